This is an optimization exercise on Yosys and OpenROAD, whose aim is small area and a short achievable clock period, not a production implementation.
RTL that was checked went through simulation tests only; none was proved equivalent to the original.
The runs stand in the order in which they began. Some may have run side by side, so a run need not build on the results above it, and the first need not be the original design.
Some runs may be left out. An edit can pass the tests and still lose a function that they never use.
For runs 2 to 7, 10 to 12 and 15 to 17, only the layout was checked, not whether the RTL still works.

File: flow/run.sh
#!/bin/bash
# synth_recipe.tcl (not shown) runs the flow's synth.tcl, then flattens the netlist and writes it again
# the make line also repeats each setting of config.mk as NAME=value (left out here)
make -C /OpenROAD-flow-scripts/flow DESIGN_CONFIG=/design/flow/config.mk WORK_HOME=/design/flow/orfs CLKGATE_MAP_FILE= SYNTH_SCRIPT=/design/flow/synth_recipe.tcl finish
File: flow/config.mk
export PLATFORM = sky130hd
export DESIGN_NAME = router
export DESIGN_NICKNAME = router
export VERILOG_FILES = /design/flow/design.v
export SDC_FILE = /design/flow/constraint.sdc
export NUM_CORES = 4
export LEC_CHECK = 0
export CAP_MARGIN = 20
export CORE_MARGIN = 2
export CORE_UTILIZATION = 45
export PLACE_DENSITY = 0.6
export SLEW_MARGIN = 20
File: flow/constraint.sdc
create_clock -name core_clock -period 7.5 [get_ports {clk_i}]
set_input_delay 1.5000 -clock core_clock [delete_from_list [all_inputs] [get_ports {clk_i}]]
set_output_delay 1.5000 -clock core_clock [all_outputs]
set_load 0.01 [all_outputs]
File: flow/design.v
module stream_fifo #(
    parameter DATA_WIDTH = 32,
    parameter FIFO_LEN = 16
) (
    input logic ACLK,
    input logic ARESETn,
    input logic [DATA_WIDTH-1:0] data_i,
    input logic valid_i,
    output logic ready_o,
    output logic [DATA_WIDTH-1:0]  data_o,
    output logic valid_o,
    input logic ready_i
);
    localparam ADDR_WIDTH = $clog2(FIFO_LEN);
    logic [DATA_WIDTH-1:0] fifo_mem [FIFO_LEN];
    logic [ADDR_WIDTH-1:0] read_ptr, read_ptr_reg;
    logic [ADDR_WIDTH-1:0] write_ptr;
    logic [ADDR_WIDTH:0] count;
    assign data_o = fifo_mem[read_ptr];
    assign valid_o = (count > 0);
    assign ready_o = !(count == FIFO_LEN);
    always_ff @(posedge ACLK or negedge ARESETn) begin
        if (!ARESETn) begin
            read_ptr <= 0;
            write_ptr <= 0;
            count <= 0;
        end
        else begin
            if (valid_i && ready_o) begin
                write_ptr <= (write_ptr == (FIFO_LEN - 1)) ? 0 : write_ptr + 1;
            end
            if (valid_o && ready_i) begin
                read_ptr <= (read_ptr == (FIFO_LEN - 1)) ? 0 : read_ptr + 1;
            end
            if (valid_i && ready_o && !(valid_o && ready_i)) begin
                count <= count + 1;
            end
            else if (!(valid_i && ready_o) && (valid_o && ready_i)) begin
                count <= count - 1;
            end
        end
    end
    always @(posedge ACLK) begin
        if (valid_i && ready_o) begin
            fifo_mem[write_ptr] <= data_i;
        end
    end
endmodule
module algorithm_selector_XY #(
    parameter MAX_ROUTERS_X = 4,
    parameter MAX_ROUTERS_X_WIDTH
    = $clog2(MAX_ROUTERS_X),
    parameter MAX_ROUTERS_Y = 4,
    parameter MAX_ROUTERS_Y_WIDTH
    = $clog2(MAX_ROUTERS_Y),
    parameter ROUTER_X = 0,
    parameter ROUTER_Y = 0,
    parameter CHANNEL_NUMBER = 5
) (
    input  logic [MAX_ROUTERS_X_WIDTH-1:0] target_x_i,
    input  logic [MAX_ROUTERS_Y_WIDTH-1:0] target_y_i,
    output logic [CHANNEL_NUMBER-1:0]      selector_o
);
    assign selector_o[0] = ((target_x_i == ROUTER_X) && (target_y_i == ROUTER_Y));
    assign selector_o[1] = (target_y_i < ROUTER_Y);
    assign selector_o[2] = (target_x_i > ROUTER_X);
    assign selector_o[3] = (target_y_i > ROUTER_Y);
    assign selector_o[4] = (target_x_i < ROUTER_X);
endmodule
module arbiter #(
    parameter AXIS_DATA_WIDTH = 40,
    parameter ID_WIDTH = 4,
    parameter CHANNEL_NUMBER = 5,
    parameter CHANNEL_NUMBER_WIDTH
    = $clog2(CHANNEL_NUMBER),
    parameter MAX_ROUTERS_X = 4,
    parameter MAX_ROUTERS_X_WIDTH
    = $clog2(MAX_ROUTERS_X),
    parameter MAX_ROUTERS_Y = 4,
    parameter MAX_ROUTERS_Y_WIDTH
    = $clog2(MAX_ROUTERS_Y),
    parameter FLIT_WIDTH = AXIS_DATA_WIDTH + 2*(AXIS_DATA_WIDTH/8) + 1 + ID_WIDTH
) (
    input clk_i, rst_n_i,
    input  logic [CHANNEL_NUMBER*FLIT_WIDTH-1:0] in_data_i,
    input  logic [CHANNEL_NUMBER-1:0]            in_valid_i,
    output logic [CHANNEL_NUMBER-1:0]            in_ready_o,
    output logic [FLIT_WIDTH-1:0]                out_data_o,
    output logic                                 out_valid_o,
    input  logic                                 out_ready_i,
    output logic [CHANNEL_NUMBER_WIDTH-1:0] current_grant_o,
    output logic [MAX_ROUTERS_X_WIDTH-1:0] target_x_o,
    output logic [MAX_ROUTERS_Y_WIDTH-1:0] target_y_o
);
    localparam [ID_WIDTH-1:0] ROUTING_HEADER = '0;
    logic [MAX_ROUTERS_X_WIDTH-1:0] target_x_reg [CHANNEL_NUMBER];
    logic [MAX_ROUTERS_Y_WIDTH-1:0] target_y_reg [CHANNEL_NUMBER];
    logic [CHANNEL_NUMBER_WIDTH-1:0] next_grant;
    logic [CHANNEL_NUMBER_WIDTH-1:0] increment;
    logic [CHANNEL_NUMBER-1:0] valid_i;
    logic [CHANNEL_NUMBER*2 - 1:0] shifted_valid_i;
    logic [7:0] packages_left [CHANNEL_NUMBER];
    logic [ID_WIDTH-1:0] out_tid;
    logic [AXIS_DATA_WIDTH-1:0] out_tdata;
    logic out_is_header;
    assign out_tid   = out_data_o[ID_WIDTH-1:0];
    assign out_tdata = out_data_o[FLIT_WIDTH-1 -: AXIS_DATA_WIDTH];
    assign out_is_header = out_valid_o && (out_tid == ROUTING_HEADER);
    assign target_x_o = out_is_header ?
                        out_tdata[
                            MAX_ROUTERS_X_WIDTH+MAX_ROUTERS_Y_WIDTH-1:
                            MAX_ROUTERS_X_WIDTH
                        ] : target_x_reg[current_grant_o];
    assign target_y_o = out_is_header ?
                        out_tdata[
                            MAX_ROUTERS_X_WIDTH-1:0
                        ] : target_y_reg[current_grant_o];
    assign valid_i = in_valid_i;
    assign shifted_valid_i = {valid_i, valid_i} >> current_grant_o;
    always_ff @(posedge clk_i or negedge rst_n_i) begin
        if (!rst_n_i) begin
            current_grant_o <= '0;
            for (int i = 0; i < CHANNEL_NUMBER; i++) begin
                packages_left[i] <= '0;
                target_x_reg[i]  <= '0;
                target_y_reg[i]  <= '0;
            end
        end
        else begin
            if (out_is_header) begin
                packages_left[current_grant_o] <= out_tdata[
                    (MAX_ROUTERS_X_WIDTH+MAX_ROUTERS_Y_WIDTH) * 2
                    +8-1:
                    (MAX_ROUTERS_X_WIDTH+MAX_ROUTERS_Y_WIDTH) * 2
                ];
                target_y_reg[current_grant_o] <= out_tdata[
                    MAX_ROUTERS_X_WIDTH-1:0
                ];
                target_x_reg[current_grant_o] <= out_tdata[
                    MAX_ROUTERS_X_WIDTH+MAX_ROUTERS_Y_WIDTH-1:
                    MAX_ROUTERS_X_WIDTH
                ];
            end
            else begin
                packages_left[current_grant_o] <= packages_left[current_grant_o] - {7'd0, (in_ready_o[current_grant_o] & out_valid_o)};
            end
            if (!in_ready_o[current_grant_o] || !out_valid_o || (packages_left[current_grant_o] == 1 && out_valid_o && in_ready_o[current_grant_o])) begin
                current_grant_o <= next_grant;
            end
        end
    end
    always_comb begin
        next_grant = current_grant_o;
        increment = 0;
        for (int i = CHANNEL_NUMBER-1; i > 0; i--) begin
            if (shifted_valid_i[i]) begin
                increment = i;
            end
        end
        next_grant = ({29'd0, next_grant} + {29'd0, increment}) >= CHANNEL_NUMBER ?
        (next_grant + increment - CHANNEL_NUMBER):
        (next_grant + increment);
    end
    always_comb begin
        in_ready_o = '0;
        out_data_o  = in_data_i[current_grant_o*FLIT_WIDTH +: FLIT_WIDTH];
        out_valid_o = in_valid_i[current_grant_o];
        in_ready_o[current_grant_o] = out_ready_i;
    end
endmodule
module algorithm #(
    parameter AXIS_DATA_WIDTH = 40,
    parameter ID_WIDTH = 4,
    parameter CHANNEL_NUMBER = 5,
    parameter CHANNEL_NUMBER_WIDTH
    = $clog2(CHANNEL_NUMBER),
    parameter MAX_ROUTERS_X = 4,
    parameter MAX_ROUTERS_X_WIDTH
    = $clog2(MAX_ROUTERS_X),
    parameter MAX_ROUTERS_Y = 4,
    parameter MAX_ROUTERS_Y_WIDTH
    = $clog2(MAX_ROUTERS_Y),
    parameter ROUTER_X = 0,
    parameter ROUTER_Y = 0,
    parameter FLIT_WIDTH = AXIS_DATA_WIDTH + 2*(AXIS_DATA_WIDTH/8) + 1 + ID_WIDTH
) (
    input clk_i, rst_n_i,
    input  logic [FLIT_WIDTH-1:0]                in_data_i,
    input  logic                                 in_valid_i,
    output logic                                 in_ready_o,
    output logic [CHANNEL_NUMBER*FLIT_WIDTH-1:0] out_data_o,
    output logic [CHANNEL_NUMBER-1:0]            out_valid_o,
    input  logic [CHANNEL_NUMBER-1:0]            out_ready_i,
    input logic [MAX_ROUTERS_X_WIDTH-1:0] target_x_i,
    input logic [MAX_ROUTERS_Y_WIDTH-1:0] target_y_i
);
    localparam [ID_WIDTH-1:0] ROUTING_HEADER = '0;
    logic [CHANNEL_NUMBER_WIDTH-1:0] ctrl;
    logic [CHANNEL_NUMBER-1:0] selector;
    logic [CHANNEL_NUMBER-1:0] busy;
    logic [CHANNEL_NUMBER-1:0] busy_next;
    logic in_is_header;
    logic in_tlast;
    logic pass;
    assign in_is_header = (in_data_i[ID_WIDTH-1:0] == ROUTING_HEADER);
    assign in_tlast     = in_data_i[ID_WIDTH];
    algorithm_selector_XY #(
       .MAX_ROUTERS_X(MAX_ROUTERS_X),
       .MAX_ROUTERS_Y(MAX_ROUTERS_Y),
       .ROUTER_X(ROUTER_X),
       .ROUTER_Y(ROUTER_Y),
       .CHANNEL_NUMBER(CHANNEL_NUMBER)
    ) algorithm_selector (
        .target_x_i(target_x_i),
        .target_y_i(target_y_i),
        .selector_o(selector)
    );
    always_comb begin
        ctrl = '0;
        for (int i = 0; i < CHANNEL_NUMBER; i++) begin
            if(selector[CHANNEL_NUMBER - 1 - i]) begin
                ctrl = CHANNEL_NUMBER - 1 - i;
            end
        end
    end
    assign pass = !in_is_header || !busy[ctrl];
    always_comb begin
        out_data_o  = '0;
        out_valid_o = '0;
        in_ready_o  = pass ? out_ready_i[ctrl] : 1'b0;
        out_data_o[ctrl*FLIT_WIDTH +: FLIT_WIDTH] = pass ? in_data_i : '0;
        out_valid_o[ctrl] = pass ? in_valid_i : 1'b0;
    end
    always_ff @(posedge clk_i or negedge rst_n_i) begin
        if(!rst_n_i) begin
            busy <= '0;
        end else begin
            busy <= busy_next;
        end
    end
    always_comb begin
        busy_next = busy;
        if (in_valid_i && in_is_header) begin
            busy_next[ctrl] = out_ready_i[ctrl] ? 1'b1 : busy[ctrl];
        end
        else if (in_valid_i) begin
            if (in_tlast && out_ready_i[ctrl]) begin
                busy_next[ctrl] = 1'b0;
            end
        end
    end
endmodule
module router #(
    parameter AXIS_DATA_WIDTH = 40,
    parameter ID_WIDTH = 4,
    parameter CHANNEL_NUMBER = 5,
    parameter BUFFER_LENGTH = 8,
    parameter MAX_ROUTERS_X = 4,
    parameter MAX_ROUTERS_X_WIDTH
    = $clog2(MAX_ROUTERS_X),
    parameter MAX_ROUTERS_Y = 4,
    parameter MAX_ROUTERS_Y_WIDTH
    = $clog2(MAX_ROUTERS_Y),
    parameter ROUTER_X = 1,
    parameter ROUTER_Y = 2,
    parameter STRB_WIDTH = AXIS_DATA_WIDTH/8
)(
    input  clk_i, rst_n_i,
    input  logic [CHANNEL_NUMBER*AXIS_DATA_WIDTH-1:0] in_tdata_i,
    input  logic [CHANNEL_NUMBER*STRB_WIDTH-1:0]      in_tstrb_i,
    input  logic [CHANNEL_NUMBER*STRB_WIDTH-1:0]      in_tkeep_i,
    input  logic [CHANNEL_NUMBER-1:0]                 in_tlast_i,
    input  logic [CHANNEL_NUMBER*ID_WIDTH-1:0]        in_tid_i,
    input  logic [CHANNEL_NUMBER-1:0]                 in_tvalid_i,
    output logic [CHANNEL_NUMBER-1:0]                 in_tready_o,
    output logic [CHANNEL_NUMBER*AXIS_DATA_WIDTH-1:0] out_tdata_o,
    output logic [CHANNEL_NUMBER*STRB_WIDTH-1:0]      out_tstrb_o,
    output logic [CHANNEL_NUMBER*STRB_WIDTH-1:0]      out_tkeep_o,
    output logic [CHANNEL_NUMBER-1:0]                 out_tlast_o,
    output logic [CHANNEL_NUMBER*ID_WIDTH-1:0]        out_tid_o,
    output logic [CHANNEL_NUMBER-1:0]                 out_tvalid_o,
    input  logic [CHANNEL_NUMBER-1:0]                 out_tready_i
);
    localparam FLIT_WIDTH = AXIS_DATA_WIDTH + 2*STRB_WIDTH + 1 + ID_WIDTH;
    logic [CHANNEL_NUMBER*FLIT_WIDTH-1:0] in_flit;
    logic [CHANNEL_NUMBER*FLIT_WIDTH-1:0] queue_o_data;
    logic [CHANNEL_NUMBER-1:0]            queue_o_valid;
    logic [CHANNEL_NUMBER-1:0]            queue_o_ready;
    logic [FLIT_WIDTH-1:0] arbiter_o_data;
    logic                  arbiter_o_valid;
    logic                  arbiter_o_ready;
    logic [CHANNEL_NUMBER*FLIT_WIDTH-1:0] out_flit;
    logic [MAX_ROUTERS_X_WIDTH-1:0] target_x;
    logic [MAX_ROUTERS_Y_WIDTH-1:0] target_y;
    generate
        genvar i;
        for (i = 0; i < CHANNEL_NUMBER; i++) begin : gen_fifos
            assign in_flit[i*FLIT_WIDTH +: FLIT_WIDTH] = {
                in_tdata_i[i*AXIS_DATA_WIDTH +: AXIS_DATA_WIDTH],
                in_tstrb_i[i*STRB_WIDTH +: STRB_WIDTH],
                in_tkeep_i[i*STRB_WIDTH +: STRB_WIDTH],
                in_tlast_i[i],
                in_tid_i[i*ID_WIDTH +: ID_WIDTH]
            };
            assign {
                out_tdata_o[i*AXIS_DATA_WIDTH +: AXIS_DATA_WIDTH],
                out_tstrb_o[i*STRB_WIDTH +: STRB_WIDTH],
                out_tkeep_o[i*STRB_WIDTH +: STRB_WIDTH],
                out_tlast_o[i],
                out_tid_o[i*ID_WIDTH +: ID_WIDTH]
            } = out_flit[i*FLIT_WIDTH +: FLIT_WIDTH];
            stream_fifo #(
                .DATA_WIDTH(FLIT_WIDTH),
                .FIFO_LEN(BUFFER_LENGTH)
            ) q (
                .ACLK(clk_i),
                .ARESETn(rst_n_i),
                .data_i(in_flit[i*FLIT_WIDTH +: FLIT_WIDTH]),
                .valid_i(in_tvalid_i[i]),
                .ready_o(in_tready_o[i]),
                .data_o(queue_o_data[i*FLIT_WIDTH +: FLIT_WIDTH]),
                .valid_o(queue_o_valid[i]),
                .ready_i(queue_o_ready[i])
            );
        end
    endgenerate
    arbiter #(
        .AXIS_DATA_WIDTH(AXIS_DATA_WIDTH),
        .ID_WIDTH(ID_WIDTH),
        .CHANNEL_NUMBER(CHANNEL_NUMBER),
        .MAX_ROUTERS_X(MAX_ROUTERS_X),
        .MAX_ROUTERS_Y(MAX_ROUTERS_Y)
    ) arb (
        .clk_i(clk_i), .rst_n_i(rst_n_i),
        .in_data_i(queue_o_data),
        .in_valid_i(queue_o_valid),
        .in_ready_o(queue_o_ready),
        .out_data_o(arbiter_o_data),
        .out_valid_o(arbiter_o_valid),
        .out_ready_i(arbiter_o_ready),
        .current_grant_o(),
        .target_x_o(target_x),
        .target_y_o(target_y)
    );
    algorithm #(
        .AXIS_DATA_WIDTH(AXIS_DATA_WIDTH),
        .ID_WIDTH(ID_WIDTH),
        .CHANNEL_NUMBER(CHANNEL_NUMBER),
        .MAX_ROUTERS_X(MAX_ROUTERS_X),
        .MAX_ROUTERS_Y(MAX_ROUTERS_Y),
        .ROUTER_X(ROUTER_X),
        .ROUTER_Y(ROUTER_Y)
    ) alg (
        .clk_i(clk_i), .rst_n_i(rst_n_i),
        .in_data_i(arbiter_o_data),
        .in_valid_i(arbiter_o_valid),
        .in_ready_o(arbiter_o_ready),
        .out_data_o(out_flit),
        .out_valid_o(out_tvalid_o),
        .out_ready_i(out_tready_i),
        .target_x_i(target_x),
        .target_y_i(target_y)
    );
endmodule
==> out/metrics.cfg, run 1 <==
[timing]
tightest_slew_ns = 1.11
skew_ns = 0.0803
rsz0062_at_grt = yes
fin_crit_ns = 7.43
drv_slew = 0
holdWs_ns = 0.479
fmax_mhz = 135
finalSetupViolations = 0
setup_ws_ns = 0.0714
fin_crit_sh = 0.990
hold_viol = 0
setup_tns_ns = 0
slew_headroom = 0.258

[clocking]
clk_latency_ns = 0.90
cts_buffer_depth = 3
htree_levels = 4
numCtsBuffers = 230
cts_hold_buf = 0
clk_pin_slew_worst_paths_ns = 0.06
root_buffer = clkbuf_16
cts.sinks = 2318
tritoncts = built

[layout]
largest_reg_flops = 2200
final_common_cell = edfxtp_1
fin_nets = 5685
fill_cells = 16000
stdcell_area_sq_um = 111000
layout-drive-gt1-share = 0.231
reg.largest.list = gen_fifos.q.fifo_mem (2200), arb.packages_left (40), gen_fifos.q.count (20)
final_cell_mix = edfxtp_1, clkdlybuf4s50_1, mux4_2
top_register = gen_fifos.q.fifo_mem
syn2layout_area_growth_pct = 19.6

[min_path]
hp-start = gen_fifos[1].q.count[3]
hold_path_end = gen_fifos[1].q.count[3]
worstHoldPathType = register to register
holdPathStages = 1

[floorplan]
die_h_um = 457
num_rows = 166
core_sq_um = 204000
initial_utilization = 0.453
io_pins = 572
die_area_sq_um = 209000
die_x_um = 457

[worst_setup_path]
start_kind = register
reg2regPathDepth = 23
r2r-start = gen_fifos[0].q.read_ptr[0]
crit_required_ns = 6.00
cp-end-kind = output pin
crit_fanout = 57
worstReg2RegEnd = gen_fifos[1].q.count[3]
critPathTopFamily = buffers and inverters
cp_cell_sequence = buf_2 -> buf_4 -> mux4_2 -> o22ai_1 -> a311oi_2 -> a31o_2 -> inv_1 -> buf_4 -> nor2_1 -> mux2i_2 -> ha_1 -> mux2_4 -> or3_2 -> buf_8 -> nor2_4 -> clkdlybuf4s50_1
path_buf_inv = 6
cpMaxStageDelayCell = clkdlybuf4s50_1
worstPathArrival_ns = 5.93
slowest_delay_ns = 0.58
crit_cells = 16
rrSetupSlack_ns = 1.48
path_class = register to output pin
cp_common_cell = buf_4

[placed_design]
pre_cts_ws_ns = 0.0983
place_area_sq_um = 102000
port_buffers = 571
gp_congestion = 0.877
hpwl_um = 160000

[yosys]
synth_ff_type = edfxtp_1
syn_inst = 4581
syn-num-nets = 4925
yosysUniqueCellTypes = 77
synth_top_cells_by_area = edfxtp_1, mux4_2, mux2i_1
synth-edff-count = 2200
yosysSeqAreaShare = 0.746
yosys_warnings = 6
synth_top_area_cell = edfxtp_1
synth_top_area_share = 0.714
ys_seq_elements = 2318
synthArstFlopShare = 0.0509
synth_area_per_cell_sq_um = 20.2
syn_area_sq_um = 92500

[route]
drtAntennaViolNets = 0
wirelength_um = 252000
drt_iter0_markers = 4570
vias = 47500
drc = 0
wire_per_inst_um = 30.6
dr.pass1.iters = 6
drt-vias-per-instance = 5.77

[global_route]
grt_pass1_vias = 46700
grt_pass1_wl_um = 353000
grt_max_degree = 97
grt_usage = 0.239
overflow = 0
antenna_found_initial = 88

[outcome]
status = finished clean

[run]
maxCapViolCount = 0

timing repair:
action                                 CTS  global route
gates cloned                             4             0
setup buffers                           24            21
pin swaps                                5             4
gates resized for setup                 42            26
endpoints found under the hold margin    0             0
setup endpoints to repair              280           255
worst max path at each step:
stage	from	end	slack, ns
2_1_floorplan	in_tvalid_i[4]	gen_fifos[4].q.fifo_mem[0][0]	0.02
3_3_place_gp	gen_fifos[4].q.read_ptr[1]	out_tdata_o[98]	0.17
3_5_place_dp	gen_fifos[4].q.read_ptr[1]	out_tdata_o[98]	0.1
4_1_cts	gen_fifos[0].q.read_ptr[0]	out_tdata_o[98]	0.005
5_1_grt	gen_fifos[4].q.read_ptr[1]	out_tdata_o[98]	-0.05
6_report	gen_fifos[0].q.read_ptr[0]	out_tdata_o[98]	0.07
worst register-to-register path, stage by stage (launching register included):
cell and delay, ns:
dfrtp_4 0.49, buf_2 0.22, buf_4 0.20, buf_16 0.29, mux4_2 0.57, mux2_2 0.32, nand3_1 0.11, o2111ai_1 0.29
nor4_2 0.27, mux2i_2 0.22, o21a_2 0.34, o21ai_4 0.10, buf_12 0.16, buf_12 0.19, nor4b_4 0.68, inv_1 0.11
ha_1 0.26, inv_1 0.12, ha_1 0.24, a21o_1 0.17, a21oi_1 0.18, xnor2_1 0.14, nor2_1 0.07, xor2_1 0.14
stage by stage:
step            util  cells
3_3_place_gp   0.500   7748
3_5_place_dp   0.500   7748
5_1_grt        0.541   8238
2_1_floorplan      -   4581
6_report       0.541   8246
4_1_cts        0.540   8207
layer usage:
| layer | up-vias | wire length (um) | GRT usage |
|---|---|---|---|
| met4 | 48 | 8900 | 0.0785 |
| met2 | 1739 | 128000 | 0.405 |
| met3 | 451 | 17300 | 0.0506 |
| met5 | - | 290 | 0 |
| met1 | 25000 | 98000 | 0.307 |
| li1 | 20300 | - | - |
logic make-up (layout without fill, tap and decap cells):
| logic type | Yosys count | in the layout | share of synthesized area |
|---|---|---|---|
| multiplexers | 925 | 925 | 0.177 |
| AND/OR/NAND/NOR | 690 | 692 | 0.0339 |
| XOR/XNOR | 29 | 29 | 0.00275 |
| adder cells (fa/ha/maj) | 57 | 57 | 0.00820 |
| flip-flops | 2318 | 2318 | 0.746 |
| AO/OA/AOI/OAI | 273 | 274 | 0.0189 |
| other | 0 | 18 | 0 |
| buffers and inverters | 289 | 1245 | 0.0130 |
Yosys cell counts (8+ instances only):
master and n:
buf_1 69, a22oi_1 23, dfrtp_1 118, edfxtp_1 2200
nor2b_1 22, nor3_1 36, xor2_1 10, mux2i_1 311
nor4_1 15, buf_4 8, nand3_1 20, o22ai_1 62
and3_1 11, a211oi_1 11, a31oi_1 9, a21o_1 11
a21oi_1 57, clkbuf_1 134, inv_1 38, xnor2_1 19
nand2_1 162, mux2_2 48, buf_2 30, nor2_1 345
nor2_4 9, ha_1 51, o21ai_0 54, mux4_2 563
nand2b_1 23
final cells by class:
class                      count  area [sq um]  area share
timing repair buffer         773          7530      0.0681
clock buffer                 272          5930      0.0536
inverter                      41           154     0.00139
tap                         2688          3360      0.0304
clock inverter               159          1700      0.0153
antenna                       18          45.0    0.000407
multi-input combinational   1977         22800       0.206
sequential                  2318         69100       0.624
Power of run 1 is not shown: the default activity estimate is doubtful for this run.
==> run 2, diff against run 1 <==
==> flow/design.v (replaced) <==
module stream_fifo #(
    parameter DATA_WIDTH = 55,
    parameter FIFO_LEN = 8
) (
    input  logic                  ACLK,
    input  logic                  ARESETn,
    input  logic [DATA_WIDTH-1:0] data_i,
    input  logic                  valid_i,
    output logic                  ready_o,
    output logic [DATA_WIDTH-1:0] data_o,
    output logic                  valid_o,
    input  logic                  ready_i
);
    localparam MEM_LEN = FIFO_LEN - 1;
    localparam CW = $clog2(FIFO_LEN + 1);
    logic [DATA_WIDTH-1:0] head;
    logic [DATA_WIDTH-1:0] mem [MEM_LEN];
    logic [MEM_LEN-1:0]    rptr, wptr;
    logic [CW-1:0]         count;
    logic                  head_valid, not_full;
    logic push, pop, c1, ld_in, ld_mem, wr_mem;
    logic [DATA_WIDTH-1:0] mem_rd;
    assign data_o  = head;
    assign valid_o = head_valid;
    assign ready_o = not_full;
    assign push   = valid_i & not_full;
    assign pop    = ready_i & head_valid;
    assign c1     = (count == 1);
    assign ld_in  = push & (!head_valid | (pop & c1));
    assign ld_mem = pop & !c1;
    assign wr_mem = push & head_valid & !(pop & c1);
    always_comb begin
        mem_rd = '0;
        for (int k = 0; k < MEM_LEN; k++)
            mem_rd = mem_rd | ({DATA_WIDTH{rptr[k]}} & mem[k]);
    end
    always_ff @(posedge ACLK) begin
        if (ld_in)
            head <= data_i;
        else if (ld_mem)
            head <= mem_rd;
    end
    always_ff @(posedge ACLK) begin
        for (int k = 0; k < MEM_LEN; k++)
            if (wr_mem && wptr[k])
                mem[k] <= data_i;
    end
    always_ff @(posedge ACLK or negedge ARESETn) begin
        if (!ARESETn) begin
            rptr       <= 1;
            wptr       <= 1;
            count      <= '0;
            head_valid <= 1'b0;
            not_full   <= 1'b1;
        end else begin
            if (ld_mem)
                rptr <= {rptr[MEM_LEN-2:0], rptr[MEM_LEN-1]};
            if (wr_mem)
                wptr <= {wptr[MEM_LEN-2:0], wptr[MEM_LEN-1]};
            if (push && !pop) begin
                count      <= count + 1'b1;
                head_valid <= 1'b1;
                not_full   <= (count != FIFO_LEN - 1);
            end else if (pop && !push) begin
                count      <= count - 1'b1;
                head_valid <= !c1;
                not_full   <= 1'b1;
            end
        end
    end
endmodule
module algorithm_selector_XY #(
    parameter MAX_ROUTERS_X = 4,
    parameter MAX_ROUTERS_X_WIDTH
    = $clog2(MAX_ROUTERS_X),
    parameter MAX_ROUTERS_Y = 4,
    parameter MAX_ROUTERS_Y_WIDTH
    = $clog2(MAX_ROUTERS_Y),
    parameter ROUTER_X = 0,
    parameter ROUTER_Y = 0,
    parameter CHANNEL_NUMBER = 5
) (
    input  logic [MAX_ROUTERS_X_WIDTH-1:0] target_x_i,
    input  logic [MAX_ROUTERS_Y_WIDTH-1:0] target_y_i,
    output logic [CHANNEL_NUMBER-1:0]      selector_o
);
    logic [CHANNEL_NUMBER-1:0] cand;
    assign cand[0] = ((target_x_i == ROUTER_X) && (target_y_i == ROUTER_Y));
    assign cand[1] = (target_y_i < ROUTER_Y);
    assign cand[2] = (target_x_i > ROUTER_X);
    assign cand[3] = (target_y_i > ROUTER_Y);
    assign cand[4] = (target_x_i < ROUTER_X);
    always_comb begin
        selector_o = '0;
        for (int i = CHANNEL_NUMBER - 1; i >= 0; i--)
            if (cand[i])
                selector_o = CHANNEL_NUMBER'(1) << i;
    end
endmodule
module arbiter #(
    parameter CHANNEL_NUMBER = 5,
    parameter [CHANNEL_NUMBER-1:0] RESET_PORT = 5'b00010
) (
    input  logic clk_i, rst_n_i,
    input  logic [CHANNEL_NUMBER-1:0]   valid_i,      
    input  logic [CHANNEL_NUMBER-1:0]   header_i,     
    input  logic [CHANNEL_NUMBER*8-1:0] count_i,      
    input  logic [CHANNEL_NUMBER*CHANNEL_NUMBER-1:0] port_i,  
    input  logic                        take_i,
    output logic [CHANNEL_NUMBER-1:0]   grant_o,      
    output logic                        valid_o,
    output logic                        header_o,
    output logic [CHANNEL_NUMBER-1:0]   ctrl_o
);
    localparam CN = CHANNEL_NUMBER;
    logic [7:0]    left [CN];
    logic [CN-1:0] stored [CN];
    logic [CN-1:0] next_grant;
    logic          last_one, move;
    always_comb begin
        valid_o  = |(grant_o & valid_i);
        header_o = |(grant_o & header_i);
        ctrl_o   = '0;
        last_one = 1'b0;
        for (int c = 0; c < CN; c++) begin
            if (grant_o[c]) begin
                ctrl_o   = ctrl_o | (header_i[c] ? port_i[c*CN +: CN] : stored[c]);
                last_one = last_one | (left[c] == 8'd1);
            end
        end
    end
    always_comb begin
        next_grant = '0;
        for (int g = 0; g < CN; g++) begin
            logic [CN-1:0] pick;
            pick = CN'(1) << g;
            for (int i = CN - 1; i > 0; i--)
                if (valid_i[(g + i) % CN])
                    pick = CN'(1) << ((g + i) % CN);
            if (grant_o[g])
                next_grant = next_grant | pick;
        end
    end
    assign move = !take_i | last_one;
    always_ff @(posedge clk_i or negedge rst_n_i) begin
        if (!rst_n_i) begin
            grant_o <= 1;
            for (int c = 0; c < CN; c++) begin
                left[c]   <= '0;
                stored[c] <= RESET_PORT;
            end
        end else begin
            for (int c = 0; c < CN; c++) begin
                if (grant_o[c]) begin
                    if (valid_o && header_o) begin
                        left[c]   <= count_i[c*8 +: 8];
                        stored[c] <= port_i[c*CN +: CN];
                    end else if (take_i) begin
                        left[c]   <= left[c] - 8'd1;
                    end
                end
            end
            if (move)
                grant_o <= next_grant;
        end
    end
endmodule
module algorithm #(
    parameter CHANNEL_NUMBER = 5
) (
    input  logic clk_i, rst_n_i,
    input  logic                      valid_i,    
    input  logic                      header_i,   
    input  logic                      tlast_i,    
    input  logic [CHANNEL_NUMBER-1:0] ctrl_i,     
    output logic                      take_o,     
    output logic [CHANNEL_NUMBER-1:0] out_valid_o,
    input  logic [CHANNEL_NUMBER-1:0] out_ready_i
);
    logic [CHANNEL_NUMBER-1:0] busy;
    logic blocked;
    assign blocked     = header_i & |(ctrl_i & busy);
    assign out_valid_o = (valid_i & !blocked) ? ctrl_i : '0;
    assign take_o      = |(out_valid_o & out_ready_i);
    always_ff @(posedge clk_i or negedge rst_n_i) begin
        if (!rst_n_i) begin
            busy <= '0;
        end else begin
            for (int o = 0; o < CHANNEL_NUMBER; o++)
                if (valid_i && ctrl_i[o] && out_ready_i[o])
                    busy[o] <= header_i | (busy[o] & !tlast_i);
        end
    end
endmodule
module router #(
    parameter AXIS_DATA_WIDTH = 40,
    parameter ID_WIDTH = 4,
    parameter CHANNEL_NUMBER = 5,
    parameter BUFFER_LENGTH = 8,
    parameter MAX_ROUTERS_X = 4,
    parameter MAX_ROUTERS_X_WIDTH
    = $clog2(MAX_ROUTERS_X),
    parameter MAX_ROUTERS_Y = 4,
    parameter MAX_ROUTERS_Y_WIDTH
    = $clog2(MAX_ROUTERS_Y),
    parameter ROUTER_X = 1,
    parameter ROUTER_Y = 2,
    parameter STRB_WIDTH = AXIS_DATA_WIDTH/8
)(
    input  clk_i, rst_n_i,
    input  logic [CHANNEL_NUMBER*AXIS_DATA_WIDTH-1:0] in_tdata_i,
    input  logic [CHANNEL_NUMBER*STRB_WIDTH-1:0]      in_tstrb_i,
    input  logic [CHANNEL_NUMBER*STRB_WIDTH-1:0]      in_tkeep_i,
    input  logic [CHANNEL_NUMBER-1:0]                 in_tlast_i,
    input  logic [CHANNEL_NUMBER*ID_WIDTH-1:0]        in_tid_i,
    input  logic [CHANNEL_NUMBER-1:0]                 in_tvalid_i,
    output logic [CHANNEL_NUMBER-1:0]                 in_tready_o,
    output logic [CHANNEL_NUMBER*AXIS_DATA_WIDTH-1:0] out_tdata_o,
    output logic [CHANNEL_NUMBER*STRB_WIDTH-1:0]      out_tstrb_o,
    output logic [CHANNEL_NUMBER*STRB_WIDTH-1:0]      out_tkeep_o,
    output logic [CHANNEL_NUMBER-1:0]                 out_tlast_o,
    output logic [CHANNEL_NUMBER*ID_WIDTH-1:0]        out_tid_o,
    output logic [CHANNEL_NUMBER-1:0]                 out_tvalid_o,
    input  logic [CHANNEL_NUMBER-1:0]                 out_tready_i
);
    localparam CN = CHANNEL_NUMBER;
    localparam FLIT_WIDTH = AXIS_DATA_WIDTH + 2*STRB_WIDTH + 1 + ID_WIDTH;
    localparam DATA_LSB = FLIT_WIDTH - AXIS_DATA_WIDTH;
    localparam XYW = MAX_ROUTERS_X_WIDTH + MAX_ROUTERS_Y_WIDTH;
    function automatic [CN-1:0] port_of_origin();
        port_of_origin = '0;
        for (int i = CN - 1; i >= 0; i--) begin
            if ((i == 0 && ROUTER_X == 0 && ROUTER_Y == 0) ||
                (i == 1 && 0 < ROUTER_Y) || (i == 2 && 0 > ROUTER_X) ||
                (i == 3 && 0 > ROUTER_Y) || (i == 4 && 0 < ROUTER_X))
                port_of_origin = CN'(1) << i;
        end
    endfunction
    logic [FLIT_WIDTH-1:0] head [CN];
    logic [CN-1:0]         head_valid;
    logic [CN-1:0]         head_header;
    logic [CN*8-1:0]       head_count;
    logic [CN*CN-1:0]      head_port;
    logic [CN-1:0]         pop;
    logic [CN-1:0]         grant;
    logic                  g_valid, g_header, take;
    logic [CN-1:0]         g_ctrl;
    logic [FLIT_WIDTH-1:0] g_flit;
    generate
        genvar i;
        for (i = 0; i < CN; i++) begin : gen_in
            logic [FLIT_WIDTH-1:0] flit;
            assign flit = {
                in_tdata_i[i*AXIS_DATA_WIDTH +: AXIS_DATA_WIDTH],
                in_tstrb_i[i*STRB_WIDTH +: STRB_WIDTH],
                in_tkeep_i[i*STRB_WIDTH +: STRB_WIDTH],
                in_tlast_i[i],
                in_tid_i[i*ID_WIDTH +: ID_WIDTH]
            };
            stream_fifo #(
                .DATA_WIDTH(FLIT_WIDTH),
                .FIFO_LEN(BUFFER_LENGTH)
            ) q (
                .ACLK(clk_i),
                .ARESETn(rst_n_i),
                .data_i(flit),
                .valid_i(in_tvalid_i[i]),
                .ready_o(in_tready_o[i]),
                .data_o(head[i]),
                .valid_o(head_valid[i]),
                .ready_i(pop[i])
            );
            assign pop[i]         = take & grant[i];
            assign head_header[i] = (head[i][ID_WIDTH-1:0] == '0);
            assign head_count[i*8 +: 8] = head[i][DATA_LSB + 2*XYW +: 8];
            algorithm_selector_XY #(
               .MAX_ROUTERS_X(MAX_ROUTERS_X),
               .MAX_ROUTERS_Y(MAX_ROUTERS_Y),
               .ROUTER_X(ROUTER_X),
               .ROUTER_Y(ROUTER_Y),
               .CHANNEL_NUMBER(CN)
            ) sel (
                .target_x_i(head[i][DATA_LSB + MAX_ROUTERS_Y_WIDTH +: MAX_ROUTERS_X_WIDTH]),
                .target_y_i(head[i][DATA_LSB +: MAX_ROUTERS_Y_WIDTH]),
                .selector_o(head_port[i*CN +: CN])
            );
            assign {
                out_tdata_o[i*AXIS_DATA_WIDTH +: AXIS_DATA_WIDTH],
                out_tstrb_o[i*STRB_WIDTH +: STRB_WIDTH],
                out_tkeep_o[i*STRB_WIDTH +: STRB_WIDTH],
                out_tlast_o[i],
                out_tid_o[i*ID_WIDTH +: ID_WIDTH]
            } = g_flit;
        end
    endgenerate
    always_comb begin
        g_flit = '0;
        for (int c = 0; c < CN; c++)
            g_flit = g_flit | ({FLIT_WIDTH{grant[c]}} & head[c]);
    end
    arbiter #(
        .CHANNEL_NUMBER(CN),
        .RESET_PORT(port_of_origin())
    ) arb (
        .clk_i(clk_i), .rst_n_i(rst_n_i),
        .valid_i(head_valid),
        .header_i(head_header),
        .count_i(head_count),
        .port_i(head_port),
        .take_i(take),
        .grant_o(grant),
        .valid_o(g_valid),
        .header_o(g_header),
        .ctrl_o(g_ctrl)
    );
    algorithm #(
        .CHANNEL_NUMBER(CN)
    ) alg (
        .clk_i(clk_i), .rst_n_i(rst_n_i),
        .valid_i(g_valid),
        .header_i(g_header),
        .tlast_i(g_flit[ID_WIDTH]),
        .ctrl_i(g_ctrl),
        .take_o(take),
        .out_valid_o(out_tvalid_o),
        .out_ready_i(out_tready_i)
    );
endmodule
==> run 2 against run 1 <==
  * Synthesized area is 0.70% lower
  * Critical path type unchanged
  * Maximum frequency is 12% higher
  * Global-route usage grew 0.45 points
  * Highest routed layer unchanged
  * Register-to-register slack improved by 0.17 ns
  * Non-clock buffer count is 86 lower
  * Clock skew decreased by 0.028 ns
  * Worst hold slack improved by 0.0067 ns
  * First-iteration DRC count rose by 59%
==> out/metrics.cfg, run 2 <==
[yosys]
syn_area_sq_um = 91800  ; -0.70%
synth_top_cells_by_area = edfxtp_1, a22oi_1, dfrtp_1
ys_seq_elements = 2375  ; +2.5%
yosys_warnings = 9  ; +3
syn_inst = 5164  ; +13%
synth_area_per_cell_sq_um = 17.8  ; -12%
yosysUniqueCellTypes = 71  ; -7.8%
synthArstFlopShare = 0.0737  ; +0.0228
synth_ff_type = edfxtp_1
yosysSeqAreaShare = 0.767  ; +0.0210
synth-edff-count = 2200  ; unchanged
syn-num-nets = 5481  ; +11%
synthTopCellsByCount = edfxtp_1, a22oi_1, a222oi_1, nand3_1, clkbuf_1
synth_top_area_cell = edfxtp_1
yosysMostFrequentCell = edfxtp_1
synth_top_area_share = 0.719  ; +0.00500

[layout]
top_register = gen_in.q.mem
reg.largest.list = gen_in.q.mem (1925), gen_in.q.head (275), arb.left (40)
largest_reg_flops = 1925  ; -13%
final_common_cell = edfxtp_1
layout-drive-gt1-share = 0.166  ; -0.0648
fill_cells = 16000  ; +0.40%
syn2layout_area_growth_pct = 16.0
fin_nets = 5855  ; +3.0%
stdcell_area_sq_um = 106000  ; -3.7%
final_cell_mix = edfxtp_1, a22oi_1, clkdlybuf4s50_1
final_cells = 8411  ; +2.0%

[worst_setup_path]
worstReg2RegEnd = gen_in[3].q.mem[0][39]
rrSetupSlack_ns = 1.65  ; +0.17 ns
cp-end-kind = output pin
worstPathArrival_ns = 5.11  ; -0.82 ns
reg2regPathDepth = 10  ; -57%
start_kind = register
crit_required_ns = 6.00  ; about the same
path_class = register to output pin
crit_fanout = 6  ; -89%
r2r-start = gen_in[2].q.head[3]

[min_path]
hp-start = arb.stored[2][1]
worstHoldPathType = register to register
hold_path_end = arb.stored[2][1]
holdPathStages = 2  ; +1

[route]
drtAntennaViolNets = 0  ; unchanged
drt_iter0_markers = 7286  ; +59%
drc = 0  ; unchanged
drt-vias-per-instance = 6.09  ; +5.6%
wirelength_um = 259000  ; +2.8%
dr.pass1.iters = 9  ; +3
wire_per_inst_um = 30.8  ; +0.80%
vias = 51200  ; +7.7%

[global_route]
grt_usage = 0.243  ; +0.00450
antenna_found_initial = 22  ; -75%
grt_pass1_wl_um = 368000  ; +4.3%
overflow = 0  ; unchanged
grt_max_degree = 69  ; -29%
grt_pass1_vias = 50000  ; +7.1%

[timing]
fmax_mhz = 151  ; +12%
setup_tns_ns = 0  ; unchanged
hold_viol = 0  ; unchanged
slew_headroom = 0.152  ; -0.106
tightest_slew_ns = 1.27  ; +0.159 ns
fin_crit_sh = 0.881  ; -0.110
drv_slew = 0  ; unchanged
finalSetupViolations = 0  ; unchanged
skew_ns = 0.0525  ; -0.0278 ns
rsz0062_at_grt = no
fin_crit_ns = 6.61  ; -0.823 ns

[run]
maxCapViolCount = 0  ; unchanged

[placed_design]
hpwl_um = 165000  ; +3.0%
gp_congestion = 0.916  ; +4.5%
placedCellCount = 7973  ; +2.9%
port_buffers = 571  ; unchanged
place_area_sq_um = 99000  ; -3.1%

[clocking]
cts_setup_buffers = 0  ; -100%
htree_levels = 4  ; unchanged
clk_latency_ns = 0.87  ; -0.03 ns
root_buffer = clkbuf_16
clk_pin_slew_worst_paths_ns = 0.06  ; about the same
tritoncts = built
cts_buffer_depth = 3  ; unchanged
numCtsBuffers = 229  ; -0.43%
cts.sinks = 2375  ; +2.5%
cts_hold_buf = 0  ; unchanged
postCtsResizedCells = 0  ; -100%

[floorplan]
die_area_sq_um = 208000  ; -0.69%
die_x_um = 456  ; -0.35%
die_h_um = 456  ; -0.35%
initial_utilization = 0.453  ; +0.000959
core_sq_um = 203000  ; -0.91%
io_pins = 572  ; unchanged
num_rows = 165  ; -0.60%

[outcome]
status = finished clean

-- run 2: changes by cell type after synthesis, moves of 36 or more --
cell,previous run,this run
a222oi_1,7,330
a22oi_1,23,612
buf_4,8,231
clkbuf_1,134,234
dfrtp_1,118,154
mux2_2,48,180
mux2_4,0,195
mux2i_1,311,20
mux4_2,563,0
nand3_1,20,307
nor2_1,345,38
o22ai_1,62,9
-- run 2: worst max-delay path, cell delays in order, from the launching register on --
cell and delay (ns):
edfxtp_1 0.43, nor4_4 0.58, mux2_2 0.39, a221oi_1 0.50, nand2_1 0.14, a222oi_1 0.55
a21o_1 0.24, nand2_1 0.11, a21oi_1 0.62, clkdlybuf4s50_1 0.67
-- run 2: metrics by stage --
stage	setup WS, ns	util	hold slack, ns
finish	0.894	0.526	0.485
global route	0.826	0.526	0.507
CTS	0.983	0.526	0.484
detailed placement	1.51	0.489	0.467
global placement	1.41	0.489	0.458
floorplan	2.62	-	0.442
-- run 2: logic make-up after synthesis --
logic type | synth area share
compound gates | 0.0983
mux | 0.0561
simple gates | 0.0370
xor+xnor | 0.00191
fa+ha+maj | 0.00409
buf+inv | 0.0353
flops | 0.767
-- run 2: worst max-delay path by stage --
stage | slack [ns] | end | from | cells after the start
after detailed placement | 1.51 | gen_in[4].q.mem[6][35] | out_tready_i[2] | 9
after global placement | 1.41 | gen_in[4].q.mem[6][42] | out_tready_i[2] | 9
final | 0.89 | out_tvalid_o[4] | gen_in[4].q.head[1] | 9
after CTS | 0.98 | out_tvalid_o[4] | gen_in[4].q.head[1] | 9
after floorplan | 2.62 | gen_in[4].q.mem[0][0] | gen_in[3].q.head[1] | 12
after global routing | 0.83 | out_tvalid_o[0] | gen_in[4].q.head[1] | 9
-- run 2: cell type report --
cell class | count | area, sq um | share of cell area
inverter | 47 | 176 | 0.00166
clock inverter | 136 | 1360 | 0.0127
tap | 2672 | 3340 | 0.0314
multi-input combinational | 2198 | 18200 | 0.171
clock buffer | 291 | 6080 | 0.0571
sequential | 2375 | 70500 | 0.662
antenna | 5 | 12.5 | 0.000117
timing repair buffer | 687 | 6780 | 0.0636
-- run 2: metal layers --
layer / vias up / part of all wire / track usage
met5: - / 0.00059 / 0
met1: 26500 / 0.39 / 0.323
met3: 386 / 0.076 / 0.0457
met4: 24 / 0.039 / 0.0913
li1: 22000 / - / -
met2: 2334 / 0.49 / 0.398
Power of run 2 is not shown: the default activity estimate is doubtful for this run.
==> run 3, diff against run 2 <==
--- a/flow/design.v
+++ b/flow/design.v
@@ -7,9 +7,14 @@
     input  logic [DATA_WIDTH-1:0] data_i,
     input  logic                  valid_i,
     output logic                  ready_o,
-    output logic [DATA_WIDTH-1:0] data_o,
-    output logic                  valid_o,
-    input  logic                  ready_i
+    output logic [DATA_WIDTH-1:0] data_o,        
+    output logic                  valid_o,       
+    input  logic                  ready_i,       
+    output logic [DATA_WIDTH-1:0] mem_head_o,    
+    output logic                  load_in_o,     
+    output logic                  load_mem_o,    
+    output logic [DATA_WIDTH-1:0] data_next_o,   
+    output logic                  valid_next_o   
 );
     localparam MEM_LEN = FIFO_LEN - 1;
     localparam CW = $clog2(FIFO_LEN + 1);
@@ -24,7 +29,7 @@
     assign valid_o = head_valid;
     assign ready_o = not_full;
     assign push   = valid_i & not_full;
-    assign pop    = ready_i & head_valid;
+    assign pop    = ready_i;
     assign c1     = (count == 1);
     assign ld_in  = push & (!head_valid | (pop & c1));
     assign ld_mem = pop & !c1;
@@ -34,11 +39,13 @@
         for (int k = 0; k < MEM_LEN; k++)
             mem_rd = mem_rd | ({DATA_WIDTH{rptr[k]}} & mem[k]);
     end
+    assign mem_head_o   = mem_rd;
+    assign load_in_o    = ld_in;
+    assign load_mem_o   = ld_mem;
+    assign data_next_o  = ld_in ? data_i : (ld_mem ? mem_rd : head);
+    assign valid_next_o = push | (head_valid & !(pop & c1));
     always_ff @(posedge ACLK) begin
-        if (ld_in)
-            head <= data_i;
-        else if (ld_mem)
-            head <= mem_rd;
+        head <= data_next_o;
     end
     always_ff @(posedge ACLK) begin
         for (int k = 0; k < MEM_LEN; k++)
@@ -57,14 +64,13 @@
                 rptr <= {rptr[MEM_LEN-2:0], rptr[MEM_LEN-1]};
             if (wr_mem)
                 wptr <= {wptr[MEM_LEN-2:0], wptr[MEM_LEN-1]};
+            head_valid <= valid_next_o;
             if (push && !pop) begin
-                count      <= count + 1'b1;
-                head_valid <= 1'b1;
-                not_full   <= (count != FIFO_LEN - 1);
+                count    <= count + 1'b1;
+                not_full <= (count != FIFO_LEN - 1);
             end else if (pop && !push) begin
-                count      <= count - 1'b1;
-                head_valid <= !c1;
-                not_full   <= 1'b1;
+                count    <= count - 1'b1;
+                not_full <= 1'b1;
             end
         end
     end
@@ -102,35 +108,37 @@
     parameter [CHANNEL_NUMBER-1:0] RESET_PORT = 5'b00010
 ) (
     input  logic clk_i, rst_n_i,
-    input  logic [CHANNEL_NUMBER-1:0]   valid_i,      
-    input  logic [CHANNEL_NUMBER-1:0]   header_i,     
-    input  logic [CHANNEL_NUMBER*8-1:0] count_i,      
-    input  logic [CHANNEL_NUMBER*CHANNEL_NUMBER-1:0] port_i,  
+    input  logic [CHANNEL_NUMBER-1:0]   valid_i,         
+    input  logic [CHANNEL_NUMBER-1:0]   valid_next_i,    
+    input  logic [CHANNEL_NUMBER-1:0]   header_next_i,   
+    input  logic [CHANNEL_NUMBER*CHANNEL_NUMBER-1:0] port_next_i,  
+    input  logic [7:0]                  count_i,         
     input  logic                        take_i,
-    output logic [CHANNEL_NUMBER-1:0]   grant_o,      
-    output logic                        valid_o,
+    output logic [CHANNEL_NUMBER-1:0]   grant_o,         
+    output logic [CHANNEL_NUMBER-1:0]   grant_next_o,
+    output logic                        valid_o,         
     output logic                        header_o,
-    output logic [CHANNEL_NUMBER-1:0]   ctrl_o
+    output logic [CHANNEL_NUMBER-1:0]   ctrl_o,
+    output logic                        valid_next_o,    
+    output logic                        header_next_o,
+    output logic [CHANNEL_NUMBER-1:0]   ctrl_next_o
 );
     localparam CN = CHANNEL_NUMBER;
     logic [7:0]    left [CN];
     logic [CN-1:0] stored [CN];
-    logic [CN-1:0] next_grant;
+    logic [CN-1:0] stored_next [CN];
+    logic [CN-1:0] header;              
+    logic [CN-1:0] port [CN];           
+    logic [CN-1:0] rr_grant;
     logic          last_one, move;
     always_comb begin
-        valid_o  = |(grant_o & valid_i);
-        header_o = |(grant_o & header_i);
-        ctrl_o   = '0;
         last_one = 1'b0;
-        for (int c = 0; c < CN; c++) begin
-            if (grant_o[c]) begin
-                ctrl_o   = ctrl_o | (header_i[c] ? port_i[c*CN +: CN] : stored[c]);
+        for (int c = 0; c < CN; c++)
+            if (grant_o[c])
                 last_one = last_one | (left[c] == 8'd1);
-            end
-        end
     end
     always_comb begin
-        next_grant = '0;
+        rr_grant = '0;
         for (int g = 0; g < CN; g++) begin
             logic [CN-1:0] pick;
             pick = CN'(1) << g;
@@ -138,30 +146,55 @@
                 if (valid_i[(g + i) % CN])
                     pick = CN'(1) << ((g + i) % CN);
             if (grant_o[g])
-                next_grant = next_grant | pick;
+                rr_grant = rr_grant | pick;
+        end
+    end
+    assign move         = !take_i | last_one;
+    assign grant_next_o = move ? rr_grant : grant_o;
+    always_comb begin
+        valid_next_o  = 1'b0;
+        header_next_o = 1'b0;
+        ctrl_next_o   = '0;
+        for (int c = 0; c < CN; c++) begin
+            stored_next[c] = (grant_o[c] && valid_o && header_o) ? port[c] : stored[c];
+            if (grant_next_o[c]) begin
+                valid_next_o  = valid_next_o  | valid_next_i[c];
+                header_next_o = header_next_o | header_next_i[c];
+                ctrl_next_o   = ctrl_next_o   |
+                                (header_next_i[c] ? port_next_i[c*CN +: CN] : stored_next[c]);
+            end
         end
     end
-    assign move = !take_i | last_one;
     always_ff @(posedge clk_i or negedge rst_n_i) begin
         if (!rst_n_i) begin
-            grant_o <= 1;
+            grant_o  <= 1;
+            valid_o  <= 1'b0;
+            header_o <= 1'b0;
+            ctrl_o   <= '0;
             for (int c = 0; c < CN; c++) begin
                 left[c]   <= '0;
                 stored[c] <= RESET_PORT;
             end
         end else begin
+            grant_o  <= grant_next_o;
+            valid_o  <= valid_next_o;
+            header_o <= header_next_o;
+            ctrl_o   <= ctrl_next_o;
             for (int c = 0; c < CN; c++) begin
+                stored[c] <= stored_next[c];
                 if (grant_o[c]) begin
-                    if (valid_o && header_o) begin
-                        left[c]   <= count_i[c*8 +: 8];
-                        stored[c] <= port_i[c*CN +: CN];
-                    end else if (take_i) begin
-                        left[c]   <= left[c] - 8'd1;
-                    end
+                    if (valid_o && header_o)
+                        left[c] <= count_i;
+                    else if (take_i)
+                        left[c] <= left[c] - 8'd1;
                 end
             end
-            if (move)
-                grant_o <= next_grant;
+        end
+    end
+    always_ff @(posedge clk_i) begin
+        for (int c = 0; c < CN; c++) begin
+            header[c] <= header_next_i[c];
+            port[c]   <= port_next_i[c*CN +: CN];
         end
     end
 endmodule
@@ -169,26 +202,32 @@
     parameter CHANNEL_NUMBER = 5
 ) (
     input  logic clk_i, rst_n_i,
-    input  logic                      valid_i,    
+    input  logic                      valid_i,
     input  logic                      header_i,   
-    input  logic                      tlast_i,    
+    input  logic                      tlast_i,
     input  logic [CHANNEL_NUMBER-1:0] ctrl_i,     
+    input  logic                      valid_next_i,
+    input  logic                      header_next_i,
+    input  logic [CHANNEL_NUMBER-1:0] ctrl_next_i,
     output logic                      take_o,     
     output logic [CHANNEL_NUMBER-1:0] out_valid_o,
     input  logic [CHANNEL_NUMBER-1:0] out_ready_i
 );
-    logic [CHANNEL_NUMBER-1:0] busy;
-    logic blocked;
-    assign blocked     = header_i & |(ctrl_i & busy);
-    assign out_valid_o = (valid_i & !blocked) ? ctrl_i : '0;
-    assign take_o      = |(out_valid_o & out_ready_i);
+    logic [CHANNEL_NUMBER-1:0] busy, busy_next;
+    assign take_o = |(out_valid_o & out_ready_i);
+    always_comb begin
+        for (int o = 0; o < CHANNEL_NUMBER; o++)
+            busy_next[o] = (valid_i && ctrl_i[o] && out_ready_i[o]) ?
+                           (header_i | (busy[o] & !tlast_i)) : busy[o];
+    end
     always_ff @(posedge clk_i or negedge rst_n_i) begin
         if (!rst_n_i) begin
-            busy <= '0;
+            busy        <= '0;
+            out_valid_o <= '0;
         end else begin
-            for (int o = 0; o < CHANNEL_NUMBER; o++)
-                if (valid_i && ctrl_i[o] && out_ready_i[o])
-                    busy[o] <= header_i | (busy[o] & !tlast_i);
+            busy        <= busy_next;
+            out_valid_o <= (valid_next_i && !(header_next_i && |(ctrl_next_i & busy_next))) ?
+                           ctrl_next_i : '0;
         end
     end
 endmodule
@@ -236,20 +275,25 @@
                 port_of_origin = CN'(1) << i;
         end
     endfunction
-    logic [FLIT_WIDTH-1:0] head [CN];
-    logic [CN-1:0]         head_valid;
-    logic [CN-1:0]         head_header;
-    logic [CN*8-1:0]       head_count;
-    logic [CN*CN-1:0]      head_port;
+    logic [FLIT_WIDTH-1:0] head_next [CN];
+    logic [FLIT_WIDTH-1:0] mem_head [CN];
+    logic [CN-1:0]         head_valid, head_valid_next;
+    logic [CN-1:0]         load_in, load_mem;
+    logic [CN-1:0]         header_next;
+    logic [CN*CN-1:0]      port_next;
     logic [CN-1:0]         pop;
-    logic [CN-1:0]         grant;
+    logic [CN-1:0]         grant, grant_next;
     logic                  g_valid, g_header, take;
     logic [CN-1:0]         g_ctrl;
-    logic [FLIT_WIDTH-1:0] g_flit;
+    logic                  g_valid_next, g_header_next;
+    logic [CN-1:0]         g_ctrl_next;
+    logic [FLIT_WIDTH-1:0] g_flit, g_flit_next;
     generate
         genvar i;
         for (i = 0; i < CN; i++) begin : gen_in
             logic [FLIT_WIDTH-1:0] flit;
+            logic [CN-1:0]         port_in, port_mem, port_head;
+            logic                  header_head;
             assign flit = {
                 in_tdata_i[i*AXIS_DATA_WIDTH +: AXIS_DATA_WIDTH],
                 in_tstrb_i[i*STRB_WIDTH +: STRB_WIDTH],
@@ -266,24 +310,40 @@
                 .data_i(flit),
                 .valid_i(in_tvalid_i[i]),
                 .ready_o(in_tready_o[i]),
-                .data_o(head[i]),
+                .data_o(),
                 .valid_o(head_valid[i]),
-                .ready_i(pop[i])
+                .ready_i(pop[i]),
+                .mem_head_o(mem_head[i]),
+                .load_in_o(load_in[i]),
+                .load_mem_o(load_mem[i]),
+                .data_next_o(head_next[i]),
+                .valid_next_o(head_valid_next[i])
             );
-            assign pop[i]         = take & grant[i];
-            assign head_header[i] = (head[i][ID_WIDTH-1:0] == '0);
-            assign head_count[i*8 +: 8] = head[i][DATA_LSB + 2*XYW +: 8];
+            assign pop[i] = take & grant[i];
             algorithm_selector_XY #(
-               .MAX_ROUTERS_X(MAX_ROUTERS_X),
-               .MAX_ROUTERS_Y(MAX_ROUTERS_Y),
-               .ROUTER_X(ROUTER_X),
-               .ROUTER_Y(ROUTER_Y),
-               .CHANNEL_NUMBER(CN)
-            ) sel (
-                .target_x_i(head[i][DATA_LSB + MAX_ROUTERS_Y_WIDTH +: MAX_ROUTERS_X_WIDTH]),
-                .target_y_i(head[i][DATA_LSB +: MAX_ROUTERS_Y_WIDTH]),
-                .selector_o(head_port[i*CN +: CN])
+               .MAX_ROUTERS_X(MAX_ROUTERS_X), .MAX_ROUTERS_Y(MAX_ROUTERS_Y),
+               .ROUTER_X(ROUTER_X), .ROUTER_Y(ROUTER_Y), .CHANNEL_NUMBER(CN)
+            ) sel_in (
+                .target_x_i(flit[DATA_LSB + MAX_ROUTERS_Y_WIDTH +: MAX_ROUTERS_X_WIDTH]),
+                .target_y_i(flit[DATA_LSB +: MAX_ROUTERS_Y_WIDTH]),
+                .selector_o(port_in)
             );
+            algorithm_selector_XY #(
+               .MAX_ROUTERS_X(MAX_ROUTERS_X), .MAX_ROUTERS_Y(MAX_ROUTERS_Y),
+               .ROUTER_X(ROUTER_X), .ROUTER_Y(ROUTER_Y), .CHANNEL_NUMBER(CN)
+            ) sel_mem (
+                .target_x_i(mem_head[i][DATA_LSB + MAX_ROUTERS_Y_WIDTH +: MAX_ROUTERS_X_WIDTH]),
+                .target_y_i(mem_head[i][DATA_LSB +: MAX_ROUTERS_Y_WIDTH]),
+                .selector_o(port_mem)
+            );
+            always_ff @(posedge clk_i) begin
+                header_head <= header_next[i];
+                port_head   <= port_next[i*CN +: CN];
+            end
+            assign header_next[i] = load_in[i]  ? (flit[ID_WIDTH-1:0] == '0) :
+                                    load_mem[i] ? (mem_head[i][ID_WIDTH-1:0] == '0) : header_head;
+            assign port_next[i*CN +: CN] = load_in[i]  ? port_in :
+                                           load_mem[i] ? port_mem : port_head;
             assign {
                 out_tdata_o[i*AXIS_DATA_WIDTH +: AXIS_DATA_WIDTH],
                 out_tstrb_o[i*STRB_WIDTH +: STRB_WIDTH],
@@ -294,9 +354,12 @@
         end
     endgenerate
     always_comb begin
-        g_flit = '0;
+        g_flit_next = '0;
         for (int c = 0; c < CN; c++)
-            g_flit = g_flit | ({FLIT_WIDTH{grant[c]}} & head[c]);
+            g_flit_next = g_flit_next | ({FLIT_WIDTH{grant_next[c]}} & head_next[c]);
+    end
+    always_ff @(posedge clk_i) begin
+        g_flit <= g_flit_next;
     end
     arbiter #(
         .CHANNEL_NUMBER(CN),
@@ -304,14 +367,19 @@
     ) arb (
         .clk_i(clk_i), .rst_n_i(rst_n_i),
         .valid_i(head_valid),
-        .header_i(head_header),
-        .count_i(head_count),
-        .port_i(head_port),
+        .valid_next_i(head_valid_next),
+        .header_next_i(header_next),
+        .port_next_i(port_next),
+        .count_i(g_flit[DATA_LSB + 2*XYW +: 8]),
         .take_i(take),
         .grant_o(grant),
+        .grant_next_o(grant_next),
         .valid_o(g_valid),
         .header_o(g_header),
-        .ctrl_o(g_ctrl)
+        .ctrl_o(g_ctrl),
+        .valid_next_o(g_valid_next),
+        .header_next_o(g_header_next),
+        .ctrl_next_o(g_ctrl_next)
     );
     algorithm #(
         .CHANNEL_NUMBER(CN)
@@ -321,6 +389,9 @@
         .header_i(g_header),
         .tlast_i(g_flit[ID_WIDTH]),
         .ctrl_i(g_ctrl),
+        .valid_next_i(g_valid_next),
+        .header_next_i(g_header_next),
+        .ctrl_next_i(g_ctrl_next),
         .take_o(take),
         .out_valid_o(out_tvalid_o),
         .out_ready_i(out_tready_i)
==> run 3 against run 2 <==
  * Core utilization rose by 0.084 points
  * First-iteration DRC count rose by 7.9%
  * Routed wire length rose by 10%
  * Synthesized area rose by 1.3%
  * Cell area rose by 1.4%
  * Final cell count rose by 12%
  * Clock skew fell by 0.0072 ns
  * Still clean
  * Synthesized cell count rose by 19%
  * Register-to-register slack improved by 0.92 ns
  * Clock-buffer cell count rose by 66
==> out/metrics.cfg, run 3 <==
[yosys]
synth_top_cells_by_area = edfxtp_1, dfxtp_1, dfrtp_1
synth-edff-count = 1925  ; -13%
yosys.area_share.simple = 0.0394  ; +0.00246
syn-num-nets = 6486  ; +18%
syn_inst = 6169  ; +19%
synth_top_area_share = 0.622  ; -0.0977
synthArstFlopShare = 0.0756  ; +0.00196
synth_top_family_by_area = compound AO/OA/AOI/OAI gates
yosysSeqAreaShare = 0.750  ; -0.0175
synth_ff_type = edfxtp_1
synth_compound_area_frac = 0.154  ; +0.0555
synth_top_area_cell = edfxtp_1
synth_mux_area_frac = 0.0119  ; -0.0443
yosysUniqueCellTypes = 88  ; +24%
ys_seq_elements = 2472  ; +4.1%
synthTopCellsByCount = edfxtp_1, a21oi_1, nand2_1, dfxtp_1, clkbuf_1
yosys_warnings = 12  ; +3
synth_area_per_cell_sq_um = 15.1  ; -15%
yosysMostFrequentCell = edfxtp_1
syn_area_sq_um = 93000  ; +1.3%
synthAdderAreaFrac = 0.00404  ; -0.0000505
synth_xor_area_frac = 0.00188  ; -0.0000236

[worst_setup_path]
crit_required_ns = 8.08  ; +2.08 ns
cp_common_cell = buf_4
path_class = input pin to register
cp-end-kind = register
critPathTopFamily = simple AND/OR/NAND/NOR gates
slowest_delay_ns = 1.02  ; +0.35 ns
path_buf_inv = 3  ; +2
start_kind = input pin
cpMaxStageDelayCell = and2_2
crit_fanout = 34  ; +28
rrSetupSlack_ns = 2.57  ; +0.92 ns
worstPathArrival_ns = 5.97  ; +0.86 ns
cp_cell_sequence = clkdlybuf4s50_1 -> a222oi_1 -> buf_4 -> and2_1 -> o21ai_0 -> nor2_1 -> and2_2 -> buf_4

[timing]
finalSetupViolations = 0  ; unchanged
fin_crit_ns = 5.38  ; -1.22 ns
drv_slew = 0  ; unchanged
tightest_slew_ns = 1.30  ; +0.0261 ns
holdWs_ns = 0.481  ; -0.00420 ns
slew_headroom = 0.125  ; -0.0266
skew_ns = 0.0453  ; -0.00724 ns
fin_crit_sh = 0.718  ; -0.163
fmax_mhz = 186  ; +23%
hold_viol = 0  ; unchanged
rsz0062_at_grt = no
setup_tns_ns = 0  ; unchanged

[layout]
final_cells = 9383  ; +12%
layout-drive-gt1-share = 0.0983  ; -0.0677
largest_reg_flops = 1925  ; unchanged
stdcell_area_sq_um = 108000  ; +1.4%
syn2layout_area_growth_pct = 16.1
fill_cells = 16800  ; +4.7%
reg.largest.list = gen_in.q.mem (1925), gen_in.q.head (275), g_flit (55)
top_register = gen_in.q.mem
final_common_cell = edfxtp_1
fin_nets = 6774  ; +16%
final_cell_mix = edfxtp_1, a21oi_1, clkdlybuf4s50_1

[floorplan]
die_x_um = 459  ; +0.62%
initial_utilization = 0.454  ; about the same
core_sq_um = 205000  ; +1.2%
die_area_sq_um = 210000  ; +1.2%
io_pins = 572  ; unchanged
die_h_um = 459  ; +0.62%
num_rows = 166  ; +0.61%

[clocking]
htree_levels = 4  ; unchanged
clk_latency_ns = 0.90  ; +0.03 ns
root_buffer = clkbuf_16
tritoncts = built
cts_hold_buf = 0  ; unchanged
clk_pin_slew_worst_paths_ns = 0.07  ; about the same
cts.sinks = 2472  ; +4.1%
cts_buffer_depth = 3  ; unchanged
numCtsBuffers = 237  ; +3.5%
cts_setup_buffers = 0  ; unchanged
postCtsResizedCells = 0  ; unchanged

[route]
dr.pass1.iters = 9  ; unchanged
wire_per_inst_um = 30.5  ; -1.1%
drc = 0  ; unchanged
wirelength_um = 286000  ; +10%
drtAntennaViolNets = 0  ; unchanged
drt-vias-per-instance = 6.16  ; +1.1%
vias = 57800  ; +13%
drt_iter0_markers = 7862  ; +7.9%

[min_path]
worstHoldPathType = register to register

[global_route]
overflow = 0  ; unchanged
grt_pass1_vias = 54600  ; +9.0%
grt_usage = 0.265  ; +0.0221
grt_pass1_wl_um = 405000  ; +9.9%
antenna_found_initial = 57  ; +160%
grt_max_degree = 101  ; +46%

[outcome]
status = finished clean

[placed_design]
place_area_sq_um = 100000  ; +1.1%
gp_congestion = 0.923  ; +0.79%
hpwl_um = 181000  ; +10%
port_buffers = 571  ; unchanged
placedCellCount = 8906  ; +12%

[run]
maxCapViolCount = 0  ; unchanged

[run 3: cell count changes after synthesis, moves of 115 or more]
cell and change:
a21oi_1 +556, dfxtp_1 +360, mux2_2 -115, nand2_1 +288
a22o_1 +288, edfxtp_1 -275, o21ai_0 +288, nand3_1 -261
a221oi_1 +283, mux2_4 -195, a22oi_1 -514
[run 3: worst min-delay path, cell delays in order (launching register included)]
cell and delay (ns):
dfrtp_1 0.32, nand2_1 0.06, nand2_1 0.06
[run 3: worst paths after layout]
kind                               startpoint                      to  cells past startpoint
hold reg to reg                   alg.busy[4]             alg.busy[4]                      2
hold / removal                    alg.busy[4]             alg.busy[4]                      2
min in group asynchronous             rst_n_i     gen_in[1].q.wptr[2]                      1
setup / recovery              out_tready_i[0]  gen_in[4].q.mem[5][21]                      8
setup reg to reg           alg.out_valid_o[0]  gen_in[4].q.mem[5][21]                      7
max in group asynchronous             rst_n_i     gen_in[0].q.rptr[6]                      2
[run 3: cell type report]
| type | instances | area (sq um) | area share |
|---|---|---|---|
| Sequential cell | 2472 | 69800 | 0.647 |
| Multi-Input combinational cell | 2967 | 19800 | 0.183 |
| Clock buffer | 357 | 6840 | 0.0633 |
| Timing Repair Buffer | 680 | 6790 | 0.0629 |
| Tap cell | 2688 | 3360 | 0.0311 |
| Clock inverter | 98 | 947 | 0.00877 |
| Inverter | 99 | 372 | 0.00344 |
| Antenna cell | 22 | 55.1 | 0.000510 |
[run 3: routing by layer]
metal	vias up	track usage	wire [um]
met4	52	0.105	12200
met1	29600	0.351	112000
met2	2647	0.422	134000
met3	520	0.0643	27000
li1	25000	-	-
met5	-	0	326
[run 3: through the flow]
step / utilization / setup WS, ns
4_1_cts: 0.526 / 2.13
3_3_place_gp: 0.488 / 1.17
2_1_floorplan: - / 2.62
3_5_place_dp: 0.488 / 1.20
5_1_grt: 0.526 / 1.96
6_report: 0.527 / 2.12
[run 3: cell families (layout without fill, tap and decap cells)]
| family | count (synthesis) | count (layout) |
|---|---|---|
| and+or+nand+nor | 805 | 805 |
| other | 0 | 22 |
| AOI/OAI and AO/OA | 2010 | 2010 |
| muxes | 102 | 102 |
| DFF | 2472 | 2472 |
| buffers and inverters | 730 | 1234 |
| xor gates and xnor gates | 20 | 20 |
| adders and majority gates | 30 | 30 |
Power of run 3 is not shown: the default activity estimate is doubtful for this run.
==> run 4, diff against run 3 <==
--- a/flow/config.mk
+++ b/flow/config.mk
@@ -5,8 +5,10 @@
 export SDC_FILE = /design/flow/constraint.sdc
 export NUM_CORES = 4
 export LEC_CHECK = 0
+export ABC_CLOCK_PERIOD_IN_PS = 3000
 export CAP_MARGIN = 20
 export CORE_MARGIN = 2
 export CORE_UTILIZATION = 45
 export PLACE_DENSITY = 0.6
+export SETUP_SLACK_MARGIN = 4.5
 export SLEW_MARGIN = 20
==> run 4 against run 3 <==
  * Critical path type unchanged
  * Cell area grew 15%
  * Global-route usage grew 5.6 points
  * Register-to-register slack improved by 1.2 ns
  * Still clean
  * Flip-flop and latch count unchanged
==> out/metrics.cfg, run 4 <==
[timing]
drv_slew = 0  ; unchanged
tightest_slew_ns = 1.07  ; -0.231 ns
finalSetupViolations = 0  ; unchanged
slew_headroom = 0.288  ; +0.163
skew_ns = 0.0754  ; +0.0301 ns
hold_viol = 0  ; unchanged
setup_ws_ns = 3.76  ; +1.64 ns
rsz0062_at_grt = yes
fin_crit_sh = 0.499  ; -0.219
fin_crit_ns = 3.74  ; -1.64 ns
setup_tns_ns = 0  ; unchanged
fmax_mhz = 267  ; +44%

[clocking]
clk_latency_ns = 0.95  ; +0.05 ns
numCtsBuffers = 275  ; +16%
htree_levels = 5  ; +1
root_buffer = clkbuf_16
cts_buffer_depth = 4  ; +1
cts.sinks = 2472  ; unchanged
cts_hold_buf = 0  ; unchanged
clk_pin_slew_worst_paths_ns = 0.06  ; about the same
tritoncts = built

[route]
wire_per_inst_um = 35.5  ; +16%
dr.pass1.iters = 10  ; +1
drc = 0  ; unchanged
vias = 67700  ; +17%
drt_iter0_markers = 10800  ; +38%
drtAntennaViolNets = 0  ; unchanged
wirelength_um = 366000  ; +28%
drt-vias-per-instance = 6.56  ; +6.5%

[yosys]
ys_seq_elements = 2472  ; unchanged
syn_inst = 6169  ; unchanged
synth_top_cells_by_area = edfxtp_1, dfxtp_1, dfrtp_1
synth-edff-count = 1925  ; unchanged
synth_top_area_share = 0.622  ; unchanged
yosysUniqueCellTypes = 88  ; unchanged
syn-num-nets = 6486  ; unchanged
yosys_warnings = 12  ; unchanged
synth_ff_type = edfxtp_1
synthTopCellsByCount = edfxtp_1, a21oi_1, nand2_1, dfxtp_1, clkbuf_1
yosysSeqAreaShare = 0.750  ; unchanged
synth_area_per_cell_sq_um = 15.1  ; unchanged
synthArstFlopShare = 0.0756  ; unchanged
syn_area_sq_um = 93000  ; unchanged
synth_top_area_cell = edfxtp_1
yosysMostFrequentCell = edfxtp_1

[layout]
fin_nets = 7726  ; +14%
largest_reg_flops = 1925  ; unchanged
final_cell_mix = edfxtp_1, buf_6, a21oi_1
layout-drive-gt1-share = 0.308  ; +0.209
top_register = gen_in.q.mem
syn2layout_area_growth_pct = 33.9
reg.largest.list = gen_in.q.mem (1925), gen_in.q.head (275), g_flit (55)
final_core_util = 0.607  ; +0.0808
final_common_cell = edfxtp_1

[floorplan]
die_h_um = 459  ; unchanged
die_area_sq_um = 210000  ; unchanged
initial_utilization = 0.454  ; unchanged
io_pins = 572  ; unchanged
core_sq_um = 205000  ; unchanged
die_x_um = 459  ; unchanged
num_rows = 166  ; unchanged

[worst_setup_path]
worstPathArrival_ns = 4.58  ; -1.39 ns
start_kind = input pin
worstReg2RegEnd = alg.out_valid_o[3]
crit_end = alg.out_valid_o[3]
r2r-start = alg.out_valid_o[3]
cp-end-kind = register
path_class = input pin to register
reg2regPathDepth = 14  ; +7
crit_required_ns = 8.34  ; +0.26 ns
cp-startpoint = out_tready_i[0]
crit_fanout = 18  ; -47%
rrSetupSlack_ns = 3.81  ; +1.24 ns

[global_route]
antenna_found_initial = 68  ; +19%
grt_max_degree = 68  ; -33%
grt_pass1_vias = 60600  ; +11%
overflow = 0  ; unchanged
grt_usage = 0.322  ; +0.0564
grt_pass1_wl_um = 479000  ; +18%

[placed_design]
pre_cts_ws_ns = 1.55  ; +0.344 ns
hpwl_um = 181000  ; -0.41%
gp_congestion = 0.908  ; -1.7%
port_buffers = 571  ; unchanged

[outcome]
status = finished clean

[min_path]
worstHoldPathType = register to register

[run]
maxCapViolCount = 0  ; unchanged

run 4: worst min path at each step:
stage	from	to	cells past startpoint
floorplan	alg.busy[2]	alg.busy[2]	2
detailed placement	arb.stored[1][4]	arb.stored[1][4]	2
finish	arb.stored[1][0]	arb.stored[1][0]	1
global route	arb.stored[2][3]	arb.stored[2][3]	1
global placement	arb.stored[0][4]	arb.stored[0][4]	2
CTS	alg.busy[2]	alg.busy[2]	2
run 4: critical path, cell delays in order:
cell and delay (ns):
buf_12 0.12, a222oi_1 0.34, buf_4 0.21, buf_6 0.12, buf_12 0.15, a211oi_2 0.10
buf_4 0.26, and4b_1 0.23, a211oi_1 0.22, a21oi_1 0.08, mux2i_1 0.27, o22a_1 0.24
a32oi_1 0.14, a2111o_1 0.41, o21ai_1 0.19
run 4: layer usage:
| metal | vias to the layer above | share of wire | GRT usage |
|---|---|---|---|
| met1 | 34100 | 0.35 | 0.417 |
| met5 | - | 0.0011 | 0 |
| met2 | 5206 | 0.44 | 0.485 |
| met3 | 1144 | 0.13 | 0.0875 |
| li1 | 27200 | - | - |
| met4 | 64 | 0.075 | 0.191 |
run 4: layout make-up:
type | count | area (sq um)
timing repair buffer | 1429 | 17700
tap | 2688 | 3360
sequential | 2472 | 70000
timing repair inverter | 1 | 11.3
clock buffer | 385 | 7730
antenna | 25 | 62.6
inverter | 99 | 414
clock inverter | 92 | 917
multi-input combinational | 3131 | 24300
fill | 14800 | 80500
run 4: what timing repair did:
| action | 4_1_cts | 5_1_grt |
|---|---|---|
| cloned | 165 | 59 |
| setup endpoints to repair | 2679 | 2407 |
| resized for setup | 2377 | 571 |
| pin swaps | 131 | 115 |
| buffers inserted | 469 | 244 |
run 4: cell families after synthesis:
kind of cell,after synthesis,share of synthesized area
AO/OA/AOI/OAI,2010,0.154
XOR/XNOR,20,0.00188
adder cells (fa/ha/maj),30,0.00404
buffers and inverters,730,0.0392
flip-flops,2472,0.750
multiplexers,102,0.0119
AND/OR/NAND/NOR,805,0.0394
run 4: stage by stage:
step                instances  cell area (sq um)  hold slack (ns)
finish                  10300             125000            0.497
global route            10300             125000            0.507
CTS                      9994             119000            0.492
detailed placement       8883             100000            0.472
global placement         8881             100000            0.464
floorplan                6169              94100            0.432
Power of run 4 is not shown: the default activity estimate is doubtful for this run.
==> run 5, diff against run 4 <==
--- a/flow/design.v
+++ b/flow/design.v
@@ -14,7 +14,9 @@
     output logic                  load_in_o,     
     output logic                  load_mem_o,    
     output logic [DATA_WIDTH-1:0] data_next_o,   
-    output logic                  valid_next_o   
+    output logic                  valid_next_o,  
+    output logic                  push_o,        
+    output logic                  single_o       
 );
     localparam MEM_LEN = FIFO_LEN - 1;
     localparam CW = $clog2(FIFO_LEN + 1);
@@ -44,12 +46,14 @@
     assign load_mem_o   = ld_mem;
     assign data_next_o  = ld_in ? data_i : (ld_mem ? mem_rd : head);
     assign valid_next_o = push | (head_valid & !(pop & c1));
+    assign push_o       = push;
+    assign single_o     = c1;
     always_ff @(posedge ACLK) begin
         head <= data_next_o;
     end
     always_ff @(posedge ACLK) begin
         for (int k = 0; k < MEM_LEN; k++)
-            if (wr_mem && wptr[k])
+            if (push && wptr[k])
                 mem[k] <= data_i;
     end
     always_ff @(posedge ACLK or negedge ARESETn) begin
@@ -109,9 +113,14 @@
 ) (
     input  logic clk_i, rst_n_i,
     input  logic [CHANNEL_NUMBER-1:0]   valid_i,         
-    input  logic [CHANNEL_NUMBER-1:0]   valid_next_i,    
-    input  logic [CHANNEL_NUMBER-1:0]   header_next_i,   
-    input  logic [CHANNEL_NUMBER*CHANNEL_NUMBER-1:0] port_next_i,  
+    input  logic [CHANNEL_NUMBER-1:0]   single_i,        
+    input  logic [CHANNEL_NUMBER-1:0]   push_i,          
+    input  logic [CHANNEL_NUMBER-1:0]   header_i,
+    input  logic [CHANNEL_NUMBER*CHANNEL_NUMBER-1:0] port_i,
+    input  logic [CHANNEL_NUMBER-1:0]   header_in_i,
+    input  logic [CHANNEL_NUMBER*CHANNEL_NUMBER-1:0] port_in_i,
+    input  logic [CHANNEL_NUMBER-1:0]   header_mem_i,
+    input  logic [CHANNEL_NUMBER*CHANNEL_NUMBER-1:0] port_mem_i,
     input  logic [7:0]                  count_i,         
     input  logic                        take_i,
     output logic [CHANNEL_NUMBER-1:0]   grant_o,         
@@ -126,16 +135,38 @@
     localparam CN = CHANNEL_NUMBER;
     logic [7:0]    left [CN];
     logic [CN-1:0] stored [CN];
-    logic [CN-1:0] stored_next [CN];
-    logic [CN-1:0] header;              
-    logic [CN-1:0] port [CN];           
     logic [CN-1:0] rr_grant;
-    logic          last_one, move;
+    logic          last_one, other, to_other, stay_pop;
+    logic          g_valid, g_single, g_push, g_hdr, g_hdr_in, g_hdr_mem;
+    logic [CN-1:0] g_port, g_port_in, g_port_mem, g_stored;
+    logic          n_hdr;
+    logic [CN-1:0] n_port, n_stored;
     always_comb begin
-        last_one = 1'b0;
-        for (int c = 0; c < CN; c++)
-            if (grant_o[c])
-                last_one = last_one | (left[c] == 8'd1);
+        last_one  = 1'b0;
+        g_valid   = 1'b0; g_single  = 1'b0; g_push    = 1'b0;
+        g_hdr     = 1'b0; g_hdr_in  = 1'b0; g_hdr_mem = 1'b0;
+        g_port    = '0;   g_port_in = '0;   g_port_mem = '0; g_stored = '0;
+        n_hdr     = 1'b0; n_port    = '0;   n_stored  = '0;
+        for (int c = 0; c < CN; c++) begin
+            if (grant_o[c]) begin
+                last_one   = last_one | (left[c] == 8'd1);
+                g_valid    = g_valid    | valid_i[c];
+                g_single   = g_single   | single_i[c];
+                g_push     = g_push     | push_i[c];
+                g_hdr      = g_hdr      | header_i[c];
+                g_hdr_in   = g_hdr_in   | header_in_i[c];
+                g_hdr_mem  = g_hdr_mem  | header_mem_i[c];
+                g_port     = g_port     | port_i[c*CN +: CN];
+                g_port_in  = g_port_in  | port_in_i[c*CN +: CN];
+                g_port_mem = g_port_mem | port_mem_i[c*CN +: CN];
+                g_stored   = g_stored   | stored[c];
+            end
+            if (rr_grant[c]) begin
+                n_hdr    = n_hdr    | header_i[c];
+                n_port   = n_port   | port_i[c*CN +: CN];
+                n_stored = n_stored | stored[c];
+            end
+        end
     end
     always_comb begin
         rr_grant = '0;
@@ -149,20 +180,47 @@
                 rr_grant = rr_grant | pick;
         end
     end
-    assign move         = !take_i | last_one;
-    assign grant_next_o = move ? rr_grant : grant_o;
+    assign other        = |(valid_i & ~grant_o);
+    assign to_other     = other & (!take_i | last_one);
+    assign stay_pop     = take_i & !to_other;
+    assign grant_next_o = to_other ? rr_grant : grant_o;
+    logic [CN-1:0] g_stored_next;
+    assign g_stored_next = (valid_o && header_o) ? g_port : g_stored;
+    logic          p_valid, p_hdr;       
+    logic [CN-1:0] p_port;
+    logic          s_valid, s_hdr;       
+    logic [CN-1:0] s_port;
     always_comb begin
-        valid_next_o  = 1'b0;
-        header_next_o = 1'b0;
-        ctrl_next_o   = '0;
-        for (int c = 0; c < CN; c++) begin
-            stored_next[c] = (grant_o[c] && valid_o && header_o) ? port[c] : stored[c];
-            if (grant_next_o[c]) begin
-                valid_next_o  = valid_next_o  | valid_next_i[c];
-                header_next_o = header_next_o | header_next_i[c];
-                ctrl_next_o   = ctrl_next_o   |
-                                (header_next_i[c] ? port_next_i[c*CN +: CN] : stored_next[c]);
-            end
+        if (g_single) begin
+            p_valid = g_push;
+            p_hdr   = g_hdr_in;
+            p_port  = g_hdr_in ? g_port_in : g_stored_next;
+        end else begin
+            p_valid = 1'b1;
+            p_hdr   = g_hdr_mem;
+            p_port  = g_hdr_mem ? g_port_mem : g_stored_next;
+        end
+        if (g_valid) begin
+            s_valid = 1'b1;
+            s_hdr   = g_hdr;
+            s_port  = g_hdr ? g_port : g_stored_next;
+        end else begin
+            s_valid = g_push;
+            s_hdr   = g_hdr_in;
+            s_port  = g_hdr_in ? g_port_in : g_stored_next;
+        end
+        if (to_other) begin
+            valid_next_o  = 1'b1;
+            header_next_o = n_hdr;
+            ctrl_next_o   = n_hdr ? n_port : n_stored;
+        end else if (take_i) begin
+            valid_next_o  = p_valid;
+            header_next_o = p_hdr;
+            ctrl_next_o   = p_port;
+        end else begin
+            valid_next_o  = s_valid;
+            header_next_o = s_hdr;
+            ctrl_next_o   = s_port;
         end
     end
     always_ff @(posedge clk_i or negedge rst_n_i) begin
@@ -181,8 +239,8 @@
             header_o <= header_next_o;
             ctrl_o   <= ctrl_next_o;
             for (int c = 0; c < CN; c++) begin
-                stored[c] <= stored_next[c];
                 if (grant_o[c]) begin
+                    stored[c] <= g_stored_next;
                     if (valid_o && header_o)
                         left[c] <= count_i;
                     else if (take_i)
@@ -191,12 +249,6 @@
             end
         end
     end
-    always_ff @(posedge clk_i) begin
-        for (int c = 0; c < CN; c++) begin
-            header[c] <= header_next_i[c];
-            port[c]   <= port_next_i[c*CN +: CN];
-        end
-    end
 endmodule
 module algorithm #(
     parameter CHANNEL_NUMBER = 5
@@ -277,10 +329,11 @@
     endfunction
     logic [FLIT_WIDTH-1:0] head_next [CN];
     logic [FLIT_WIDTH-1:0] mem_head [CN];
-    logic [CN-1:0]         head_valid, head_valid_next;
+    logic [CN-1:0]         head_valid;
     logic [CN-1:0]         load_in, load_mem;
-    logic [CN-1:0]         header_next;
-    logic [CN*CN-1:0]      port_next;
+    logic [CN-1:0]         push, single;
+    logic [CN-1:0]         header_next, header_head, header_in, header_mem;
+    logic [CN*CN-1:0]      port_next, port_head, port_in, port_mem;
     logic [CN-1:0]         pop;
     logic [CN-1:0]         grant, grant_next;
     logic                  g_valid, g_header, take;
@@ -292,8 +345,6 @@
         genvar i;
         for (i = 0; i < CN; i++) begin : gen_in
             logic [FLIT_WIDTH-1:0] flit;
-            logic [CN-1:0]         port_in, port_mem, port_head;
-            logic                  header_head;
             assign flit = {
                 in_tdata_i[i*AXIS_DATA_WIDTH +: AXIS_DATA_WIDTH],
                 in_tstrb_i[i*STRB_WIDTH +: STRB_WIDTH],
@@ -317,7 +368,9 @@
                 .load_in_o(load_in[i]),
                 .load_mem_o(load_mem[i]),
                 .data_next_o(head_next[i]),
-                .valid_next_o(head_valid_next[i])
+                .valid_next_o(),
+                .push_o(push[i]),
+                .single_o(single[i])
             );
             assign pop[i] = take & grant[i];
             algorithm_selector_XY #(
@@ -326,7 +379,7 @@
             ) sel_in (
                 .target_x_i(flit[DATA_LSB + MAX_ROUTERS_Y_WIDTH +: MAX_ROUTERS_X_WIDTH]),
                 .target_y_i(flit[DATA_LSB +: MAX_ROUTERS_Y_WIDTH]),
-                .selector_o(port_in)
+                .selector_o(port_in[i*CN +: CN])
             );
             algorithm_selector_XY #(
                .MAX_ROUTERS_X(MAX_ROUTERS_X), .MAX_ROUTERS_Y(MAX_ROUTERS_Y),
@@ -334,16 +387,19 @@
             ) sel_mem (
                 .target_x_i(mem_head[i][DATA_LSB + MAX_ROUTERS_Y_WIDTH +: MAX_ROUTERS_X_WIDTH]),
                 .target_y_i(mem_head[i][DATA_LSB +: MAX_ROUTERS_Y_WIDTH]),
-                .selector_o(port_mem)
+                .selector_o(port_mem[i*CN +: CN])
             );
             always_ff @(posedge clk_i) begin
-                header_head <= header_next[i];
-                port_head   <= port_next[i*CN +: CN];
+                header_head[i]           <= header_next[i];
+                port_head[i*CN +: CN]    <= port_next[i*CN +: CN];
             end
-            assign header_next[i] = load_in[i]  ? (flit[ID_WIDTH-1:0] == '0) :
-                                    load_mem[i] ? (mem_head[i][ID_WIDTH-1:0] == '0) : header_head;
-            assign port_next[i*CN +: CN] = load_in[i]  ? port_in :
-                                           load_mem[i] ? port_mem : port_head;
+            assign header_in[i]  = (flit[ID_WIDTH-1:0] == '0);
+            assign header_mem[i] = (mem_head[i][ID_WIDTH-1:0] == '0);
+            assign header_next[i] = load_in[i]  ? header_in[i] :
+                                    load_mem[i] ? header_mem[i] : header_head[i];
+            assign port_next[i*CN +: CN] = load_in[i]  ? port_in[i*CN +: CN] :
+                                           load_mem[i] ? port_mem[i*CN +: CN] :
+                                                         port_head[i*CN +: CN];
             assign {
                 out_tdata_o[i*AXIS_DATA_WIDTH +: AXIS_DATA_WIDTH],
                 out_tstrb_o[i*STRB_WIDTH +: STRB_WIDTH],
@@ -367,9 +423,14 @@
     ) arb (
         .clk_i(clk_i), .rst_n_i(rst_n_i),
         .valid_i(head_valid),
-        .valid_next_i(head_valid_next),
-        .header_next_i(header_next),
-        .port_next_i(port_next),
+        .single_i(single),
+        .push_i(push),
+        .header_i(header_head),
+        .port_i(port_head),
+        .header_in_i(header_in),
+        .port_in_i(port_in),
+        .header_mem_i(header_mem),
+        .port_mem_i(port_mem),
         .count_i(g_flit[DATA_LSB + 2*XYW +: 8]),
         .take_i(take),
         .grant_o(grant),
==> run 5 against run 4 <==
  * Highest routed layer unchanged
  * Final cell count shrank 2.8%
  * Critical endpoint unchanged
  * Via count shrank 3.7%
  * Critical path type is now register to register
  * Sequential share of layout area grew 3.3 points
  * Still clean on timing, DRC and antenna
==> out/metrics.cfg, run 5 <==
[yosys]
synth_top_area_cell = edfxtp_1
synth_top_area_share = 0.627  ; +0.00574
syn_area_sq_um = 93600  ; +0.63%
synth-edff-count = 1955  ; +1.6%
syn_inst = 6228  ; +0.96%
syn-num-nets = 6545  ; +0.91%
synth_area_per_cell_sq_um = 15.0  ; -0.32%
synth_ff_type = edfxtp_1
ys_seq_elements = 2472  ; unchanged
yosysMostFrequentCell = edfxtp_1
yosys_warnings = 10  ; -2
yosysUniqueCellTypes = 80  ; -9.1%
yosysSeqAreaShare = 0.748  ; -0.00148
synth_top_cells_by_area = edfxtp_1, dfxtp_1, a22oi_1
synthArstFlopShare = 0.0756  ; unchanged
synthTopCellsByCount = edfxtp_1, a22oi_1, o21ai_0, nand2_1, dfxtp_1

[timing]
fin_crit_sh = 0.474  ; -0.0251
slew_headroom = 0.257  ; -0.0318
rsz0062_at_grt = yes
hold_viol = 0  ; unchanged
skew_ns = 0.0656  ; -0.00979 ns
drv_slew = 0  ; unchanged
fin_crit_ns = 3.55  ; -0.188 ns
fmax_mhz = 281  ; +5.3%
setup_ws_ns = 3.95  ; +0.188 ns
setup_tns_ns = 0  ; unchanged
tightest_slew_ns = 1.12  ; +0.0477 ns
finalSetupViolations = 0  ; unchanged

[route]
dr.pass1.iters = 10  ; unchanged
wire_per_inst_um = 34.7  ; -2.1%
vias = 65200  ; -3.7%
drt-vias-per-instance = 6.50  ; -0.96%
drc = 0  ; unchanged
drtAntennaViolNets = 0  ; unchanged
drt_iter0_markers = 10600  ; -2.0%
wirelength_um = 348000  ; -4.8%

[floorplan]
io_pins = 572  ; unchanged
die_area_sq_um = 212000  ; +0.62%
num_rows = 167  ; +0.60%
die_h_um = 460  ; +0.31%
initial_utilization = 0.452  ; -0.00125
die_x_um = 460  ; +0.31%
core_sq_um = 207000  ; +0.91%

[clocking]
numCtsBuffers = 240  ; -13%
tritoncts = built
htree_levels = 4  ; -1
cts.sinks = 2472  ; unchanged
root_buffer = clkbuf_16
clk_pin_slew_worst_paths_ns = 0.06  ; about the same
clk_latency_ns = 0.91  ; -0.04 ns
cts_buffer_depth = 3  ; -1

[placed_design]
pre_cts_ws_ns = 2.02  ; +0.474 ns
port_buffers = 571  ; unchanged
hpwl_um = 199000  ; +9.9%
gp_congestion = 0.938  ; +3.3%

[global_route]
antenna_found_initial = 99  ; +46%
grt_pass1_wl_um = 473000  ; -1.2%
grt_max_degree = 141  ; +110%
grt_usage = 0.316  ; -0.00544
grt_pass1_vias = 60000  ; -1.0%
overflow = 0  ; unchanged

[layout]
final_core_util = 0.571  ; -0.0362
fin_nets = 7375  ; -4.5%
layout-drive-gt1-share = 0.277  ; -0.0306
final_common_cell = edfxtp_1
largest_reg_flops = 1925  ; unchanged
syn2layout_area_growth_pct = 26.3
regArea_sq_um = 70400  ; +0.43%
final_cell_mix = edfxtp_1, a22oi_1, nand2_1
top_register = gen_in.q.mem
multi_input_area_sq_um = 22800  ; -6.3%
fill_cells = 15900  ; +7.2%
reg.largest.list = gen_in.q.mem (1925), gen_in.q.head (275), g_flit (55)

[worst_setup_path]
crit_fanout = 43  ; +25
path_buf_inv = 2  ; -3
critPathTopFamily = compound AO/OA/AOI/OAI gates
cp_common_cell = buf_4
slowest_delay_ns = 0.65  ; +0.24 ns
crit_required_ns = 8.24  ; -0.10 ns
worstPathArrival_ns = 4.29  ; -0.29 ns
cp-end-kind = register
cp_cell_sequence = buf_4 -> a222oi_1 -> and3_1 -> nor4_2 -> a32oi_1 -> o211ai_1 -> o21ai_1 -> a32oi_2 -> a221oi_2 -> buf_4 -> a31oi_4 -> nor2b_1
path_class = register to register
cpMaxStageDelayCell = buf_4
start_kind = register

[min_path]
worstHoldPathType = register to register

[outcome]
status = finished clean

[run]
maxCapViolCount = 0  ; unchanged

## run 5: worst paths after layout
path	slack, ns	end	start	cells after the start
min reg2reg	0.50	arb.stored[1][1]	arb.stored[1][1]	2
min	0.50	arb.stored[1][1]	arb.stored[1][1]	2
min in group asynchronous	0.58	gen_in[0].q.wptr[4]	rst_n_i	1
max in group asynchronous	5.57	gen_in[2].q.rptr[5]	rst_n_i	2
max	3.95	alg.out_valid_o[3]	gen_in[4].q.rptr[6]	12
max reg2reg	3.95	alg.out_valid_o[3]	gen_in[4].q.rptr[6]	12
## run 5: through the flow
| stage | std cells | instance area [sq um] | hold slack (ns) |
|---|---|---|---|
| finish | 10000 | 118000 | 0.497 |
| global placement | 9012 | 101000 | 0.485 |
| floorplan | 6228 | 94000 | 0.434 |
| detailed placement | 9014 | 101000 | 0.483 |
| global route | 9999 | 118000 | 0.525 |
| CTS | 9869 | 115000 | 0.505 |
## run 5: timing repair
action / 4_1_cts / 5_1_grt
gates resized for setup: 2212 / 510
hold buffers: 0 / 0
cloned: 52 / 10
setup buffers: 342 / 102
endpoints found under the setup margin: 1045 / 384
pin swaps: 137 / 118
## run 5: cell type report
| cell class | count | share of cell area |
|---|---|---|
| multi-input combinational | 3099 | 0.193 |
| clock buffer | 322 | 0.0568 |
| timing repair buffer | 1199 | 0.112 |
| antenna | 55 | 0.00116 |
| inverter | 46 | 0.00159 |
| sequential | 2472 | 0.595 |
| clock inverter | 139 | 0.0119 |
| tap | 2704 | 0.0286 |
## run 5: kinds of logic (layout without fill, tap and decap cells)
group	Yosys count	count (layout)	share of synthesized area
fa+ha+maj	30	30	0.00401
compound gates	1744	1750	0.132
flops	2472	2472	0.748
other cells	0	55	0
buf+inv	686	1706	0.0380
mux	135	135	0.0158
xor+xnor	20	20	0.00187
simple gates	1141	1164	0.0606
## run 5: tightest hold or removal path, delay by kind of cell (launching register included)
kind	cells	cell delay (ns)
buffers and inverters	1	0.06
AO/OA/AOI/OAI	1	0.07
flip-flops	1	0.37
## run 5: per-layer routing
| metal | part of all wire | track usage | vias to the layer above | routed length (um) |
|---|---|---|---|---|
| met5 | 0.0013 | 0 | - | 440 |
| met4 | 0.050 | 0.141 | 70 | 17400 |
| met3 | 0.13 | 0.0843 | 668 | 46500 |
| met2 | 0.45 | 0.469 | 4510 | 155000 |
| met1 | 0.37 | 0.437 | 33300 | 129000 |
| li1 | - | - | 26600 | - |
Power of run 5 is not shown: the default activity estimate is doubtful for this run.
==> run 6, diff against run 5 <==
--- a/flow/design.v
+++ b/flow/design.v
@@ -1,6 +1,7 @@
 module stream_fifo #(
     parameter DATA_WIDTH = 55,
-    parameter FIFO_LEN = 8
+    parameter FIFO_LEN = 8,
+    parameter [DATA_WIDTH-1:0] KEY_MASK = '0
 ) (
     input  logic                  ACLK,
     input  logic                  ARESETn,
@@ -11,6 +12,7 @@
     output logic                  valid_o,       
     input  logic                  ready_i,       
     output logic [DATA_WIDTH-1:0] mem_head_o,    
+    output logic [DATA_WIDTH-1:0] mem_key_o,     
     output logic                  load_in_o,     
     output logic                  load_mem_o,    
     output logic [DATA_WIDTH-1:0] data_next_o,   
@@ -26,7 +28,8 @@
     logic [CW-1:0]         count;
     logic                  head_valid, not_full;
     logic push, pop, c1, ld_in, ld_mem, wr_mem;
-    logic [DATA_WIDTH-1:0] mem_rd;
+    logic [DATA_WIDTH-1:0] mem_rd, mem_rd2, mem_key;
+    logic [MEM_LEN-1:0]    rptr_inc;
     assign data_o  = head;
     assign valid_o = head_valid;
     assign ready_o = not_full;
@@ -41,7 +44,20 @@
         for (int k = 0; k < MEM_LEN; k++)
             mem_rd = mem_rd | ({DATA_WIDTH{rptr[k]}} & mem[k]);
     end
+    assign rptr_inc = {rptr[MEM_LEN-2:0], rptr[MEM_LEN-1]};
+    always_comb begin
+        mem_rd2 = '0;
+        for (int k = 0; k < MEM_LEN; k++)
+            mem_rd2 = mem_rd2 | ({DATA_WIDTH{rptr_inc[k]}} & mem[k] & KEY_MASK);
+    end
+    always_ff @(posedge ACLK) begin
+        if (push && (ld_mem ? |(wptr & rptr_inc) : |(wptr & rptr)))
+            mem_key <= data_i & KEY_MASK;
+        else if (ld_mem)
+            mem_key <= mem_rd2;
+    end
     assign mem_head_o   = mem_rd;
+    assign mem_key_o    = mem_key;
     assign load_in_o    = ld_in;
     assign load_mem_o   = ld_mem;
     assign data_next_o  = ld_in ? data_i : (ld_mem ? mem_rd : head);
@@ -65,7 +81,7 @@
             not_full   <= 1'b1;
         end else begin
             if (ld_mem)
-                rptr <= {rptr[MEM_LEN-2:0], rptr[MEM_LEN-1]};
+                rptr <= rptr_inc;
             if (wr_mem)
                 wptr <= {wptr[MEM_LEN-2:0], wptr[MEM_LEN-1]};
             head_valid <= valid_next_o;
@@ -318,6 +334,8 @@
     localparam FLIT_WIDTH = AXIS_DATA_WIDTH + 2*STRB_WIDTH + 1 + ID_WIDTH;
     localparam DATA_LSB = FLIT_WIDTH - AXIS_DATA_WIDTH;
     localparam XYW = MAX_ROUTERS_X_WIDTH + MAX_ROUTERS_Y_WIDTH;
+    localparam [FLIT_WIDTH-1:0] KEY_MASK =
+        {{(FLIT_WIDTH-DATA_LSB-XYW){1'b0}}, {XYW{1'b1}}, {(DATA_LSB-ID_WIDTH){1'b0}}, {ID_WIDTH{1'b1}}};
     function automatic [CN-1:0] port_of_origin();
         port_of_origin = '0;
         for (int i = CN - 1; i >= 0; i--) begin
@@ -329,6 +347,7 @@
     endfunction
     logic [FLIT_WIDTH-1:0] head_next [CN];
     logic [FLIT_WIDTH-1:0] mem_head [CN];
+    logic [FLIT_WIDTH-1:0] mem_key [CN];
     logic [CN-1:0]         head_valid;
     logic [CN-1:0]         load_in, load_mem;
     logic [CN-1:0]         push, single;
@@ -354,7 +373,8 @@
             };
             stream_fifo #(
                 .DATA_WIDTH(FLIT_WIDTH),
-                .FIFO_LEN(BUFFER_LENGTH)
+                .FIFO_LEN(BUFFER_LENGTH),
+                .KEY_MASK(KEY_MASK)
             ) q (
                 .ACLK(clk_i),
                 .ARESETn(rst_n_i),
@@ -365,6 +385,7 @@
                 .valid_o(head_valid[i]),
                 .ready_i(pop[i]),
                 .mem_head_o(mem_head[i]),
+                .mem_key_o(mem_key[i]),
                 .load_in_o(load_in[i]),
                 .load_mem_o(load_mem[i]),
                 .data_next_o(head_next[i]),
@@ -385,8 +406,8 @@
                .MAX_ROUTERS_X(MAX_ROUTERS_X), .MAX_ROUTERS_Y(MAX_ROUTERS_Y),
                .ROUTER_X(ROUTER_X), .ROUTER_Y(ROUTER_Y), .CHANNEL_NUMBER(CN)
             ) sel_mem (
-                .target_x_i(mem_head[i][DATA_LSB + MAX_ROUTERS_Y_WIDTH +: MAX_ROUTERS_X_WIDTH]),
-                .target_y_i(mem_head[i][DATA_LSB +: MAX_ROUTERS_Y_WIDTH]),
+                .target_x_i(mem_key[i][DATA_LSB + MAX_ROUTERS_Y_WIDTH +: MAX_ROUTERS_X_WIDTH]),
+                .target_y_i(mem_key[i][DATA_LSB +: MAX_ROUTERS_Y_WIDTH]),
                 .selector_o(port_mem[i*CN +: CN])
             );
             always_ff @(posedge clk_i) begin
@@ -394,7 +415,7 @@
                 port_head[i*CN +: CN]    <= port_next[i*CN +: CN];
             end
             assign header_in[i]  = (flit[ID_WIDTH-1:0] == '0);
-            assign header_mem[i] = (mem_head[i][ID_WIDTH-1:0] == '0);
+            assign header_mem[i] = (mem_key[i][ID_WIDTH-1:0] == '0);
             assign header_next[i] = load_in[i]  ? header_in[i] :
                                     load_mem[i] ? header_mem[i] : header_head[i];
             assign port_next[i*CN +: CN] = load_in[i]  ? port_in[i*CN +: CN] :
==> flow/flow/run.sh (new file) <==
#!/bin/bash
# The standard layout, with plain buffers (rather than the delay cells
# buffer_ports picks by itself) as the port buffers.
set -uo pipefail
export BUFFER_PORTS_ARGS="-buffer_cell sky130_fd_sc_hd__buf_2"
bash standard.sh > standard.log 2>&1
==> flow/standard.sh (new file) <==
#!/bin/bash
# synth_recipe.tcl (not shown) runs the flow's synth.tcl, then flattens the netlist and writes it again
# the make line also repeats each setting of config.mk as NAME=value (left out here)
make -C /OpenROAD-flow-scripts/flow DESIGN_CONFIG=/design/flow/config.mk WORK_HOME=/design/flow/orfs CLKGATE_MAP_FILE= SYNTH_SCRIPT=/design/flow/synth_recipe.tcl "${@:-finish}"
--- a/flow/config.mk
+++ b/flow/config.mk
@@ -10,5 +10,5 @@
 export CORE_MARGIN = 2
 export CORE_UTILIZATION = 45
 export PLACE_DENSITY = 0.6
-export SETUP_SLACK_MARGIN = 4.5
+export SETUP_SLACK_MARGIN = 4.3
 export SLEW_MARGIN = 20
removed: flow/run.sh
==> run 6 against run 5 <==
  * Die area rose by 3.4%
  * Clock skew rose by 0.029 ns
  * Via count rose by 1.2%
  * Routed wire length fell by 4.1%
  * Critical path type is now input pin to register
  * Non-clock buffer count fell by 233
  * Core utilization fell by 3.2 points
  * Synthesized area rose by 3.4%
  * Flip-flop and latch count rose by 40
  * Sequential share of layout area rose by 2.2 points
==> out/metrics.cfg, run 6 <==
[outcome]
status = finished clean

[placed_design]
gp_congestion = 0.970  ; +3.4%
port_buffers = 571  ; unchanged
hpwl_um = 201000  ; +1.0%

[timing]
skew_ns = 0.0949  ; +0.0293 ns
hold_viol = 0  ; unchanged
tightest_slew_ns = 1.08  ; -0.0357 ns
setup_tns_ns = 0  ; unchanged
rsz0062_at_grt = yes
slew_headroom = 0.280  ; +0.0238
fin_crit_ns = 3.47  ; -0.0786 ns
holdWs_ns = 0.501  ; +0.00389 ns
finalSetupViolations = 0  ; unchanged
fmax_mhz = 288  ; +2.3%
fin_crit_sh = 0.463  ; -0.0105
drv_slew = 0  ; unchanged

[yosys]
syn_area_sq_um = 96800  ; +3.4%
yosysUniqueCellTypes = 81  ; +1.3%
synth-edff-count = 1995  ; +2.0%
synth_ff_type = edfxtp_1
syn-num-nets = 6841  ; +4.5%
yosysSeqAreaShare = 0.736  ; -0.0122
synth_top_area_share = 0.619  ; -0.00823
synthArstFlopShare = 0.0744  ; -0.00120
synth_top_cells_by_area = edfxtp_1, dfxtp_1, a22oi_1
synth_area_per_cell_sq_um = 14.8  ; -1.3%
yosysMostFrequentCell = edfxtp_1
synthTopCellsByCount = edfxtp_1, a22oi_1, nand2_1, clkbuf_1, a222oi_1
ys_seq_elements = 2512  ; +1.6%
syn_inst = 6524  ; +4.8%
yosys_warnings = 11  ; +1
synth_top_area_cell = edfxtp_1

[floorplan]
core_sq_um = 214000  ; +3.5%
io_pins = 572  ; unchanged
die_h_um = 468  ; +1.7%
die_area_sq_um = 219000  ; +3.4%
num_rows = 170  ; +1.8%
initial_utilization = 0.452  ; -0.000619
die_x_um = 468  ; +1.7%

[worst_setup_path]
crit_required_ns = 8.25  ; about the same
worstPathArrival_ns = 4.22  ; -0.07 ns
cp-end-kind = register
r2r-start = arb.grant_o[3]
cp-startpoint = out_tready_i[0]
cpMaxStageDelayCell = a22oi_2
rrSetupSlack_ns = 4.13  ; +0.18 ns
worstReg2RegEnd = g_flit[20]
crit_fanout = 23  ; -47%
path_class = input pin to register
cp_common_cell = buf_4
cp_cell_sequence = buf_6 -> a222oi_1 -> nand2_2 -> buf_12 -> buf_4 -> buf_4 -> nand3_4 -> buf_8 -> a31oi_1 -> a21oi_1 -> o21ai_1 -> a22oi_2 -> o211ai_1
start_kind = input pin
reg2regPathDepth = 12  ; unchanged
crit_end = g_flit[49]
slowest_delay_ns = 0.46  ; -0.19 ns

[route]
wire_per_inst_um = 32.7  ; -5.7%
vias = 66000  ; +1.2%
wirelength_um = 334000  ; -4.1%
dr.pass1.iters = 10  ; unchanged
drtAntennaViolNets = 0  ; unchanged
drc = 0  ; unchanged
drt_iter0_markers = 10200  ; -3.7%
drt-vias-per-instance = 6.46  ; -0.52%

[clocking]
clk_pin_slew_worst_paths_ns = 0.06  ; about the same
cts_buffer_depth = 4  ; +1
root_buffer = clkbuf_16
numCtsBuffers = 278  ; +16%
cts.sinks = 2512  ; +1.6%
clk_latency_ns = 0.94  ; +0.03 ns
htree_levels = 5  ; +1
tritoncts = built

[global_route]
top_usage_layer = met2
grt_max_degree = 92  ; -35%
grt_use_met3 = 0.0762  ; -0.00812
grt_usage = 0.293  ; -0.0230
grt_pass1_vias = 60500  ; +0.80%
gr-usage-met2 = 0.427  ; -0.0418
overflow = 0  ; unchanged
antenna_found_initial = 127  ; +28%
grtUsageMet1 = 0.407  ; -0.0302
grt_pass1_wl_um = 461000  ; -2.5%

[layout]
fin_nets = 7430  ; +0.75%
top_register = gen_in.q.mem
final_common_cell = edfxtp_1
final_cell_mix = edfxtp_1, a22oi_1, buf_2
largest_reg_flops = 1925  ; unchanged
syn2layout_area_growth_pct = 19.4
layout-drive-gt1-share = 0.273  ; -0.00440
reg.largest.list = gen_in.q.mem (1925), gen_in.q.head (275), g_flit (55)

[min_path]
worstHoldPathType = register to register
holdPathStages = 2  ; unchanged

[run]
maxCapViolCount = 0  ; unchanged

[run 6: worst min-delay path by stage]
stage,slack (ns),to,startpoint
after CTS,0.50,alg.busy[2],alg.busy[2]
after floorplan,0.43,alg.busy[0],alg.busy[0]
after global routing,0.53,gen_in[1].q.count[3],gen_in[1].q.count[3]
after global placement,0.47,alg.busy[2],alg.busy[2]
final,0.50,alg.busy[2],alg.busy[2]
after detailed placement,0.49,alg.busy[2],alg.busy[2]
[run 6: cell type report]
| class | count | area (sq um) |
|---|---|---|
| flip-flops and latches | 2512 | 71400 |
| clock buffers | 408 | 7950 |
| diodes | 54 | 135 |
| clock inverters | 80 | 714 |
| inverters | 112 | 463 |
| multi-input cells | 3240 | 24100 |
| fillers | 17200 | 98700 |
| repair inverters | 3 | 17.5 |
| repair buffers | 966 | 7200 |
| well taps | 2838 | 3550 |
[run 6: through the flow]
step	util	setup slack, ns	instances	cell area [sq um]
after global placement	0.474	1.74	9417	101000
after floorplan	-	4.06	6524	97300
after detailed placement	0.474	1.97	9428	102000
after CTS	0.527	4.03	10000	113000
after global routing	0.539	4.00	10200	115000
final	0.539	4.03	10200	116000
[run 6: kinds of logic after synthesis]
group / synth area share
adder cells (fa/ha/maj): 0.00388
AO/OA/AOI/OAI: 0.164
multiplexers: 0.0147
flip-flops: 0.736
XOR/XNOR: 0.00181
AND/OR/NAND/NOR: 0.0397
buffers and inverters: 0.0401
[run 6: repair_timing]
item / in CTS / in global routing
gates cloned: 29 / 10
hold buffers: 0 / 0
pin swaps: 44 / 115
buffers inserted: 90 / 114
resized for setup: 429 / 317
endpoints found under the setup margin: 549 / 138
[run 6: critical path, delay by kind of cell]
kind | cells | cell delay, ns
compound gates | 6 | 1.42
buf+inv | 5 | 0.89
simple gates | 2 | 0.38
[run 6: metal layers]
metal | up-vias | routed length [um]
met4 | 80 | 19300
li1 | 27600 | -
met5 | - | 510
met3 | 757 | 39300
met1 | 33600 | 128000
met2 | 4057 | 147000
Power of run 6 is not shown: the default activity estimate is doubtful for this run.
==> run 7, diff against run 6 <==
--- a/flow/config.mk
+++ b/flow/config.mk
@@ -10,5 +10,5 @@
 export CORE_MARGIN = 2
 export CORE_UTILIZATION = 45
 export PLACE_DENSITY = 0.6
-export SETUP_SLACK_MARGIN = 4.3
+export SETUP_SLACK_MARGIN = 4.0
 export SLEW_MARGIN = 20
==> run 7 against run 6 <==
  * Clock skew decreased by 0.024 ns
  * Cell area decreased by 2.9%
  * Register-to-register slack got worse by 0.22 ns
  * Setup slack got worse by 0.20 ns
  * Synthesized cell count unchanged
  * Clock-buffer cell count decreased by 10
  * Routed wire length increased by 2.3%
  * Global-route usage increased by 0.68 points
  * Sequential share of layout area increased by 1.8 points
  * Worst hold slack got worse by 0.0070 ns
  * Final cell count decreased by 1.6%
==> out/metrics.cfg, run 7 <==
[worst_setup_path]
cp-end-kind = register
path_class = input pin to register
crit_required_ns = 8.28  ; +0.03 ns
slowest_delay_ns = 0.72  ; +0.26 ns
worstPathArrival_ns = 4.45  ; +0.23 ns
cp_common_cell = buf_4
cp_cell_sequence = buf_4 -> a222oi_1 -> nand2_1 -> buf_12 -> buf_4 -> nand2_4 -> o21ai_4 -> and2_4 -> buf_4 -> o21ai_1 -> a22oi_2 -> o211ai_1
cpMaxStageDelayCell = a22oi_2
crit_fanout = 13  ; -43%
start_kind = input pin

[yosys]
yosysMostFrequentCell = edfxtp_1
synth_ff_type = edfxtp_1
synth_area_per_cell_sq_um = 14.8  ; unchanged
ys_seq_elements = 2512  ; unchanged
synth_compound_area_frac = 0.164  ; unchanged
synth_top_area_share = 0.619  ; unchanged
synth_xor_area_frac = 0.00181  ; unchanged
synthAdderAreaFrac = 0.00388  ; unchanged
yosysUniqueCellTypes = 81  ; unchanged
yosysSeqAreaShare = 0.736  ; unchanged
yosys_warnings = 11  ; unchanged
synthArstFlopShare = 0.0744  ; unchanged
syn-num-nets = 6841  ; unchanged
synth-edff-count = 1995  ; unchanged
synth_top_family_by_area = compound AO/OA/AOI/OAI gates
synth_top_cells_by_area = edfxtp_1, dfxtp_1, a22oi_1
synth_top_area_cell = edfxtp_1
synthTopCellsByCount = edfxtp_1, a22oi_1, nand2_1, clkbuf_1, a222oi_1
yosys.area_share.simple = 0.0397  ; unchanged
syn_area_sq_um = 96800  ; unchanged
synth_mux_area_frac = 0.0147  ; unchanged
syn_inst = 6524  ; unchanged

[route]
drt_iter0_markers = 10100  ; -1.2%
drt-vias-per-instance = 6.50  ; +0.57%
dr.pass1.iters = 10  ; unchanged
drtAntennaViolNets = 0  ; unchanged
wire_per_inst_um = 34.0  ; +4.0%
vias = 65300  ; -1.0%
wirelength_um = 342000  ; +2.3%
drc = 0  ; unchanged

[global_route]
grt_max_degree = 96  ; +4.3%
grt_usage = 0.300  ; +0.00683
grt_pass1_vias = 60600  ; +0.16%
antenna_found_initial = 110  ; -13%
overflow = 0  ; unchanged
grt_pass1_wl_um = 468000  ; +1.4%

[run]
maxCapViolCount = 0  ; unchanged

[layout]
final_core_util = 0.524  ; -0.0156
fill_cells = 17500  ; +1.8%
final_cell_mix = edfxtp_1, a22oi_1, buf_2
largest_reg_flops = 1925  ; unchanged
final_cells = 10100  ; -1.6%
layout-drive-gt1-share = 0.222  ; -0.0504
multi_input_area_sq_um = 22700  ; -6.2%
final_common_cell = edfxtp_1
top_register = gen_in.q.mem
syn2layout_area_growth_pct = 15.9
fin_nets = 7299  ; -1.8%
reg.largest.list = gen_in.q.mem (1925), gen_in.q.head (275), g_flit (55)
regArea_sq_um = 71300  ; -0.12%

[floorplan]
io_pins = 572  ; unchanged
die_area_sq_um = 219000  ; unchanged
num_rows = 170  ; unchanged
core_sq_um = 214000  ; unchanged
die_x_um = 468  ; unchanged
die_h_um = 468  ; unchanged
initial_utilization = 0.452  ; unchanged

[placed_design]
port_buffers = 571  ; unchanged
placedCellCount = 9438  ; +0.11%
gp_congestion = 0.981  ; +1.1%
hpwl_um = 211000  ; +5.2%

[clocking]
root_buffer = clkbuf_16
cts_buffer_depth = 4  ; unchanged
tritoncts = built
clk_latency_ns = 0.95  ; about the same
numCtsBuffers = 279  ; +0.36%
cts.sinks = 2512  ; unchanged
htree_levels = 5  ; unchanged
clk_pin_slew_worst_paths_ns = 0.06  ; about the same

[timing]
slew_headroom = 0.188  ; -0.0921
fmax_mhz = 272  ; -5.4%
finalSetupViolations = 0  ; unchanged
drv_slew = 0  ; unchanged
skew_ns = 0.0714  ; -0.0235 ns
rsz0062_at_grt = yes
hold_viol = 0  ; unchanged
setup_tns_ns = 0  ; unchanged
fin_crit_ns = 3.67  ; +0.197 ns
fin_crit_sh = 0.490  ; +0.0263
holdWs_ns = 0.494  ; -0.00696 ns
tightest_slew_ns = 1.22  ; +0.138 ns

[outcome]
status = finished clean

[min_path]
worstHoldPathType = register to register

-- run 7: changes by cell type in the layout (fill, tap and decap cells not counted), sizes merged --
cell      change
and2          +2
buf         -130
bufbuf        -2
bufinv        +5
clkbuf       -10
clkinv        -2
clkinvlp      +4
diode        -26
nand3         -2
nor2          +1
-- run 7: worst max-delay path: cells and delay by family --
family	cells	cell delay [ns]
AND/OR/NAND/NOR	3	0.56
buffers and inverters	4	0.76
AO/OA/AOI/OAI	5	1.57
-- run 7: final timing paths --
kind | depth (start not counted) | from | slack [ns] | endpoint
min reg2reg | 2 | alg.busy[0] | 0.49 | alg.busy[0]
max | 12 | out_tready_i[0] | 3.83 | g_flit[33]
max reg2reg | 10 | arb.grant_o[2] | 3.91 | g_flit[26]
min | 2 | alg.busy[0] | 0.49 | alg.busy[0]
max in group asynchronous | 2 | rst_n_i | 5.60 | gen_in[1].q.rptr[5]
min in group asynchronous | 1 | rst_n_i | 0.69 | gen_in[3].q.wptr[4]
-- run 7: stage by stage --
stage	area, sq um	worst slack (ns)
finish	112000	3.83
global route	112000	3.88
CTS	111000	3.85
detailed placement	101000	1.86
global placement	101000	1.70
floorplan	96800	3.98
-- run 7: area by class of cell --
class                      instances  area share
clock buffer                     398      0.0708
multi-input combinational       3241       0.202
timing repair buffer             834      0.0479
clock inverter                    88     0.00731
antenna                           28    0.000625
tap                             2838      0.0317
timing repair inverter             2    0.000156
sequential                      2512       0.635
inverter                         112     0.00438
-- run 7: repair_timing --
item                       CTS  global route
hold buffers                 0             0
setup endpoints to repair  285            82
gates cloned                17            14
buffers inserted            29            41
resized for setup          134           127
pin swaps                   20            36
-- run 7: logic make-up after synthesis --
family | after synthesis
DFF | 2512
AOI/OAI and AO/OA | 2193
and+or+nand+nor | 849
buffers and inverters | 792
muxes | 128
adders and majority gates | 30
xor gates and xnor gates | 20
-- run 7: layer usage --
layer | GRT usage | wire, um | vias to the layer above | share of wire
met5 | 0 | 471 | - | 0.0014
met4 | 0.161 | 20600 | 72 | 0.060
met3 | 0.0745 | 38400 | 759 | 0.11
met2 | 0.461 | 156000 | 4167 | 0.46
met1 | 0.393 | 126000 | 33100 | 0.37
li1 | - | - | 27200 | -
Power of run 7 is not shown: the default activity estimate is doubtful for this run.
==> run 8, diff against run 7 <==
--- a/flow/design.v
+++ b/flow/design.v
@@ -11,10 +11,7 @@
     output logic [DATA_WIDTH-1:0] data_o,        
     output logic                  valid_o,       
     input  logic                  ready_i,       
-    output logic [DATA_WIDTH-1:0] mem_head_o,    
     output logic [DATA_WIDTH-1:0] mem_key_o,     
-    output logic                  load_in_o,     
-    output logic                  load_mem_o,    
     output logic [DATA_WIDTH-1:0] data_next_o,   
     output logic                  valid_next_o,  
     output logic                  push_o,        
@@ -27,7 +24,7 @@
     logic [MEM_LEN-1:0]    rptr, wptr;
     logic [CW-1:0]         count;
     logic                  head_valid, not_full;
-    logic push, pop, c1, ld_in, ld_mem, wr_mem;
+    logic push, pop, c1, ld_mem, wr_mem;
     logic [DATA_WIDTH-1:0] mem_rd, mem_rd2, mem_key;
     logic [MEM_LEN-1:0]    rptr_inc;
     assign data_o  = head;
@@ -36,7 +33,6 @@
     assign push   = valid_i & not_full;
     assign pop    = ready_i;
     assign c1     = (count == 1);
-    assign ld_in  = push & (!head_valid | (pop & c1));
     assign ld_mem = pop & !c1;
     assign wr_mem = push & head_valid & !(pop & c1);
     always_comb begin
@@ -56,11 +52,8 @@
         else if (ld_mem)
             mem_key <= mem_rd2;
     end
-    assign mem_head_o   = mem_rd;
     assign mem_key_o    = mem_key;
-    assign load_in_o    = ld_in;
-    assign load_mem_o   = ld_mem;
-    assign data_next_o  = ld_in ? data_i : (ld_mem ? mem_rd : head);
+    assign data_next_o  = pop ? (c1 ? data_i : mem_rd) : (head_valid ? head : data_i);
     assign valid_next_o = push | (head_valid & !(pop & c1));
     assign push_o       = push;
     assign single_o     = c1;
@@ -346,10 +339,8 @@
         end
     endfunction
     logic [FLIT_WIDTH-1:0] head_next [CN];
-    logic [FLIT_WIDTH-1:0] mem_head [CN];
     logic [FLIT_WIDTH-1:0] mem_key [CN];
     logic [CN-1:0]         head_valid;
-    logic [CN-1:0]         load_in, load_mem;
     logic [CN-1:0]         push, single;
     logic [CN-1:0]         header_next, header_head, header_in, header_mem;
     logic [CN*CN-1:0]      port_next, port_head, port_in, port_mem;
@@ -384,10 +375,7 @@
                 .data_o(),
                 .valid_o(head_valid[i]),
                 .ready_i(pop[i]),
-                .mem_head_o(mem_head[i]),
                 .mem_key_o(mem_key[i]),
-                .load_in_o(load_in[i]),
-                .load_mem_o(load_mem[i]),
                 .data_next_o(head_next[i]),
                 .valid_next_o(),
                 .push_o(push[i]),
@@ -416,11 +404,11 @@
             end
             assign header_in[i]  = (flit[ID_WIDTH-1:0] == '0);
             assign header_mem[i] = (mem_key[i][ID_WIDTH-1:0] == '0);
-            assign header_next[i] = load_in[i]  ? header_in[i] :
-                                    load_mem[i] ? header_mem[i] : header_head[i];
-            assign port_next[i*CN +: CN] = load_in[i]  ? port_in[i*CN +: CN] :
-                                           load_mem[i] ? port_mem[i*CN +: CN] :
-                                                         port_head[i*CN +: CN];
+            assign header_next[i] = pop[i] ? (single[i] ? header_in[i] : header_mem[i]) :
+                                    (head_valid[i] ? header_head[i] : header_in[i]);
+            assign port_next[i*CN +: CN] =
+                pop[i] ? (single[i] ? port_in[i*CN +: CN] : port_mem[i*CN +: CN]) :
+                         (head_valid[i] ? port_head[i*CN +: CN] : port_in[i*CN +: CN]);
             assign {
                 out_tdata_o[i*AXIS_DATA_WIDTH +: AXIS_DATA_WIDTH],
                 out_tstrb_o[i*STRB_WIDTH +: STRB_WIDTH],
--- a/flow/config.mk
+++ b/flow/config.mk
@@ -8,7 +8,7 @@
 export ABC_CLOCK_PERIOD_IN_PS = 3000
 export CAP_MARGIN = 20
 export CORE_MARGIN = 2
-export CORE_UTILIZATION = 45
-export PLACE_DENSITY = 0.6
-export SETUP_SLACK_MARGIN = 4.0
+export CORE_UTILIZATION = 60
+export PLACE_DENSITY = 0.7
+export SETUP_SLACK_MARGIN = 4.3
 export SLEW_MARGIN = 20
==> run 8 against run 7 <==
  * Via count shrank 2.9%
  * Routed wire length shrank 9.8%
  * Still clean
  * Cell area shrank 2.6%
  * Critical endpoint is now g_flit[42]
  * Flip-flop and latch count is the same
  * Synthesized cell count shrank 8.0%
  * Sequential share of layout area grew 1.7 points
  * Maximum frequency grew 12%
  * Clock skew shrank 0.020 ns
  * Largest cell class unchanged
  * First-iteration DRC count grew 11%
  * Highest routed layer unchanged
==> out/metrics.cfg, run 8 <==
[route]
drc = 0  ; unchanged
wirelength_um = 308000  ; -9.8%
vias = 63500  ; -2.9%
drt-vias-per-instance = 7.29  ; +12%
dr.pass1.iters = 10  ; unchanged
drtAntennaViolNets = 0  ; unchanged
drt_iter0_markers = 11200  ; +11%
wire_per_inst_um = 35.4  ; +4.2%

[worst_setup_path]
start_kind = input pin
critPathTopFamily = compound AO/OA/AOI/OAI gates
r2r-start = arb.grant_o[2]
cp_cell_sequence = buf_4 -> a22oi_2 -> nand4_1 -> buf_6 -> buf_12 -> nand3_4 -> nor2b_4 -> buf_4 -> a221o_1 -> a22oi_1 -> nand3_1
worstPathArrival_ns = 4.08  ; -0.37 ns
cp-end-kind = register
slowest_delay_ns = 0.60  ; -0.12 ns
path_buf_inv = 4  ; unchanged
cpMaxStageDelayCell = a221o_1
crit_required_ns = 8.30  ; +0.02 ns
cp-startpoint = out_tready_i[3]
crit_fanout = 30  ; +17
path_class = input pin to register
cp_common_cell = buf_4

[placed_design]
hpwl_um = 181000  ; -14%
gp_congestion = 0.957  ; -2.4%
port_buffers = 571  ; unchanged

[outcome]
status = finished clean

[layout]
fill_cells = 10400  ; -41%
syn2layout_area_growth_pct = 14.2
largest_reg_flops = 1925  ; unchanged
top_register = gen_in.q.mem
regArea_sq_um = 71300  ; about the same
multi_input_area_sq_um = 22000  ; -2.8%
reg.largest.list = gen_in.q.mem (1925), gen_in.q.head (275), g_flit (55)
final_common_cell = edfxtp_1
final_cell_mix = edfxtp_1, a22oi_1, buf_2
layout-drive-gt1-share = 0.239  ; +0.0169
fin_nets = 6695  ; -8.3%

[clocking]
numCtsBuffers = 233  ; -16%
htree_levels = 4  ; -1
cts.sinks = 2512  ; unchanged
clk_latency_ns = 0.88  ; -0.07 ns
clk_pin_slew_worst_paths_ns = 0.06  ; about the same
cts_buffer_depth = 3  ; -1
tritoncts = built
root_buffer = clkbuf_16

[yosys]
ys_seq_elements = 2512  ; unchanged
syn_area_sq_um = 95700  ; -1.1%
yosysMostFrequentCell = edfxtp_1
synth-edff-count = 1995  ; unchanged
syn_inst = 6005  ; -8.0%
synth_xor_area_frac = 0.00183  ; +0.0000204
synth_ff_type = edfxtp_1
yosysSeqAreaShare = 0.744  ; +0.00829
yosysUniqueCellTypes = 81  ; unchanged
syn-num-nets = 6322  ; -7.6%
synthArstFlopShare = 0.0744  ; unchanged
synth_mux_area_frac = 0.0153  ; +0.000623
synth_compound_area_frac = 0.162  ; -0.00160
synth_top_area_cell = edfxtp_1
yosys_warnings = 10  ; -1
yosys.area_share.simple = 0.0349  ; -0.00478
synth_top_cells_by_area = edfxtp_1, dfxtp_1, a22oi_1
synth_top_family_by_area = compound AO/OA/AOI/OAI gates
synth_top_area_share = 0.626  ; +0.00697
synth_area_per_cell_sq_um = 15.9  ; +7.4%
synthAdderAreaFrac = 0.00392  ; +0.0000437
synthTopCellsByCount = edfxtp_1, a22oi_1, a222oi_1, clkbuf_1, dfxtp_1

[timing]
slew_headroom = 0.252  ; +0.0637
tightest_slew_ns = 1.12  ; -0.0956 ns
skew_ns = 0.0509  ; -0.0204 ns
fmax_mhz = 305  ; +12%
fin_crit_sh = 0.437  ; -0.0521
hold_viol = 0  ; unchanged
drv_slew = 0  ; unchanged
fin_crit_ns = 3.28  ; -0.390 ns
setup_tns_ns = 0  ; unchanged
finalSetupViolations = 0  ; unchanged
rsz0062_at_grt = yes

[floorplan]
die_x_um = 403  ; -14%
die_area_sq_um = 163000  ; -26%
io_pins = 572  ; unchanged
die_h_um = 403  ; -14%
initial_utilization = 0.604  ; +0.152
core_sq_um = 158000  ; -26%
num_rows = 146  ; -14%

[global_route]
overflow = 0  ; unchanged
antenna_found_initial = 90  ; -18%
grt_usage = 0.368  ; +0.0684
grt_max_degree = 76  ; -21%
grt_pass1_wl_um = 432000  ; -7.7%
grt_pass1_vias = 59000  ; -2.6%

[run]
maxCapViolCount = 0  ; unchanged

[min_path]
worstHoldPathType = register to register
hp-start = gen_in[3].q.head[12]

## run 8: cells by family (layout without fill, tap and decap cells)
| kind of cell | Yosys count | in the layout |
|---|---|---|
| flip-flops | 2512 | 2512 |
| AO/OA/AOI/OAI | 1934 | 1935 |
| buffers and inverters | 702 | 1278 |
| AND/OR/NAND/NOR | 675 | 684 |
| multiplexers | 132 | 132 |
| adder cells (fa/ha/maj) | 30 | 30 |
| XOR/XNOR | 20 | 20 |
| other | 0 | 43 |
## run 8: per-stage QoR
step | instances | setup WS, ns | utilization | hold WS (ns) | cell area (sq um)
after CTS | 8627 | 4.21 | 0.685 | 0.490 | 108000
final | 8706 | 4.22 | 0.690 | 0.490 | 109000
after detailed placement | 8107 | 1.56 | 0.625 | 0.470 | 99000
after floorplan | 6005 | 4.20 | - | 0.434 | 96000
after global routing | 8681 | 4.26 | 0.690 | 0.497 | 109000
after global placement | 8105 | 1.38 | 0.625 | 0.470 | 99000
## run 8: layer usage
metal | global-route usage | share of wire | vias up | routed length (um)
met5 | 0 | 0.0013 | - | 400
met4 | 0.206 | 0.065 | 68 | 20000
met3 | 0.0922 | 0.13 | 847 | 40800
met2 | 0.547 | 0.45 | 4931 | 138000
met1 | 0.502 | 0.35 | 31800 | 109000
li1 | - | - | 25800 | -
## run 8: path summary, 6_finish.rpt
check | slack [ns] | endpoint | cells past startpoint
min in group asynchronous | 0.59 | gen_in[3].q.wptr[6] | 1
max in group asynchronous | 5.43 | arb.grant_o[1] | 2
hold / removal | 0.49 | gen_in[3].q.head[12] | 1
setup reg to reg | 4.28 | g_flit[53] | 12
hold reg to reg | 0.49 | gen_in[3].q.head[12] | 1
setup / recovery | 4.22 | g_flit[42] | 11
## run 8: cell type report
type	instances	area share
Multi-Input combinational cell	2801	0.201
Clock inverter	96	0.00839
Sequential cell	2512	0.652
Clock buffer	352	0.0630
Timing Repair Buffer	782	0.0483
Antenna cell	43	0.000985
Inverter	48	0.00167
Tap cell	2072	0.0237
## run 8: worst reg2reg max path, stage by stage, from the launching register on
cell and delay [ns]:
dfrtp_2 0.42, buf_12 0.18, nand2_1 0.12, nor4_2 0.05
or4_4 0.52, o31ai_4 0.24, buf_6 0.15, buf_12 0.15
a21oi_4 0.08, buf_12 0.16, buf_16 0.19, a22oi_2 0.63
nand3_1 0.16
## run 8: repair_timing
| item | in CTS | in global routing |
|---|---|---|
| setup endpoints to repair | 618 | 74 |
| hold buffers | 0 | 0 |
| gates cloned | 20 | 9 |
| pin swaps | 32 | 40 |
| gates resized for setup | 202 | 74 |
| setup buffers | 52 | 27 |
Power of run 8 is not shown: the default activity estimate is doubtful for this run.
==> run 9, diff against run 8 <==
--- a/flow/config.mk
+++ b/flow/config.mk
@@ -9,6 +9,8 @@
 export CAP_MARGIN = 20
 export CORE_MARGIN = 2
 export CORE_UTILIZATION = 60
+export CTS_CLUSTER_DIAMETER = 50
+export CTS_CLUSTER_SIZE = 20
 export PLACE_DENSITY = 0.7
 export SETUP_SLACK_MARGIN = 4.3
 export SLEW_MARGIN = 20
==> run 9 against run 8 <==
  * Via count decreased by 1.0%
  * Critical path depth is the same
  * Critical endpoint is now g_flit[20]
  * Setup slack got worse by 0.026 ns
==> out/metrics.cfg, run 9 <==
[clocking]
cts_buffer_depth = 3  ; unchanged
numCtsBuffers = 181  ; -22%
cts.sinks = 2512  ; unchanged
htree_levels = 4  ; unchanged
clk_pin_slew_worst_paths_ns = 0.08  ; +0.02 ns
tritoncts = built
clk_latency_ns = 0.87  ; about the same
root_buffer = clkbuf_16
cts_hold_buf = 0  ; unchanged

[worst_setup_path]
cp-end-kind = register
r2r-start = arb.grant_o[0]
start_kind = register
rrSetupSlack_ns = 4.19  ; -0.09 ns
path_class = register to register
worstReg2RegEnd = g_flit[20]
crit_required_ns = 8.20  ; -0.10 ns
worstPathArrival_ns = 4.01  ; -0.07 ns
reg2regPathDepth = 11  ; -1
crit_fanout = 56  ; +87%

[timing]
hold_viol = 0  ; unchanged
slew_headroom = 0.247  ; -0.00490
rsz0062_at_grt = yes
tightest_slew_ns = 1.13  ; +0.00735 ns
fin_crit_ns = 3.31  ; +0.0260 ns
fmax_mhz = 302  ; -0.79%
fin_crit_sh = 0.441  ; +0.00346
skew_ns = 0.0508  ; -0.000128 ns
finalSetupViolations = 0  ; unchanged
setup_tns_ns = 0  ; unchanged
drv_slew = 0  ; unchanged

[layout]
syn2layout_area_growth_pct = 12.6
top_register = gen_in.q.mem
fin_nets = 6647  ; -0.72%
layout-drive-gt1-share = 0.233  ; -0.00622
final_cell_mix = edfxtp_1, a22oi_1, buf_2
final_common_cell = edfxtp_1
reg.largest.list = gen_in.q.mem (1925), gen_in.q.head (275), g_flit (55)
fill_cells = 10600  ; +2.0%
largest_reg_flops = 1925  ; unchanged

[yosys]
yosysUniqueCellTypes = 81  ; unchanged
synth_area_per_cell_sq_um = 15.9  ; unchanged
syn_inst = 6005  ; unchanged
synthArstFlopShare = 0.0744  ; unchanged
synth-edff-count = 1995  ; unchanged
synthTopCellsByCount = edfxtp_1, a22oi_1, a222oi_1, clkbuf_1, dfxtp_1
yosys_warnings = 10  ; unchanged
synth_top_cells_by_area = edfxtp_1, dfxtp_1, a22oi_1
synth_top_area_share = 0.626  ; unchanged
yosysMostFrequentCell = edfxtp_1
syn_area_sq_um = 95700  ; unchanged
synth_ff_type = edfxtp_1
ys_seq_elements = 2512  ; unchanged
syn-num-nets = 6322  ; unchanged
yosysSeqAreaShare = 0.744  ; unchanged
synth_top_area_cell = edfxtp_1

[min_path]
holdPathStages = 1  ; unchanged
worstHoldPathType = register to register
hold_path_end = gen_in[4].q.count[3]
hp-start = gen_in[4].q.count[3]

[global_route]
antenna_found_initial = 93  ; +3.3%
overflow = 0  ; unchanged
grt_usage = 0.368  ; -0.000868
grt_pass1_wl_um = 430000  ; -0.43%
grt_max_degree = 76  ; unchanged
grt_pass1_vias = 58500  ; -0.76%

[floorplan]
die_x_um = 403  ; unchanged
die_h_um = 403  ; unchanged
initial_utilization = 0.604  ; unchanged
num_rows = 146  ; unchanged
die_area_sq_um = 163000  ; unchanged
core_sq_um = 158000  ; unchanged
io_pins = 572  ; unchanged

[placed_design]
hpwl_um = 181000  ; unchanged
gp_congestion = 0.957  ; unchanged
port_buffers = 571  ; unchanged

[route]
drc = 0  ; unchanged
wirelength_um = 307000  ; -0.47%
dr.pass1.iters = 13  ; +3
wire_per_inst_um = 35.7  ; +0.82%
drtAntennaViolNets = 0  ; unchanged
vias = 62800  ; -1.0%
drt_iter0_markers = 11300  ; +1.2%
drt-vias-per-instance = 7.31  ; +0.23%

[run]
maxCapViolCount = 0  ; unchanged

[outcome]
status = finished clean

## run 9: cells by family (layout without fill, tap and decap cells)
kind of cell    after synthesis  in the layout  share of synthesized area
compound gates             1934           1935                      0.162
simple gates                675            684                     0.0349
flops                      2512           2512                      0.744
fa+ha+maj                    30             30                    0.00392
buf+inv                     702           1175                     0.0375
other cells                   0             35                          0
xor+xnor                     20             20                    0.00183
mux                         132            132                     0.0153
## run 9: final cells by class
cell class              count  area [sq um]  area share
inverters                  48           186     0.00173
clock inverters           112          1230      0.0115
flip-flops and latches   2512         71300       0.662
well taps                2072          2590      0.0241
multi-input cells        2801         22000       0.204
repair buffers            786          5380      0.0500
clock buffers             229          4890      0.0454
diodes                     35          87.6    0.000813
## run 9: critical path, stage by stage (launching register included)
cell and delay, ns:
dfstp_2 0.43, buf_12 0.18, nand3b_1 0.11, nor3_2 0.05, or4_4 0.54, o31ai_4 0.24, buf_12 0.17, buf_6 0.18
o21ai_4 0.08, buf_8 0.24, a22oi_2 0.66, nand3_1 0.14
## run 9: worst max path at each step
stage	cells past startpoint	slack [ns]	from	endpoint
floorplan	9	4.20	out_tready_i[0]	g_flit[47]
global placement	11	1.38	out_tready_i[0]	g_flit[4]
detailed placement	11	1.56	out_tready_i[0]	g_flit[34]
CTS	13	4.20	arb.left[2][0]	g_flit[4]
global route	13	4.26	arb.grant_o[3]	alg.out_valid_o[0]
finish	11	4.19	arb.grant_o[0]	g_flit[20]
## run 9: stage by stage
| stage | utilization | std cells | instance area (sq um) | setup WS (ns) | hold WS (ns) |
|---|---|---|---|---|---|
| after floorplan | - | 6005 | 96000 | 4.20 | 0.434 |
| after global placement | 0.625 | 8105 | 99000 | 1.38 | 0.470 |
| after detailed placement | 0.625 | 8107 | 99000 | 1.56 | 0.470 |
| after CTS | 0.675 | 8529 | 107000 | 4.20 | 0.492 |
| after global routing | 0.680 | 8584 | 108000 | 4.26 | 0.499 |
| final | 0.680 | 8595 | 108000 | 4.19 | 0.493 |
## run 9: what timing repair did
action                     CTS  global route
pin swaps                   26            41
gates cloned                20             9
buffers inserted            61            21
setup endpoints to repair  612            80
resized for setup          199            77
## run 9: per-layer routing
| metal | global-route usage | part of all wire |
|---|---|---|
| met3 | 0.101 | 0.13 |
| met1 | 0.499 | 0.35 |
| met5 | 0 | 0.0015 |
| met2 | 0.543 | 0.45 |
| met4 | 0.204 | 0.061 |
Power of run 9 is not shown: the default activity estimate is doubtful for this run.
==> run 10, diff against run 9 <==
--- a/flow/design.v
+++ b/flow/design.v
@@ -1,7 +1,6 @@
 module stream_fifo #(
     parameter DATA_WIDTH = 55,
-    parameter FIFO_LEN = 8,
-    parameter [DATA_WIDTH-1:0] KEY_MASK = '0
+    parameter FIFO_LEN = 8
 ) (
     input  logic                  ACLK,
     input  logic                  ARESETn,
@@ -11,7 +10,7 @@
     output logic [DATA_WIDTH-1:0] data_o,        
     output logic                  valid_o,       
     input  logic                  ready_i,       
-    output logic [DATA_WIDTH-1:0] mem_key_o,     
+    output logic [DATA_WIDTH-1:0] mem_head_o,    
     output logic [DATA_WIDTH-1:0] data_next_o,   
     output logic                  valid_next_o,  
     output logic                  push_o,        
@@ -25,8 +24,7 @@
     logic [CW-1:0]         count;
     logic                  head_valid, not_full;
     logic push, pop, c1, ld_mem, wr_mem;
-    logic [DATA_WIDTH-1:0] mem_rd, mem_rd2, mem_key;
-    logic [MEM_LEN-1:0]    rptr_inc;
+    logic [DATA_WIDTH-1:0] mem_rd;
     assign data_o  = head;
     assign valid_o = head_valid;
     assign ready_o = not_full;
@@ -40,19 +38,7 @@
         for (int k = 0; k < MEM_LEN; k++)
             mem_rd = mem_rd | ({DATA_WIDTH{rptr[k]}} & mem[k]);
     end
-    assign rptr_inc = {rptr[MEM_LEN-2:0], rptr[MEM_LEN-1]};
-    always_comb begin
-        mem_rd2 = '0;
-        for (int k = 0; k < MEM_LEN; k++)
-            mem_rd2 = mem_rd2 | ({DATA_WIDTH{rptr_inc[k]}} & mem[k] & KEY_MASK);
-    end
-    always_ff @(posedge ACLK) begin
-        if (push && (ld_mem ? |(wptr & rptr_inc) : |(wptr & rptr)))
-            mem_key <= data_i & KEY_MASK;
-        else if (ld_mem)
-            mem_key <= mem_rd2;
-    end
-    assign mem_key_o    = mem_key;
+    assign mem_head_o   = mem_rd;
     assign data_next_o  = pop ? (c1 ? data_i : mem_rd) : (head_valid ? head : data_i);
     assign valid_next_o = push | (head_valid & !(pop & c1));
     assign push_o       = push;
@@ -74,7 +60,7 @@
             not_full   <= 1'b1;
         end else begin
             if (ld_mem)
-                rptr <= rptr_inc;
+                rptr <= {rptr[MEM_LEN-2:0], rptr[MEM_LEN-1]};
             if (wr_mem)
                 wptr <= {wptr[MEM_LEN-2:0], wptr[MEM_LEN-1]};
             head_valid <= valid_next_o;
@@ -327,8 +313,6 @@
     localparam FLIT_WIDTH = AXIS_DATA_WIDTH + 2*STRB_WIDTH + 1 + ID_WIDTH;
     localparam DATA_LSB = FLIT_WIDTH - AXIS_DATA_WIDTH;
     localparam XYW = MAX_ROUTERS_X_WIDTH + MAX_ROUTERS_Y_WIDTH;
-    localparam [FLIT_WIDTH-1:0] KEY_MASK =
-        {{(FLIT_WIDTH-DATA_LSB-XYW){1'b0}}, {XYW{1'b1}}, {(DATA_LSB-ID_WIDTH){1'b0}}, {ID_WIDTH{1'b1}}};
     function automatic [CN-1:0] port_of_origin();
         port_of_origin = '0;
         for (int i = CN - 1; i >= 0; i--) begin
@@ -339,7 +323,7 @@
         end
     endfunction
     logic [FLIT_WIDTH-1:0] head_next [CN];
-    logic [FLIT_WIDTH-1:0] mem_key [CN];
+    logic [FLIT_WIDTH-1:0] mem_head [CN];
     logic [CN-1:0]         head_valid;
     logic [CN-1:0]         push, single;
     logic [CN-1:0]         header_next, header_head, header_in, header_mem;
@@ -364,8 +348,7 @@
             };
             stream_fifo #(
                 .DATA_WIDTH(FLIT_WIDTH),
-                .FIFO_LEN(BUFFER_LENGTH),
-                .KEY_MASK(KEY_MASK)
+                .FIFO_LEN(BUFFER_LENGTH)
             ) q (
                 .ACLK(clk_i),
                 .ARESETn(rst_n_i),
@@ -375,7 +358,7 @@
                 .data_o(),
                 .valid_o(head_valid[i]),
                 .ready_i(pop[i]),
-                .mem_key_o(mem_key[i]),
+                .mem_head_o(mem_head[i]),
                 .data_next_o(head_next[i]),
                 .valid_next_o(),
                 .push_o(push[i]),
@@ -394,8 +377,8 @@
                .MAX_ROUTERS_X(MAX_ROUTERS_X), .MAX_ROUTERS_Y(MAX_ROUTERS_Y),
                .ROUTER_X(ROUTER_X), .ROUTER_Y(ROUTER_Y), .CHANNEL_NUMBER(CN)
             ) sel_mem (
-                .target_x_i(mem_key[i][DATA_LSB + MAX_ROUTERS_Y_WIDTH +: MAX_ROUTERS_X_WIDTH]),
-                .target_y_i(mem_key[i][DATA_LSB +: MAX_ROUTERS_Y_WIDTH]),
+                .target_x_i(mem_head[i][DATA_LSB + MAX_ROUTERS_Y_WIDTH +: MAX_ROUTERS_X_WIDTH]),
+                .target_y_i(mem_head[i][DATA_LSB +: MAX_ROUTERS_Y_WIDTH]),
                 .selector_o(port_mem[i*CN +: CN])
             );
             always_ff @(posedge clk_i) begin
@@ -403,7 +386,7 @@
                 port_head[i*CN +: CN]    <= port_next[i*CN +: CN];
             end
             assign header_in[i]  = (flit[ID_WIDTH-1:0] == '0);
-            assign header_mem[i] = (mem_key[i][ID_WIDTH-1:0] == '0);
+            assign header_mem[i] = (mem_head[i][ID_WIDTH-1:0] == '0);
             assign header_next[i] = pop[i] ? (single[i] ? header_in[i] : header_mem[i]) :
                                     (head_valid[i] ? header_head[i] : header_in[i]);
             assign port_next[i*CN +: CN] =
--- a/flow/config.mk
+++ b/flow/config.mk
@@ -9,8 +9,9 @@
 export CAP_MARGIN = 20
 export CORE_MARGIN = 2
 export CORE_UTILIZATION = 60
-export CTS_CLUSTER_DIAMETER = 50
-export CTS_CLUSTER_SIZE = 20
+export CTS_BUF_LIST = sky130_fd_sc_hd__clkbuf_8 sky130_fd_sc_hd__clkbuf_16
+export CTS_CLUSTER_DIAMETER = 70
+export CTS_CLUSTER_SIZE = 25
 export PLACE_DENSITY = 0.7
 export SETUP_SLACK_MARGIN = 4.3
 export SLEW_MARGIN = 20
==> run 10 against run 9 <==
  * Still clean
  * Sequential share of layout area increased by 1.4 points
  * Die area is 3.3% lower
  * Routed wire length fell by 0.65%
  * Largest cell class unchanged
  * Highest routed layer unchanged
==> out/metrics.cfg, run 10 <==
[placed_design]
port_buffers = 571  ; unchanged
hpwl_um = 177000  ; -2.2%
gp_congestion = 0.930  ; -2.9%
placedCellCount = 7824  ; -3.5%

[global_route]
grt_max_degree = 97  ; +28%
overflow = 0  ; unchanged
grt_pass1_wl_um = 418000  ; -2.9%
antenna_found_initial = 93  ; unchanged
grt_pass1_vias = 55200  ; -5.6%
gr-usage-met2 = 0.533  ; -0.00903
grt_usage = 0.372  ; +0.00461
top_usage_layer = met2
grt_use_met3 = 0.107  ; +0.00658
grtUsageMet1 = 0.533  ; +0.0339

[timing]
drv_slew = 0  ; unchanged
fin_crit_sh = 0.463  ; +0.0219
finalSetupViolations = 0  ; unchanged
fin_crit_ns = 3.47  ; +0.165 ns
rsz0062_at_grt = yes
hold_viol = 0  ; unchanged
skew_ns = 0.0493  ; -0.00155 ns
setup_tns_ns = 0  ; unchanged
tightest_slew_ns = 1.10  ; -0.0319 ns
slew_headroom = 0.268  ; +0.0212
fmax_mhz = 288  ; -4.7%
holdWs_ns = 0.490  ; -0.00354 ns

[layout]
final_cell_mix = edfxtp_1, buf_2, a22oi_1
top_register = gen_in.q.mem
layout-drive-gt1-share = 0.231  ; -0.00162
final_cells = 8299  ; -3.4%
syn2layout_area_growth_pct = 12.2
reg.largest.list = gen_in.q.mem (1925), gen_in.q.head (275), g_flit (55)
final_core_util = 0.676  ; -0.00431
largest_reg_flops = 1925  ; unchanged
fin_nets = 6420  ; -3.4%
final_common_cell = edfxtp_1

[worst_setup_path]
worstPathArrival_ns = 4.15  ; +0.14 ns
cp-end-kind = register
crit_fanout = 8  ; -86%
crit_required_ns = 8.18  ; -0.02 ns
path_class = register to register
start_kind = register

[clocking]
numCtsBuffers = 134  ; -26%
root_buffer = clkbuf_16
tritoncts = built
htree_levels = 4  ; unchanged
clk_latency_ns = 0.83  ; -0.04 ns
cts_buffer_depth = 3  ; unchanged
cts_hold_buf = 0  ; unchanged
clk_pin_slew_worst_paths_ns = 0.09  ; about the same
cts.sinks = 2472  ; -1.6%

[yosys]
synth_ff_type = edfxtp_1
synth_top_cells_by_area = edfxtp_1, dfxtp_1, a22oi_1
yosys_warnings = 10  ; unchanged
yosysSeqAreaShare = 0.757  ; +0.0123
synth_top_area_share = 0.634  ; +0.00827
ys_seq_elements = 2472  ; -1.6%
synthTopCellsByCount = edfxtp_1, a22oi_1, dfxtp_1, a222oi_1, clkbuf_1
syn_area_sq_um = 92500  ; -3.3%
yosysUniqueCellTypes = 90  ; +11%
syn-num-nets = 6036  ; -4.5%
synth_area_per_cell_sq_um = 16.2  ; +1.6%
synth_top_area_cell = edfxtp_1
syn_inst = 5719  ; -4.8%
yosysMostFrequentCell = edfxtp_1
synth-edff-count = 1955  ; -2.0%
synthArstFlopShare = 0.0756  ; +0.00120

[floorplan]
die_h_um = 397  ; -1.6%
io_pins = 572  ; unchanged
die_area_sq_um = 157000  ; -3.3%
initial_utilization = 0.602  ; -0.00199
num_rows = 144  ; -1.4%
die_x_um = 397  ; -1.6%
core_sq_um = 154000  ; -3.0%

[route]
vias = 60900  ; -3.1%
wirelength_um = 305000  ; -0.65%
dr.pass1.iters = 8  ; -5
drc = 0  ; unchanged
drt-vias-per-instance = 7.34  ; +0.41%
drtAntennaViolNets = 0  ; unchanged
wire_per_inst_um = 36.8  ; +2.9%
drt_iter0_markers = 11300  ; +0.13%

[outcome]
status = finished clean

[run]
maxCapViolCount = 0  ; unchanged

[min_path]
worstHoldPathType = register to register

## run 10: changes by cell type in the layout (fill, tap and decap cells not counted), moves of 29 or more
cell	before	now
a21oi_1	43	98
a221oi_1	5	52
a222oi_1	350	299
a22o_1	10	50
a22oi_1	720	522
a31oi_1	299	201
buf_4	145	181
clkbuf_1	37	0
clkbuf_16	196	156
edfxtp_1	1995	1955
inv_1	46	86
mux2_2	114	81
nand3_1	130	93
nor2_1	77	106
## run 10: layout make-up
cell class / instances / area (sq um)
Timing Repair Buffer: 855 / 6140
Multi-Input combinational cell: 2595 / 20300
Inverter: 45 / 188
Sequential cell: 2472 / 70200
Fill cell: 10200 / 49800
Clock inverter: 94 / 768
Tap cell: 2044 / 2560
Antenna cell: 46 / 115
Clock buffer: 148 / 3660
## run 10: layer usage
layer  share of wire  vias up  wire length [um]
li1                -    24300                 -
met1            0.36    30700            110000
met2            0.43     5144            132000
met3            0.15      751             46700
met4           0.051       62             15600
met5          0.0013        -               390
## run 10: kinds of logic (layout without fill, tap and decap cells)
| logic type | after synthesis | after routing | synth area share |
|---|---|---|---|
| DFF | 2472 | 2472 | 0.757 |
| AOI/OAI and AO/OA | 1723 | 1724 | 0.150 |
| and+or+nand+nor | 708 | 722 | 0.0381 |
| buffers and inverters | 668 | 1142 | 0.0373 |
| muxes | 98 | 99 | 0.0118 |
| adders and majority gates | 30 | 30 | 0.00406 |
| xor gates and xnor gates | 20 | 20 | 0.00189 |
| other | 0 | 46 | 0 |
## run 10: through the flow
step / setup WS (ns) / cell area [sq um]
floorplan: 4.07 / 92800
global placement: 2.21 / 95800
detailed placement: 2.14 / 95800
CTS: 4.22 / 102000
global route: 4.01 / 104000
finish: 4.03 / 104000
## run 10: repair_timing
action / CTS / global route
setup endpoints to repair: 359 / 62
pin swaps: 46 / 63
resized for setup: 218 / 117
buffers inserted: 87 / 67
gates cloned: 16 / 17
## run 10: final timing paths
check,startpoint,to,slack (ns),depth (start not counted)
max in group asynchronous,rst_n_i,gen_in[1].q.rptr[5],5.36,2
min in group asynchronous,rst_n_i,alg.busy[2],0.76,1
min reg2reg,alg.busy[2],alg.busy[2],0.49,2
min,alg.busy[2],alg.busy[2],0.49,2
max,gen_in[3].q.rptr[2],alg.out_valid_o[0],4.03,12
max reg2reg,gen_in[3].q.rptr[2],alg.out_valid_o[0],4.03,12
## run 10: worst max-delay path, cell delays in order, from the launching register on
cell and delay [ns]:
dfrtp_4 0.53, a222oi_1 0.51, nand3_2 0.20, nor4_4 0.31, buf_6 0.18, a222oi_1 0.10
buf_4 0.19, and2_4 0.20, a311o_1 0.33, a32oi_2 0.32, a32oi_2 0.13, a21oi_4 0.26
nor3b_2 0.07
Power of run 10 is not shown: the default activity estimate is doubtful for this run.
==> run 11, diff against run 10 <==
--- a/flow/design.v
+++ b/flow/design.v
@@ -1,6 +1,7 @@
 module stream_fifo #(
     parameter DATA_WIDTH = 55,
-    parameter FIFO_LEN = 8
+    parameter FIFO_LEN = 8,
+    parameter [DATA_WIDTH-1:0] KEY_MASK = '0
 ) (
     input  logic                  ACLK,
     input  logic                  ARESETn,
@@ -10,7 +11,7 @@
     output logic [DATA_WIDTH-1:0] data_o,        
     output logic                  valid_o,       
     input  logic                  ready_i,       
-    output logic [DATA_WIDTH-1:0] mem_head_o,    
+    output logic [DATA_WIDTH-1:0] mem_key_o,     
     output logic [DATA_WIDTH-1:0] data_next_o,   
     output logic                  valid_next_o,  
     output logic                  push_o,        
@@ -22,13 +23,16 @@
     logic [DATA_WIDTH-1:0] mem [MEM_LEN];
     logic [MEM_LEN-1:0]    rptr, wptr;
     logic [CW-1:0]         count;
-    logic                  head_valid, not_full;
+    logic                  head_valid, full_q;
     logic push, pop, c1, ld_mem, wr_mem;
-    logic [DATA_WIDTH-1:0] mem_rd;
+    logic [DATA_WIDTH-1:0] mem_rd, mem_rd2, mem_key;
+    logic [MEM_LEN-1:0]    rptr_inc;
+    logic [MEM_LEN-1:0]    rptr_q;       
+    assign rptr = rptr_q ^ MEM_LEN'(1);
     assign data_o  = head;
     assign valid_o = head_valid;
-    assign ready_o = not_full;
-    assign push   = valid_i & not_full;
+    assign ready_o = !full_q;
+    assign push   = valid_i & (count != FIFO_LEN);
     assign pop    = ready_i;
     assign c1     = (count == 1);
     assign ld_mem = pop & !c1;
@@ -38,7 +42,19 @@
         for (int k = 0; k < MEM_LEN; k++)
             mem_rd = mem_rd | ({DATA_WIDTH{rptr[k]}} & mem[k]);
     end
-    assign mem_head_o   = mem_rd;
+    assign rptr_inc = {rptr[MEM_LEN-2:0], rptr[MEM_LEN-1]};
+    always_comb begin
+        mem_rd2 = '0;
+        for (int k = 0; k < MEM_LEN; k++)
+            mem_rd2 = mem_rd2 | ({DATA_WIDTH{rptr_inc[k]}} & mem[k] & KEY_MASK);
+    end
+    always_ff @(posedge ACLK) begin
+        if (push && (ld_mem ? |(wptr & rptr_inc) : |(wptr & rptr)))
+            mem_key <= data_i & KEY_MASK;
+        else if (ld_mem)
+            mem_key <= mem_rd2;
+    end
+    assign mem_key_o    = mem_key;
     assign data_next_o  = pop ? (c1 ? data_i : mem_rd) : (head_valid ? head : data_i);
     assign valid_next_o = push | (head_valid & !(pop & c1));
     assign push_o       = push;
@@ -53,23 +69,23 @@
     end
     always_ff @(posedge ACLK or negedge ARESETn) begin
         if (!ARESETn) begin
-            rptr       <= 1;
+            rptr_q     <= '0;
             wptr       <= 1;
             count      <= '0;
             head_valid <= 1'b0;
-            not_full   <= 1'b1;
+            full_q     <= 1'b0;
         end else begin
             if (ld_mem)
-                rptr <= {rptr[MEM_LEN-2:0], rptr[MEM_LEN-1]};
+                rptr_q <= rptr_inc ^ MEM_LEN'(1);
             if (wr_mem)
                 wptr <= {wptr[MEM_LEN-2:0], wptr[MEM_LEN-1]};
             head_valid <= valid_next_o;
             if (push && !pop) begin
                 count    <= count + 1'b1;
-                not_full <= (count != FIFO_LEN - 1);
+                full_q   <= (count == FIFO_LEN - 1);
             end else if (pop && !push) begin
                 count    <= count - 1'b1;
-                not_full <= 1'b1;
+                full_q   <= 1'b0;
             end
         end
     end
@@ -179,6 +195,8 @@
     assign to_other     = other & (!take_i | last_one);
     assign stay_pop     = take_i & !to_other;
     assign grant_next_o = to_other ? rr_grant : grant_o;
+    logic [CN-1:0] grant_q;
+    assign grant_o = grant_q ^ CN'(1);
     logic [CN-1:0] g_stored_next;
     assign g_stored_next = (valid_o && header_o) ? g_port : g_stored;
     logic          p_valid, p_hdr;       
@@ -220,7 +238,7 @@
     end
     always_ff @(posedge clk_i or negedge rst_n_i) begin
         if (!rst_n_i) begin
-            grant_o  <= 1;
+            grant_q  <= '0;
             valid_o  <= 1'b0;
             header_o <= 1'b0;
             ctrl_o   <= '0;
@@ -229,7 +247,7 @@
                 stored[c] <= RESET_PORT;
             end
         end else begin
-            grant_o  <= grant_next_o;
+            grant_q  <= grant_next_o ^ CN'(1);
             valid_o  <= valid_next_o;
             header_o <= header_next_o;
             ctrl_o   <= ctrl_next_o;
@@ -313,6 +331,8 @@
     localparam FLIT_WIDTH = AXIS_DATA_WIDTH + 2*STRB_WIDTH + 1 + ID_WIDTH;
     localparam DATA_LSB = FLIT_WIDTH - AXIS_DATA_WIDTH;
     localparam XYW = MAX_ROUTERS_X_WIDTH + MAX_ROUTERS_Y_WIDTH;
+    localparam [FLIT_WIDTH-1:0] KEY_MASK =
+        {{(FLIT_WIDTH-DATA_LSB-XYW){1'b0}}, {XYW{1'b1}}, {(DATA_LSB-ID_WIDTH){1'b0}}, {ID_WIDTH{1'b1}}};
     function automatic [CN-1:0] port_of_origin();
         port_of_origin = '0;
         for (int i = CN - 1; i >= 0; i--) begin
@@ -323,7 +343,7 @@
         end
     endfunction
     logic [FLIT_WIDTH-1:0] head_next [CN];
-    logic [FLIT_WIDTH-1:0] mem_head [CN];
+    logic [FLIT_WIDTH-1:0] mem_key [CN];
     logic [CN-1:0]         head_valid;
     logic [CN-1:0]         push, single;
     logic [CN-1:0]         header_next, header_head, header_in, header_mem;
@@ -348,7 +368,8 @@
             };
             stream_fifo #(
                 .DATA_WIDTH(FLIT_WIDTH),
-                .FIFO_LEN(BUFFER_LENGTH)
+                .FIFO_LEN(BUFFER_LENGTH),
+                .KEY_MASK(KEY_MASK)
             ) q (
                 .ACLK(clk_i),
                 .ARESETn(rst_n_i),
@@ -358,7 +379,7 @@
                 .data_o(),
                 .valid_o(head_valid[i]),
                 .ready_i(pop[i]),
-                .mem_head_o(mem_head[i]),
+                .mem_key_o(mem_key[i]),
                 .data_next_o(head_next[i]),
                 .valid_next_o(),
                 .push_o(push[i]),
@@ -377,8 +398,8 @@
                .MAX_ROUTERS_X(MAX_ROUTERS_X), .MAX_ROUTERS_Y(MAX_ROUTERS_Y),
                .ROUTER_X(ROUTER_X), .ROUTER_Y(ROUTER_Y), .CHANNEL_NUMBER(CN)
             ) sel_mem (
-                .target_x_i(mem_head[i][DATA_LSB + MAX_ROUTERS_Y_WIDTH +: MAX_ROUTERS_X_WIDTH]),
-                .target_y_i(mem_head[i][DATA_LSB +: MAX_ROUTERS_Y_WIDTH]),
+                .target_x_i(mem_key[i][DATA_LSB + MAX_ROUTERS_Y_WIDTH +: MAX_ROUTERS_X_WIDTH]),
+                .target_y_i(mem_key[i][DATA_LSB +: MAX_ROUTERS_Y_WIDTH]),
                 .selector_o(port_mem[i*CN +: CN])
             );
             always_ff @(posedge clk_i) begin
@@ -386,7 +407,7 @@
                 port_head[i*CN +: CN]    <= port_next[i*CN +: CN];
             end
             assign header_in[i]  = (flit[ID_WIDTH-1:0] == '0);
-            assign header_mem[i] = (mem_head[i][ID_WIDTH-1:0] == '0);
+            assign header_mem[i] = (mem_key[i][ID_WIDTH-1:0] == '0);
             assign header_next[i] = pop[i] ? (single[i] ? header_in[i] : header_mem[i]) :
                                     (head_valid[i] ? header_head[i] : header_in[i]);
             assign port_next[i*CN +: CN] =
==> run 11 against run 10 <==
  * Non-clock buffer count decreased by 37
  * Synthesized cell count increased by 5.5%
  * Sequential share of layout area decreased by 1.1 points
  * First-iteration DRC count increased by 6.0%
  * Global-route usage increased by 0.44 points
  * Cell area increased by 3.4%
  * Highest routed layer unchanged
==> out/metrics.cfg, run 11 <==
[outcome]
status = finished clean

[yosys]
syn_area_sq_um = 95900  ; +3.6%
synthArstFlopShare = 0.0744  ; -0.00120
synth_top_area_share = 0.625  ; -0.00972
yosysSeqAreaShare = 0.742  ; -0.0142
synth_top_area_cell = edfxtp_1
yosysMostFrequentCell = edfxtp_1
yosysUniqueCellTypes = 81  ; -10%
syn_inst = 6036  ; +5.5%
ys_seq_elements = 2512  ; +1.6%
yosys_warnings = 10  ; unchanged
syn-num-nets = 6353  ; +5.3%
synth_ff_type = edfxtp_1
synth_area_per_cell_sq_um = 15.9  ; -1.8%
synth-edff-count = 1995  ; +2.0%
synthTopCellsByCount = edfxtp_1, a22oi_1, clkbuf_1, a222oi_1, dfxtp_1
synth_top_cells_by_area = edfxtp_1, dfxtp_1, dfrtp_1

[route]
wire_per_inst_um = 37.0  ; +0.75%
drt-vias-per-instance = 7.42  ; +1.1%
drtAntennaViolNets = 0  ; unchanged
drt_iter0_markers = 12000  ; +6.0%
wirelength_um = 318000  ; +4.1%
drc = 0  ; unchanged
vias = 63600  ; +4.5%
dr.pass1.iters = 10  ; +2

[global_route]
grt_pass1_wl_um = 438000  ; +4.9%
grtUsageMet1 = 0.513  ; -0.0198
grt_pass1_vias = 57800  ; +4.6%
grt_use_met3 = 0.118  ; +0.0105
overflow = 0  ; unchanged
top_usage_layer = met2
grt_usage = 0.377  ; +0.00438
antenna_found_initial = 87  ; -6.5%
grt_max_degree = 86  ; -11%
gr-usage-met2 = 0.541  ; +0.00759

[run]
maxCapViolCount = 0  ; unchanged

[worst_setup_path]
crit_fanout = 8  ; unchanged
slowest_delay_ns = 0.51  ; -0.02 ns
cp_cell_sequence = buf_6 -> a222oi_1 -> buf_4 -> and3_4 -> nor2_4 -> clkinv_4 -> o21ai_4 -> buf_12 -> buf_6 -> a221o_1 -> a22oi_2 -> nand3_1
cp-end-kind = register
r2r-start = arb.grant_q[4]
critPathTopFamily = compound AO/OA/AOI/OAI gates
path_class = input pin to register
cpMaxStageDelayCell = a22oi_2
worstPathArrival_ns = 4.06  ; -0.09 ns
cp_common_cell = buf_6
path_buf_inv = 5  ; +3
rrSetupSlack_ns = 4.19  ; +0.16 ns
start_kind = input pin
cp-startpoint = out_tready_i[0]
crit_required_ns = 8.16  ; -0.02 ns

[timing]
skew_ns = 0.0421  ; -0.00716 ns
drv_slew = 0  ; unchanged
slew_headroom = 0.280  ; +0.0112
fmax_mhz = 294  ; +2.1%
rsz0062_at_grt = yes
fin_crit_sh = 0.453  ; -0.00964
fin_crit_ns = 3.40  ; -0.0723 ns
hold_viol = 0  ; unchanged
tightest_slew_ns = 1.08  ; -0.0168 ns
setup_tns_ns = 0  ; unchanged
finalSetupViolations = 0  ; unchanged

[clocking]
cts.sinks = 2512  ; +1.6%
tritoncts = built
root_buffer = clkbuf_16
cts_hold_buf = 0  ; unchanged
cts_buffer_depth = 3  ; unchanged
clk_latency_ns = 0.81  ; -0.02 ns
htree_levels = 4  ; unchanged
clk_pin_slew_worst_paths_ns = 0.10  ; about the same
numCtsBuffers = 132  ; -1.5%

[floorplan]
die_area_sq_um = 163000  ; +3.6%
num_rows = 146  ; +1.4%
io_pins = 572  ; unchanged
die_h_um = 404  ; +1.8%
initial_utilization = 0.605  ; +0.00270
die_x_um = 404  ; +1.8%
core_sq_um = 159000  ; +3.2%

[layout]
fill_cells = 10600  ; +4.0%
fin_nets = 6669  ; +3.9%
syn2layout_area_growth_pct = 11.9
final_common_cell = edfxtp_1
reg.largest.list = gen_in.q.mem (1925), gen_in.q.head (275), g_flit (55)
layout-drive-gt1-share = 0.237  ; +0.00564
largest_reg_flops = 1925  ; unchanged
top_register = gen_in.q.mem
final_cell_mix = edfxtp_1, buf_2, a22oi_1

[placed_design]
hpwl_um = 196000  ; +11%
gp_congestion = 0.941  ; +1.3%
port_buffers = 571  ; unchanged

[min_path]
worstHoldPathType = register to register
hp-start = gen_in[0].q.full_q

[run 11: changes by cell type in the layout (fill, tap and decap cells not counted), moves of 33 or more]
cell      change
a22oi_1      -51
a31oi_1      -46
a221o_1      -33
a221oi_1     +61
a21oi_1      +54
nand3_1      +34
a22o_1       +70
edfxtp_1     +40
a222oi_1     +48
a221o_2      +42
[run 11: metal layers]
metal	up-vias	share of wire
met4	42	0.066
met5	-	0.0026
met3	811	0.15
li1	25600	-
met2	5315	0.43
met1	31800	0.35
[run 11: cell type report]
class,instances,area (sq um),area share
sequential,2512,71300,0.664
multi-input combinational,2824,23000,0.214
timing repair buffer,818,5810,0.0541
clock buffer,143,3520,0.0328
tap,2072,2590,0.0241
clock inverter,93,729,0.00680
inverter,64,256,0.00239
antenna,52,130,0.00121
[run 11: worst paths after layout]
| kind | to | cells past startpoint |
|---|---|---|
| setup reg to reg | g_flit[11] | 12 |
| max in group asynchronous | gen_in[1].q.rptr_q[5] | 2 |
| hold reg to reg | gen_in[0].q.full_q | 2 |
| hold / removal | gen_in[0].q.full_q | 2 |
| setup / recovery | g_flit[33] | 12 |
| min in group asynchronous | gen_in[3].q.wptr[3] | 1 |
[run 11: logic make-up (layout without fill, tap and decap cells)]
family                     after synthesis  in the layout  share of synthesized area
AOI/OAI and AO/OA                     1955           1955                      0.164
DFF                                   2512           2512                      0.742
adders and majority gates               30             30                    0.00391
other                                    0             52                          0
buffers and inverters                  716           1118                     0.0374
muxes                                  135            136                     0.0156
and+or+nand+nor                        668            683                     0.0344
xor gates and xnor gates                20             20                    0.00183
[run 11: metrics by stage]
stage                     hold WS, ns  area (sq um)  worst slack, ns  instances   util
after global placement          0.470         99400             2.37       8139  0.627
after floorplan                 0.434         96600             3.99       6036      -
final                           0.503        107000             4.10       8578  0.677
after global routing            0.528        107000             4.09       8546  0.677
after CTS                       0.498        106000             4.22       8458  0.666
after detailed placement        0.470         99400             2.38       8139  0.627
[run 11: repair_timing]
action                     in CTS  in global routing
setup endpoints to repair     604                252
gates cloned                   27                 13
pin swaps                      45                 96
setup buffers                  56                 55
resized for setup             243                190
[run 11: worst min-delay path, stage by stage (launching register included)]
cell and delay (ns):
dfrtp_1 0.36, nand2_1 0.05, o41ai_1 0.06
Power of run 11 is not shown: the default activity estimate is doubtful for this run.
==> run 12, diff against run 11 <==
==> flow/flow/run.sh (replaced) <==
#!/bin/bash
# The standard layout, with plain buffers (rather than the delay cells
# buffer_ports picks by itself) as the port buffers.
set -uo pipefail
export BUFFER_PORTS_ARGS="-buffer_cell sky130_fd_sc_hd__buf_1"
bash standard.sh > standard.log 2>&1
--- a/flow/config.mk
+++ b/flow/config.mk
@@ -13,5 +13,5 @@
 export CTS_CLUSTER_DIAMETER = 70
 export CTS_CLUSTER_SIZE = 25
 export PLACE_DENSITY = 0.7
-export SETUP_SLACK_MARGIN = 4.3
+export SETUP_SLACK_MARGIN = 4.5
 export SLEW_MARGIN = 20
==> run 12 against run 11 <==
  * Register-to-register slack worse by 0.04 ns
  * Clock skew up 0.0011 ns
  * Via count up 0.95%
  * Critical path type unchanged
  * Critical endpoint is now g_flit[23]
  * Largest cell class unchanged
  * Highest routed layer unchanged
==> out/metrics.cfg, run 12 <==
[clocking]
numCtsBuffers = 134  ; +1.5%
cts_buffer_depth = 3  ; unchanged
tritoncts = built
clk_latency_ns = 0.84  ; +0.03 ns
htree_levels = 4  ; unchanged
cts_hold_buf = 0  ; unchanged
clk_pin_slew_worst_paths_ns = 0.09  ; about the same
cts.sinks = 2512  ; unchanged
root_buffer = clkbuf_16

[worst_setup_path]
cp-end-kind = register
cpMaxStageDelayCell = a22oi_2
path_class = input pin to register
slowest_delay_ns = 0.45  ; -0.06 ns
reg2regPathDepth = 7  ; -5
worstPathArrival_ns = 4.14  ; +0.08 ns
worstReg2RegEnd = g_flit[35]
r2r-start = gen_in[2].q.rptr_q[4]
cp_common_cell = buf_4
rrSetupSlack_ns = 4.15  ; -0.04 ns
start_kind = input pin
cp_cell_sequence = buf_6 -> a222oi_1 -> buf_4 -> buf_4 -> and3_4 -> nor2_4 -> buf_4 -> nand2_8 -> buf_4 -> a31oi_1 -> a221o_1 -> a22oi_2 -> nand3_1
crit_fanout = 9  ; +1
crit_required_ns = 8.19  ; +0.03 ns

[floorplan]
io_pins = 572  ; unchanged
num_rows = 146  ; unchanged
initial_utilization = 0.605  ; unchanged
die_h_um = 404  ; unchanged
die_area_sq_um = 163000  ; unchanged
die_x_um = 404  ; unchanged
core_sq_um = 159000  ; unchanged

[global_route]
grt_usage = 0.377  ; about the same
antenna_found_initial = 62  ; -29%
grt_pass1_vias = 58400  ; +1.1%
overflow = 0  ; unchanged
grt_pass1_wl_um = 441000  ; +0.59%
grt_max_degree = 104  ; +21%

[yosys]
syn_area_sq_um = 95900  ; unchanged
synth_ff_type = edfxtp_1
synth_top_area_share = 0.625  ; unchanged
syn-num-nets = 6353  ; unchanged
yosysUniqueCellTypes = 81  ; unchanged
yosys_warnings = 10  ; unchanged
synth-edff-count = 1995  ; unchanged
yosysMostFrequentCell = edfxtp_1
synthArstFlopShare = 0.0744  ; unchanged
synthTopCellsByCount = edfxtp_1, a22oi_1, clkbuf_1, a222oi_1, dfxtp_1
synth_top_cells_by_area = edfxtp_1, dfxtp_1, dfrtp_1
ys_seq_elements = 2512  ; unchanged
synth_top_area_cell = edfxtp_1
synth_area_per_cell_sq_um = 15.9  ; unchanged
yosysSeqAreaShare = 0.742  ; unchanged
syn_inst = 6036  ; unchanged

[route]
drt_iter0_markers = 12900  ; +7.7%
drt-vias-per-instance = 7.43  ; +0.17%
wire_per_inst_um = 36.6  ; -1.3%
dr.pass1.iters = 13  ; +3
wirelength_um = 316000  ; -0.50%
drc = 0  ; unchanged
drtAntennaViolNets = 0  ; unchanged
vias = 64300  ; +0.95%

[placed_design]
gp_congestion = 0.931  ; -1.1%
port_buffers = 571  ; unchanged
hpwl_um = 187000  ; -4.6%
pre_cts_ws_ns = 1.77  ; -0.603 ns

[min_path]
worstHoldPathType = register to register
hold_path_end = alg.busy[3]
hp-start = alg.busy[3]
holdPathStages = 2  ; unchanged

[run]
maxCapViolCount = 0  ; unchanged

[timing]
setup_ws_ns = 4.05  ; -0.0549 ns
fmax_mhz = 290  ; -1.6%
tightest_slew_ns = 1.19  ; +0.111 ns
finalSetupViolations = 0  ; unchanged
fin_crit_ns = 3.45  ; +0.0549 ns
slew_headroom = 0.206  ; -0.0738
drv_slew = 0  ; unchanged
skew_ns = 0.0432  ; +0.00105 ns
fin_crit_sh = 0.461  ; +0.00731
rsz0062_at_grt = yes
hold_viol = 0  ; unchanged
setup_tns_ns = 0  ; unchanged

[layout]
reg.largest.list = gen_in.q.mem (1925), gen_in.q.head (275), g_flit (55)
final_cell_mix = edfxtp_1, buf_1, a22oi_1
fin_nets = 6751  ; +1.2%
final_common_cell = edfxtp_1
syn2layout_area_growth_pct = 12.5
largest_reg_flops = 1925  ; unchanged
layout-drive-gt1-share = 0.164  ; -0.0725
top_register = gen_in.q.mem

[outcome]
status = finished clean

[run 12: cell count changes in the layout (fill, tap and decap cells not counted), moves of 17 or more]
cell and change:
dfxtp_4 +30, buf_12 +21, buf_1 +528, buf_6 +27, buf_2 -551, and2_4 +22, a31oi_1 +24, a31oi_4 -17
buf_4 +31, and2_2 -19
[run 12: critical path, delay by kind of cell]
| kind | cells | cell delay (ns) |
|---|---|---|
| compound gates | 4 | 1.24 |
| simple gates | 4 | 0.58 |
| buf+inv | 5 | 0.79 |
[run 12: worst max path at each step]
stage	to	from	depth (start not counted)	slack, ns
6_report	g_flit[23]	out_tready_i[0]	13	4.05
5_1_grt	g_flit[52]	out_tready_i[0]	14	4.06
4_1_cts	g_flit[35]	out_tready_i[0]	12	4.22
3_5_place_dp	g_flit[35]	out_tready_i[0]	11	1.77
3_3_place_gp	g_flit[31]	out_tready_i[0]	11	1.74
2_1_floorplan	g_flit[17]	out_tready_i[0]	10	4.10
[run 12: final cells by class]
class,count,area [sq um]
Tap cell,2072,2590
Clock buffer,145,3560
Sequential cell,2512,71400
Fill cell,10600,50700
Timing Repair Buffer,892,6320
Inverter,64,258
Antenna cell,36,90.1
Clock inverter,94,800
Multi-Input combinational cell,2830,22900
[run 12: repair_timing]
item | 4_1_cts | 5_1_grt
resized for setup | 400 | 135
gates cloned | 49 | 8
pin swaps | 110 | 64
setup buffers | 121 | 53
setup endpoints to repair | 969 | 239
[run 12: logic make-up after synthesis]
logic type               count (synthesis)  synth area share
flip-flops                            2512             0.742
AO/OA/AOI/OAI                         1955             0.164
buffers and inverters                  716            0.0374
AND/OR/NAND/NOR                        668            0.0344
multiplexers                           135            0.0156
adder cells (fa/ha/maj)                 30           0.00391
XOR/XNOR                                20           0.00183
[run 12: metrics by stage]
step / utilization / cells / instance area (sq um) / hold slack [ns]
final: 0.680 / 8645 / 108000 / 0.489
after global routing: 0.680 / 8631 / 108000 / 0.518
after CTS: 0.673 / 8548 / 107000 / 0.494
after detailed placement: 0.623 / 8139 / 98700 / 0.458
after global placement: 0.623 / 8139 / 98700 / 0.466
after floorplan: - / 6036 / 96700 / 0.434
[run 12: routing by layer]
metal  track usage  part of all wire  vias to the layer above
li1              -                 -                    25800
met1         0.539              0.36                    32200
met2         0.526              0.43                     5453
met3         0.122              0.16                      771
met4         0.178             0.056                       38
met5             0            0.0010                        -
Power of run 12 is not shown: the default activity estimate is doubtful for this run.
==> run 13, diff against run 12 <==
==> flow/design.v: back to that of run 8 <==
==> flow/flow/run.sh (replaced) <==
#!/bin/bash
# The standard layout, with plain buffers (rather than the delay cells
# buffer_ports picks by itself) as the port buffers.
set -uo pipefail
export BUFFER_PORTS_ARGS="-buffer_cell sky130_fd_sc_hd__buf_2"
bash standard.sh > standard.log 2>&1
--- a/flow/config.mk
+++ b/flow/config.mk
@@ -13,5 +13,5 @@
 export CTS_CLUSTER_DIAMETER = 70
 export CTS_CLUSTER_SIZE = 25
 export PLACE_DENSITY = 0.7
-export SETUP_SLACK_MARGIN = 4.5
+export SETUP_SLACK_MARGIN = 4.3
 export SLEW_MARGIN = 20
==> run 13 against run 12 <==
  * Clock skew up 0.0091 ns
  * Global-route usage down 1.2 points
  * Final cell count down 1.5%
  * Synthesized cell count down 0.51%
  * Register-to-register slack better by 0.08 ns
  * Setup slack better by 0.099 ns
  * Largest cell class unchanged
==> out/metrics.cfg, run 13 <==
[worst_setup_path]
critPathTopFamily = compound AO/OA/AOI/OAI gates
worstPathArrival_ns = 4.01  ; -0.13 ns
path_buf_inv = 5  ; unchanged
r2r-start = arb.grant_o[3]
cpMaxStageDelayCell = a22oi_2
path_class = input pin to register
cp-startpoint = out_tready_i[1]
start_kind = input pin
slowest_delay_ns = 0.60  ; +0.15 ns
cp-end-kind = register
crit_fanout = 36  ; +27
cp_cell_sequence = buf_4 -> nand2_4 -> nand4_1 -> buf_6 -> buf_12 -> nand2_8 -> and2_4 -> buf_4 -> buf_6 -> a221o_1 -> a22oi_2 -> nand3_1
crit_required_ns = 8.16  ; -0.03 ns

[placed_design]
port_buffers = 571  ; unchanged
hpwl_um = 181000  ; -3.0%
gp_congestion = 0.957  ; +2.8%

[layout]
final_common_cell = edfxtp_1
reg.largest.list = gen_in.q.mem (1925), gen_in.q.head (275), g_flit (55)
top_register = gen_in.q.mem
syn2layout_area_growth_pct = 11.1
final_cell_mix = edfxtp_1, a22oi_1, buf_2
fill_cells = 10700  ; +1.3%
layout-drive-gt1-share = 0.222  ; +0.0574
largest_reg_flops = 1925  ; unchanged
fin_nets = 6610  ; -2.1%

[yosys]
synth_top_cells_by_area = edfxtp_1, dfxtp_1, a22oi_1
yosys_warnings = 10  ; unchanged
yosysUniqueCellTypes = 81  ; unchanged
yosysMostFrequentCell = edfxtp_1
yosysSeqAreaShare = 0.744  ; +0.00187
synth_top_area_cell = edfxtp_1
syn_area_sq_um = 95700  ; -0.23%
synth_area_per_cell_sq_um = 15.9  ; +0.28%
synthTopCellsByCount = edfxtp_1, a22oi_1, a222oi_1, clkbuf_1, dfxtp_1
synthArstFlopShare = 0.0744  ; unchanged
synth_top_area_share = 0.626  ; +0.00145
synth_ff_type = edfxtp_1
synth-edff-count = 1995  ; unchanged
syn_inst = 6005  ; -0.51%
ys_seq_elements = 2512  ; unchanged
syn-num-nets = 6322  ; -0.49%

[route]
dr.pass1.iters = 10  ; -3
wirelength_um = 305000  ; -3.4%
drt_iter0_markers = 11200  ; -13%
drc = 0  ; unchanged
wire_per_inst_um = 35.9  ; -1.9%
drt-vias-per-instance = 7.34  ; -1.2%
drtAntennaViolNets = 0  ; unchanged
vias = 62500  ; -2.7%

[timing]
setup_tns_ns = 0  ; unchanged
drv_slew = 0  ; unchanged
skew_ns = 0.0523  ; +0.00911 ns
fin_crit_sh = 0.447  ; -0.0131
finalSetupViolations = 0  ; unchanged
fmax_mhz = 298  ; +2.9%
fin_crit_ns = 3.36  ; -0.0985 ns
tightest_slew_ns = 1.12  ; -0.0665 ns
rsz0062_at_grt = yes
hold_viol = 0  ; unchanged
slew_headroom = 0.250  ; +0.0443

[clocking]
root_buffer = clkbuf_16
numCtsBuffers = 134  ; unchanged
htree_levels = 4  ; unchanged
clk_latency_ns = 0.81  ; -0.03 ns
tritoncts = built
cts.sinks = 2512  ; unchanged
cts_buffer_depth = 3  ; unchanged
clk_pin_slew_worst_paths_ns = 0.09  ; about the same

[outcome]
status = finished clean

[run]
maxCapViolCount = 0  ; unchanged

[global_route]
grt_usage = 0.365  ; -0.0118
grt_max_degree = 76  ; -27%
grt_pass1_vias = 57700  ; -1.2%
overflow = 0  ; unchanged
antenna_found_initial = 93  ; +50%
grt_pass1_wl_um = 427000  ; -3.0%

[min_path]
hp-start = gen_in[4].q.count[3]
worstHoldPathType = register to register

[floorplan]
die_h_um = 403  ; -0.12%
io_pins = 572  ; unchanged
core_sq_um = 158000  ; -0.12%
die_x_um = 403  ; -0.12%
num_rows = 146  ; unchanged
die_area_sq_um = 163000  ; -0.23%
initial_utilization = 0.604  ; -0.000709

## run 13: changes by cell type after synthesis, moves of 26 or more
cell	previous run	this run
a22o_1	121	10
and3_1	15	41
a22oi_1	552	781
a21oi_1	164	52
and2_1	37	6
a221oi_1	114	5
a31oi_1	184	302
## run 13: path summary, 6_finish.rpt
kind | cells past startpoint | end | slack (ns)
max | 12 | g_flit[37] | 4.14
max reg2reg | 13 | g_flit[37] | 4.23
max in group asynchronous | 2 | arb.grant_o[1] | 5.33
min | 1 | gen_in[4].q.count[3] | 0.49
min in group asynchronous | 1 | gen_in[3].q.rptr[6] | 0.65
min reg2reg | 1 | gen_in[4].q.count[3] | 0.49
## run 13: cell type report
cell class / count / area, sq um / share of cell area
multi-input combinational: 2801 / 22200 / 0.209
clock inverter: 106 / 887 / 0.00834
antenna: 37 / 92.6 / 0.000871
inverter: 48 / 186 / 0.00175
timing repair buffer: 796 / 5530 / 0.0520
sequential: 2512 / 71300 / 0.670
clock buffer: 143 / 3530 / 0.0332
tap: 2072 / 2590 / 0.0244
## run 13: metal layers
metal	global-route usage	vias up	share of wire
li1	-	25500	-
met1	0.496	31600	0.36
met2	0.545	4629	0.45
met3	0.0953	749	0.13
met4	0.193	68	0.061
met5	0	-	0.0014
## run 13: timing repair
action / CTS / global route
setup buffers: 48 / 39
endpoints found under the setup margin: 570 / 83
hold buffers: 0 / 0
gates resized for setup: 205 / 95
cloned: 24 / 11
pin swaps: 38 / 61
## run 13: kinds of logic after synthesis
family | after synthesis | share of synthesized area
AO/OA/AOI/OAI | 1934 | 0.162
flip-flops | 2512 | 0.744
XOR/XNOR | 20 | 0.00183
multiplexers | 132 | 0.0153
adder cells (fa/ha/maj) | 30 | 0.00392
AND/OR/NAND/NOR | 675 | 0.0349
buffers and inverters | 702 | 0.0375
## run 13: stage by stage
step                hold WS [ns]  cells  setup WS (ns)  cell area (sq um)   util
floorplan                  0.434   6005           4.20              96000      -
global placement           0.470   8105           1.38              99000  0.625
detailed placement         0.470   8107           1.56              99000  0.625
CTS                        0.495   8428           4.22             105000  0.664
global route               0.506   8496           4.20             106000  0.671
finish                     0.494   8515           4.14             106000  0.671
Power of run 13 is not shown: the default activity estimate is doubtful for this run.
==> run 14, diff against run 13 <==
--- a/flow/config.mk
+++ b/flow/config.mk
@@ -13,5 +13,5 @@
 export CTS_CLUSTER_DIAMETER = 70
 export CTS_CLUSTER_SIZE = 25
 export PLACE_DENSITY = 0.7
-export SETUP_SLACK_MARGIN = 4.3
+export SETUP_SLACK_MARGIN = 4.15
 export SLEW_MARGIN = 20
==> run 14 against run 13 <==
  * Sequential share of layout area is 1.3 points higher
  * Flip-flop and latch count is the same
  * Critical path type is now register to register
  * Final cell count is 1.1% lower
==> out/metrics.cfg, run 14 <==
[yosys]
synthAdderAreaFrac = 0.00392  ; unchanged
yosysUniqueCellTypes = 81  ; unchanged
synth_compound_area_frac = 0.162  ; unchanged
syn_area_sq_um = 95700  ; unchanged
yosysSeqAreaShare = 0.744  ; unchanged
synth-edff-count = 1995  ; unchanged
synth_top_cells_by_area = edfxtp_1, dfxtp_1, a22oi_1
syn-num-nets = 6322  ; unchanged
synth_xor_area_frac = 0.00183  ; unchanged
ys_seq_elements = 2512  ; unchanged
yosysMostFrequentCell = edfxtp_1
synthArstFlopShare = 0.0744  ; unchanged
synth_top_family_by_area = compound AO/OA/AOI/OAI gates
synth_area_per_cell_sq_um = 15.9  ; unchanged
synth_ff_type = edfxtp_1
syn_inst = 6005  ; unchanged
yosys_warnings = 10  ; unchanged
yosys.area_share.simple = 0.0349  ; unchanged
synthTopCellsByCount = edfxtp_1, a22oi_1, a222oi_1, clkbuf_1, dfxtp_1
synth_top_area_share = 0.626  ; unchanged
synth_top_area_cell = edfxtp_1
synth_mux_area_frac = 0.0153  ; unchanged

[layout]
syn2layout_area_growth_pct = 9.07
layout-drive-gt1-share = 0.196  ; -0.0259
final_cells = 8425  ; -1.1%
final_cell_mix = edfxtp_1, a22oi_1, buf_2
final_common_cell = edfxtp_1
fill_cells = 10800  ; +0.82%
fin_nets = 6521  ; -1.3%
stdcell_area_sq_um = 104000  ; -1.8%
reg.largest.list = gen_in.q.mem (1925), gen_in.q.head (275), g_flit (55)
largest_reg_flops = 1925  ; unchanged
top_register = gen_in.q.mem

[route]
drt-vias-per-instance = 7.42  ; +1.1%
wire_per_inst_um = 36.7  ; +2.4%
drc = 0  ; unchanged
drtAntennaViolNets = 0  ; unchanged
drt_iter0_markers = 12200  ; +9.0%
wirelength_um = 309000  ; +1.3%
dr.pass1.iters = 12  ; +2
vias = 62500  ; -0.011%

[timing]
setup_tns_ns = 0  ; unchanged
fin_crit_sh = 0.456  ; +0.00837
rsz0062_at_grt = yes
drv_slew = 0  ; unchanged
finalSetupViolations = 0  ; unchanged
setup_ws_ns = 4.08  ; -0.0628 ns
tightest_slew_ns = 1.21  ; +0.0819 ns
hold_viol = 0  ; unchanged
fmax_mhz = 293  ; -1.8%
fin_crit_ns = 3.42  ; +0.0628 ns
skew_ns = 0.0412  ; -0.0111 ns
slew_headroom = 0.192  ; -0.0583

[clocking]
root_buffer = clkbuf_16
numCtsBuffers = 134  ; unchanged
htree_levels = 4  ; unchanged
cts.sinks = 2512  ; unchanged
clk_latency_ns = 0.83  ; +0.02 ns
cts_hold_buf = 0  ; unchanged
tritoncts = built
cts_buffer_depth = 3  ; unchanged
clk_pin_slew_worst_paths_ns = 0.09  ; about the same

[floorplan]
num_rows = 146  ; unchanged
core_sq_um = 158000  ; unchanged
initial_utilization = 0.604  ; unchanged
die_x_um = 403  ; unchanged
die_area_sq_um = 163000  ; unchanged
io_pins = 572  ; unchanged
die_h_um = 403  ; unchanged

[placed_design]
port_buffers = 571  ; unchanged
pre_cts_ws_ns = 2.43  ; +0.869 ns
hpwl_um = 190000  ; +5.1%
place_area_sq_um = 98800  ; -0.19%
placedCellCount = 8095  ; -0.15%
gp_congestion = 0.996  ; +4.1%

[worst_setup_path]
cp-end-kind = register
crit_required_ns = 8.19  ; +0.03 ns
path_class = register to register
worstPathArrival_ns = 4.11  ; +0.10 ns
start_kind = register
crit_fanout = 16  ; -56%
cp-startpoint = arb.grant_o[1]
r2r-start = arb.grant_o[1]
worstReg2RegEnd = g_flit[14]
rrSetupSlack_ns = 4.08  ; -0.15 ns
reg2regPathDepth = 11  ; -2

[min_path]
holdPathStages = 1  ; unchanged
hp-start = gen_in[4].q.head[25]
hold_path_end = gen_in[4].q.head[25]
worstHoldPathType = register to register

[outcome]
status = finished clean

[global_route]
antenna_found_initial = 89  ; -4.3%
grt_pass1_vias = 57200  ; -0.89%
overflow = 0  ; unchanged
grt_pass1_wl_um = 431000  ; +0.85%
grt_usage = 0.371  ; +0.00577
grt_max_degree = 134  ; +76%

[run]
maxCapViolCount = 0  ; unchanged

run 14: cell families after synthesis:
logic type | count (synthesis)
AOI/OAI and AO/OA | 1934
xor gates and xnor gates | 20
adders and majority gates | 30
buffers and inverters | 702
DFF | 2512
muxes | 132
and+or+nand+nor | 675
run 14: worst max-delay path by stage:
stage,to,slack [ns],depth (start not counted)
6_report,g_flit[14],4.08,11
5_1_grt,alg.out_valid_o[1],4.15,10
4_1_cts,g_flit[27],4.05,11
3_5_place_dp,g_flit[42],2.43,11
3_3_place_gp,g_flit[23],1.77,9
2_1_floorplan,alg.out_valid_o[0],4.15,9
run 14: cell type report:
type / instances / area (sq um) / share of cell area
Antenna cell: 44 / 110 / 0.00106
Clock buffer: 145 / 3580 / 0.0343
Clock inverter: 96 / 749 / 0.00718
Inverter: 48 / 186 / 0.00179
Multi-Input combinational cell: 2801 / 21600 / 0.207
Sequential cell: 2512 / 71300 / 0.683
Tap cell: 2072 / 2590 / 0.0248
Timing Repair Buffer: 707 / 4210 / 0.0404
run 14: routing by layer:
metal  GRT usage  vias up  wire [um]
met1       0.507    31300     109000
met5           0        -        312
met3      0.0999      790      42700
li1            -    25300          -
met2       0.541     5070     137000
met4       0.210       50      20700
run 14: worst max-delay path: stages, from the launching register on:
cell and delay [ns]:
dfrtp_4 0.52, buf_4 0.25, inv_1 0.30, a21oi_1 0.11
nand4_1 0.24, o31ai_4 0.17, buf_12 0.20, nor2_2 0.45
a21oi_4 0.12, buf_6 0.24, a22oi_1 0.53, nand3_1 0.13
run 14: what timing repair did:
action / in CTS / in global routing
endpoints found under the setup margin: 372 / 99
buffers inserted: 20 / 11
cloned: 10 / 4
endpoints found under the hold margin: 0 / 0
pin swaps: 10 / 12
gates resized for setup: 97 / 51
run 14: stage by stage:
step	utilization	hold slack [ns]
CTS	0.656	0.496
global route	0.659	0.511
floorplan	-	0.434
global placement	0.624	0.470
detailed placement	0.624	0.470
finish	0.659	0.495
Power of run 14 is not shown: the default activity estimate is doubtful for this run.
==> run 15, diff against run 14 <==
--- a/flow/design.v
+++ b/flow/design.v
@@ -23,14 +23,16 @@
     logic [DATA_WIDTH-1:0] mem [MEM_LEN];
     logic [MEM_LEN-1:0]    rptr, wptr;
     logic [CW-1:0]         count;
-    logic                  head_valid, not_full;
+    logic                  head_valid, full_q;
     logic push, pop, c1, ld_mem, wr_mem;
     logic [DATA_WIDTH-1:0] mem_rd, mem_rd2, mem_key;
     logic [MEM_LEN-1:0]    rptr_inc;
+    logic [MEM_LEN-1:0]    rptr_q;       
+    assign rptr = rptr_q ^ MEM_LEN'(1);
     assign data_o  = head;
     assign valid_o = head_valid;
-    assign ready_o = not_full;
-    assign push   = valid_i & not_full;
+    assign ready_o = !full_q;
+    assign push   = valid_i & (count != FIFO_LEN);
     assign pop    = ready_i;
     assign c1     = (count == 1);
     assign ld_mem = pop & !c1;
@@ -67,23 +69,23 @@
     end
     always_ff @(posedge ACLK or negedge ARESETn) begin
         if (!ARESETn) begin
-            rptr       <= 1;
+            rptr_q     <= '0;
             wptr       <= 1;
             count      <= '0;
             head_valid <= 1'b0;
-            not_full   <= 1'b1;
+            full_q     <= 1'b0;
         end else begin
             if (ld_mem)
-                rptr <= rptr_inc;
+                rptr_q <= rptr_inc ^ MEM_LEN'(1);
             if (wr_mem)
                 wptr <= {wptr[MEM_LEN-2:0], wptr[MEM_LEN-1]};
             head_valid <= valid_next_o;
             if (push && !pop) begin
                 count    <= count + 1'b1;
-                not_full <= (count != FIFO_LEN - 1);
+                full_q   <= (count == FIFO_LEN - 1);
             end else if (pop && !push) begin
                 count    <= count - 1'b1;
-                not_full <= 1'b1;
+                full_q   <= 1'b0;
             end
         end
     end
@@ -193,6 +195,8 @@
     assign to_other     = other & (!take_i | last_one);
     assign stay_pop     = take_i & !to_other;
     assign grant_next_o = to_other ? rr_grant : grant_o;
+    logic [CN-1:0] grant_q;
+    assign grant_o = grant_q ^ CN'(1);
     logic [CN-1:0] g_stored_next;
     assign g_stored_next = (valid_o && header_o) ? g_port : g_stored;
     logic          p_valid, p_hdr;       
@@ -234,7 +238,7 @@
     end
     always_ff @(posedge clk_i or negedge rst_n_i) begin
         if (!rst_n_i) begin
-            grant_o  <= 1;
+            grant_q  <= '0;
             valid_o  <= 1'b0;
             header_o <= 1'b0;
             ctrl_o   <= '0;
@@ -243,7 +247,7 @@
                 stored[c] <= RESET_PORT;
             end
         end else begin
-            grant_o  <= grant_next_o;
+            grant_q  <= grant_next_o ^ CN'(1);
             valid_o  <= valid_next_o;
             header_o <= header_next_o;
             ctrl_o   <= ctrl_next_o;
@@ -270,13 +274,20 @@
     input  logic                      valid_next_i,
     input  logic                      header_next_i,
     input  logic [CHANNEL_NUMBER-1:0] ctrl_next_i,
+    input  logic [CHANNEL_NUMBER-1:0] grant_next_i,  
     output logic                      take_o,     
+    output logic [CHANNEL_NUMBER-1:0] pop_o,      
     output logic [CHANNEL_NUMBER-1:0] out_valid_o,
     input  logic [CHANNEL_NUMBER-1:0] out_ready_i
 );
-    logic [CHANNEL_NUMBER-1:0] busy, busy_next;
+    logic [CHANNEL_NUMBER-1:0] busy, busy_next, out_valid_next;
+    logic [CHANNEL_NUMBER-1:0] in_valid [CHANNEL_NUMBER];
     assign take_o = |(out_valid_o & out_ready_i);
     always_comb begin
+        for (int c = 0; c < CHANNEL_NUMBER; c++)
+            pop_o[c] = |(in_valid[c] & out_ready_i);
+    end
+    always_comb begin
         for (int o = 0; o < CHANNEL_NUMBER; o++)
             busy_next[o] = (valid_i && ctrl_i[o] && out_ready_i[o]) ?
                            (header_i | (busy[o] & !tlast_i)) : busy[o];
@@ -285,12 +296,17 @@
         if (!rst_n_i) begin
             busy        <= '0;
             out_valid_o <= '0;
+            for (int c = 0; c < CHANNEL_NUMBER; c++)
+                in_valid[c] <= '0;
         end else begin
             busy        <= busy_next;
-            out_valid_o <= (valid_next_i && !(header_next_i && |(ctrl_next_i & busy_next))) ?
-                           ctrl_next_i : '0;
+            out_valid_o <= out_valid_next;
+            for (int c = 0; c < CHANNEL_NUMBER; c++)
+                in_valid[c] <= grant_next_i[c] ? out_valid_next : '0;
         end
     end
+    assign out_valid_next = (valid_next_i && !(header_next_i && |(ctrl_next_i & busy_next))) ?
+                            ctrl_next_i : '0;
 endmodule
 module router #(
     parameter AXIS_DATA_WIDTH = 40,
@@ -381,7 +397,6 @@
                 .push_o(push[i]),
                 .single_o(single[i])
             );
-            assign pop[i] = take & grant[i];
             algorithm_selector_XY #(
                .MAX_ROUTERS_X(MAX_ROUTERS_X), .MAX_ROUTERS_Y(MAX_ROUTERS_Y),
                .ROUTER_X(ROUTER_X), .ROUTER_Y(ROUTER_Y), .CHANNEL_NUMBER(CN)
@@ -462,7 +477,9 @@
         .valid_next_i(g_valid_next),
         .header_next_i(g_header_next),
         .ctrl_next_i(g_ctrl_next),
+        .grant_next_i(grant_next),
         .take_o(take),
+        .pop_o(pop),
         .out_valid_o(out_tvalid_o),
         .out_ready_i(out_tready_i)
     );
--- a/flow/config.mk
+++ b/flow/config.mk
@@ -13,5 +13,5 @@
 export CTS_CLUSTER_DIAMETER = 70
 export CTS_CLUSTER_SIZE = 25
 export PLACE_DENSITY = 0.7
-export SETUP_SLACK_MARGIN = 4.15
+export SETUP_SLACK_MARGIN = 4.3
 export SLEW_MARGIN = 20
==> run 15 against run 14 <==
  * Critical path depth is 1 higher
  * Cell area is 4.1% higher
  * Synthesized cell count is 1.4% higher
  * Core utilization is 2.0 points higher
  * Via count is 3.2% higher
  * Sequential share of layout area is 2.1 points lower
  * Die area is 0.78% higher
  * Synthesized area is 0.78% higher
  * Critical path type is now input pin to register
==> out/metrics.cfg, run 15 <==
[global_route]
overflow = 0  ; unchanged
grt_pass1_vias = 58600  ; +2.3%
grt_max_degree = 82  ; -39%
grt_pass1_wl_um = 440000  ; +2.2%
antenna_found_initial = 102  ; +15%
grt_usage = 0.377  ; +0.00663

[clocking]
clk_latency_ns = 0.84  ; about the same
cts.sinks = 2537  ; +1.0%
htree_levels = 4  ; unchanged
cts_hold_buf = 0  ; unchanged
clk_pin_slew_worst_paths_ns = 0.09  ; about the same
cts_buffer_depth = 3  ; unchanged
root_buffer = clkbuf_16
tritoncts = built
numCtsBuffers = 133  ; -0.75%

[yosys]
synth_top_family_by_area = compound AO/OA/AOI/OAI gates
synthTopCellsByCount = edfxtp_1, a22oi_1, a222oi_1, clkbuf_1, dfxtp_1
synthAdderAreaFrac = 0.00389  ; -0.0000305
yosysSeqAreaShare = 0.745  ; about the same
yosys_warnings = 11  ; +1
yosysUniqueCellTypes = 83  ; +2.5%
synth_top_area_cell = edfxtp_1
syn_inst = 6088  ; +1.4%
synth_top_area_share = 0.621  ; -0.00487
synth_compound_area_frac = 0.164  ; +0.00141
synth_mux_area_frac = 0.0132  ; -0.00217
synthArstFlopShare = 0.0836  ; +0.00912
synth-edff-count = 1995  ; unchanged
syn-num-nets = 6405  ; +1.3%
synth_xor_area_frac = 0.00182  ; -0.0000143
syn_area_sq_um = 96400  ; +0.78%
yosys.area_share.simple = 0.0354  ; +0.000455
synth_ff_type = edfxtp_1
yosysMostFrequentCell = edfxtp_1
ys_seq_elements = 2537  ; +1.0%
synth_top_cells_by_area = edfxtp_1, dfxtp_1, a22oi_1
synth_area_per_cell_sq_um = 15.8  ; -0.59%

[worst_setup_path]
cp-end-kind = register
worstReg2RegEnd = g_flit[19]
worstPathArrival_ns = 4.63  ; +0.52 ns
r2r-start = arb.left[2][3]
crit_required_ns = 8.16  ; -0.03 ns
rrSetupSlack_ns = 3.68  ; -0.40 ns
crit_fanout = 8  ; -8
path_class = input pin to register
reg2regPathDepth = 10  ; -1
start_kind = input pin

[placed_design]
gp_congestion = 1.01  ; +1.7%
hpwl_um = 195000  ; +2.3%
port_buffers = 571  ; unchanged
pre_cts_ws_ns = 1.92  ; -0.504 ns

[layout]
layout-drive-gt1-share = 0.242  ; +0.0458
fill_cells = 10600  ; -1.7%
final_common_cell = edfxtp_1
regArea_sq_um = 71900  ; +0.88%
final_cell_mix = edfxtp_1, a22oi_1, buf_2
top_register = gen_in.q.mem
syn2layout_area_growth_pct = 12.7
fin_nets = 6849  ; +5.0%
multi_input_area_sq_um = 22200  ; +2.9%
largest_reg_flops = 1925  ; unchanged
reg.largest.list = gen_in.q.mem (1925), gen_in.q.head (275), g_flit (55)

[timing]
hold_viol = 0  ; unchanged
tightest_slew_ns = 1.16  ; -0.0488 ns
fin_crit_ns = 3.98  ; +0.558 ns
skew_ns = 0.0445  ; +0.00337 ns
drv_slew = 0  ; unchanged
setup_ws_ns = 3.52  ; -0.558 ns
fin_crit_sh = 0.530  ; +0.0744
finalSetupViolations = 0  ; unchanged
rsz0062_at_grt = yes
slew_headroom = 0.228  ; +0.0363
fmax_mhz = 251  ; -14%
setup_tns_ns = 0  ; unchanged

[route]
vias = 64600  ; +3.2%
drt-vias-per-instance = 7.35  ; -0.94%
wirelength_um = 317000  ; +2.4%
drc = 0  ; unchanged
dr.pass1.iters = 13  ; +1
drtAntennaViolNets = 0  ; unchanged
wire_per_inst_um = 36.1  ; -1.8%
drt_iter0_markers = 12700  ; +3.5%

[floorplan]
initial_utilization = 0.603  ; -0.00149
die_area_sq_um = 164000  ; +0.78%
num_rows = 147  ; +0.68%
die_x_um = 405  ; +0.39%
core_sq_um = 160000  ; +1.0%
io_pins = 572  ; unchanged
die_h_um = 405  ; +0.39%

[min_path]
holdPathStages = 2  ; +1
worstHoldPathType = register to register
hold_path_end = gen_in[4].q.full_q
hp-start = gen_in[4].q.full_q

[outcome]
status = finished clean

[run]
maxCapViolCount = 0  ; unchanged

==> run 15: changes by cell type after synthesis, moves of 27 or more <==
cell / change
o21ai_0: +34
nand3_1: -52
a222oi_1: +58
nand2_1: +40
nor2_1: +28
and3_1: -30
clkbuf_1: +27
dfrtp_1: +36
a22oi_1: -68
and2_1: +35
==> run 15: per-stage QoR <==
stage                     area (sq um)  hold slack [ns]  std cells  utilization
after global routing            109000            0.515       8762        0.679
after CTS                       107000            0.494       8665        0.671
after detailed placement        100000            0.469       8265        0.627
after floorplan                  96700            0.443       6088            -
after global placement          100000            0.467       8251        0.626
final                           109000            0.494       8781        0.679
==> run 15: worst max path at each step <==
stage                          from                  to  slack, ns  cells after the start
finish              out_tready_i[1]          g_flit[19]       3.52                     12
global route        out_tready_i[1]          g_flit[32]       3.58                     13
CTS                 out_tready_i[1]          g_flit[23]       3.66                     12
detailed placement  out_tready_i[3]          g_flit[23]       1.92                     10
global placement    out_tready_i[3]          g_flit[20]       1.70                     10
floorplan           out_tready_i[0]  alg.in_valid[1][1]       3.58                     12
==> run 15: timing repair <==
item,in CTS,in global routing
resized for setup,285,142
pin swaps,91,92
setup buffers,135,59
gates cloned,18,3
setup endpoints to repair,581,379
==> run 15: cells by family (layout without fill, tap and decap cells) <==
logic type / after synthesis / in the layout
AOI/OAI and AO/OA: 1956 / 1956
xor gates and xnor gates: 20 / 20
adders and majority gates: 30 / 30
buffers and inverters: 727 / 1274
DFF: 2537 / 2537
muxes: 114 / 114
other: 0 / 51
and+or+nand+nor: 704 / 713
==> run 15: per-layer routing <==
layer,vias to the layer above,part of all wire,global-route usage
li1,26100,-,-
met1,32200,0.34,0.511
met2,5380,0.45,0.555
met3,906,0.15,0.115
met4,54,0.060,0.195
met5,-,0.0011,0
==> run 15: layout make-up <==
class,instances,area share
Clock buffer,144,0.0328
Tap cell,2086,0.0240
Sequential cell,2537,0.662
Inverter,69,0.00249
Antenna cell,51,0.00117
Multi-Input combinational cell,2833,0.205
Clock inverter,103,0.00857
Timing Repair Buffer,958,0.0644
==> run 15: critical path, cell delays in order <==
cell and delay, ns:
buf_8 0.11, buf_6 0.11, a222oi_1 0.30, inv_1 0.10, a221oi_2 0.28, buf_4 0.22
nand2b_4 0.16, buf_8 0.15, a31oi_2 0.05, a221o_2 0.44, a222oi_1 1.03, nand2_1 0.16
Power of run 15 is not shown: the default activity estimate is doubtful for this run.
==> run 16, diff against run 15 <==
--- a/flow/design.v
+++ b/flow/design.v
@@ -145,6 +145,7 @@
 );
     localparam CN = CHANNEL_NUMBER;
     logic [7:0]    left [CN];
+    logic [CN-1:0] left_one;            
     logic [CN-1:0] stored [CN];
     logic [CN-1:0] rr_grant;
     logic          last_one, other, to_other, stay_pop;
@@ -160,7 +161,7 @@
         n_hdr     = 1'b0; n_port    = '0;   n_stored  = '0;
         for (int c = 0; c < CN; c++) begin
             if (grant_o[c]) begin
-                last_one   = last_one | (left[c] == 8'd1);
+                last_one   = last_one | left_one[c];
                 g_valid    = g_valid    | valid_i[c];
                 g_single   = g_single   | single_i[c];
                 g_push     = g_push     | push_i[c];
@@ -245,6 +246,7 @@
             for (int c = 0; c < CN; c++) begin
                 left[c]   <= '0;
                 stored[c] <= RESET_PORT;
+                left_one[c] <= 1'b0;
             end
         end else begin
             grant_q  <= grant_next_o ^ CN'(1);
@@ -254,10 +256,13 @@
             for (int c = 0; c < CN; c++) begin
                 if (grant_o[c]) begin
                     stored[c] <= g_stored_next;
-                    if (valid_o && header_o)
-                        left[c] <= count_i;
-                    else if (take_i)
-                        left[c] <= left[c] - 8'd1;
+                    if (valid_o && header_o) begin
+                        left[c]     <= count_i;
+                        left_one[c] <= (count_i == 8'd1);
+                    end else if (take_i) begin
+                        left[c]     <= left[c] - 8'd1;
+                        left_one[c] <= (left[c] == 8'd2);
+                    end
                 end
             end
         end
==> run 16 against run 15 <==
  * Flip-flop and latch count increased by 5
  * Non-clock buffer count decreased by 124
  * Largest cell class unchanged
  * Synthesized cell count increased by 2.3%
  * Via count is 0.70% lower
  * Final cell count is 0.92% higher
  * Worst hold slack got worse by 0.011 ns
==> out/metrics.cfg, run 16 <==
[global_route]
grt_pass1_vias = 58400  ; -0.28%
grt_usage = 0.367  ; -0.0103
grt_max_degree = 90  ; +9.8%
antenna_found_initial = 94  ; -7.8%
grt_pass1_wl_um = 433000  ; -1.6%
overflow = 0  ; unchanged

[timing]
tightest_slew_ns = 1.12  ; -0.0420 ns
fin_crit_sh = 0.462  ; -0.0684
finalSetupViolations = 0  ; unchanged
fmax_mhz = 289  ; +15%
rsz0062_at_grt = yes
hold_viol = 0  ; unchanged
setup_tns_ns = 0  ; unchanged
slew_headroom = 0.256  ; +0.0280
fin_crit_ns = 3.46  ; -0.513 ns
skew_ns = 0.0500  ; +0.00549 ns
drv_slew = 0  ; unchanged

[worst_setup_path]
crit_cells = 13  ; +1
reg2regPathDepth = 10  ; unchanged
critPathTopFamily = compound AO/OA/AOI/OAI gates
cp_common_cell = buf_4
crit_required_ns = 8.17  ; about the same
cp_cell_sequence = buf_12 -> a222oi_1 -> inv_1 -> a221oi_4 -> buf_4 -> and2_4 -> nor2_4 -> buf_8 -> buf_4 -> buf_16 -> a221o_1 -> a22oi_2 -> nand4_1
path_buf_inv = 6  ; +1
worstPathArrival_ns = 4.13  ; -0.50 ns
worstReg2RegEnd = alg.in_valid[4][4]
cp-end-kind = register
cp-startpoint = out_tready_i[1]
start_kind = input pin
r2r-start = gen_in[3].q.mem_key[1]
cpMaxStageDelayCell = a22oi_2
slowest_delay_ns = 0.43  ; -0.60 ns
path_class = input pin to register
crit_fanout = 8  ; unchanged
crit_end = g_flit[37]
rrSetupSlack_ns = 4.22  ; +0.54 ns

[yosys]
ys_seq_elements = 2542  ; +0.20%
synth_area_per_cell_sq_um = 15.6  ; -1.6%
synthArstFlopShare = 0.0854  ; +0.00180
synthTopCellsByCount = edfxtp_1, a22oi_1, nand2_1, a222oi_1, clkbuf_1
syn_area_sq_um = 97000  ; +0.61%
synth-edff-count = 1995  ; unchanged
synth_top_area_share = 0.617  ; -0.00378
synth_top_area_cell = edfxtp_1
synth_top_cells_by_area = edfxtp_1, dfxtp_1, a22oi_1
yosysMostFrequentCell = edfxtp_1
yosys_warnings = 11  ; unchanged
yosysUniqueCellTypes = 88  ; +6.0%
syn-num-nets = 6542  ; +2.1%
yosysSeqAreaShare = 0.742  ; -0.00324
synth_ff_type = edfxtp_1
syn_inst = 6225  ; +2.3%

[clocking]
clk_latency_ns = 0.82  ; -0.02 ns
cts_hold_buf = 0  ; unchanged
tritoncts = built
numCtsBuffers = 134  ; +0.75%
root_buffer = clkbuf_16
cts_buffer_depth = 3  ; unchanged
clk_pin_slew_worst_paths_ns = 0.09  ; about the same
htree_levels = 4  ; unchanged
cts.sinks = 2542  ; +0.20%

[floorplan]
core_sq_um = 161000  ; +0.34%
io_pins = 572  ; unchanged
die_h_um = 406  ; +0.30%
die_area_sq_um = 165000  ; +0.61%
num_rows = 147  ; unchanged
initial_utilization = 0.604  ; +0.00161
die_x_um = 406  ; +0.30%

[placed_design]
gp_congestion = 0.960  ; -5.2%
port_buffers = 571  ; unchanged
hpwl_um = 187000  ; -3.9%

[layout]
final_common_cell = edfxtp_1
regArea_sq_um = 72000  ; +0.17%
fin_nets = 6863  ; +0.20%
final_cell_mix = edfxtp_1, a22oi_1, buf_2
multi_input_area_sq_um = 22800  ; +2.6%
layout-drive-gt1-share = 0.226  ; -0.0151
fill_cells = 10800  ; +1.5%
largest_reg_flops = 1925  ; unchanged
reg.largest.list = gen_in.q.mem (1925), gen_in.q.head (275), g_flit (55)
syn2layout_area_growth_pct = 11.4
top_register = gen_in.q.mem

[min_path]
worstHoldPathType = register to register

[route]
wirelength_um = 309000  ; -2.4%
drc = 0  ; unchanged
dr.pass1.iters = 10  ; -3
drt-vias-per-instance = 7.23  ; -1.6%
drtAntennaViolNets = 0  ; unchanged
wire_per_inst_um = 34.9  ; -3.3%
drt_iter0_markers = 12200  ; -3.9%
vias = 64100  ; -0.70%

[run]
maxCapViolCount = 0  ; unchanged

[outcome]
status = finished clean

-- run 16: kinds of logic (layout without fill, tap and decap cells) --
family / after synthesis / count (layout) / synth area share
adders and majority gates: 30 / 30 / 0.00387
and+or+nand+nor: 922 / 927 / 0.0463
AOI/OAI and AO/OA: 1867 / 1872 / 0.156
other: 0 / 43 / 0
DFF: 2542 / 2542 / 0.742
muxes: 108 / 108 / 0.0124
xor gates and xnor gates: 20 / 20 / 0.00181
buffers and inverters: 736 / 1160 / 0.0378
-- run 16: cell type report --
class | instances | area share
Sequential cell | 2542 | 0.666
Multi-Input combinational cell | 2957 | 0.211
Timing Repair Buffer | 834 | 0.0529
Clock buffer | 147 | 0.0333
Tap cell | 2160 | 0.0250
Clock inverter | 102 | 0.00730
Inverter | 77 | 0.00277
Antenna cell | 43 | 0.000995
-- run 16: per-stage QoR --
step	std cells	setup slack [ns]	hold slack, ns	cell area, sq um	util
3_5_place_dp	8424	2.23	0.470	101000	0.627
6_report	8862	4.04	0.483	108000	0.673
4_1_cts	8785	4.10	0.481	107000	0.668
5_1_grt	8844	4.03	0.496	108000	0.673
2_1_floorplan	6225	3.71	0.443	97400	-
3_3_place_gp	8424	2.28	0.464	101000	0.627
-- run 16: how the worst min path moves through the flow --
| stage | start | endpoint | depth (start not counted) |
|---|---|---|---|
| 2_1_floorplan | gen_in[4].q.full_q | gen_in[4].q.full_q | 2 |
| 3_3_place_gp | arb.stored[0][1] | arb.stored[0][1] | 2 |
| 3_5_place_dp | gen_in[1].q.head[36] | gen_in[1].q.head[36] | 1 |
| 4_1_cts | arb.stored[0][1] | arb.stored[0][1] | 2 |
| 5_1_grt | arb.stored[0][1] | arb.stored[0][1] | 2 |
| 6_report | arb.stored[0][1] | arb.stored[0][1] | 2 |
-- run 16: routing by layer --
layer | wire, um | track usage | part of all wire
met1 | 112000 | 0.524 | 0.36
met4 | 16000 | 0.166 | 0.052
met5 | 345 | 0 | 0.0011
met3 | 45000 | 0.104 | 0.15
met2 | 136000 | 0.527 | 0.44
-- run 16: repair_timing --
action / in CTS / in global routing
cloned: 19 / 2
setup endpoints to repair: 804 / 353
pin swaps: 60 / 78
resized for setup: 247 / 93
buffers inserted: 93 / 32
-- run 16: worst min-delay path, stage by stage, from the launching register on --
cell	delay [ns]
dfstp_2	0.39
nand2_1	0.06
nand2_1	0.04
Power of run 16 is not shown: the default activity estimate is doubtful for this run.
==> run 17, diff against run 16 <==
--- a/flow/design.v
+++ b/flow/design.v
@@ -23,16 +23,14 @@
     logic [DATA_WIDTH-1:0] mem [MEM_LEN];
     logic [MEM_LEN-1:0]    rptr, wptr;
     logic [CW-1:0]         count;
-    logic                  head_valid, full_q;
+    logic                  head_valid, not_full;
     logic push, pop, c1, ld_mem, wr_mem;
     logic [DATA_WIDTH-1:0] mem_rd, mem_rd2, mem_key;
     logic [MEM_LEN-1:0]    rptr_inc;
-    logic [MEM_LEN-1:0]    rptr_q;       
-    assign rptr = rptr_q ^ MEM_LEN'(1);
     assign data_o  = head;
     assign valid_o = head_valid;
-    assign ready_o = !full_q;
-    assign push   = valid_i & (count != FIFO_LEN);
+    assign ready_o = not_full;
+    assign push   = valid_i & not_full;
     assign pop    = ready_i;
     assign c1     = (count == 1);
     assign ld_mem = pop & !c1;
@@ -69,23 +67,23 @@
     end
     always_ff @(posedge ACLK or negedge ARESETn) begin
         if (!ARESETn) begin
-            rptr_q     <= '0;
+            rptr       <= 1;
             wptr       <= 1;
             count      <= '0;
             head_valid <= 1'b0;
-            full_q     <= 1'b0;
+            not_full   <= 1'b1;
         end else begin
             if (ld_mem)
-                rptr_q <= rptr_inc ^ MEM_LEN'(1);
+                rptr <= rptr_inc;
             if (wr_mem)
                 wptr <= {wptr[MEM_LEN-2:0], wptr[MEM_LEN-1]};
             head_valid <= valid_next_o;
             if (push && !pop) begin
                 count    <= count + 1'b1;
-                full_q   <= (count == FIFO_LEN - 1);
+                not_full <= (count != FIFO_LEN - 1);
             end else if (pop && !push) begin
                 count    <= count - 1'b1;
-                full_q   <= 1'b0;
+                not_full <= 1'b1;
             end
         end
     end
@@ -196,8 +194,6 @@
     assign to_other     = other & (!take_i | last_one);
     assign stay_pop     = take_i & !to_other;
     assign grant_next_o = to_other ? rr_grant : grant_o;
-    logic [CN-1:0] grant_q;
-    assign grant_o = grant_q ^ CN'(1);
     logic [CN-1:0] g_stored_next;
     assign g_stored_next = (valid_o && header_o) ? g_port : g_stored;
     logic          p_valid, p_hdr;       
@@ -239,7 +235,7 @@
     end
     always_ff @(posedge clk_i or negedge rst_n_i) begin
         if (!rst_n_i) begin
-            grant_q  <= '0;
+            grant_o  <= 1;
             valid_o  <= 1'b0;
             header_o <= 1'b0;
             ctrl_o   <= '0;
@@ -249,7 +245,7 @@
                 left_one[c] <= 1'b0;
             end
         end else begin
-            grant_q  <= grant_next_o ^ CN'(1);
+            grant_o  <= grant_next_o;
             valid_o  <= valid_next_o;
             header_o <= header_next_o;
             ctrl_o   <= ctrl_next_o;
@@ -279,20 +275,13 @@
     input  logic                      valid_next_i,
     input  logic                      header_next_i,
     input  logic [CHANNEL_NUMBER-1:0] ctrl_next_i,
-    input  logic [CHANNEL_NUMBER-1:0] grant_next_i,  
     output logic                      take_o,     
-    output logic [CHANNEL_NUMBER-1:0] pop_o,      
     output logic [CHANNEL_NUMBER-1:0] out_valid_o,
     input  logic [CHANNEL_NUMBER-1:0] out_ready_i
 );
-    logic [CHANNEL_NUMBER-1:0] busy, busy_next, out_valid_next;
-    logic [CHANNEL_NUMBER-1:0] in_valid [CHANNEL_NUMBER];
+    logic [CHANNEL_NUMBER-1:0] busy, busy_next;
     assign take_o = |(out_valid_o & out_ready_i);
     always_comb begin
-        for (int c = 0; c < CHANNEL_NUMBER; c++)
-            pop_o[c] = |(in_valid[c] & out_ready_i);
-    end
-    always_comb begin
         for (int o = 0; o < CHANNEL_NUMBER; o++)
             busy_next[o] = (valid_i && ctrl_i[o] && out_ready_i[o]) ?
                            (header_i | (busy[o] & !tlast_i)) : busy[o];
@@ -301,17 +290,12 @@
         if (!rst_n_i) begin
             busy        <= '0;
             out_valid_o <= '0;
-            for (int c = 0; c < CHANNEL_NUMBER; c++)
-                in_valid[c] <= '0;
         end else begin
             busy        <= busy_next;
-            out_valid_o <= out_valid_next;
-            for (int c = 0; c < CHANNEL_NUMBER; c++)
-                in_valid[c] <= grant_next_i[c] ? out_valid_next : '0;
+            out_valid_o <= (valid_next_i && !(header_next_i && |(ctrl_next_i & busy_next))) ?
+                           ctrl_next_i : '0;
         end
     end
-    assign out_valid_next = (valid_next_i && !(header_next_i && |(ctrl_next_i & busy_next))) ?
-                            ctrl_next_i : '0;
 endmodule
 module router #(
     parameter AXIS_DATA_WIDTH = 40,
@@ -402,6 +386,7 @@
                 .push_o(push[i]),
                 .single_o(single[i])
             );
+            assign pop[i] = take & grant[i];
             algorithm_selector_XY #(
                .MAX_ROUTERS_X(MAX_ROUTERS_X), .MAX_ROUTERS_Y(MAX_ROUTERS_Y),
                .ROUTER_X(ROUTER_X), .ROUTER_Y(ROUTER_Y), .CHANNEL_NUMBER(CN)
@@ -482,9 +467,7 @@
         .valid_next_i(g_valid_next),
         .header_next_i(g_header_next),
         .ctrl_next_i(g_ctrl_next),
-        .grant_next_i(grant_next),
         .take_o(take),
-        .pop_o(pop),
         .out_valid_o(out_tvalid_o),
         .out_ready_i(out_tready_i)
     );
==> run 17 against run 16 <==
  * Still clean on timing, DRC and antenna
  * Cell area about the same
  * Clock-buffer cell count grew 4
  * Sequential share of layout area down 0.59 points
  * Die area is 1.2% lower
  * Via count fell by 0.27%
  * Clock skew down 0.014 ns
  * Synthesized cell count fell by 4.6%
  * Global-route usage up 2.2 points
  * Synthesized area fell by 1.2%
  * Non-clock buffer count increased by 78
  * Register-to-register slack lost 0.73 ns
  * Routed wire length grew 6.1%
  * Critical endpoint is now g_flit[41]
==> out/metrics.cfg, run 17 <==
[yosys]
ys_seq_elements = 2517  ; -0.98%
synth_xor_area_frac = 0.00183  ; +0.0000221
syn_inst = 5937  ; -4.6%
synth_top_cells_by_area = edfxtp_1, dfxtp_1, a22oi_1
syn_area_sq_um = 95900  ; -1.2%
yosysMostFrequentCell = edfxtp_1
yosys_warnings = 10  ; -1
yosysUniqueCellTypes = 89  ; +1.1%
synth_top_area_cell = edfxtp_1
synth_compound_area_frac = 0.156  ; -0.000189
yosysSeqAreaShare = 0.744  ; +0.00270
synth-edff-count = 1995  ; unchanged
synth_top_area_share = 0.625  ; +0.00756
synthTopCellsByCount = edfxtp_1, a22oi_1, a222oi_1, dfxtp_1, clkbuf_1
synthAdderAreaFrac = 0.00392  ; +0.0000474
synthArstFlopShare = 0.0763  ; -0.00908
yosys.area_share.simple = 0.0404  ; -0.00589
synth_top_family_by_area = compound AO/OA/AOI/OAI gates
synth_ff_type = edfxtp_1
synth_mux_area_frac = 0.0161  ; +0.00373
syn-num-nets = 6254  ; -4.4%
synth_area_per_cell_sq_um = 16.1  ; +3.6%

[route]
drt-vias-per-instance = 7.44  ; +2.8%
dr.pass1.iters = 13  ; +3
wirelength_um = 328000  ; +6.1%
wire_per_inst_um = 38.2  ; +9.4%
drc = 0  ; unchanged
drt_iter0_markers = 11900  ; -2.2%
vias = 63900  ; -0.27%
drtAntennaViolNets = 0  ; unchanged

[worst_setup_path]
worstPathArrival_ns = 4.62  ; +0.49 ns
start_kind = register
cpMaxStageDelayCell = a222oi_1
crit_fanout = 55  ; +47
crit_required_ns = 8.12  ; -0.05 ns
critPathTopFamily = simple AND/OR/NAND/NOR gates
rrSetupSlack_ns = 3.49  ; -0.73 ns
cp_cell_sequence = nor2_1 -> nand2_1 -> nor2_1 -> a21oi_4 -> buf_12 -> o221a_2 -> a222oi_1 -> nand2_1
cp-startpoint = gen_in[2].q.count[2]
cp-end-kind = register
path_buf_inv = 1  ; -5
slowest_delay_ns = 0.99  ; +0.56 ns
path_class = register to register
r2r-start = gen_in[2].q.count[2]

[clocking]
clk_latency_ns = 0.82  ; about the same
tritoncts = built
numCtsBuffers = 136  ; +1.5%
clk_pin_slew_worst_paths_ns = 0.09  ; about the same
root_buffer = clkbuf_16
cts_buffer_depth = 3  ; unchanged
cts_hold_buf = 0  ; unchanged
cts.sinks = 2517  ; -0.98%
htree_levels = 4  ; unchanged

[layout]
largest_reg_flops = 1925  ; unchanged
syn2layout_area_growth_pct = 12.8
stdcell_area_sq_um = 108000  ; about the same
final_cells = 8596  ; -3.0%
final_cell_mix = edfxtp_1, a22oi_1, buf_2
fin_nets = 6679  ; -2.7%
layout-drive-gt1-share = 0.264  ; +0.0375
final_common_cell = edfxtp_1
reg.largest.list = gen_in.q.mem (1925), gen_in.q.head (275), g_flit (55)
top_register = gen_in.q.mem

[timing]
hold_viol = 0  ; unchanged
fin_crit_ns = 4.01  ; +0.543 ns
skew_ns = 0.0359  ; -0.0141 ns
fmax_mhz = 250  ; -14%
slew_headroom = 0.145  ; -0.111
fin_crit_sh = 0.534  ; +0.0724
finalSetupViolations = 0  ; unchanged
drv_slew = 0  ; unchanged
tightest_slew_ns = 1.28  ; +0.167 ns
rsz0062_at_grt = yes
setup_tns_ns = 0  ; unchanged

[placed_design]
hpwl_um = 193000  ; +3.1%
port_buffers = 571  ; unchanged
placedCellCount = 8052  ; -4.4%
place_area_sq_um = 99400  ; -1.2%
gp_congestion = 1.04  ; +7.9%

[floorplan]
die_x_um = 404  ; -0.60%
initial_utilization = 0.605  ; about the same
die_h_um = 404  ; -0.60%
core_sq_um = 159000  ; -1.2%
die_area_sq_um = 163000  ; -1.2%
num_rows = 146  ; -0.68%
io_pins = 572  ; unchanged

[global_route]
grt_usage = 0.389  ; +0.0222
overflow = 0  ; unchanged
grt_pass1_vias = 58800  ; +0.73%
grt_max_degree = 131  ; +46%
antenna_found_initial = 94  ; unchanged
grt_pass1_wl_um = 449000  ; +3.6%

[min_path]
hp-start = gen_in[2].q.count[3]
worstHoldPathType = register to register

[run]
maxCapViolCount = 0  ; unchanged

[outcome]
status = finished clean

-- run 17: area by class of cell --
class / count / area [sq um]
diodes: 56 / 140
clock buffers: 151 / 3700
clock inverters: 93 / 708
fillers: 10600 / 50400
inverters: 48 / 194
multi-input cells: 2747 / 22700
flip-flops and latches: 2517 / 71400
well taps: 2072 / 2590
repair buffers: 912 / 6620
-- run 17: path summary, 6_finish.rpt --
| path | to | depth (start not counted) |
|---|---|---|
| max in group asynchronous | gen_in[4].q.rptr[1] | 2 |
| setup reg to reg | g_flit[41] | 8 |
| setup / recovery | g_flit[41] | 8 |
| min in group asynchronous | gen_in[2].q.rptr[5] | 1 |
| hold / removal | gen_in[2].q.count[3] | 1 |
| hold reg to reg | gen_in[2].q.count[3] | 1 |
-- run 17: metrics by stage --
step	utilization	worst slack (ns)	hold slack, ns
after CTS	0.669	3.76	0.491
after global placement	0.626	1.33	0.467
after global routing	0.682	3.65	0.505
after floorplan	-	4.02	0.434
after detailed placement	0.627	1.77	0.472
final	0.682	3.49	0.489
-- run 17: cells by family (layout without fill, tap and decap cells) --
logic type,Yosys count,in the layout
AOI/OAI and AO/OA,1784,1791
xor gates and xnor gates,20,20
adders and majority gates,30,30
buffers and inverters,699,1204
DFF,2517,2517
muxes,139,147
other,0,56
and+or+nand+nor,748,759
-- run 17: worst reg2reg max path, cell delays in order (launching register included) --
cell and delay (ns):
dfrtp_1 0.43, nor2_1 0.84, nand2_1 0.30, nor2_1 0.26
a21oi_4 0.06, buf_12 0.18, o221a_2 0.57, a222oi_1 0.99
nand2_1 0.20
-- run 17: repair_timing --
action                                  CTS  global route
resized for setup                       182           151
endpoints found under the setup margin  355           155
gates cloned                             33            17
pin swaps                                52            91
buffers inserted                         93            95
-- run 17: routing by layer --
metal  global-route usage  vias to the layer above  part of all wire
li1                     -                    25700                 -
met1                0.511                    31900              0.34
met4                0.240                       54             0.077
met3                0.103                      963              0.14
met5                    0                        -            0.0010
met2                0.585                     5347              0.45
Power of run 17 is not shown: the default activity estimate is doubtful for this run.
==> run 18, diff against run 17 <==
--- a/flow/design.v
+++ b/flow/design.v
@@ -143,7 +143,6 @@
 );
     localparam CN = CHANNEL_NUMBER;
     logic [7:0]    left [CN];
-    logic [CN-1:0] left_one;            
     logic [CN-1:0] stored [CN];
     logic [CN-1:0] rr_grant;
     logic          last_one, other, to_other, stay_pop;
@@ -159,7 +158,7 @@
         n_hdr     = 1'b0; n_port    = '0;   n_stored  = '0;
         for (int c = 0; c < CN; c++) begin
             if (grant_o[c]) begin
-                last_one   = last_one | left_one[c];
+                last_one   = last_one | (left[c] == 8'd1);
                 g_valid    = g_valid    | valid_i[c];
                 g_single   = g_single   | single_i[c];
                 g_push     = g_push     | push_i[c];
@@ -242,7 +241,6 @@
             for (int c = 0; c < CN; c++) begin
                 left[c]   <= '0;
                 stored[c] <= RESET_PORT;
-                left_one[c] <= 1'b0;
             end
         end else begin
             grant_o  <= grant_next_o;
@@ -252,13 +250,10 @@
             for (int c = 0; c < CN; c++) begin
                 if (grant_o[c]) begin
                     stored[c] <= g_stored_next;
-                    if (valid_o && header_o) begin
-                        left[c]     <= count_i;
-                        left_one[c] <= (count_i == 8'd1);
-                    end else if (take_i) begin
-                        left[c]     <= left[c] - 8'd1;
-                        left_one[c] <= (left[c] == 8'd2);
-                    end
+                    if (valid_o && header_o)
+                        left[c] <= count_i;
+                    else if (take_i)
+                        left[c] <= left[c] - 8'd1;
                 end
             end
         end
--- a/flow/config.mk
+++ b/flow/config.mk
@@ -8,10 +8,10 @@
 export ABC_CLOCK_PERIOD_IN_PS = 3000
 export CAP_MARGIN = 20
 export CORE_MARGIN = 2
-export CORE_UTILIZATION = 60
+export CORE_UTILIZATION = 55
 export CTS_BUF_LIST = sky130_fd_sc_hd__clkbuf_8 sky130_fd_sc_hd__clkbuf_16
 export CTS_CLUSTER_DIAMETER = 70
 export CTS_CLUSTER_SIZE = 25
-export PLACE_DENSITY = 0.7
+export PLACE_DENSITY = 0.65
 export SETUP_SLACK_MARGIN = 4.3
 export SLEW_MARGIN = 20
==> run 18 against run 17 <==
  * Setup slack improved by 0.59 ns
  * Final cell count rose by 1.8%
  * Core utilization fell by 6.9 points
  * Clock-buffer cell count decreased by 3
  * Synthesized area fell by 0.17%
  * Critical path type is now input pin to register
  * Critical path depth increased by 5
==> out/metrics.cfg, run 18 <==
[yosys]
synth_ff_type = edfxtp_1
synth_top_cells_by_area = edfxtp_1, dfxtp_1, a22oi_1
synth_area_per_cell_sq_um = 15.9  ; -1.3%
synth_top_area_cell = edfxtp_1
yosysUniqueCellTypes = 81  ; -9.0%
synth_top_area_share = 0.626  ; +0.00110
syn-num-nets = 6322  ; +1.1%
yosysSeqAreaShare = 0.744  ; about the same
yosys_warnings = 10  ; unchanged
synthArstFlopShare = 0.0744  ; -0.00184
syn_inst = 6005  ; +1.1%
syn_area_sq_um = 95700  ; -0.17%
synth-edff-count = 1995  ; unchanged
ys_seq_elements = 2512  ; -0.20%
synthTopCellsByCount = edfxtp_1, a22oi_1, a222oi_1, clkbuf_1, dfxtp_1
yosysMostFrequentCell = edfxtp_1

[floorplan]
die_x_um = 421  ; +4.3%
num_rows = 153  ; +4.8%
die_area_sq_um = 177000  ; +8.8%
initial_utilization = 0.552  ; -0.0528
io_pins = 572  ; unchanged
die_h_um = 421  ; +4.3%
core_sq_um = 173000  ; +9.4%

[clocking]
cts_hold_buf = 0  ; unchanged
cts_buffer_depth = 3  ; unchanged
cts.sinks = 2512  ; -0.20%
clk_latency_ns = 0.86  ; +0.04 ns
clk_pin_slew_worst_paths_ns = 0.09  ; about the same
tritoncts = built
htree_levels = 4  ; unchanged
numCtsBuffers = 138  ; +1.5%
root_buffer = clkbuf_16

[timing]
hold_viol = 0  ; unchanged
skew_ns = 0.0507  ; +0.0148 ns
tightest_slew_ns = 1.19  ; -0.0886 ns
slew_headroom = 0.204  ; +0.0590
fin_crit_ns = 3.41  ; -0.594 ns
rsz0062_at_grt = yes
fin_crit_sh = 0.455  ; -0.0792
drv_slew = 0  ; unchanged
setup_tns_ns = 0  ; unchanged
finalSetupViolations = 0  ; unchanged
fmax_mhz = 293  ; +17%
holdWs_ns = 0.498  ; +0.00917 ns

[global_route]
grt_use_met3 = 0.0909  ; -0.0124
grt_max_degree = 72  ; -45%
overflow = 0  ; unchanged
grtUsageMet1 = 0.478  ; -0.0321
gr-usage-met2 = 0.515  ; -0.0693
antenna_found_initial = 101  ; +7.4%
top_usage_layer = met2
grt_pass1_vias = 57800  ; -1.8%
grt_usage = 0.348  ; -0.0414
grt_pass1_wl_um = 444000  ; -0.96%

[min_path]
worstHoldPathType = register to register

[route]
drtAntennaViolNets = 0  ; unchanged
vias = 62400  ; -2.5%
dr.pass1.iters = 9  ; -4
drt_iter0_markers = 11100  ; -6.7%
wire_per_inst_um = 36.4  ; -4.5%
drt-vias-per-instance = 7.12  ; -4.2%
wirelength_um = 319000  ; -2.7%
drc = 0  ; unchanged

[worst_setup_path]
worstPathArrival_ns = 4.07  ; -0.55 ns
cp-end-kind = register
crit_fanout = 8  ; -85%
crit_required_ns = 8.16  ; +0.04 ns
start_kind = input pin
path_class = input pin to register

[layout]
fin_nets = 6588  ; -1.4%
syn2layout_area_growth_pct = 11.1
multi_input_area_sq_um = 22100  ; -2.9%
layout-drive-gt1-share = 0.222  ; -0.0415
final_common_cell = edfxtp_1
final_cell_mix = edfxtp_1, a22oi_1, buf_2
reg.largest.list = gen_in.q.mem (1925), gen_in.q.head (275), g_flit (55)
top_register = gen_in.q.mem
regArea_sq_um = 71300  ; -0.15%
largest_reg_flops = 1925  ; unchanged
fill_cells = 12800  ; +21%

[placed_design]
port_buffers = 571  ; unchanged
hpwl_um = 196000  ; +1.4%
gp_congestion = 0.967  ; -6.7%

[run]
maxCapViolCount = 0  ; unchanged

[outcome]
status = finished clean

-- run 18: cell types whose count changed after synthesis, moves of 24 or more --
cell and change:
a222oi_1 -50, nand3_1 +56, nand4_1 -161, a31oi_1 +170
o221a_2 -164, nand2_1 +24, a22oi_1 +55, a221o_1 +161
-- run 18: cells by family after synthesis --
logic type,synth area share
flip-flops,0.744
AO/OA/AOI/OAI,0.162
multiplexers,0.0153
adder cells (fa/ha/maj),0.00392
buffers and inverters,0.0375
AND/OR/NAND/NOR,0.0349
XOR/XNOR,0.00183
-- run 18: repair_timing --
| action | CTS | global route |
|---|---|---|
| gates resized for setup | 189 | 94 |
| gates cloned | 13 | 11 |
| pin swaps | 42 | 51 |
| setup buffers | 34 | 23 |
| setup endpoints to repair | 642 | 87 |
-- run 18: per-stage QoR --
step / instances / util / setup slack, ns / cell area, sq um
2_1_floorplan: 6005 / - / 4.20 / 96000
3_3_place_gp: 8366 / 0.573 / 1.23 / 99400
3_5_place_dp: 8375 / 0.574 / 1.45 / 99500
4_1_cts: 8680 / 0.608 / 4.09 / 105000
5_1_grt: 8737 / 0.612 / 4.15 / 106000
6_report: 8755 / 0.613 / 4.09 / 106000
-- run 18: worst max-delay path, cell delays in order --
cell and delay [ns]:
buf_8 0.10, a22oi_2 0.20, nand4_1 0.13, buf_6 0.16
buf_6 0.14, nand2_4 0.06, and2_4 0.16, buf_12 0.14
nor2_4 0.10, buf_12 0.18, a221o_1 0.35, a22oi_2 0.61
nand3_1 0.20
-- run 18: worst paths after layout --
| kind | start | endpoint | slack [ns] | cells after the start |
|---|---|---|---|---|
| max | out_tready_i[0] | g_flit[50] | 4.09 | 13 |
| min | gen_in[4].q.head[34] | gen_in[4].q.head[34] | 0.50 | 1 |
| max reg2reg | gen_in[3].q.rptr[2] | g_flit[46] | 4.18 | 6 |
| min reg2reg | gen_in[4].q.head[34] | gen_in[4].q.head[34] | 0.50 | 1 |
| max in group asynchronous | rst_n_i | gen_in[1].q.rptr[1] | 5.36 | 2 |
| min in group asynchronous | rst_n_i | gen_in[3].q.wptr[6] | 0.67 | 1 |
-- run 18: cell type report --
type,count,share of cell area
sequential,2512,0.671
multi-input combinational,2804,0.208
timing repair buffer,767,0.0470
clock buffer,148,0.0341
tap,2325,0.0274
clock inverter,110,0.00997
inverter,48,0.00172
antenna,41,0.000965
-- run 18: metal layers --
layer  share of wire  wire length, um  vias to the layer above
met5          0.0014              460                        -
met4           0.055            17500                       66
met1            0.37           118000                    31800
met3            0.12            39200                      692
li1                -                -                    25500
met2            0.45           144000                     4315
Power of run 18 is not shown: the default activity estimate is doubtful for this run.
==> run 19, diff against run 18 <==
--- a/flow/config.mk
+++ b/flow/config.mk
@@ -8,10 +8,11 @@
 export ABC_CLOCK_PERIOD_IN_PS = 3000
 export CAP_MARGIN = 20
 export CORE_MARGIN = 2
-export CORE_UTILIZATION = 55
+export CORE_UTILIZATION = 60
 export CTS_BUF_LIST = sky130_fd_sc_hd__clkbuf_8 sky130_fd_sc_hd__clkbuf_16
 export CTS_CLUSTER_DIAMETER = 70
 export CTS_CLUSTER_SIZE = 25
-export PLACE_DENSITY = 0.65
+export GPL_ROUTABILITY_DRIVEN = 0
+export PLACE_DENSITY = 0.7
 export SETUP_SLACK_MARGIN = 4.3
 export SLEW_MARGIN = 20
==> run 19 against run 18 <==
  * Global-route usage grew 1.4 points
  * Final cell count shrank 2.5%
  * Core utilization is 5.8 points higher
  * First-iteration DRC count grew 5.6%
  * Register-to-register slack got worse by 0.04 ns
  * Non-clock buffer count grew 47
  * Synthesized area unchanged
  * Flip-flop and latch count unchanged
  * Largest cell class unchanged
  * Die area decreased by 8.3%
  * Routed wire length is 4.5% lower
  * Critical path depth grew 1
==> out/metrics.cfg, run 19 <==
[yosys]
synth_xor_area_frac = 0.00183  ; unchanged
yosysMostFrequentCell = edfxtp_1
syn-num-nets = 6322  ; unchanged
ys_seq_elements = 2512  ; unchanged
synth_top_area_share = 0.626  ; unchanged
synthArstFlopShare = 0.0744  ; unchanged
syn_area_sq_um = 95700  ; unchanged
synth_area_per_cell_sq_um = 15.9  ; unchanged
synth_mux_area_frac = 0.0153  ; unchanged
synth-edff-count = 1995  ; unchanged
yosys_warnings = 10  ; unchanged
yosysSeqAreaShare = 0.744  ; unchanged
yosys.area_share.simple = 0.0349  ; unchanged
synthTopCellsByCount = edfxtp_1, a22oi_1, a222oi_1, clkbuf_1, dfxtp_1
synth_top_area_cell = edfxtp_1
synthAdderAreaFrac = 0.00392  ; unchanged
synth_ff_type = edfxtp_1
syn_inst = 6005  ; unchanged
yosysUniqueCellTypes = 81  ; unchanged
synth_top_cells_by_area = edfxtp_1, dfxtp_1, a22oi_1
synth_top_family_by_area = compound AO/OA/AOI/OAI gates
synth_compound_area_frac = 0.162  ; unchanged

[global_route]
overflow = 0  ; unchanged
antenna_found_initial = 95  ; -5.9%
grt_pass1_vias = 57600  ; -0.27%
grt_max_degree = 74  ; +2.8%
grt_pass1_wl_um = 425000  ; -4.5%
grt_usage = 0.362  ; +0.0143

[clocking]
cts_buffer_depth = 3  ; unchanged
clk_latency_ns = 0.81  ; -0.05 ns
htree_levels = 4  ; unchanged
root_buffer = clkbuf_16
tritoncts = built
clk_pin_slew_worst_paths_ns = 0.10  ; about the same
numCtsBuffers = 135  ; -2.2%
cts.sinks = 2512  ; unchanged

[worst_setup_path]
worstPathArrival_ns = 4.01  ; -0.06 ns
crit_fanout = 10  ; +2
path_class = input pin to register
start_kind = input pin
crit_required_ns = 8.14  ; -0.02 ns
cp-end-kind = register

[route]
vias = 63100  ; +1.2%
drc = 0  ; unchanged
dr.pass1.iters = 10  ; +1
drt_iter0_markers = 11700  ; +5.6%
drtAntennaViolNets = 0  ; unchanged
wire_per_inst_um = 35.7  ; -2.0%
wirelength_um = 305000  ; -4.5%
drt-vias-per-instance = 7.39  ; +3.7%

[floorplan]
die_x_um = 403  ; -4.2%
num_rows = 146  ; -4.6%
initial_utilization = 0.604  ; +0.0525
die_area_sq_um = 163000  ; -8.3%
io_pins = 572  ; unchanged
die_h_um = 403  ; -4.2%
core_sq_um = 158000  ; -8.7%

[layout]
fin_nets = 6634  ; +0.70%
reg.largest.list = gen_in.q.mem (1925), gen_in.q.head (275), g_flit (55)
syn2layout_area_growth_pct = 11.1  ; about the same
final_cell_mix = edfxtp_1, a22oi_1, buf_2
largest_reg_flops = 1925  ; unchanged
final_common_cell = edfxtp_1
top_register = gen_in.q.mem
layout-drive-gt1-share = 0.223  ; +0.000224

[placed_design]
hpwl_um = 181000  ; -7.5%
port_buffers = 571  ; unchanged

[timing]
finalSetupViolations = 0  ; unchanged
setup_tns_ns = 0  ; unchanged
fmax_mhz = 297  ; +1.4%
skew_ns = 0.0448  ; -0.00589 ns
fin_crit_sh = 0.449  ; -0.00643
fin_crit_ns = 3.36  ; -0.0483 ns
rsz0062_at_grt = yes
slew_headroom = 0.290  ; +0.0865
hold_viol = 0  ; unchanged
drv_slew = 0  ; unchanged
tightest_slew_ns = 1.06  ; -0.130 ns

[run]
maxCapViolCount = 0  ; unchanged

[min_path]
worstHoldPathType = register to register

[outcome]
status = finished clean

run 19: cell types whose count changed in the layout (fill, tap and decap cells not counted), moves of 5 or more:
cell	previous run	this run
clkbuf_16	148	156
dfrtp_4	5	0
a22oi_2	75	61
inv_6	21	7
clkinv_8	11	4
a221o_1	270	265
buf_12	22	36
buf_4	128	157
dfxtp_1	301	312
buf_6	29	21
clkinv_2	9	17
a22oi_1	706	720
dfxtp_2	26	18
run 19: layout make-up:
cell class	instances	area, sq um
Antenna cell	42	105
Timing Repair Buffer	814	5720
Tap cell	2072	2590
Sequential cell	2512	71300
Inverter	48	184
Multi-Input combinational cell	2806	22000
Fill cell	10700	52100
Clock inverter	95	712
Clock buffer	148	3620
run 19: per-stage QoR:
step / instance area, sq um / util / instances / worst slack [ns] / hold slack [ns]
after floorplan: 96000 / - / 6005 / 4.20 / 0.434
after global placement: 99000 / 0.625 / 8105 / 1.73 / 0.469
after detailed placement: 99000 / 0.625 / 8105 / 1.74 / 0.470
after CTS: 105000 / 0.663 / 8425 / 4.20 / 0.496
after global routing: 106000 / 0.671 / 8518 / 4.15 / 0.505
final: 106000 / 0.671 / 8537 / 4.14 / 0.494
run 19: per-layer routing:
metal,wire length (um),vias to the layer above,GRT usage
li1,-,25500,-
met1,107000,31700,0.492
met2,136000,4885,0.534
met3,41200,831,0.0999
met4,19400,76,0.200
met5,487,-,0
run 19: worst max-delay path: stages:
cell and delay, ns:
buf_2 0.10, nand2_1 0.07, nand4_1 0.11, buf_6 0.18, buf_4 0.13, buf_6 0.10
buf_12 0.13, nand2_2 0.09, nor2_4 0.26, nor2_4 0.12, buf_4 0.15, a221o_1 0.32
a22oi_2 0.56, nand3_1 0.16
run 19: logic make-up (layout without fill, tap and decap cells):
group / after synthesis / count (layout)
adders and majority gates: 30 / 30
AOI/OAI and AO/OA: 1934 / 1937
buffers and inverters: 702 / 1105
muxes: 132 / 132
xor gates and xnor gates: 20 / 20
DFF: 2512 / 2512
and+or+nand+nor: 675 / 687
other: 0 / 42
run 19: worst paths after layout:
kind,start,end,slack [ns],depth (start not counted)
min in group asynchronous,rst_n_i,gen_in[3].q.wptr[6],0.71,1
max reg2reg,arb.grant_o[2],g_flit[3],4.14,13
max in group asynchronous,rst_n_i,gen_in[0].q.head_valid,5.24,2
min reg2reg,gen_in[4].q.head[3],gen_in[4].q.head[3],0.49,1
min,gen_in[4].q.head[3],gen_in[4].q.head[3],0.49,1
max,out_tready_i[4],g_flit[53],4.14,14
run 19: repair_timing:
item / 4_1_cts / 5_1_grt
pin swaps: 40 / 51
gates cloned: 21 / 17
buffers inserted: 56 / 53
gates resized for setup: 202 / 82
hold buffers: 0 / 0
setup endpoints to repair: 577 / 78
Power of run 19 is not shown: the default activity estimate is doubtful for this run.

-- afterwards: timing with drivers on the ports --
No port has a modelled driver above. Below, the same layouts with a new extraction and two added sets of constraints. Step 1 sets driving cells, clkbuf_16 on the clock port and buf_2 on the other inputs (assumed; they add their load-dependent delay and slew). Step 2 times the ports against the registers' clock, not the clock port: input delays grow and output delays shrink by t, the midpoint of the rising clock arrivals with the driver on. Slacks: no drivers / after step 1 / after step 2; pairs: no drivers / after step 1.
| run | shift t [ns] | setup WS [ns] | worst register clock-pin slew, ns | worst data-port slew with drivers (ns) |
|---|---|---|---|---|
| run 1 | 0.957 | 0.071 / -0.023 / 0.934 | 0.07 / 0.07 | 0.22 |
| run 2 | 0.940 | 0.894 / 0.803 / 1.468 | 0.07 / 0.07 | 0.15 |
| run 3 | 0.964 | 2.118 / 2.049 / 1.085 | 0.07 / 0.07 | 0.26 |
| run 4 | 1.007 | 3.759 / 3.661 / 2.654 | 0.07 / 0.07 | 0.25 |
| run 5 | 0.978 | 3.947 / 3.947 / 3.030 | 0.07 / 0.07 | 0.31 |
| run 6 | 0.984 | 4.026 / 4.087 / 3.103 | 0.06 / 0.06 | 0.21 |
| run 7 | 0.996 | 3.829 / 3.874 / 2.878 | 0.07 / 0.07 | 0.20 |
| run 8 | 0.948 | 4.219 / 4.216 / 3.322 | 0.07 / 0.07 | 0.26 |
| run 9 | 0.935 | 4.193 / 4.193 / 3.330 | 0.09 / 0.09 | 0.25 |
| run 10 | 0.889 | 4.028 / 4.028 / 3.164 | 0.10 / 0.10 | 0.27 |
| run 11 | 0.877 | 4.101 / 4.120 / 3.243 | 0.11 / 0.11 | 0.31 |
| run 12 | 0.901 | 4.046 / 4.104 / 3.203 | 0.11 / 0.11 | 0.24 |
| run 13 | 0.879 | 4.144 / 4.189 / 3.311 | 0.10 / 0.10 | 0.27 |
| run 14 | 0.901 | 4.082 / 4.082 / 3.258 | 0.10 / 0.10 | 0.23 |
| run 15 | 0.911 | 3.524 / 3.564 / 2.653 | 0.10 / 0.10 | 0.25 |
| run 16 | 0.885 | 4.037 / 4.077 / 3.192 | 0.10 / 0.10 | 0.23 |
| run 17 | 0.883 | 3.494 / 3.494 / 2.758 | 0.10 / 0.10 | 0.26 |
| run 18 | 0.927 | 4.088 / 4.147 / 3.220 | 0.10 / 0.10 | 0.22 |
| run 19 | 0.876 | 4.136 / 4.136 / 3.319 | 0.10 / 0.10 | 0.25 |
After both steps every run listed still meets setup and hold. The setup slack of run 4, which loses most, moves by -0.098 ns with the drivers and by -1.105 ns with both steps.
